Context: an optimization exercise on an open-source flow, tuned for small area, a short achievable clock period and few clock cycles per item. The choices shown serve that exercise and are no tape-out recipe. The RTL was checked by simulation tests, not by an equivalence proof against the original design. The runs stand in the order in which they began. Some may have run side by side, so a run need not build on the results above it, and the first need not be the original design. Not every run is shown, and edits may drop behaviour that the tests do not exercise. Power figures rest on the tool's default switching activity, not on a simulated workload.

==> flow/design.v <==
module cache(
    clk,
    proc_reset,
    proc_read,
    proc_write,
    proc_addr,
    proc_rdata,
    proc_wdata,
    proc_stall,
    mem_read,
    mem_write,
    mem_addr,
    mem_rdata,
    mem_wdata,
    mem_ready
);
    input          clk;
    input          proc_reset;
    input          proc_read, proc_write;
    input   [29:0] proc_addr;
    input   [31:0] proc_wdata;
    output         proc_stall;
    output  [31:0] proc_rdata;
    input  [127:0] mem_rdata;
    input          mem_ready;
    output         mem_read, mem_write;
    output  [27:0] mem_addr;
    output [127:0] mem_wdata;
parameter WAYS = 2;    
parameter BLOCK_WIDTH = 128;
parameter TAG_WIDTH = 26;
parameter WORD_WIDTH = 32;
parameter LINE_NUM = 4;
localparam S_IDLE = 0, S_WB = 1, S_FETCH = 2;
genvar gen_i;
integer i;
reg                     wen_sets    [0:WAYS-1];  
reg                     update_sets [0:WAYS-1];  
wire                    valid_sets    [0:WAYS-1];
wire                    hit_sets    [0:WAYS-1];
wire                    dirty_sets    [0:WAYS-1];
wire [TAG_WIDTH-1:0]    tag_sets    [0:WAYS-1];
wire [BLOCK_WIDTH-1:0]  rdata_sets  [0:WAYS-1];  
reg                     valid_next;  
reg                     dirty_next;  
wire                    input_src;  
reg  [BLOCK_WIDTH-1:0]  wdata;       
wire [BLOCK_WIDTH-1:0]  rdata;      
wire [1:0]              index_i;
wire [1:0]              offset_i;
reg  [1:0]              state_r, state_w;
reg                     lru_lines_r [0:LINE_NUM-1], lru_lines_w   [0:LINE_NUM-1];      
reg                    replace_sel;
wire [WAYS-1:0]         hit_tmp;
wire                    hit;  
wire                    dirty;
reg                     stall;
reg                     wen;  
reg                     update;
generate
    for (gen_i = 0; gen_i < WAYS; gen_i = gen_i + 1)begin:gen_blk1
        set u0(
            .clk(clk),
            .rst(proc_reset),
            .write_i(wen_sets[gen_i]),
            .update_i(update_sets[gen_i]),
            .valid_i(valid_next),
            .dirty_i(dirty_next),
            .input_src_i(input_src),
            .wdata_i(wdata),
            .addr_i(proc_addr),
            .dirty_o(dirty_sets[gen_i]),
            .valid_o(valid_sets[gen_i]),
            .hit_o(hit_sets[gen_i]),
            .tag_o(tag_sets[gen_i]),
            .rdata_o(rdata_sets[gen_i])
        );
        assign hit_tmp[gen_i] = hit_sets[gen_i];
    end
endgenerate
assign hit = |hit_tmp;
assign index_i = proc_addr[3:2];
assign offset_i = proc_addr[1:0];
assign dirty = dirty_sets[replace_sel];
assign input_src = (state_r == S_FETCH);
assign mem_read = (state_r == S_FETCH);
assign mem_write = (state_r == S_WB);
assign mem_addr = (state_r == S_WB) ? {tag_sets[replace_sel], index_i} : proc_addr[29:2];
assign mem_wdata = (state_r == S_WB) ? rdata_sets[replace_sel] : 0;
assign proc_stall = !(state_r == S_IDLE && hit);
assign proc_rdata = rdata[WORD_WIDTH*offset_i +: WORD_WIDTH];
always @(*) begin:state_logic
    state_w = state_r;
    update = 0;
    valid_next = 0;
    dirty_next = 0;
    wen = 0;
    wdata = 0;
    for (i = 0; i < LINE_NUM; i = i + 1)
        lru_lines_w[i] = lru_lines_r[i];
    case (state_r)
        S_IDLE: begin
            if (proc_read || proc_write) begin
                if (!hit) begin
                    if (dirty) 
                        state_w = S_WB;
                    else
                        state_w = S_FETCH;
                end else begin
                    lru_lines_w[index_i] = ~replace_sel;
                    if (proc_write) begin
                        wen = 1;
                        update = 1;
                        valid_next = 1;
                        dirty_next = 1;
                        wdata = proc_wdata;
                    end
                    state_w = S_IDLE;
                end
            end else begin
                state_w = S_IDLE;
            end
        end
        S_WB: begin
            if (mem_ready) begin
                state_w = S_FETCH;
            end else begin
                state_w = S_WB;
            end
        end
        S_FETCH: begin
            if (mem_ready) begin
                lru_lines_w[index_i] = ~replace_sel;
                state_w = S_IDLE;
                wen = 1;
                update = 1;
                valid_next = 1;
                if (proc_write) begin  
                    dirty_next = 1;
                    case (offset_i)
                        2'b00: wdata = {mem_rdata[127:32], proc_wdata[31:0]};
                        2'b01: wdata = {mem_rdata[127:64], proc_wdata[31:0], mem_rdata[31:0]};
                        2'b10: wdata = {mem_rdata[127:96], proc_wdata[31:0], mem_rdata[63:0]};
                        2'b11: wdata = {proc_wdata, mem_rdata[95:0]};
                    endcase
                end else begin
                    wdata = mem_rdata;
                    dirty_next = 0;
                end
            end else begin
                state_w = S_FETCH;
            end
        end
    endcase
end
generate 
    for (gen_i = 0;gen_i < BLOCK_WIDTH; gen_i = gen_i + 1) begin:gen_blk3
        assign rdata[gen_i] = rdata_sets[0][gen_i] & hit_sets[0] | rdata_sets[1][gen_i] & hit_sets[1];
    end
endgenerate
always @(*) begin: replace
    replace_sel = 0;
    if (hit) begin
        replace_sel = hit_sets[1];
    end else if (!valid_sets[0]) begin
        replace_sel = 0;
    end else if(!valid_sets[1]) begin
        replace_sel = 1;
    end else begin
        replace_sel = lru_lines_r[index_i];
    end
end
always @(*) begin: set_control_signal
    for (i = 0; i < WAYS; i = i + 1) begin
        wen_sets[i] = (i == replace_sel) ? wen : 0;
        update_sets[i] = (i == replace_sel) ? update : 0;
    end
end
always @(posedge clk) begin
    if (proc_reset) begin
        state_r <= S_IDLE;
        for (i = 0;i < LINE_NUM; i = i + 1) begin
            lru_lines_r[i] <= 0;
        end
    end else begin
        state_r <= state_w;
        for (i = 0;i < LINE_NUM; i = i + 1) begin
            lru_lines_r[i] <= lru_lines_w[i];
        end
    end
end
endmodule
module set #(
    parameter LINE_NUM = 4,
    parameter TAG_WIDTH = 26,
    parameter BLOCK_WIDTH = 128
)(
    input clk,
    input rst,
    input write_i,
    input update_i,
    input valid_i,
    input dirty_i,
    input input_src_i,  
    input [BLOCK_WIDTH-1:0] wdata_i,
    input [29:0] addr_i,
    output        valid_o,
    output        dirty_o,
    output        hit_o, 
    output [TAG_WIDTH-1:0] tag_o,
    output [BLOCK_WIDTH-1:0] rdata_o
);
wire                      valid_lines [0:LINE_NUM-1];
wire                      dirty_lines [0:LINE_NUM-1];
wire    [TAG_WIDTH-1:0]   tag_lines   [0:LINE_NUM-1];
wire    [BLOCK_WIDTH-1:0] rdata_lines [0:LINE_NUM-1];
wire    [TAG_WIDTH-1:0]            tag_i;
wire    [1:0]             index_i;
wire    [1:0]             offset_i;
wire                      valid;
wire                      dirty;
wire                      hit;
wire    [BLOCK_WIDTH-1:0] rdata;
wire    [1:0]             offset;
reg                       wen_lines    [0:LINE_NUM-1];  
wire                      valid_next;  
wire                      dirty_next;  
reg     [BLOCK_WIDTH-1:0] wdata;       
genvar gen_i;
integer i;
assign {tag_i, index_i, offset_i} = addr_i;
assign valid = valid_lines[index_i];
assign dirty = dirty_lines[index_i];
assign rdata  = rdata_lines[index_i];
assign hit  = (valid && (tag_i == tag_lines[index_i]));
assign valid_o = valid;
assign hit_o = hit;
assign rdata_o = rdata;
assign dirty_o = dirty;
assign tag_o = tag_lines[index_i];
generate
    for (gen_i = 0; gen_i < LINE_NUM; gen_i = gen_i + 1) begin:gen_blk2
        line l(
            .clk(clk),
            .rst(rst),
            .write_i(wen_lines[gen_i]),
            .valid_i(valid_next),
            .dirty_i(dirty_next),
            .tag_i(tag_i),
            .wdata_i(wdata),
            .valid_o(valid_lines[gen_i]),
            .dirty_o(dirty_lines[gen_i]),
            .tag_o(tag_lines[gen_i]),
            .rdata_o(rdata_lines[gen_i])
        );
    end
endgenerate
always @(*) begin
    for (i = 0; i < LINE_NUM; i = i + 1) begin
        wen_lines[i] = (write_i || update_i)&& (index_i == i);
    end
    if (write_i) begin
        if (input_src_i) begin
            wdata = wdata_i;
        end else begin
            case(offset_i)
                2'b00: wdata = {rdata[127:32], wdata_i[31:0]};
                2'b01: wdata = {rdata[127:64], wdata_i[31:0], rdata[31:0]};
                2'b10: wdata = {rdata[127:96], wdata_i[31:0], rdata[63:0]};
                2'b11: wdata = {wdata_i, rdata[95:0]};
            endcase
        end
    end else begin
        wdata = rdata;
    end
end
assign valid_next = (update_i) ? valid_i : valid;
assign dirty_next = (update_i) ? dirty_i : dirty;
endmodule
module line #(
    parameter TAG_WIDTH = 26,
    parameter BLOCK_WIDTH = 128,
    parameter WORD_WIDTH = 32
)(
    input clk,
    input rst,
    input write_i,
    input valid_i,
    input dirty_i,
    input [TAG_WIDTH-1:0] tag_i,
    input [BLOCK_WIDTH-1:0] wdata_i,
    output valid_o,
    output dirty_o,
    output [TAG_WIDTH-1:0] tag_o,
    output [BLOCK_WIDTH-1:0] rdata_o
);
integer i;
reg         valid_r, valid_w;
reg         dirty_r, dirty_w;
reg [TAG_WIDTH-1:0] tag_r, tag_w;
reg [BLOCK_WIDTH-1:0]  data_r, data_w;
assign valid_o = valid_r;
assign dirty_o = dirty_r;
assign tag_o = tag_r;
assign rdata_o = data_r;
always @(*) begin:update_logic
    if (write_i) begin
        valid_w = valid_i;
        dirty_w = dirty_i;
        tag_w = tag_i;
        data_w = wdata_i;
    end else begin
        valid_w = valid_r;
        dirty_w = dirty_r;
        tag_w = tag_r;
        data_w = data_r;
    end
end
always @(posedge clk) begin
    if (rst) begin
        valid_r <= 0;
        dirty_r <= 0;
        tag_r <= 0;
        data_r <= 0;
    end else begin
        valid_r <= valid_w;
        dirty_r <= dirty_w;
        tag_r <= tag_w;
        data_r <= data_w;
    end
end
endmodule
==> flow/run.sh <==
#!/bin/bash
# synth_recipe.tcl (not shown) runs the flow's synth.tcl, then flattens the netlist and writes it again
# the make line also repeats each setting of config.mk as NAME=value (left out here)
make -C /OpenROAD-flow-scripts/flow DESIGN_CONFIG=/design/flow/config.mk WORK_HOME=/design/flow/orfs CLKGATE_MAP_FILE= SYNTH_SCRIPT=/design/flow/synth_recipe.tcl finish
==> flow/config.mk <==
export PLATFORM = sky130hd
export DESIGN_NAME = cache
export DESIGN_NICKNAME = cache
export VERILOG_FILES = /design/flow/design.v
export SDC_FILE = /design/flow/constraint.sdc
export NUM_CORES = 4
export LEC_CHECK = 0
export CAP_MARGIN = 20
export CORE_MARGIN = 2
export CORE_UTILIZATION = 40
export SETUP_SLACK_MARGIN = 0.4
export SLEW_MARGIN = 20
==> flow/constraint.sdc <==
create_clock -name core_clock -period 8.0 [get_ports {clk}]
set_input_delay 1.6000 -clock core_clock [delete_from_list [all_inputs] [get_ports {clk}]]
set_output_delay 1.6000 -clock core_clock [all_outputs]
set_load 0.01 [all_outputs]
==> results of run 1 <==
registers in the layout (all words and copies together) (netlist names):
name / cells
state_r: 2
gen_blk1.u0.gen_blk2.l.data_r: 1024
gen_blk1.u0.gen_blk2.l.valid_r: 8
gen_blk1.u0.gen_blk2.l.tag_r: 208
gen_blk1.u0.gen_blk2.l.dirty_r: 8
lru_lines_r: 4
cell type report:
type,instances,area [um2],share of cell area
tap,2058,2570,0.0350
inverter,98,368,0.00500
sequential,1254,25100,0.341
timing repair buffer,655,6650,0.0905
clock inverter,35,377,0.00512
antenna,16,40.0,0.000545
multi-input combinational,4972,34200,0.465
clock buffer,211,4200,0.0571
cell usage after synthesis, types with 4 or more instances:
cell	n	area, um2
mux4_2	304	6850
nor3b_1	5	37.5
o221ai_1	4	35.0
a31oi_1	60	375
nand3b_1	137	1030
and2_1	89	557
o21bai_1	4	30.0
clkbuf_1	511	1920
buf_6	9	101
nor2b_1	33	206
a211oi_1	438	3290
nand2b_1	20	125
nor3_1	10	50.1
buf_2	177	886
o31ai_1	12	90.1
buf_1	34	128
o21ai_1	14	70.1
o21ai_2	4	35.0
mux2_2	7	78.8
a21oi_1	413	2070
o21ai_0	102	510
nand4_1	12	75.1
nor2_1	866	3250
nand3_1	115	576
xnor2_1	33	289
mux2i_1	47	470
nand2_1	1046	3930
o22ai_1	6	37.5
dfxtp_1	1254	25100
ha_1	4	50.1
a22oi_1	241	1810
a21o_1	119	893
inv_1	97	364
a21boi_0	129	968
buf_4	15	113
a221oi_1	165	1450
o211ai_1	20	150
a221o_1	28	280
or3_1	37	231
a311oi_1	392	3430
timing repair:
item / 4_1_cts / 5_1_grt
cloned: 1 / 1
hold buffers: 0 / 0
buffers inserted: 4 / 0
pin swaps: 2 / 2
setup endpoints to repair: 27 / 42
gates resized for setup: 11 / 17
hold endpoints to repair: 0 / 0
worst reg2reg max path, delay by kind of cell, from the launching register on:
kind	cells	cell delay [ps]
simple gates	4	2140
flops	1	350
compound gates	2	450
buf+inv	3	800
fa+ha+maj	1	750
metal layers:
metal	vias to the layer above	routed length (um)	global-route usage
met1	29400	107000	0.449
li1	26300	-	-
met3	845	35900	0.0960
met4	14	23000	0.239
met2	4078	118000	0.492
met5	-	97	0
report_power, final:
group	leakage [nW]	switching [mW]	internal [mW]
Sequential	10.1	0.0346	6.32
Clock	2.25	2.76	3.76
Combinational	10.9	1.03	0.473
Total	23.3	3.82	10.5
cell families after synthesis:
family | count (synthesis) | share of synthesized area
xor+xnor | 35 | 0.00491
mux | 358 | 0.118
flops | 1254 | 0.402
fa+ha+maj | 4 | 0.000801
compound gates | 2175 | 0.252
buf+inv | 844 | 0.0562
simple gates | 2400 | 0.166
worst paths after layout:
kind                                                          endpoint                                                 start  slack (ps)  cells after the start
setup / recovery                                         mem_wdata[49]                                          proc_addr[3]         390                     12
hold / removal    gen_blk1[1].u0.gen_blk2[2].l.data_r[10]$_SDFFE_PP0P_  gen_blk1[1].u0.gen_blk2[2].l.data_r[10]$_SDFFE_PP0P_         450                      2
setup reg to reg  gen_blk1[0].u0.gen_blk2[3].l.data_r[41]$_SDFFE_PP0P_                               state_r[0]$_SDFFE_PP0P_        3410                     10
hold reg to reg   gen_blk1[1].u0.gen_blk2[2].l.data_r[10]$_SDFFE_PP0P_  gen_blk1[1].u0.gen_blk2[2].l.data_r[10]$_SDFFE_PP0P_         450                      2
==> qor.yml, run 1 <==
drc: 0
ant_nets: 0
initial_utilization: 0.401
rsz0062_at_grt: "true"
die_area_um2: 159000
finalPower_mw: 14.4
grt_max_degree: 243
arrival_ps: 6010
crit_family: "buffers and inverters"
cp_max_fo: 91
end_kind: "primary output"
fin_crit_sh: 0.951
grt_antenna_before_repair: 24
crit_slowest_cell: "clkdlybuf4s50_1"
wl_per_cell_um: 30.5
yosys_warnings: 13
ys_types: 75
grt_use_total: 0.345
finalClockSkew_ps: 37.9
final_cell_mix: "dfxtp_1, nand2_1, nor2_1, a211oi_1, a21oi_1"
slew_violations: 0
p_leak_nw: 23.3
die_height_um: 399
netlist_instances: 7070
final_nets: 7323
cts.sinks: 1254
synth_nets: 7269
first_pass_iters: 7
tritoncts: "yes"
hold_viol: 0
path_cells: "buf_16 -> buf_4 -> mux4_2 -> xnor2_1 -> nand4_1 -> nor3_1 -> nand4bb_1 -> nand2_4 -> buf_12 -> nand2_1 -> a21boi_0 -> clkdlybuf4s50_1"
ys_ff_latch: 1254
setup_slack_ps: 388
avgSynthCellArea_um2: 8.84
p_per_area_nw_per_um2: 195
holdWs_ps: 452
place.gp.congestion: 0.997
dp.final_hpwl_um: 187000
cp-start-kind: "primary input"
utilization: 0.472
wirelength_um: 284000
fin_area_um2: 73500
synth_flop_cell: "dfxtp_1"
ir_worst_vdd_mv: 0.182
setup_tns_ps: 0
cts_buffers: 143
period_minus_slack_ps: 7610
core_area_um2: 156000
worstMarginPinSlew_ps: 1280
clockBufferDepth: 3
place_area_um2: 68700
num_vias: 60700
port_buffers: 385
hold_path_class: "register to register"
clockRootBuffer: "clkbuf_16"
worst-path-buf-inv: 4
relSlewSlack: 0.145
fp-row-count: 145
synth-edff-count: 0
grt_pass1_wl_um: 404000
final_cells: 9299
routed_via_density: 6.53
yosysSeqAreaShare: 0.402
required_ps: 6400
htreeDepth: 4
fillCellCount: 14800
final_common_cell: "dfxtp_1"
maxCapViolCount: 0
fmax_mhz: 131
layout-drive-gt1-share: 0.121
die_w_um: 399
area_growth_pct: 17.7
drt_first_iter_violations: 8861
overflow: 0
clkLatencyLatePin_ps: 820
synth_area_um2: 62500
path_class: "primary input to primary output"
pre_cts_slack_ps: -81.6
finalSetupViolations: 0
pin_count: 386
synthArstFlopShare: 0
clkTransAtPathRegs_ps: 60
slowest_delay_ps: 650
status: "timing/DRC/antenna clean"
grt_pass1_vias: 55700
dpl.cell_count: 9031
Testbench counts, summed over its fixed seeds: cycles 99,976, requests 18,000.
==> inputs of run 2 (changes only) <==
==> flow/design.v (replaced) <==
module cache(
    clk,
    proc_reset,
    proc_read,
    proc_write,
    proc_addr,
    proc_rdata,
    proc_wdata,
    proc_stall,
    mem_read,
    mem_write,
    mem_addr,
    mem_rdata,
    mem_wdata,
    mem_ready
);
    input          clk;
    input          proc_reset;
    input          proc_read, proc_write;
    input   [29:0] proc_addr;
    input   [31:0] proc_wdata;
    output         proc_stall;
    output  [31:0] proc_rdata;
    input  [127:0] mem_rdata;
    input          mem_ready;
    output         mem_read, mem_write;
    output  [27:0] mem_addr;
    output [127:0] mem_wdata;
    localparam S_IDLE = 2'd0, S_WB = 2'd1, S_RD = 2'd2;
    integer i, k;
    reg [127:0] data_r  [0:7];
    reg  [25:0] tag_r   [0:7];
    reg   [7:0] valid_r;
    reg   [7:0] dirty_r;
    reg   [3:0] lru_r;           
    reg   [1:0] state_r;
    wire  [1:0] idx    = proc_addr[3:2];
    wire  [1:0] off    = proc_addr[1:0];
    wire [25:0] tag_in = proc_addr[29:4];
    wire        req    = proc_read | proc_write;
    wire s_idle = (state_r == S_IDLE);
    wire s_wb   = (state_r == S_WB);
    wire s_rd   = (state_r == S_RD);
    wire [127:0] blk0 = data_r[{idx, 1'b0}];
    wire [127:0] blk1 = data_r[{idx, 1'b1}];
    wire  [25:0] tag0 = tag_r[{idx, 1'b0}];
    wire  [25:0] tag1 = tag_r[{idx, 1'b1}];
    wire         v0   = valid_r[{idx, 1'b0}];
    wire         v1   = valid_r[{idx, 1'b1}];
    wire         d0   = dirty_r[{idx, 1'b0}];
    wire         d1   = dirty_r[{idx, 1'b1}];
    wire hit0 = v0 & (tag0 == tag_in);
    wire hit1 = v1 & (tag1 == tag_in);
    wire hit  = hit0 | hit1;
    wire vict = v0 ? (v1 ? lru_r[idx] : 1'b1) : 1'b0;
    wire vict_dirty = vict ? (v1 & d1) : (v0 & d0);
    wire miss_start = s_idle & req & ~hit;
    wire fill = s_rd & mem_ready;
    assign mem_write = s_wb | (miss_start & vict_dirty);
    assign mem_read  = s_rd | (miss_start & ~vict_dirty);
    wire   wb_addr   = s_wb | (s_idle & vict_dirty);
    assign mem_addr  = {wb_addr ? (vict ? tag1 : tag0) : tag_in, idx};
    assign mem_wdata = vict ? blk1 : blk0;
    wire [31:0] w0 = blk0[32*off +: 32];
    wire [31:0] w1 = blk1[32*off +: 32];
    wire [31:0] wm = mem_rdata[32*off +: 32];
    assign proc_rdata = s_rd ? wm : (hit1 ? w1 : w0);
    assign proc_stall = ~((s_idle & hit) | fill);
    wire wway = s_rd ? vict : hit1;
    wire whit = s_idle & hit & proc_write;
    reg [127:0] din;
    always @(*) begin
        for (k = 0; k < 4; k = k + 1)
            din[32*k +: 32] = (s_rd & ~(proc_write & (off == k))) ? mem_rdata[32*k +: 32] : proc_wdata;
    end
    always @(posedge clk) begin
        for (i = 0; i < 8; i = i + 1) begin
            for (k = 0; k < 4; k = k + 1)
                if ((i[2:1] == idx) && (i[0] == wway) && (fill | (whit & (off == k))))
                    data_r[i][32*k +: 32] <= din[32*k +: 32];
            if ((i[2:1] == idx) && (i[0] == wway) && fill)
                tag_r[i] <= tag_in;
            if ((i[2:1] == idx) && (i[0] == wway) && (fill | whit))
                dirty_r[i] <= proc_write;
        end
        if ((s_idle & hit & req) | fill)
            lru_r[idx] <= ~wway;
    end
    always @(posedge clk) begin
        if (proc_reset) begin
            state_r <= S_IDLE;
            valid_r <= 8'd0;
        end else begin
            if (fill)
                valid_r[{idx, wway}] <= 1'b1;
            case (state_r)
                S_IDLE: if (req & ~hit) state_r <= vict_dirty ? S_WB : S_RD;
                S_WB:   if (mem_ready) state_r <= S_RD;
                S_RD:   if (mem_ready) state_r <= S_IDLE;
                default: state_r <= S_IDLE;
            endcase
        end
    end
endmodule
==> qor.yml, run 2 <==
routed_via_density: 6.33  # -3.0%
swShare: 0.257  # -0.00936
tritoncts: "yes"
pwr-share-comb: 0.132  # +0.028
synth_nets: 4102  # -44%
required_ps: 6400  # about the same
hold_path_class: "register to register"
finalSetupViolations: 0  # unchanged
netlist_instances: 3899  # -45%
hold_viol: 0  # unchanged
relSlewSlack: 0.262  # +0.117
clkTransAtPathRegs_ps: 60  # about the same
grt_pass1_wl_um: 288000  # -29%
seq_power_share: 0.476  # +0.034
setup_tns_ps: 0  # unchanged
ir_worst_vdd_mv: 0.189  # +3.9%
synthArstFlopShare: 0  # unchanged
finalPower_mw: 15.5  # +8.0%
path_class: "primary input to primary output"
end_kind: "primary output"
p_per_area_nw_per_um2: 230  # +18%
fin_crit_sh: 0.959  # +0.00772
final_nets: 4680  # -36%
fmax_mhz: 130  # -0.80%
synth_flop_cell: "edfxtp_1"
grt_pass1_vias: 38100  # -31%
p_clk_frac: 0.392  # -0.062
grt_max_degree: 140  # -42%
num_vias: 40300  # -34%
overflow: 0  # unchanged
wirelength_um: 208000  # -27%
dpl.cell_count: 6097  # -32%
finalClockSkew_ps: 32.4  # -5.49 ps
grt_use_total: 0.294  # -0.0503
synth-edff-count: 1244  # +1244
arrival_ps: 6070  # +60 ps
fp-row-count: 134  # -7.6%
worstMarginPinSlew_ps: 1110  # -175 ps
drc: 0  # unchanged
initial_utilization: 0.404  # +0.00282
place.gp.congestion: 0.968  # -3.0%
core_area_um2: 134000  # -14%
final_cell_mix: "edfxtp_1, clkdlybuf4s50_1, o21ai_0, a22oi_1, buf_4"
pin_count: 386  # unchanged
final_cells: 6358  # -32%
first_pass_iters: 8  # +1
ant_nets: 0  # unchanged
internal-power_mw: 11.5  # +9.4%
slew_violations: 0  # unchanged
ys_types: 68  # -9.3%
drt_first_iter_violations: 6262  # -29%
period_minus_slack_ps: 7670  # +61.7 ps
area_growth_pct: 24.7
largest_reg_flops: 1024  # unchanged
cp-start-kind: "primary input"
fin_area_um2: 67500  # -8.2%
dp.final_hpwl_um: 136000  # -27%
final_common_cell: "edfxtp_1"
utilization: 0.504  # +0.0316
avgSynthCellArea_um2: 13.9  # +57%
synth_most_common_cell: "edfxtp_1"
grt_antenna_before_repair: 12  # -50%
rsz0062_at_grt: "true"
die_height_um: 372  # -6.8%
cts_buffers: 136  # -4.9%
largest-register: "data_r"
die_w_um: 372  # -6.8%
yosys_warnings: 3  # -10
p_leak_nw: 23.2  # -0.29%
status: "timing/DRC/antenna clean"
die_area_um2: 138000  # -13%
clockBufferDepth: 3  # unchanged
clockRootBuffer: "clkbuf_16"
htreeDepth: 4  # unchanged
cp_max_fo: 12  # -87%
clkLatencyLatePin_ps: 790  # -30 ps
cts.sinks: 1254  # unchanged
synth.top_cells.by_count: "edfxtp_1, o21ai_0, a22oi_1"
yosysTopAreaCell: "edfxtp_1"
synthTopCellsByArea: "edfxtp_1, a22oi_1, mux2i_1"
yosysSeqAreaShare: 0.694  # +0.292
port_buffers: 385  # unchanged
reg_top3: "data_r: 1024 flops, tag_r: 208 flops"
wl_per_cell_um: 32.7  # +7.2%
synth_top_cell_area_share: 0.690  # +0.288
layout-drive-gt1-share: 0.178  # +0.0574
ys_ff_latch: 1254  # unchanged
synth_area_um2: 54100  # -13%
switchingPower_mw: 3.98  # +4.2%
place_area_um2: 62800  # -8.6%
maxCapViolCount: 0  # unchanged
run 2: final cells by class:
type / count / area, um2
Fill cell: 11400 / 66500
Sequential cell: 1254 / 37600
Multi-Input combinational cell: 2313 / 15900
Timing Repair Buffer: 749 / 7470
Clock buffer: 157 / 3500
Tap cell: 1768 / 2210
Clock inverter: 89 / 776
Inverter: 23 / 96.3
Antenna cell: 5 / 12.5
run 2: timing repair:
action / CTS / global route
buffers inserted: 0 / 6
hold buffers: 0 / 0
setup endpoints to repair: 33 / 31
gates resized for setup: 73 / 36
pin swaps: 16 / 15
gates cloned: 4 / 0
run 2: through the flow:
step,setup slack (ps),hold slack [ps]
6_report,327,477
5_1_grt,312,501
4_1_cts,212,475
3_5_place_dp,-587,459
3_3_place_gp,-608,441
2_1_floorplan,856,432
run 2: cell families after synthesis:
kind of cell / count (synthesis) / synth area share
mux: 336 / 0.0665
flops: 1254 / 0.694
compound gates: 1008 / 0.128
fa+ha+maj: 8 / 0.00185
xor+xnor: 26 / 0.00421
buf+inv: 332 / 0.0241
simple gates: 935 / 0.0812
run 2: worst max-delay path, stage by stage:
cell             delay (ps)
buf_2                   140
buf_6                   140
ha_4                    160
or4_4                   590
buf_6                   160
nor2_4                  100
o32ai_1                 100
or4_4                   500
or4_4                   590
nor3_4                  290
buf_12                  170
buf_12                  150
buf_12                  110
buf_12                  130
nor3_1                   60
nor2_1                  250
a22oi_1                 120
buf_4                   180
clkdlybuf4s50_1         480
run 2: worst paths after layout:
check | start | end | slack, ps | cells after the start
setup / recovery | proc_addr[3] | proc_rdata[4] | 330 | 19
setup reg to reg | tag_r[0][9]$_DFFE_PP_ | data_r[7][65]$_DFFE_PP_ | 2950 | 15
hold reg to reg | valid_r[6]$_SDFFE_PP0P_ | valid_r[6]$_SDFFE_PP0P_ | 480 | 2
hold / removal | valid_r[6]$_SDFFE_PP0P_ | valid_r[6]$_SDFFE_PP0P_ | 480 | 2
run 2: per-layer routing:
| metal | track usage | part of all wire | vias to the layer above | wire length, um |
|---|---|---|---|---|
| li1 | - | - | 16800 | - |
| met1 | 0.407 | 0.39 | 20300 | 81800 |
| met2 | 0.449 | 0.45 | 2731 | 92800 |
| met3 | 0.0792 | 0.12 | 390 | 25700 |
| met4 | 0.0991 | 0.037 | 18 | 7620 |
| met5 | 0 | 0.00057 | - | 119 |
run 2: power by group through the flow:
stage / Combinational (mW) / Clock [mW] / Sequential (mW)
floorplan: 0.873 / 0 / 7.52
global placement: 1.98 / 0 / 7.52
detailed placement: 1.99 / 0 / 7.52
CTS: 2.01 / 6.14 / 7.38
global route: 2.13 / 6.40 / 7.38
finish: 2.05 / 6.09 / 7.38
Testbench counts for the RTL of run 2, summed over its fixed seeds: cycles 79,804, requests 18,000.
==> inputs of run 3 (changes only) <==
==> flow/design.v (replaced) <==
module cache(
    clk,
    proc_reset,
    proc_read,
    proc_write,
    proc_addr,
    proc_rdata,
    proc_wdata,
    proc_stall,
    mem_read,
    mem_write,
    mem_addr,
    mem_rdata,
    mem_wdata,
    mem_ready
);
    input          clk;
    input          proc_reset;
    input          proc_read, proc_write;
    input   [29:0] proc_addr;
    input   [31:0] proc_wdata;
    output         proc_stall;
    output  [31:0] proc_rdata;
    input  [127:0] mem_rdata;
    input          mem_ready;
    output         mem_read, mem_write;
    output  [27:0] mem_addr;
    output [127:0] mem_wdata;
    integer i, k;
    reg [127:0] data_r  [0:7];
    reg  [25:0] tag_r   [0:7];
    reg   [7:0] valid_r;
    reg   [7:0] dirty_r;
    reg   [3:0] lru_r;           
    reg         done_r, wb_r, rd_r;
    reg         stall_r;         
    reg   [7:0] hsel_r;          
    reg  [31:0] rdata_r;
    reg  [27:0] maddr_r;
    reg [127:0] mwdata_r;
    wire  [1:0] idx    = proc_addr[3:2];
    wire  [1:0] off    = proc_addr[1:0];
    wire [25:0] tag_in = proc_addr[29:4];
    wire        req    = proc_read | proc_write;
    wire        look   = ~(done_r | wb_r | rd_r);
    wire [3:0] sset  = 4'b0001 << idx;
    wire [3:0] sword = 4'b0001 << off;
    reg [3:0] vict_set, vdirty_set;
    always @(*) begin
        for (i = 0; i < 4; i = i + 1) begin
            vict_set[i] = valid_r[2*i] ? (valid_r[2*i+1] ? lru_r[i] : 1'b1) : 1'b0;
            vdirty_set[i] = vict_set[i] ? (valid_r[2*i+1] & dirty_r[2*i+1])
                                        : (valid_r[2*i] & dirty_r[2*i]);
        end
    end
    reg [7:0] hv;        
    reg [7:0] vsel;      
    always @(*) begin
        for (i = 0; i < 8; i = i + 1) begin
            hv[i] = sset[i/2] & valid_r[i] & (tag_r[i] == tag_in);
            vsel[i] = sset[i/2] & (vict_set[i/2] == i[0]);
        end
    end
    wire hit0 = hv[0] | hv[2] | hv[4] | hv[6];
    wire hit1 = hv[1] | hv[3] | hv[5] | hv[7];
    wire hit  = hit0 | hit1;
    wire vict       = |(sset & vict_set);
    wire vict_dirty = |(sset & vdirty_set);
    reg [127:0] vblk;
    reg  [25:0] vtag;
    always @(*) begin
        vblk = 128'd0;
        vtag = 26'd0;
        for (i = 0; i < 8; i = i + 1) begin
            vblk = vblk | ({128{vsel[i]}} & data_r[i]);
            vtag = vtag | ({26{vsel[i]}} & tag_r[i]);
        end
    end
    reg [31:0] w0, w1, wm;
    always @(*) begin
        w0 = 32'd0;
        w1 = 32'd0;
        wm = 32'd0;
        for (i = 0; i < 4; i = i + 1)
            for (k = 0; k < 4; k = k + 1) begin
                w0 = w0 | ({32{sset[i] & sword[k]}} & data_r[2*i][32*k +: 32]);
                w1 = w1 | ({32{sset[i] & sword[k]}} & data_r[2*i+1][32*k +: 32]);
            end
        for (k = 0; k < 4; k = k + 1)
            wm = wm | ({32{sword[k]}} & mem_rdata[32*k +: 32]);
    end
    wire miss = look & req & ~hit;
    wire fill = rd_r & mem_ready;
    wire to_done = (look & req & hit) | fill;
    wire to_wb = (miss & vict_dirty) | (wb_r & ~mem_ready);
    wire to_rd = (miss & ~vict_dirty) | (wb_r & mem_ready) | (rd_r & ~mem_ready);
    assign proc_stall = stall_r;
    assign proc_rdata = rdata_r;
    assign mem_write  = wb_r;
    assign mem_read   = rd_r;
    assign mem_addr   = maddr_r;
    assign mem_wdata  = mwdata_r;
    reg [127:0] din;
    always @(*) begin
        for (k = 0; k < 4; k = k + 1)
            din[32*k +: 32] = (rd_r & ~(proc_write & sword[k])) ? mem_rdata[32*k +: 32] : proc_wdata;
    end
    wire whit = done_r & proc_write;
    always @(posedge clk) begin
        hsel_r   <= hv;
        rdata_r  <= ({32{hit0}} & w0) | ({32{hit1}} & w1) | ({32{rd_r}} & wm);
        maddr_r  <= {((look & vict_dirty) | (wb_r & ~mem_ready)) ? vtag : tag_in, idx};
        mwdata_r <= vblk;
        for (i = 0; i < 8; i = i + 1) begin
            for (k = 0; k < 4; k = k + 1)
                if ((vsel[i] & fill) | (hsel_r[i] & whit & sword[k]))
                    data_r[i][32*k +: 32] <= din[32*k +: 32];
            if (vsel[i] & fill)
                tag_r[i] <= tag_in;
            if ((vsel[i] & fill) | (hsel_r[i] & whit))
                dirty_r[i] <= proc_write;
        end
        for (i = 0; i < 4; i = i + 1) begin
            if (sset[i] & fill)
                lru_r[i] <= ~vict;
            if (done_r & (hsel_r[2*i] | hsel_r[2*i+1]))
                lru_r[i] <= hsel_r[2*i];
        end
    end
    always @(posedge clk) begin
        if (proc_reset) begin
            done_r  <= 1'b0;
            wb_r    <= 1'b0;
            rd_r    <= 1'b0;
            stall_r <= 1'b1;
            valid_r <= 8'd0;
        end else begin
            done_r  <= to_done;
            wb_r    <= to_wb;
            rd_r    <= to_rd;
            stall_r <= ~to_done;
            for (i = 0; i < 8; i = i + 1)
                if (vsel[i] & fill)
                    valid_r[i] <= 1'b1;
        end
    end
endmodule
--- a/flow/config.mk
+++ b/flow/config.mk
@@ -9,4 +9,5 @@
 export CORE_MARGIN = 2
-export CORE_UTILIZATION = 40
-export SETUP_SLACK_MARGIN = 0.4
+export CORE_UTILIZATION = 60
+export SETUP_SLACK_MARGIN = 5.0
 export SLEW_MARGIN = 20
+export TNS_END_PERCENT = 5
==> qor.yml, run 3 <==
die_height_um: 322  # -14%
critPathMostFrequentCell: "buf_4"
initial_utilization: 0.605  # +0.201
pwr-share-comb: 0.098  # -0.034
cp_max_fo: 11  # -1
synthArstFlopShare: 0  # unchanged
wirelength_um: 250000  # +20%
fmax_mhz: 301  # +130%
p_clk_frac: 0.404  # +0.012
setup_tns_ps: 0  # unchanged
core_area_um2: 100000  # -25%
pre_cts_slack_ps: 2880  # +3470 ps
routed_via_density: 7.95  # +25%
die_area_um2: 103000  # -25%
port_buffers: 385  # unchanged
seq_power_share: 0.498  # +0.022
cp-start-kind: "primary input"
grt_pass1_vias: 44100  # +16%
worst-path-buf-inv: 3  # -6
path_class: "primary input to register"
synth_nets: 4164  # +1.5%
netlist_instances: 3969  # +1.8%
clkLatencyLatePin_ps: 790  # about the same
slew_violations: 0  # unchanged
status: "timing/DRC/antenna clean"
avgSynthCellArea_um2: 15.2  # +9.7%
yosysTopAreaCell: "edfxtp_1"
ys_ff_latch: 1452  # +16%
synth-edff-count: 1244  # unchanged
setup_slack_ps: 4680  # +4350 ps
layout-drive-gt1-share: 0.179  # +0.00102
switchingPower_mw: 4.17  # +4.7%
die_w_um: 322  # -14%
maxCapViolCount: 0  # unchanged
yosysSeqAreaShare: 0.686  # -0.00720
num_vias: 46200  # +15%
ir_worst_vdd_mv: 0.212  # +12%
ant_nets: 0  # unchanged
period_minus_slack_ps: 3320  # -4350 ps
path_cells: "clkdlybuf4s15_2 -> and2_1 -> nand2_1 -> o21ai_4 -> buf_4 -> buf_4"
reg_top3: "data_r: 1024 flops, tag_r: 208 flops, mwdata_r: 128 flops"
hold_path_class: "register to register"
first_pass_iters: 10  # +2
drt_first_iter_violations: 10300  # +65%
worstMarginPinSlew_ps: 1320  # +215 ps
clkTransAtPathRegs_ps: 60  # about the same
final_cell_mix: "edfxtp_1, a22oi_1, clkdlybuf4s50_1, nand3_1, mux2_2"
required_ps: 8450  # +2050 ps
grt_max_degree: 96  # -31%
tritoncts: "yes"
finalSetupViolations: 0  # unchanged
largest-register: "data_r"
fp-row-count: 116  # -13%
rsz0062_at_grt: "true"
htreeDepth: 4  # unchanged
drc: 0  # unchanged
arrival_ps: 3780  # -2290 ps
final_common_cell: "edfxtp_1"
overflow: 0  # unchanged
relSlewSlack: 0.119  # -0.143
p_per_area_nw_per_um2: 240  # +4.4%
end_kind: "register"
grt_use_total: 0.476  # +0.181
pin_count: 386  # unchanged
grt_pass1_wl_um: 339000  # +18%
hold_viol: 0  # unchanged
yosys_warnings: 3  # unchanged
largest_reg_flops: 1024  # unchanged
clockBufferDepth: 3  # unchanged
cts_buffers: 150  # +10%
crit_slowest_cell: "o21ai_4"
synthTopCellsByArea: "edfxtp_1, a22oi_1, dfxtp_1"
wl_per_cell_um: 42.9  # +31%
r2r-start: "valid_r[5]$_SDFFE_PP0P_"
synth.top_cells.by_count: "edfxtp_1, a22oi_1, dfxtp_1"
slowest_delay_ps: 510  # -80 ps
fillCellCount: 6604  # -42%
crit_family: "buffers and inverters"
clockRootBuffer: "clkbuf_16"
area_growth_pct: 19.3
synth_area_um2: 60500  # +12%
dp.final_hpwl_um: 131000  # -4.0%
place.gp.congestion: 0.908  # -6.2%
cts.sinks: 1452  # +16%
hold_start: "data_r[2][78]$_DFFE_PP_"
grt_antenna_before_repair: 12  # unchanged
ys_types: 58  # -15%
fin_crit_sh: 0.415  # -0.544
p_leak_nw: 24.0  # +3.6%
synth_top_cell_area_share: 0.618  # -0.0724
final_nets: 4572  # -2.3%
internal-power_mw: 13.1  # +14%
rrSetupSlack_ps: 5000  # +2050 ps
cp-startpoint: "proc_write"
synth_flop_cell: "edfxtp_1"
finalClockSkew_ps: 31.0  # -1.42 ps
swShare: 0.241  # -0.0158
synth_most_common_cell: "edfxtp_1"
==> run 3: changes by cell type in the layout (fill, tap and decap cells not counted), moves of 139 or more <==
cell	previous run	this run
o21ai_0	326	8
nor3_1	201	5
nor2_1	235	92
a22oi_1	312	744
nand2_1	162	23
buf_4	296	97
a22o_1	13	152
dfxtp_1	10	187
xor2_1	0	187
mux2i_1	190	18
a221oi_1	1	150
==> run 3: layout make-up <==
type	instances	area [um2]	share of cell area
Sequential cell	1452	41500	0.576
Multi-Input combinational cell	2206	18200	0.253
Clock inverter	73	701	0.00971
Clock buffer	205	4170	0.0578
Inverter	13	63.8	0.000885
Tap cell	1298	1620	0.0225
Timing Repair Buffer	550	5720	0.0793
Antenna cell	11	27.5	0.000382
Timing Repair inverter	4	30.0	0.000416
==> run 3: metal layers <==
| metal | routed length (um) | up-vias | global-route usage |
|---|---|---|---|
| met2 | 104000 | 5156 | 0.676 |
| met1 | 80200 | 22400 | 0.610 |
| met3 | 44700 | 1300 | 0.186 |
| met5 | 42 | - | 0 |
| li1 | - | 17400 | - |
| met4 | 20900 | 6 | 0.309 |
==> run 3: logic make-up after synthesis <==
group                  after synthesis  share of synthesized area
AO/OA/AOI/OAI                     1212                      0.156
XOR/XNOR                           208                     0.0302
buffers and inverters              326                     0.0280
flip-flops                        1452                      0.686
multiplexers                       244                     0.0510
AND/OR/NAND/NOR                    527                     0.0487
==> run 3: worst register-to-register path: cells and delay by family, from the launching register on <==
| kind | cells | cell delay, ps |
|---|---|---|
| buf+inv | 3 | 1180 |
| compound gates | 3 | 940 |
| flops | 1 | 350 |
| simple gates | 2 | 460 |
==> run 3: metrics by stage <==
step	power (mW)	instance area, um2	std cells	util	hold WS, ps
finish	17.3	72100	5812	0.721	516
global route	17.6	72100	5801	0.721	531
CTS	17.2	72000	5797	0.720	505
detailed placement	10.3	65700	5440	0.657	498
global placement	10.3	65700	5440	0.657	486
floorplan	9.51	60900	3969	-	469
==> run 3: what timing repair did <==
item                        CTS  global route
setup buffers                52             2
hold buffers                  0             0
resized for setup           431            16
setup endpoints to repair  2652          1653
pin swaps                    54             1
cloned                       27             2
==> run 3: worst paths after layout <==
path,endpoint,cells past startpoint
max reg2reg,mwdata_r[71]$_DFF_P_,8
max,data_r[7][60]$_DFFE_PP_,6
min reg2reg,mwdata_r[78]$_DFF_P_,2
min,mwdata_r[78]$_DFF_P_,2
==> run 3: power groups by stage <==
stage	clock (mW)	sequential, mW	combinational [mW]
final	7.00	8.62	1.69
after global routing	7.28	8.62	1.72
after CTS	6.98	8.61	1.62
after detailed placement	0	8.78	1.54
after global placement	0	8.78	1.53
after floorplan	0	8.76	0.753
Testbench counts for the RTL of run 3, summed over its fixed seeds: cycles 107,890, requests 18,000.
==> inputs of run 4 (changes only) <==
--- a/flow/config.mk
+++ b/flow/config.mk
@@ -10,4 +10,4 @@
 export CORE_UTILIZATION = 60
-export SETUP_SLACK_MARGIN = 5.0
+export SETUP_SLACK_MARGIN = 4.8
 export SLEW_MARGIN = 20
-export TNS_END_PERCENT = 5
+export TNS_END_PERCENT = 20
==> qor.yml, run 4 <==
ctsHoldBuffers: 0  # unchanged
fillCellCount: 6513  # -1.4%
cp.depth: 1  # -5
finalSetupViolations: 0  # unchanged
cts_buffers: 147  # -2.0%
finalPower_mw: 17.2  # -0.88%
area_growth_pct: 19.4
synthArstFlopShare: 0  # unchanged
synth_area_um2: 60500  # unchanged
crit_slowest_cell: "clkdlybuf4s50_1"
setup_tns_ps: 0  # unchanged
cp-startpoint: "mwdata_r[38]$_DFF_P_"
port_buffers: 385  # unchanged
p_per_area_nw_per_um2: 237  # -1.0%
path_cells: "clkdlybuf4s50_1"
path_class: "register to primary output"
synth_flop_cell: "edfxtp_1"
fin_area_um2: 72200  # +0.15%
relSlewSlack: 0.108  # -0.0112
regArea_um2: 41500  # about the same
rrSetupSlack_ps: 4640  # -360 ps
p_leak_nw: 23.8  # -0.88%
cts.sinks: 1452  # unchanged
worst-path-buf-inv: 1  # -2
worstMarginPinSlew_ps: 1340  # +16.8 ps
routed_via_density: 7.93  # -0.20%
yosys_warnings: 3  # unchanged
clockBufferDepth: 3  # unchanged
worstRegToRegCells: 8  # unchanged
yosysSeqAreaShare: 0.686  # unchanged
endpoint: "mem_wdata[38]"
grt_antenna_before_repair: 13  # +1
reg2reg_to: "mwdata_r[118]$_DFF_P_"
wirelength_um: 248000  # -0.62%
largest-register: "data_r"
first_pass_iters: 9  # -1
synthSimpleGateAreaFrac: 0.0487  # unchanged
finalClockSkew_ps: 33.6  # +2.63 ps
htreeDepth: 4  # unchanged
fin_crit_sh: 0.430  # +0.0148
hold_path_class: "register to register"
required_ps: 6400  # -2050 ps
pre_cts_slack_ps: 2860  # -21.9 ps
synth-adder-area-share: 0  # unchanged
core_area_um2: 100000  # unchanged
cp-start-kind: "register"
slew_violations: 0  # unchanged
synthXorXnorAreaFrac: 0.0302  # unchanged
die_area_um2: 103000  # unchanged
drc: 0  # unchanged
netlist_instances: 3969  # unchanged
maxCapViolCount: 0  # unchanged
die_height_um: 322  # unchanged
synth_top_family_by_area: "compound AO/OA/AOI/OAI gates"
clkLatencyLatePin_ps: 780  # about the same
ys_ff_latch: 1452  # unchanged
synthMuxAreaShare: 0.0510  # unchanged
holdWs_ps: 506  # -9.97 ps
setup_slack_ps: 4560  # -118 ps
pin_count: 386  # unchanged
fp-row-count: 116  # unchanged
grt_pass1_wl_um: 341000  # +0.66%
arrival_ps: 1840  # -1940 ps
ir_worst_vdd_mv: 0.203  # -4.3%
synth.top_cells.by_count: "edfxtp_1, a22oi_1, dfxtp_1"
wl_per_cell_um: 42.7  # -0.60%
final_cell_mix: "edfxtp_1, a22oi_1, clkdlybuf4s50_1, dfxtp_1, nand3_1"
die_w_um: 322  # unchanged
drt_first_iter_violations: 10100  # -1.9%
overflow: 0  # unchanged
synth_top_cell_area_share: 0.618  # unchanged
status: "timing/DRC/antenna clean"
hold_viol: 0  # unchanged
clkTransAtPathRegs_ps: 60  # about the same
initial_utilization: 0.605  # unchanged
crit_family: "buffers and inverters"
fmax_mhz: 291  # -3.4%
clockRootBuffer: "clkbuf_16"
end_kind: "primary output"
utilization: 0.722  # +0.00109
avgSynthCellArea_um2: 15.2  # unchanged
grt_use_total: 0.476  # +0.000688
final_cells: 5811  # -0.017%
largest_reg_flops: 1024  # unchanged
slowest_delay_ps: 600  # +90 ps
dpl.cell_count: 5437  # -0.055%
yosysTopAreaCell: "edfxtp_1"
grt_pass1_vias: 44800  # +1.7%
synthTopCellsByArea: "edfxtp_1, a22oi_1, dfxtp_1"
synth_most_common_cell: "edfxtp_1"
synth_nets: 4164  # unchanged
reg_top3: "data_r: 1024 flops, tag_r: 208 flops, mwdata_r: 128 flops"
place.gp.congestion: 0.915  # +0.72%
layout-drive-gt1-share: 0.180  # +0.000911
synth_compound_area_frac: 0.156  # unchanged
final_common_cell: "edfxtp_1"
r2r-start: "valid_r[1]$_SDFFE_PP0P_"
place_area_um2: 65800  # about the same
ys_types: 58  # unchanged
ant_nets: 0  # unchanged
final_nets: 4581  # +0.20%
multi_input_area_um2: 18300  # +0.19%
num_vias: 46100  # -0.22%
rsz0062_at_grt: "true"
dp.final_hpwl_um: 130000  # -0.20%
period_minus_slack_ps: 3440  # +118 ps
cp_max_fo: 1  # -10
grt_max_degree: 123  # +28%
tritoncts: "yes"
synth-edff-count: 1244  # unchanged
[run 4: cell counts after synthesis]
No cell type changed its count.
[run 4: layout make-up]
| cell class | instances | share of cell area |
|---|---|---|
| clock buffer | 202 | 0.0575 |
| clock inverter | 69 | 0.00781 |
| inverter | 13 | 0.000935 |
| sequential | 1452 | 0.575 |
| timing repair buffer | 559 | 0.0826 |
| multi-input combinational | 2209 | 0.253 |
| antenna | 5 | 0.000173 |
| tap | 1298 | 0.0225 |
| timing repair inverter | 4 | 0.000416 |
[run 4: cells by family after synthesis]
logic type	after synthesis
flip-flops	1452
AO/OA/AOI/OAI	1212
AND/OR/NAND/NOR	527
multiplexers	244
XOR/XNOR	208
buffers and inverters	326
[run 4: timing repair]
action                                  in CTS  in global routing
cloned                                      33                  0
pin swaps                                   50                 21
setup buffers                               60                  5
endpoints found under the setup margin    2580               1706
hold endpoints to repair                     0                  0
gates resized for setup                    262                107
[run 4: how the worst min path moves through the flow]
stage / startpoint / end / slack [ps] / cells after the start
final: data_r[5][127]$_DFFE_PP_ / mwdata_r[127]$_DFF_P_ / 510 / 2
after global routing: data_r[3][110]$_DFFE_PP_ / mwdata_r[110]$_DFF_P_ / 530 / 2
after CTS: data_r[5][127]$_DFFE_PP_ / mwdata_r[127]$_DFF_P_ / 500 / 2
after detailed placement: data_r[3][127]$_DFFE_PP_ / mwdata_r[127]$_DFF_P_ / 490 / 2
after global placement: data_r[2][42]$_DFFE_PP_ / mwdata_r[42]$_DFF_P_ / 490 / 2
after floorplan: valid_r[0]$_SDFFE_PP0P_ / hsel_r[0]$_DFF_P_ / 470 / 2
[run 4: where the power goes]
part,internal (mW),switching (mW)
Clock,3.90,2.91
Combinational,0.650,1.08
Sequential,8.50,0.114
Total,13.1,4.11
[run 4: metal layers]
layer	share of wire	track usage	up-vias
li1	-	-	17400
met1	0.32	0.606	22200
met2	0.41	0.667	5210
met3	0.18	0.192	1341
met4	0.086	0.332	18
met5	0.00047	0	-
==> inputs of run 5 (changes only) <==
--- a/flow/design.v
+++ b/flow/design.v
@@ -36,3 +36,3 @@
     reg         stall_r;         
-    reg   [7:0] hsel_r;          
+    reg   [7:0] hw_r;            
     reg  [31:0] rdata_r;
@@ -44,3 +44,3 @@
     wire        req    = proc_read | proc_write;
-    wire        look   = ~(done_r | wb_r | rd_r);
+    wire        look   = ~(done_r | rd_r);
     wire [3:0] sset  = 4'b0001 << idx;
@@ -68,12 +68,16 @@
     wire vict_dirty = |(sset & vdirty_set);
-    reg [127:0] vblk;
+    reg [127:0] blk0, blk1;
     reg  [25:0] vtag;
     always @(*) begin
-        vblk = 128'd0;
+        blk0 = 128'd0;
+        blk1 = 128'd0;
         vtag = 26'd0;
-        for (i = 0; i < 8; i = i + 1) begin
-            vblk = vblk | ({128{vsel[i]}} & data_r[i]);
+        for (i = 0; i < 4; i = i + 1) begin
+            blk0 = blk0 | ({128{sset[i]}} & data_r[2*i]);
+            blk1 = blk1 | ({128{sset[i]}} & data_r[2*i+1]);
+        end
+        for (i = 0; i < 8; i = i + 1)
             vtag = vtag | ({26{vsel[i]}} & tag_r[i]);
-        end
     end
+    wire [127:0] vblk = vict ? blk1 : blk0;
     reg [31:0] w0, w1, wm;
@@ -83,10 +87,9 @@
         wm = 32'd0;
-        for (i = 0; i < 4; i = i + 1)
-            for (k = 0; k < 4; k = k + 1) begin
-                w0 = w0 | ({32{sset[i] & sword[k]}} & data_r[2*i][32*k +: 32]);
-                w1 = w1 | ({32{sset[i] & sword[k]}} & data_r[2*i+1][32*k +: 32]);
-            end
-        for (k = 0; k < 4; k = k + 1)
+        for (k = 0; k < 4; k = k + 1) begin
+            w0 = w0 | ({32{sword[k]}} & blk0[32*k +: 32]);
+            w1 = w1 | ({32{sword[k]}} & blk1[32*k +: 32]);
             wm = wm | ({32{sword[k]}} & mem_rdata[32*k +: 32]);
+        end
     end
+    wire wb_busy = wb_r & ~mem_ready;    
     wire miss = look & req & ~hit;
@@ -94,4 +97,4 @@
     wire to_done = (look & req & hit) | fill;
-    wire to_wb = (miss & vict_dirty) | (wb_r & ~mem_ready);
-    wire to_rd = (miss & ~vict_dirty) | (wb_r & mem_ready) | (rd_r & ~mem_ready);
+    wire to_rd = (miss & ~wb_busy) | (rd_r & ~mem_ready);
+    wire to_wb = (fill & vict_dirty) | wb_busy;
     assign proc_stall = stall_r;
@@ -107,11 +110,13 @@
     end
-    wire whit = done_r & proc_write;
+    wire whit = done_r;
     always @(posedge clk) begin
-        hsel_r   <= hv;
+        hw_r     <= hv & {8{proc_write}};
         rdata_r  <= ({32{hit0}} & w0) | ({32{hit1}} & w1) | ({32{rd_r}} & wm);
-        maddr_r  <= {((look & vict_dirty) | (wb_r & ~mem_ready)) ? vtag : tag_in, idx};
-        mwdata_r <= vblk;
+        if (fill | (~rd_r & ~wb_busy))
+            maddr_r <= {rd_r ? vtag : tag_in, idx};
+        if (fill)
+            mwdata_r <= vblk;
         for (i = 0; i < 8; i = i + 1) begin
             for (k = 0; k < 4; k = k + 1)
-                if ((vsel[i] & fill) | (hsel_r[i] & whit & sword[k]))
+                if ((vsel[i] & fill) | (hw_r[i] & whit & sword[k]))
                     data_r[i][32*k +: 32] <= din[32*k +: 32];
@@ -119,3 +124,3 @@
                 tag_r[i] <= tag_in;
-            if ((vsel[i] & fill) | (hsel_r[i] & whit))
+            if ((vsel[i] & fill) | (hw_r[i] & whit))
                 dirty_r[i] <= proc_write;
@@ -125,4 +130,4 @@
                 lru_r[i] <= ~vict;
-            if (done_r & (hsel_r[2*i] | hsel_r[2*i+1]))
-                lru_r[i] <= hsel_r[2*i];
+            if (look & req & (hv[2*i] | hv[2*i+1]))
+                lru_r[i] <= hv[2*i];
         end
==> flow/flow/run.sh (new file) <==
#!/bin/bash
# The standard layout, with three changes: ports are buffered with buf_2
# cells instead of the default delay-buffer cells; the resizer may swap cells
# across footprints (so those buffers can be resized like any other cell);
# and clock tree synthesis adds no dummy loads.
set -euo pipefail
bash standard.sh MATCH_CELL_FOOTPRINT=0 \
  "BUFFER_PORTS_ARGS=-buffer_cell sky130_fd_sc_hd__buf_2" \
  "CTS_ARGS=-sink_clustering_enable -repair_clock_nets -sink_clustering_size 25 -sink_clustering_max_diameter 100 -dont_use_dummy_load" \
  finish > standard.log 2>&1
==> flow/standard.sh (new file) <==
#!/bin/bash
# synth_recipe.tcl (not shown) runs the flow's synth.tcl, then flattens the netlist and writes it again
# the make line also repeats each setting of config.mk as NAME=value (left out here)
make -C /OpenROAD-flow-scripts/flow DESIGN_CONFIG=/design/flow/config.mk WORK_HOME=/design/flow/orfs CLKGATE_MAP_FILE= SYNTH_SCRIPT=/design/flow/synth_recipe.tcl "${@:-finish}"
--- a/flow/config.mk
+++ b/flow/config.mk
@@ -10,4 +10,6 @@
 export CORE_UTILIZATION = 60
-export SETUP_SLACK_MARGIN = 4.8
+export CTS_CLUSTER_DIAMETER = 100
+export CTS_CLUSTER_SIZE = 25
+export SETUP_SLACK_MARGIN = 5.0
 export SLEW_MARGIN = 20
-export TNS_END_PERCENT = 20
+export TNS_END_PERCENT = 5
removed: flow/run.sh
==> qor.yml, run 5 <==
status: "timing/DRC/antenna clean"
end_kind: "register"
ir_worst_vdd_mv: 0.180  # -11%
die_area_um2: 103000  # -0.26%
seq_power_share: 0.624  # +0.122
htreeDepth: 3  # -1
initial_utilization: 0.604  # -0.000700
wl_per_cell_um: 36.1  # -15%
overflow: 0  # unchanged
swShare: 0.229  # -0.0106
fin_area_um2: 68300  # -5.4%
ctsHoldBuffers: 0  # unchanged
synth_most_common_cell: "edfxtp_1"
die_w_um: 321  # -0.13%
final_nets: 3913  # -15%
synth_flop_cell: "edfxtp_1"
synth_nets: 3453  # -17%
routed_via_density: 6.83  # -14%
place_area_um2: 64000  # -2.6%
p_leak_nw: 23.0  # -3.7%
synth.top_cells.by_count: "edfxtp_1, nand2_1, mux4_2"
avgSynthCellArea_um2: 18.5  # +22%
die_height_um: 321  # -0.13%
clkLatencyLatePin_ps: 680  # -100 ps
largest_reg_flops: 1024  # unchanged
p_per_area_nw_per_um2: 201  # -16%
clkTransAtPathRegs_ps: 100  # +40 ps
period_minus_slack_ps: 3290  # -155 ps
largest-register: "data_r"
required_ps: 8560  # +2160 ps
setup_slack_ps: 4710  # +155 ps
reg_top3: "data_r: 1024 flops, tag_r: 208 flops, mwdata_r: 128 flops"
relSlewSlack: 0.309  # +0.201
finalPower_mw: 13.7  # -20%
core_area_um2: 99900  # -0.15%
utilization: 0.684  # -0.0382
pwr-share-comb: 0.101  # about the same
grt_antenna_before_repair: 5  # -8
drc: 0  # unchanged
synthArstFlopShare: 0  # unchanged
cts.sinks: 1452  # unchanged
setup_tns_ps: 0  # unchanged
fp-row-count: 116  # unchanged
synth-edff-count: 1400  # +13%
clockRootBuffer: "clkbuf_16"
clockBufferDepth: 3  # unchanged
p_clk_frac: 0.275  # -0.122
ant_nets: 0  # unchanged
final_common_cell: "edfxtp_1"
rsz0062_at_grt: "true"
hold_path_class: "register to register"
synth_area_um2: 60300  # -0.26%
path_class: "primary input to register"
finalClockSkew_ps: 91.1  # +57.4 ps
synth_top_cell_area_share: 0.697  # +0.0793
internal-power_mw: 10.6  # -19%
place.gp.congestion: 0.908  # -0.70%
first_pass_iters: 7  # -2
port_buffers: 385  # unchanged
arrival_ps: 3850  # +2010 ps
fin_crit_sh: 0.411  # -0.0194
dp.final_hpwl_um: 109000  # -17%
grt_pass1_vias: 33500  # -25%
ys_types: 51  # -12%
area_growth_pct: 13.3
grt_max_degree: 150  # +22%
synthTopCellsByArea: "edfxtp_1, mux4_2, nand2_1"
cp_max_fo: 11  # +10
grt_use_total: 0.344  # -0.132
tritoncts: "yes"
switchingPower_mw: 3.13  # -24%
slew_violations: 0  # unchanged
ys_ff_latch: 1452  # unchanged
yosysTopAreaCell: "edfxtp_1"
fmax_mhz: 304  # +4.7%
final_cell_mix: "edfxtp_1, nand2_1, mux4_2, buf_2, mux2_2"
maxCapViolCount: 0  # unchanged
drt_first_iter_violations: 4955  # -51%
yosysSeqAreaShare: 0.714  # +0.0277
hold_viol: 0  # unchanged
cp-start-kind: "primary input"
grt_pass1_wl_um: 247000  # -28%
worstMarginPinSlew_ps: 1030  # -304 ps
yosys_warnings: 3  # unchanged
finalSetupViolations: 0  # unchanged
num_vias: 34300  # -26%
cts_buffers: 68  # -54%
pre_cts_slack_ps: 2470  # -390 ps
wirelength_um: 181000  # -27%
pin_count: 386  # unchanged
layout-drive-gt1-share: 0.349  # +0.169
netlist_instances: 3258  # -18%
-- run 5: cell types whose count changed after synthesis, sizes merged, moves of 133 or more --
cell | previous run | this run
a221oi | 153 | 20
a22o | 152 | 18
a22oi | 744 | 28
dfxtp | 208 | 52
edfxtp | 1244 | 1400
mux4 | 32 | 355
nand2 | 30 | 452
nand3 | 193 | 6
-- run 5: per-stage QoR --
stage,instances,hold WS (ps)
3_5_place_dp,4826,524
6_report,5018,536
2_1_floorplan,3258,455
3_3_place_gp,4823,505
4_1_cts,4954,520
5_1_grt,5014,569
-- run 5: kinds of logic after synthesis --
group,share of synthesized area
AOI/OAI and AO/OA,0.0271
xor gates and xnor gates,0.0302
buffers and inverters,0.0219
DFF,0.714
muxes,0.163
and+or+nand+nor,0.0438
-- run 5: layout make-up --
| type | instances | area [um2] |
|---|---|---|
| timing repair inverter | 4 | 25.0 |
| sequential | 1452 | 43100 |
| clock buffer | 68 | 1700 |
| inverter | 82 | 330 |
| tap | 1298 | 1620 |
| fill | 6644 | 31500 |
| timing repair buffer | 572 | 4510 |
| antenna | 4 | 10.0 |
| multi-input combinational | 1538 | 17000 |
-- run 5: power by group through the flow --
stage | combinational (mW) | sequential [mW] | clock (mW)
2_1_floorplan | 0.733 | 8.75 | 0
3_3_place_gp | 1.23 | 8.73 | 0
3_5_place_dp | 1.25 | 8.74 | 0
4_1_cts | 1.32 | 8.56 | 3.81
5_1_grt | 1.45 | 8.56 | 4.05
6_report | 1.38 | 8.56 | 3.77
-- run 5: worst max-delay path: stages --
cell and delay, ps:
buf_16 130, xnor2_4 170, nand4_1 240, nor4_4 540
nand4_1 310, and4_4 320, buf_16 200, buf_4 170
o221ai_4 130
-- run 5: what timing repair did --
| item | 4_1_cts | 5_1_grt |
|---|---|---|
| buffers inserted | 48 | 47 |
| pin swaps | 27 | 27 |
| cloned | 12 | 13 |
| endpoints found under the setup margin | 2432 | 2118 |
| gates resized for setup | 166 | 143 |
-- run 5: worst paths after layout --
check                          startpoint                      to  slack (ps)  cells past startpoint
setup / recovery            proc_addr[19]     rdata_r[14]$_DFF_P_        4710                      9
hold reg to reg   valid_r[3]$_SDFFE_PP0P_         hw_r[3]$_DFF_P_         540                      2
setup reg to reg       lru_r[0]$_DFFE_PP_  mwdata_r[92]$_DFFE_PP_        5060                      8
hold / removal    valid_r[3]$_SDFFE_PP0P_         hw_r[3]$_DFF_P_         540                      2
-- run 5: metal layers --
layer | track usage | share of wire | vias up
li1 | - | - | 13700
met1 | 0.495 | 0.37 | 18000
met2 | 0.543 | 0.48 | 2222
met3 | 0.0619 | 0.11 | 284
met4 | 0.113 | 0.036 | 0
met5 | 0 | 0 | -
Testbench counts for the RTL of run 5, summed over its fixed seeds: cycles 94,456, requests 18,000.
==> inputs of run 6 (changes only) <==
==> flow/run.sh (new file) <==
#!/bin/bash
# synth_recipe.tcl (not shown) runs the flow's synth.tcl, then flattens the netlist and writes it again
# the make line also repeats each setting of config.mk as NAME=value (left out here)
make -C /OpenROAD-flow-scripts/flow DESIGN_CONFIG=/design/flow/config.mk WORK_HOME=/design/flow/orfs CLKGATE_MAP_FILE= SYNTH_SCRIPT=/design/flow/synth_recipe.tcl finish
removed: flow/flow/run.sh
removed: flow/standard.sh
==> qor.yml, run 6 <==
dp.final_hpwl_um: 109000  # +0.26%
final_nets: 3904  # -0.23%
worst-path-buf-inv: 1  # -2
finalClockSkew_ps: 25.2  # -65.9 ps
largest_reg_flops: 1024  # unchanged
swShare: 0.229  # +0.000625
fin_crit_sh: 0.419  # +0.00867
synth-edff-count: 1400  # unchanged
holdWs_ps: 558  # +22.2 ps
final_cell_mix: "edfxtp_1, nand2_1, mux4_2, clkdlybuf4s50_1, mux2_2"
synthArstFlopShare: 0  # unchanged
pin_count: 386  # unchanged
die_w_um: 321  # unchanged
yosys_warnings: 3  # unchanged
synth_top_family_by_area: "multiplexers"
synth_top_cell_area_share: 0.697  # unchanged
crit_family: "buffers and inverters"
num_vias: 34900  # +1.9%
wl_per_cell_um: 37.1  # +2.6%
overflow: 0  # unchanged
required_ps: 6400  # -2160 ps
fmax_mhz: 298  # -2.1%
grt_max_degree: 133  # -11%
cts_buffers: 68  # unchanged
grt_pass1_wl_um: 259000  # +4.9%
grt_antenna_before_repair: 6  # +1
switchingPower_mw: 3.22  # +2.8%
netlist_instances: 3258  # unchanged
rsz0062_at_grt: "true"
fillCellCount: 6241  # -6.1%
htreeDepth: 3  # unchanged
synth_area_um2: 60300  # unchanged
clockRootBuffer: "clkbuf_16"
area_growth_pct: 16.3
ys_types: 51  # unchanged
tritoncts: "yes"
fin_area_um2: 70200  # +2.7%
maxCapViolCount: 0  # unchanged
wirelength_um: 187000  # +3.3%
slowest_delay_ps: 600  # +60 ps
p_per_area_nw_per_um2: 200  # -0.23%
cp_max_fo: 1  # -10
status: "timing/DRC/antenna clean"
p_clk_frac: 0.284  # +0.009
synth-adder-area-share: 0  # unchanged
die_area_um2: 103000  # unchanged
first_pass_iters: 6  # -1
yosysTopAreaCell: "edfxtp_1"
synth_most_common_cell: "edfxtp_1"
yosysSeqAreaShare: 0.714  # unchanged
crit_slowest_cell: "clkdlybuf4s50_1"
synthTopCellsByArea: "edfxtp_1, mux4_2, nand2_1"
pwr-share-comb: 0.106  # +0.005
min_path_cells: 2  # unchanged
layout-drive-gt1-share: 0.250  # -0.0988
synth_flop_cell: "edfxtp_1"
ir_worst_vdd_mv: 0.162  # -9.8%
ant_nets: 0  # unchanged
place_area_um2: 65900  # +2.9%
cp-startpoint: "mwdata_r[32]$_DFFE_PP_"
worstMarginPinSlew_ps: 1020  # -14.2 ps
cts.sinks: 1452  # unchanged
core_area_um2: 99900  # unchanged
drc: 0  # unchanged
final_common_cell: "edfxtp_1"
grt_pass1_vias: 34300  # +2.2%
clkLatencyLatePin_ps: 680  # about the same
worstRegToRegCells: 10  # +2
setup_tns_ps: 0  # unchanged
p_leak_nw: 23.0  # about the same
place.gp.congestion: 0.889  # -2.2%
reg_top3: "data_r: 1024 flops, tag_r: 208 flops, mwdata_r: 128 flops"
finalSetupViolations: 0  # unchanged
clkTransAtPathRegs_ps: 100  # about the same
die_height_um: 321  # unchanged
arrival_ps: 1750  # -2100 ps
port_buffers: 385  # unchanged
clockBufferDepth: 3  # unchanged
synthSimpleGateAreaFrac: 0.0438  # unchanged
largest-register: "data_r"
fp-row-count: 116  # unchanged
drt_first_iter_violations: 5058  # +2.1%
synth.top_cells.by_count: "edfxtp_1, nand2_1, mux4_2"
hold_path_class: "register to register"
cp.depth: 1  # -8
slew_violations: 0  # unchanged
internal-power_mw: 10.8  # +2.4%
period_minus_slack_ps: 3350  # +69.3 ps
hold_viol: 0  # unchanged
hold_start: "valid_r[3]$_SDFFE_PP0P_"
avgSynthCellArea_um2: 18.5  # unchanged
cp-start-kind: "register"
seq_power_share: 0.610  # -0.014
initial_utilization: 0.604  # unchanged
r2r-start: "valid_r[7]$_SDFFE_PP0P_"
routed_via_density: 6.91  # +1.1%
synthMuxAreaShare: 0.163  # unchanged
path_cells: "clkdlybuf4s50_1"
end_kind: "primary output"
grt_use_total: 0.362  # +0.0177
synth_compound_area_frac: 0.0271  # unchanged
synth_nets: 3453  # unchanged
finalPower_mw: 14.0  # +2.5%
relSlewSlack: 0.320  # +0.0113
ys_ff_latch: 1452  # unchanged
path_class: "register to primary output"
synthXorXnorAreaFrac: 0.0302  # unchanged
## run 6: changes by cell type in the layout (fill, tap and decap cells not counted), sizes merged
cell,before,now
clkdlybuf4s18,0,1
dlymetal6s2s,0,1
diode,4,2
clkinv,61,67
dlygate4sd2,0,1
clkbuf,90,116
clkinvlp,10,8
clkdlybuf4s50,0,352
buf,550,194
inv,15,13
bufbuf,0,10
## run 6: cells by family after synthesis
| kind of cell | after synthesis |
|---|---|
| flops | 1452 |
| simple gates | 615 |
| mux | 520 |
| buf+inv | 270 |
| xor+xnor | 208 |
| compound gates | 193 |
## run 6: final timing paths
path / endpoint / slack (ps)
worst min-delay path: valid_r[3]$_SDFFE_PP0P_ / 560
worst max register to register: mwdata_r[34]$_DFFE_PP_ / 4830
worst min register to register: valid_r[3]$_SDFFE_PP0P_ / 560
worst max-delay path: mem_wdata[32] / 4650
## run 6: area by class of cell
cell class	count	area, um2	share of cell area
repair inverters	4	25.0	0.000357
diodes	2	5.00	0.0000713
inverters	82	340	0.00485
clock inverters	2	38.8	0.000553
repair buffers	563	6160	0.0878
flip-flops and latches	1452	43100	0.614
multi-input cells	1538	17000	0.242
well taps	1298	1620	0.0231
clock buffers	112	1930	0.0275
## run 6: per-stage QoR
stage          cells  utilization  worst slack (ps)
5_1_grt         5052        0.703              4620
3_5_place_dp    4826        0.660              2210
6_report        5053        0.703              4650
2_1_floorplan   3258            -              4270
3_3_place_gp    4826        0.660              2230
4_1_cts         5029        0.699              4620
## run 6: power by group through the flow
stage	registers (mW)	logic [mW]	clock network, mW
2_1_floorplan	8.75	0.736	0
5_1_grt	8.57	1.55	4.26
4_1_cts	8.56	1.46	4.01
6_report	8.56	1.49	3.99
3_5_place_dp	8.73	1.37	0
3_3_place_gp	8.73	1.35	0
## run 6: routing by layer
metal / vias to the layer above / GRT usage / part of all wire
li1: 13700 / - / -
met1: 18200 / 0.508 / 0.37
met2: 2535 / 0.569 / 0.47
met3: 385 / 0.0770 / 0.12
met4: 8 / 0.132 / 0.041
met5: - / 0 / 0.00028
## run 6: repair_timing
item,CTS,global route
gates resized for setup,338,37
setup endpoints to repair,2785,2604
endpoints found under the hold margin,0,0
buffers inserted,68,18
hold buffers,0,0
cloned,21,4
pin swaps,38,3
==> inputs of run 7 (changes only) <==
--- a/flow/design.v
+++ b/flow/design.v
@@ -37,2 +37,5 @@
     reg   [7:0] hw_r;            
+    reg   [7:0] vs_r;            
+    reg   [3:0] sw_r;            
+    reg         way_r;           
     reg  [31:0] rdata_r;
@@ -108,3 +111,3 @@
         for (k = 0; k < 4; k = k + 1)
-            din[32*k +: 32] = (rd_r & ~(proc_write & sword[k])) ? mem_rdata[32*k +: 32] : proc_wdata;
+            din[32*k +: 32] = sw_r[k] ? proc_wdata : mem_rdata[32*k +: 32];
     end
@@ -113,3 +116,6 @@
         hw_r     <= hv & {8{proc_write}};
-        rdata_r  <= ({32{hit0}} & w0) | ({32{hit1}} & w1) | ({32{rd_r}} & wm);
+        rdata_r  <= hit1 ? w1 : (rd_r ? wm : w0);
+        vs_r     <= vsel;
+        sw_r     <= sword & {4{proc_write}};
+        way_r    <= rd_r ? vict : hit1;
         if (fill | (~rd_r & ~wb_busy))
@@ -120,15 +126,12 @@
             for (k = 0; k < 4; k = k + 1)
-                if ((vsel[i] & fill) | (hw_r[i] & whit & sword[k]))
+                if ((vs_r[i] & fill) | (hw_r[i] & whit & sw_r[k]))
                     data_r[i][32*k +: 32] <= din[32*k +: 32];
-            if (vsel[i] & fill)
+            if (vs_r[i] & fill)
                 tag_r[i] <= tag_in;
-            if ((vsel[i] & fill) | (hw_r[i] & whit))
+            if ((vs_r[i] & fill) | (hw_r[i] & whit))
                 dirty_r[i] <= proc_write;
         end
-        for (i = 0; i < 4; i = i + 1) begin
-            if (sset[i] & fill)
-                lru_r[i] <= ~vict;
-            if (look & req & (hv[2*i] | hv[2*i+1]))
-                lru_r[i] <= hv[2*i];
-        end
+        for (i = 0; i < 4; i = i + 1)
+            if (sset[i] & done_r)
+                lru_r[i] <= ~way_r;
     end
@@ -147,3 +150,3 @@
             for (i = 0; i < 8; i = i + 1)
-                if (vsel[i] & fill)
+                if (vs_r[i] & fill)
                     valid_r[i] <= 1'b1;
==> flow/flow/run.sh (new file) <==
#!/bin/bash
# The standard layout, with three changes: ports are buffered with buf_2
# cells instead of the default delay-buffer cells; the resizer may swap cells
# across footprints (so those buffers can be resized like any other cell);
# and clock tree synthesis adds no dummy loads.
set -euo pipefail
bash standard.sh MATCH_CELL_FOOTPRINT=0 \
  "BUFFER_PORTS_ARGS=-buffer_cell sky130_fd_sc_hd__buf_2" \
  "CTS_ARGS=-sink_clustering_enable -repair_clock_nets -sink_clustering_size 25 -sink_clustering_max_diameter 100 -dont_use_dummy_load" \
  finish > standard.log 2>&1
==> flow/standard.sh (new file) <==
#!/bin/bash
# synth_recipe.tcl (not shown) runs the flow's synth.tcl, then flattens the netlist and writes it again
# the make line also repeats each setting of config.mk as NAME=value (left out here)
make -C /OpenROAD-flow-scripts/flow DESIGN_CONFIG=/design/flow/config.mk WORK_HOME=/design/flow/orfs CLKGATE_MAP_FILE= SYNTH_SCRIPT=/design/flow/synth_recipe.tcl "${@:-finish}"
removed: flow/run.sh
==> qor.yml, run 7 <==
hold_start: "valid_r[0]$_SDFFE_PP0P_"
first_pass_iters: 6  # unchanged
place_area_um2: 63700  # -3.4%
cp-start-kind: "register"
synth_nets: 3212  # -7.0%
ir_worst_vdd_mv: 0.167  # +3.1%
port_buffers: 385  # unchanged
clkLatencyLatePin_ps: 680  # about the same
die_area_um2: 103000  # about the same
final_cell_mix: "edfxtp_1, buf_2, mux4_2, mux2_2, xor2_1"
synthTopCellsByArea: "edfxtp_1, mux4_2, mux2_2"
pin_count: 386  # unchanged
holdPathEnd: "valid_r[0]$_SDFFE_PP0P_"
wirelength_um: 200000  # +6.6%
slew_violations: 0  # unchanged
grt_pass1_wl_um: 269000  # +3.9%
drt_first_iter_violations: 5940  # +17%
grt_antenna_before_repair: 9  # +3
rsz0062_at_grt: "true"
yosysSeqAreaShare: 0.718  # +0.00366
reg2reg_to: "data_r[0][102]$_DFFE_PP_"
synth_most_common_cell: "edfxtp_1"
end_kind: "register"
ys_ff_latch: 1465  # +0.90%
path_class: "register to register"
cts_buffers: 68  # unchanged
avgSynthCellArea_um2: 20.0  # +8.1%
fin_crit_sh: 0.412  # -0.00706
wl_per_cell_um: 41.5  # +12%
yosys_warnings: 3  # unchanged
initial_utilization: 0.605  # about the same
synth_top_cell_area_share: 0.696  # about the same
netlist_instances: 3017  # -7.4%
synth_area_um2: 60400  # about the same
grt_max_degree: 63  # -53%
fmax_mhz: 303  # +1.7%
ctsHoldBuffers: 0  # unchanged
finalSetupViolations: 0  # unchanged
clockRootBuffer: "clkbuf_16"
relSlewSlack: 0.211  # -0.109
fin_area_um2: 69600  # -0.80%
ant_nets: 0  # unchanged
die_height_um: 321  # about the same
fp-row-count: 116  # unchanged
p_leak_nw: 22.8  # -0.67%
overflow: 0  # unchanged
grt_pass1_vias: 33200  # -3.1%
r2r-start: "rd_r$_SDFF_PP0_"
core_area_um2: 99900  # unchanged
drc: 0  # unchanged
ys_types: 45  # -12%
hold_viol: 0  # unchanged
final_common_cell: "edfxtp_1"
routed_via_density: 7.25  # +5.0%
dp.final_hpwl_um: 99500  # -8.8%
maxCapViolCount: 0  # unchanged
area_growth_pct: 15.3
synth_flop_cell: "edfxtp_1"
cts.sinks: 1465  # +0.90%
clkTransAtPathRegs_ps: 110  # about the same
period_minus_slack_ps: 3300  # -56.5 ps
synthArstFlopShare: 0  # unchanged
synth.top_cells.by_count: "edfxtp_1, mux4_2, mux2_2"
num_vias: 34900  # +0.011%
cp_max_fo: 39  # +38
layout-drive-gt1-share: 0.397  # +0.147
p_per_area_nw_per_um2: 198  # -1.0%
synth-edff-count: 1400  # unchanged
final_nets: 3708  # -5.0%
rrSetupSlack_ps: 4700  # -130 ps
arrival_ps: 3610  # +1860 ps
worstRegToRegCells: 5  # -5
worstMarginPinSlew_ps: 1180  # +161 ps
place.gp.congestion: 0.925  # +4.1%
clockBufferDepth: 3  # unchanged
htreeDepth: 3  # unchanged
hold_path_class: "register to register"
setup_tns_ps: 0  # unchanged
reg_top3: "data_r: 1024 flops, tag_r: 208 flops, mwdata_r: 128 flops"
tritoncts: "yes"
status: "timing/DRC/antenna clean"
largest_reg_flops: 1024  # unchanged
min_path_cells: 2  # unchanged
largest-register: "data_r"
required_ps: 8320  # +1920 ps
yosysTopAreaCell: "edfxtp_1"
grt_use_total: 0.384  # +0.0222
die_w_um: 321  # about the same
finalClockSkew_ps: 34.0  # +8.82 ps
==> run 7: power breakdown <==
part / switching (mW) / total [mW] / internal, mW
Clock: 2.29 / 3.82 / 1.53
Combinational: 0.795 / 1.34 / 0.549
Sequential: 0.0729 / 8.62 / 8.55
==> run 7: per-layer routing <==
metal  GRT usage  wire length (um)  up-vias
li1            -                 -    13400
met1       0.535             72000    18500
met2       0.602             94000     2602
met3      0.0837             24800      415
met4       0.149              8720        6
met5           0                98        -
==> run 7: how the worst max path moves through the flow <==
| stage | start | endpoint | slack, ps | cells after the start |
|---|---|---|---|---|
| 4_1_cts | mem_ready | data_r[7][86]$_DFFE_PP_ | 4730 | 5 |
| 6_report | rd_r$_SDFF_PP0_ | data_r[0][102]$_DFFE_PP_ | 4700 | 5 |
| 3_3_place_gp | proc_addr[3] | mwdata_r[24]$_DFFE_PP_ | 2610 | 7 |
| 5_1_grt | proc_addr[2] | mwdata_r[63]$_DFFE_PP_ | 4780 | 8 |
| 2_1_floorplan | proc_addr[3] | mwdata_r[100]$_DFFE_PP_ | 4540 | 8 |
| 3_5_place_dp | proc_addr[2] | rdata_r[22]$_DFF_P_ | 2590 | 8 |
==> run 7: logic make-up after synthesis <==
| family | share of synthesized area |
|---|---|
| flops | 0.718 |
| mux | 0.186 |
| compound gates | 0.0308 |
| buf+inv | 0.0183 |
| xor+xnor | 0.0302 |
| simple gates | 0.0171 |
==> run 7: layout make-up <==
type / instances / area [um2]
inverter: 35 / 131
timing repair buffer: 583 / 5520
fill: 6257 / 30200
sequential: 1465 / 43400
multi-input combinational: 1360 / 17300
antenna: 5 / 12.5
tap: 1298 / 1620
clock buffer: 68 / 1700
==> run 7: per-stage QoR <==
stage | power (mW) | instances | util | hold WS (ps) | worst slack (ps)
final | 13.8 | 4814 | 0.697 | 553 | 4700
after global placement | 9.94 | 4543 | 0.637 | 488 | 2610
after global routing | 14.1 | 4813 | 0.697 | 570 | 4780
after floorplan | 9.50 | 3017 | - | 459 | 4540
after CTS | 13.8 | 4776 | 0.691 | 538 | 4730
after detailed placement | 9.96 | 4546 | 0.638 | 516 | 2590
==> run 7: what timing repair did <==
action                     in CTS  in global routing
setup endpoints to repair    1222               1197
pin swaps                      16                  0
gates cloned                   70                  4
resized for setup             250                 15
setup buffers                  92                 29
==> run 7: critical path: stages, from the launching register on <==
cell and delay (ps):
dfxtp_4 690, buf_8 430, and3_1 250, buf_6 470
a21o_2 440, o21a_4 510
Testbench counts for the RTL of run 7, summed over its fixed seeds: cycles 94,456, requests 18,000.
==> inputs of run 8 (changes only) <==
--- a/flow/config.mk
+++ b/flow/config.mk
@@ -9,3 +9,3 @@
 export CORE_MARGIN = 2
-export CORE_UTILIZATION = 60
+export CORE_UTILIZATION = 70
 export CTS_CLUSTER_DIAMETER = 100
==> qor.yml, run 8 <==
first_pass_iters: 9  # +3
yosys_warnings: 3  # unchanged
multi_input_area_um2: 17100  # -0.93%
pwr-share-comb: 0.095  # -0.003
synth_most_common_cell: "edfxtp_1"
final_nets: 3692  # -0.43%
setup_tns_ps: 0  # unchanged
pin_count: 386  # unchanged
fin_crit_sh: 0.421  # +0.00856
dp.final_hpwl_um: 96600  # -3.0%
p_per_area_nw_per_um2: 199  # +0.70%
ys_ff_latch: 1465  # unchanged
swShare: 0.226  # -0.00274
cts.sinks: 1465  # unchanged
crit_slowest_cell: "clkbuf_16"
drt_first_iter_violations: 6455  # +8.7%
slew_violations: 0  # unchanged
place.gp.congestion: 0.931  # +0.65%
netlist_instances: 3017  # unchanged
required_ps: 8540  # +220 ps
largest-register: "data_r"
finalClockSkew_ps: 58.1  # +24.0 ps
final_common_cell: "edfxtp_1"
wirelength_um: 197000  # -1.3%
num_vias: 35600  # +1.9%
internal-power_mw: 10.6  # -0.23%
core_area_um2: 85300  # -15%
ant_nets: 0  # unchanged
fmax_mhz: 297  # -2.0%
clkTransAtPathRegs_ps: 100  # about the same
slowest_delay_ps: 390  # -300 ps
grt_pass1_vias: 34500  # +3.8%
ctsHoldBuffers: 0  # unchanged
worstMarginPinSlew_ps: 1140  # -42.3 ps
relSlewSlack: 0.241  # +0.0299
period_minus_slack_ps: 3370  # +68.5 ps
fp-row-count: 107  # -7.8%
die_w_um: 298  # -7.3%
critPathMostFrequentCell: "mux2_2"
cp-start-kind: "primary input"
path_cells: "buf_16 -> buf_12 -> clkbuf_16 -> mux4_2 -> mux2_2 -> o22ai_1 -> a21oi_1 -> mux2_2"
final_cell_mix: "edfxtp_1, buf_2, mux4_2, mux2_2, xor2_1"
die_height_um: 298  # -7.3%
port_buffers: 385  # unchanged
ir_worst_vdd_mv: 0.267  # +60%
clkLatencyLatePin_ps: 660  # -20 ps
cp_max_fo: 61  # +56%
yosysTopAreaCell: "edfxtp_1"
synth.top_cells.by_count: "edfxtp_1, mux4_2, mux2_2"
status: "timing/DRC/antenna clean"
ys_types: 45  # unchanged
hold_path_class: "register to register"
arrival_ps: 3910  # +300 ps
clockBufferDepth: 3  # unchanged
htreeDepth: 3  # unchanged
yosysSeqAreaShare: 0.718  # unchanged
synth_area_um2: 60400  # unchanged
tritoncts: "yes"
rsz0062_at_grt: "true"
die_area_um2: 88600  # -14%
synth_flop_cell: "edfxtp_1"
path_class: "primary input to register"
overflow: 0  # unchanged
synth_top_cell_area_share: 0.696  # unchanged
layout-drive-gt1-share: 0.383  # -0.0139
grt_antenna_before_repair: 8  # -1
hold_viol: 0  # unchanged
routed_via_density: 7.66  # +5.6%
seq_power_share: 0.630  # +0.005
area_growth_pct: 13.8
largest_reg_flops: 1024  # unchanged
synth_nets: 3212  # unchanged
synthArstFlopShare: 0  # unchanged
grt_pass1_wl_um: 262000  # -2.4%
fillCellCount: 4186  # -33%
grt_max_degree: 66  # +4.8%
initial_utilization: 0.708  # +0.103
end_kind: "register"
grt_use_total: 0.431  # +0.0473
avgSynthCellArea_um2: 20.0  # unchanged
p_clk_frac: 0.275  # -0.002
maxCapViolCount: 0  # unchanged
reg_top3: "data_r: 1024 flops, tag_r: 208 flops, mwdata_r: 128 flops"
regArea_um2: 43400  # unchanged
clockRootBuffer: "clkbuf_16"
p_leak_nw: 22.5  # -1.5%
finalSetupViolations: 0  # unchanged
synthTopCellsByArea: "edfxtp_1, mux4_2, mux2_2"
switchingPower_mw: 3.10  # -1.8%
wl_per_cell_um: 42.4  # +2.3%
cts_buffers: 68  # unchanged
drc: 0  # unchanged
synth-edff-count: 1400  # unchanged
holdWs_ps: 529  # -23.5 ps
run 8: area by class of cell:
| type | count | area share |
|---|---|---|
| diodes | 5 | 0.000182 |
| inverters | 35 | 0.00191 |
| repair buffers | 566 | 0.0725 |
| clock buffers | 68 | 0.0248 |
| well taps | 1144 | 0.0208 |
| multi-input cells | 1361 | 0.249 |
| flip-flops and latches | 1465 | 0.631 |
run 8: cells by family after synthesis:
group	Yosys count	share of synthesized area
multiplexers	677	0.186
buffers and inverters	226	0.0183
flip-flops	1465	0.718
AND/OR/NAND/NOR	191	0.0171
AO/OA/AOI/OAI	250	0.0308
XOR/XNOR	208	0.0302
run 8: path summary, 6_finish.rpt:
path	from	end	cells past startpoint	slack (ps)
setup / recovery	proc_addr[3]	rdata_r[15]$_DFF_P_	8	4630
setup reg to reg	rd_r$_SDFF_PP0_	data_r[2][62]$_DFFE_PP_	4	5100
hold / removal	valid_r[0]$_SDFFE_PP0P_	valid_r[0]$_SDFFE_PP0P_	2	530
hold reg to reg	valid_r[0]$_SDFFE_PP0P_	valid_r[0]$_SDFFE_PP0P_	2	530
run 8: worst max-delay path, delay by kind of cell:
family,cells,cell delay (ps)
compound gates,2,310
buf+inv,3,880
mux,3,1010
run 8: through the flow:
| stage | total power, mW | utilization | instances | worst slack (ps) | area (um2) |
|---|---|---|---|---|---|
| finish | 13.7 | 0.806 | 4644 | 4630 | 68700 |
| global route | 14.0 | 0.806 | 4643 | 4680 | 68700 |
| CTS | 13.6 | 0.792 | 4573 | 4750 | 67500 |
| detailed placement | 9.95 | 0.744 | 4399 | 2510 | 63400 |
| global placement | 9.91 | 0.744 | 4399 | 2600 | 63400 |
| floorplan | 9.50 | - | 3017 | 4540 | 61000 |
run 8: timing repair:
action / CTS / global route
cloned: 50 / 7
resized for setup: 235 / 24
pin swaps: 12 / 1
endpoints found under the setup margin: 1267 / 1143
buffers inserted: 56 / 59
run 8: per-layer routing:
| layer | vias to the layer above | track usage | part of all wire |
|---|---|---|---|
| met5 | - | 0.00162 | 0.0010 |
| met4 | 8 | 0.216 | 0.063 |
| met3 | 699 | 0.112 | 0.15 |
| met2 | 3536 | 0.666 | 0.47 |
| met1 | 18000 | 0.581 | 0.31 |
| li1 | 13300 | - | - |
run 8: power by group through the flow:
stage          Combinational (mW)  Sequential, mW  Clock [mW]
6_report                     1.31            8.64        3.77
5_1_grt                      1.35            8.64        3.97
4_1_cts                      1.25            8.63        3.72
3_5_place_dp                 1.14            8.81           0
3_3_place_gp                 1.10            8.81           0
2_1_floorplan               0.698            8.80           0
==> inputs of run 9 (changes only) <==
--- a/flow/design.v
+++ b/flow/design.v
@@ -38,2 +38,5 @@
     reg   [7:0] vs_r;            
+    reg         vw_r;            
+    reg   [7:0] fl_r;            
+    reg   [3:0] so_r;            
     reg   [3:0] sw_r;            
@@ -82,5 +85,5 @@
         for (i = 0; i < 8; i = i + 1)
-            vtag = vtag | ({26{vsel[i]}} & tag_r[i]);
+            vtag = vtag | ({26{vs_r[i]}} & tag_r[i]);
     end
-    wire [127:0] vblk = vict ? blk1 : blk0;
+    wire [127:0] vblk = vw_r ? blk1 : blk0;
     reg [31:0] w0, w1, wm;
@@ -93,3 +96,3 @@
             w1 = w1 | ({32{sword[k]}} & blk1[32*k +: 32]);
-            wm = wm | ({32{sword[k]}} & mem_rdata[32*k +: 32]);
+            wm = wm | ({32{so_r[k]}} & mem_rdata[32*k +: 32]);
         end
@@ -113,7 +116,8 @@
     end
-    wire whit = done_r;
     always @(posedge clk) begin
-        hw_r     <= hv & {8{proc_write}};
+        hw_r     <= hv & {8{proc_write & look}};
         rdata_r  <= hit1 ? w1 : (rd_r ? wm : w0);
         vs_r     <= vsel;
+        vw_r     <= vict;
+        so_r     <= sword;
         sw_r     <= sword & {4{proc_write}};
@@ -126,7 +130,7 @@
             for (k = 0; k < 4; k = k + 1)
-                if ((vs_r[i] & fill) | (hw_r[i] & whit & sw_r[k]))
+                if ((fl_r[i] & mem_ready) | (hw_r[i] & sw_r[k]))
                     data_r[i][32*k +: 32] <= din[32*k +: 32];
-            if (vs_r[i] & fill)
+            if (fl_r[i] & mem_ready)
                 tag_r[i] <= tag_in;
-            if ((vs_r[i] & fill) | (hw_r[i] & whit))
+            if ((fl_r[i] & mem_ready) | hw_r[i])
                 dirty_r[i] <= proc_write;
@@ -144,3 +148,5 @@
             valid_r <= 8'd0;
+            fl_r    <= 8'd0;
         end else begin
+            fl_r    <= vsel & {8{to_rd}};
             done_r  <= to_done;
@@ -150,3 +156,3 @@
             for (i = 0; i < 8; i = i + 1)
-                if (vs_r[i] & fill)
+                if (fl_r[i] & mem_ready)
                     valid_r[i] <= 1'b1;
--- a/flow/config.mk
+++ b/flow/config.mk
@@ -9,3 +9,3 @@
 export CORE_MARGIN = 2
-export CORE_UTILIZATION = 70
+export CORE_UTILIZATION = 60
 export CTS_CLUSTER_DIAMETER = 100
==> qor.yml, run 9 <==
place.gp.congestion: 0.924  # -0.82%
final_common_cell: "edfxtp_1"
cts_buffers: 70  # +2.9%
slowest_delay_ps: 550  # +160 ps
dp.final_hpwl_um: 106000  # +10%
synth_flop_cell: "edfxtp_1"
htreeDepth: 3  # unchanged
crit_family: "simple AND/OR/NAND/NOR gates"
cts.sinks: 1478  # +0.89%
synth_top_cell_area_share: 0.694  # -0.00236
synthSimpleGateAreaFrac: 0.0306  # +0.0135
die_area_um2: 104000  # +17%
fillCellCount: 6668  # +59%
status: "timing/DRC/antenna clean"
layout-drive-gt1-share: 0.345  # -0.0385
clockBufferDepth: 3  # unchanged
path_cells: "clkbuf_4 -> xor2_1 -> nor4_2 -> nand2_1 -> or4_4 -> and4_4 -> clkbuf_16 -> mux2_4"
pre_cts_slack_ps: 2540  # +28.6 ps
area_growth_pct: 9.61
synth_top_family_by_area: "multiplexers"
ctsHoldBuffers: 0  # unchanged
maxCapViolCount: 0  # unchanged
cp.depth: 8  # unchanged
grt_pass1_wl_um: 251000  # -4.4%
grt_antenna_before_repair: 10  # +2
grt_use_total: 0.351  # -0.0799
crit_slowest_cell: "or4_4"
avgSynthCellArea_um2: 19.5  # -2.7%
yosysTopAreaCell: "edfxtp_1"
overflow: 0  # unchanged
synth.top_cells.by_count: "edfxtp_1, mux4_2, mux2_2"
ant_nets: 0  # unchanged
tritoncts: "yes"
fmax_mhz: 297  # about the same
r2r-start: "rd_r$_SDFF_PP0_"
synth_area_um2: 60600  # +0.34%
final_cell_mix: "edfxtp_1, buf_2, mux4_2, mux2_2, xor2_1"
synthArstFlopShare: 0  # unchanged
die_w_um: 322  # +8.1%
synth_most_common_cell: "edfxtp_1"
relSlewSlack: 0.289  # +0.0484
grt_max_degree: 75  # +14%
yosysSeqAreaShare: 0.720  # +0.00186
first_pass_iters: 6  # -3
routed_via_density: 7.06  # -7.8%
finalSetupViolations: 0  # unchanged
wl_per_cell_um: 38.3  # -9.7%
initial_utilization: 0.605  # -0.103
num_vias: 33500  # -5.8%
grt_pass1_vias: 33300  # -3.3%
synthTopCellsByArea: "edfxtp_1, mux4_2, mux2_2"
cp_max_fo: 17  # -72%
slew_violations: 0  # unchanged
endpoint: "rdata_r[13]$_DFF_P_"
reg_top3: "data_r: 1024 flops, tag_r: 208 flops, mwdata_r: 128 flops"
synth_nets: 3306  # +2.9%
cp-start-kind: "primary input"
yosys_warnings: 3  # unchanged
drc: 0  # unchanged
cp-startpoint: "proc_addr[11]"
ys_ff_latch: 1478  # +0.89%
clockRootBuffer: "clkbuf_16"
setup_tns_ps: 0  # unchanged
synth_compound_area_frac: 0.0315  # +0.000722
reg2reg_to: "mwdata_r[26]$_DFFE_PP_"
worstRegToRegCells: 3  # -1
netlist_instances: 3111  # +3.1%
worstMarginPinSlew_ps: 1060  # -75.5 ps
clkTransAtPathRegs_ps: 100  # about the same
period_minus_slack_ps: 3370  # +1.51 ps
largest_reg_flops: 1024  # unchanged
rrSetupSlack_ps: 5250  # +150 ps
die_height_um: 322  # +8.1%
worst-path-buf-inv: 2  # -1
wirelength_um: 182000  # -7.8%
drt_first_iter_violations: 4651  # -28%
synth-edff-count: 1400  # unchanged
clkLatencyLatePin_ps: 680  # +20 ps
finalClockSkew_ps: 38.6  # -19.5 ps
path_class: "primary input to register"
pin_count: 386  # unchanged
p_per_area_nw_per_um2: 210  # +5.1%
largest-register: "data_r"
hold_path_class: "register to register"
ir_worst_vdd_mv: 0.219  # -18%
end_kind: "register"
synth-adder-area-share: 0  # unchanged
hold_viol: 0  # unchanged
fin_crit_sh: 0.421  # about the same
ys_types: 45  # unchanged
arrival_ps: 3930  # +20 ps
core_area_um2: 100000  # +17%
port_buffers: 385  # unchanged
final_nets: 3639  # -1.4%
required_ps: 8560  # +20 ps
rsz0062_at_grt: "true"
p_leak_nw: 21.8  # -3.2%
fp-row-count: 116  # +8.4%
synthXorXnorAreaFrac: 0.0301  # -0.000102
setup_slack_ps: 4630  # -1.51 ps
synthMuxAreaShare: 0.175  # -0.0110
[run 9: cell count changes after synthesis, sizes merged, moves of 31 or more]
cell	previous run	this run
a21oi	37	5
a221oi	52	84
a22o	52	84
buf	112	48
clkbuf	79	139
mux2	355	289
nand2	5	111
nor4	42	88
o21a	32	1
o21ai	2	34
o22ai	35	4
[run 9: cell type report]
| class | instances | area (um2) | share of cell area |
|---|---|---|---|
| antenna | 4 | 10.0 | 0.000151 |
| tap | 1298 | 1620 | 0.0245 |
| timing repair buffer | 448 | 2820 | 0.0425 |
| multi-input combinational | 1428 | 16500 | 0.249 |
| sequential | 1478 | 43600 | 0.657 |
| inverter | 18 | 67.6 | 0.00102 |
| clock buffer | 70 | 1750 | 0.0264 |
[run 9: worst min-delay path by stage]
stage                                  startpoint                       to  cells after the start
final                     valid_r[0]$_SDFFE_PP0P_  valid_r[0]$_SDFFE_PP0P_                      2
after global routing      valid_r[0]$_SDFFE_PP0P_  valid_r[0]$_SDFFE_PP0P_                      2
after CTS                 valid_r[0]$_SDFFE_PP0P_  valid_r[0]$_SDFFE_PP0P_                      2
after detailed placement  valid_r[0]$_SDFFE_PP0P_  valid_r[0]$_SDFFE_PP0P_                      2
after global placement    valid_r[0]$_SDFFE_PP0P_  valid_r[0]$_SDFFE_PP0P_                      2
after floorplan           valid_r[7]$_SDFFE_PP0P_  valid_r[7]$_SDFFE_PP0P_                      2
[run 9: repair_timing]
action                                  4_1_cts  5_1_grt
gates resized for setup                      53       30
gates cloned                                  9        1
buffers inserted                             10        1
endpoints found under the setup margin      232      130
pin swaps                                     4        4
[run 9: routing by layer]
layer  track usage  up-vias  share of wire
met5             0        -        0.00015
met4         0.141        4          0.047
met3        0.0519      414          0.092
met2         0.573     2123           0.49
met1         0.484    17600           0.37
li1              -    13400              -
[run 9: cells by family (layout without fill, tap and decap cells)]
| logic type | count (synthesis) | after routing |
|---|---|---|
| AO/OA/AOI/OAI | 244 | 244 |
| XOR/XNOR | 208 | 208 |
| buffers and inverters | 205 | 536 |
| flip-flops | 1478 | 1478 |
| multiplexers | 612 | 612 |
| other | 0 | 4 |
| AND/OR/NAND/NOR | 364 | 364 |
[run 9: through the flow]
step / hold slack [ps] / util / instances / area, um2 / power, mW
after floorplan: 441 / - / 3111 / 60700 / 9.66
after global placement: 467 / 0.639 / 4649 / 64000 / 10.2
after detailed placement: 474 / 0.639 / 4649 / 64000 / 10.2
after CTS: 494 / 0.662 / 4738 / 66300 / 13.9
after global routing: 527 / 0.663 / 4742 / 66400 / 14.3
final: 505 / 0.663 / 4744 / 66400 / 13.9
[run 9: report_power, final]
part / internal (mW) / switching [mW] / total [mW]
clock network: 1.58 / 2.27 / 3.84
logic: 0.519 / 0.803 / 1.32
registers: 8.68 / 0.0884 / 8.76
total: 10.8 / 3.16 / 13.9
[run 9: tightest hold or removal path, stage by stage (launching register included)]
cell and delay (ps):
dfxtp_1 330, nor2_1 100, nor2_1 40
Testbench counts for the RTL of run 9, summed over its fixed seeds: cycles 94,456, requests 18,000.
==> inputs of run 10 (changes only) <==
--- a/flow/config.mk
+++ b/flow/config.mk
@@ -14,2 +14,2 @@
 export SLEW_MARGIN = 20
-export TNS_END_PERCENT = 5
+export TNS_END_PERCENT = 15
==> qor.yml, run 10 <==
path_class: "primary input to register"
clkTransAtPathRegs_ps: 100  # about the same
synth_top_cell_area_share: 0.694  # unchanged
cts_buffers: 69  # -1.4%
worstRegToRegCells: 3  # unchanged
hold_start: "valid_r[7]$_SDFFE_PP0P_"
met1_usage: 0.502  # +0.0181
synthTopCellsByArea: "edfxtp_1, mux4_2, mux2_2"
synth-adder-area-share: 0  # unchanged
drt_first_iter_violations: 4841  # +4.1%
place_area_um2: 64100  # about the same
ys_ff_latch: 1478  # unchanged
end_kind: "register"
ctsHoldBuffers: 0  # unchanged
arrival_ps: 3860  # -70 ps
regArea_um2: 43600  # about the same
grt_max_degree: 76  # +1.3%
num_vias: 33900  # +1.3%
multi_input_area_um2: 16700  # +1.3%
final_nets: 3652  # +0.36%
die_w_um: 322  # unchanged
synth_flop_cell: "edfxtp_1"
layout-drive-gt1-share: 0.356  # +0.0114
place.gp.congestion: 0.968  # +4.8%
ir_worst_vdd_mv: 0.204  # -7.1%
dpl.cell_count: 4649  # unchanged
largest-register: "data_r"
status: "timing/DRC/antenna clean"
clockRootBuffer: "clkbuf_16"
synthXorXnorAreaFrac: 0.0301  # unchanged
fin_area_um2: 66800  # +0.63%
cp-startpoint: "proc_addr[2]"
grt_antenna_before_repair: 5  # -5
relSlewSlack: 0.311  # +0.0217
synthArstFlopShare: 0  # unchanged
core_area_um2: 100000  # unchanged
overflow: 0  # unchanged
finalClockSkew_ps: 52.4  # +13.9 ps
yosys_warnings: 3  # unchanged
fp-row-count: 116  # unchanged
synth_area_um2: 60600  # unchanged
fin_crit_sh: 0.412  # -0.00899
finalSetupViolations: 0  # unchanged
setup_tns_ps: 0  # unchanged
synthSimpleGateAreaFrac: 0.0306  # unchanged
synth_compound_area_frac: 0.0315  # unchanged
dp.final_hpwl_um: 108000  # +1.8%
r2r-start: "sw_r[3]$_DFF_P_"
fmax_mhz: 303  # +2.2%
ys_types: 45  # unchanged
synth_most_common_cell: "edfxtp_1"
netlist_instances: 3111  # unchanged
ant_nets: 0  # unchanged
drc: 0  # unchanged
avgSynthCellArea_um2: 19.5  # unchanged
p_leak_nw: 21.9  # +0.57%
period_minus_slack_ps: 3300  # -71.9 ps
worstMarginPinSlew_ps: 1030  # -29.7 ps
wirelength_um: 187000  # +2.9%
yosysTopAreaCell: "edfxtp_1"
synth.top_cells.by_count: "edfxtp_1, mux4_2, mux2_2"
cts.sinks: 1478  # unchanged
first_pass_iters: 5  # -1
die_area_um2: 104000  # unchanged
slew_violations: 0  # unchanged
busiest_layer: "met2"
cp_max_fo: 10  # -7
final_cells: 4757  # +0.27%
tritoncts: "yes"
synth_top_family_by_area: "multiplexers"
initial_utilization: 0.605  # unchanged
hold_viol: 0  # unchanged
final_common_cell: "edfxtp_1"
clkLatencyLatePin_ps: 680  # about the same
min_path_cells: 2  # unchanged
reg_top3: "data_r: 1024 flops, tag_r: 208 flops, mwdata_r: 128 flops"
maxCapViolCount: 0  # unchanged
largest_reg_flops: 1024  # unchanged
synth_nets: 3306  # unchanged
required_ps: 8570  # about the same
fillCellCount: 6604  # -0.96%
yosysSeqAreaShare: 0.720  # unchanged
clockBufferDepth: 3  # unchanged
grt_pass1_vias: 33100  # -0.67%
final_cell_mix: "edfxtp_1, buf_2, mux4_2, mux2_2, xor2_1"
port_buffers: 385  # unchanged
p_per_area_nw_per_um2: 209  # -0.44%
routed_via_density: 7.13  # +0.97%
synth-edff-count: 1400  # unchanged
rsz0062_at_grt: "true"
grt_pass1_wl_um: 256000  # +2.1%
use_met2: 0.583  # +0.00967
wl_per_cell_um: 39.3  # +2.6%
area_growth_pct: 10.3
cp-start-kind: "primary input"
grt_use_met3: 0.0624  # +0.0105
pin_count: 386  # unchanged
htreeDepth: 3  # unchanged
hold_path_class: "register to register"
die_height_um: 322  # unchanged
grt_use_total: 0.360  # +0.00912
synthMuxAreaShare: 0.175  # unchanged
run 10: cell counts after synthesis:
Identical to the previous run, type by type.
run 10: layer usage:
layer	up-vias	routed length [um]
met5	-	14
met4	2	7610
met3	345	18400
met2	2263	91000
met1	18000	69700
li1	13400	-
run 10: path summary, 6_finish.rpt:
path / end / slack (ps)
worst max-delay path: rdata_r[31]$_DFF_P_ / 4700
worst min-delay path: valid_r[7]$_SDFFE_PP0P_ / 490
worst max register to register: data_r[5][112]$_DFFE_PP_ / 5110
worst min register to register: valid_r[7]$_SDFFE_PP0P_ / 490
run 10: per-stage QoR:
step	hold slack, ps	worst slack [ps]	utilization	total power [mW]
floorplan	441	4140	-	9.67
global placement	463	3070	0.639	10.2
detailed placement	473	3070	0.640	10.2
CTS	488	4700	0.664	13.9
global route	507	4680	0.667	14.3
finish	485	4700	0.667	14.0
run 10: logic make-up (layout without fill, tap and decap cells):
family                    after synthesis  in the layout
muxes                                 612            612
DFF                                  1478           1478
xor gates and xnor gates              208            208
and+or+nand+nor                       364            365
other                                   0              4
AOI/OAI and AO/OA                     244            244
buffers and inverters                 205            548
run 10: power by group:
part	total, mW	switching (mW)	internal (mW)
Sequential	8.76	0.0815	8.68
Combinational	1.37	0.835	0.534
Clock	3.83	2.27	1.55
Total	14.0	3.19	10.8
run 10: final cells by class:
| cell class | instances | area share |
|---|---|---|
| Antenna cell | 4 | 0.000150 |
| Clock buffer | 69 | 0.0258 |
| Sequential cell | 1478 | 0.653 |
| Multi-Input combinational cell | 1429 | 0.250 |
| Inverter | 18 | 0.00101 |
| Tap cell | 1298 | 0.0243 |
| Timing Repair Buffer | 461 | 0.0456 |
run 10: critical path, stage by stage:
cell and delay [ps]:
buf_16 120, or3b_4 420, or4b_4 490, or4_4 480, and4_4 250, buf_12 170
mux2_1 320
run 10: what timing repair did:
| item | 4_1_cts | 5_1_grt |
|---|---|---|
| endpoints found under the setup margin | 270 | 156 |
| resized for setup | 57 | 50 |
| pin swaps | 8 | 7 |
| buffers inserted | 19 | 2 |
| cloned | 10 | 4 |
==> inputs of run 11 (changes only) <==
--- a/flow/design.v
+++ b/flow/design.v
@@ -61,12 +61,21 @@
     end
-    reg [7:0] hv;        
     reg [7:0] vsel;      
+    reg [7:0] sv;        
     always @(*) begin
         for (i = 0; i < 8; i = i + 1) begin
-            hv[i] = sset[i/2] & valid_r[i] & (tag_r[i] == tag_in);
             vsel[i] = sset[i/2] & (vict_set[i/2] == i[0]);
-        end
-    end
-    wire hit0 = hv[0] | hv[2] | hv[4] | hv[6];
-    wire hit1 = hv[1] | hv[3] | hv[5] | hv[7];
+            sv[i] = sset[i/2] & valid_r[i];
+        end
+    end
+    wire [7:0] hv_n;     
+    genvar gl;
+    generate
+        for (gl = 0; gl < 8; gl = gl + 1) begin : g_match
+            tag_miss u_miss(.a(tag_r[gl]), .b(tag_in), .v(sv[gl]), .y(hv_n[gl]));
+        end
+    endgenerate
+    wire [7:0] hv = ~hv_n;
+    wire hit0, hit1;
+    g_nand4 u_hit0(.a(hv_n[0]), .b(hv_n[2]), .c(hv_n[4]), .d(hv_n[6]), .y(hit0));
+    g_nand4 u_hit1(.a(hv_n[1]), .b(hv_n[3]), .c(hv_n[5]), .d(hv_n[7]), .y(hit1));
     wire hit  = hit0 | hit1;
@@ -118,3 +127,3 @@
         hw_r     <= hv & {8{proc_write & look}};
-        rdata_r  <= hit1 ? w1 : (rd_r ? wm : w0);
+        rdata_r  <= hit1 ? w1 : ((|fl_r) ? wm : w0);
         vs_r     <= vsel;
@@ -161 +170,49 @@
 endmodule
+module tag_miss(
+    input  [25:0] a,
+    input  [25:0] b,
+    input         v,
+    output        y
+);
+    wire [25:0] d;
+    wire [13:0] ok1;     
+    wire  [6:0] bad2;    
+    wire  [2:0] ok3;
+    genvar g;
+    generate
+        for (g = 0; g < 26; g = g + 1) begin : g_d
+            g_xor2 u(.a(a[g]), .b(b[g]), .y(d[g]));
+        end
+        for (g = 0; g < 13; g = g + 1) begin : g_ok1
+            g_nor2 u(.a(d[2*g]), .b(d[2*g+1]), .y(ok1[g]));
+        end
+    endgenerate
+    assign ok1[13] = v;
+    generate
+        for (g = 0; g < 7; g = g + 1) begin : g_bad2
+            g_nand2 u(.a(ok1[2*g]), .b(ok1[2*g+1]), .y(bad2[g]));
+        end
+    endgenerate
+    g_nor3  u_ok3a(.a(bad2[0]), .b(bad2[1]), .c(bad2[2]), .y(ok3[0]));
+    g_nor2  u_ok3b(.a(bad2[3]), .b(bad2[4]), .y(ok3[1]));
+    g_nor2  u_ok3c(.a(bad2[5]), .b(bad2[6]), .y(ok3[2]));
+    g_nand3 u_y(.a(ok3[0]), .b(ok3[1]), .c(ok3[2]), .y(y));
+endmodule
+module g_xor2(input a, input b, output y);
+    assign y = a ^ b;
+endmodule
+module g_nor2(input a, input b, output y);
+    assign y = ~(a | b);
+endmodule
+module g_nand2(input a, input b, output y);
+    assign y = ~(a & b);
+endmodule
+module g_nor3(input a, input b, input c, output y);
+    assign y = ~(a | b | c);
+endmodule
+module g_nand3(input a, input b, input c, output y);
+    assign y = ~(a & b & c);
+endmodule
+module g_nand4(input a, input b, input c, input d, output y);
+    assign y = ~(a & b & c & d);
+endmodule
--- a/flow/config.mk
+++ b/flow/config.mk
@@ -14,2 +14,4 @@
 export SLEW_MARGIN = 20
+export SYNTH_HIERARCHICAL = 1
+export SYNTH_MINIMUM_KEEP_SIZE = 0
 export TNS_END_PERCENT = 15
==> qor.yml, run 11 <==
avgSynthCellArea_um2: 16.0  # -18%
grt_pass1_vias: 36800  # +11%
area_growth_pct: 10.5
pre_cts_slack_ps: 2740  # -322 ps
synth_most_common_cell: "edfxtp_1"
path_class: "primary input to register"
fmax_mhz: 307  # +1.3%
rrSetupSlack_ps: 4770  # -340 ps
cts.sinks: 1478  # unchanged
synth_nets: 4061  # +23%
fin_crit_sh: 0.407  # -0.00510
ir_worst_vdd_mv: 0.188  # -7.8%
reg_top3: "data_r: 1024 flops, tag_r: 208 flops, mwdata_r: 128 flops"
maxCapViolCount: 0  # unchanged
drc: 0  # unchanged
wl_per_cell_um: 36.8  # -6.4%
place.gp.congestion: 0.955  # -1.3%
num_vias: 38900  # +15%
cts_buffers: 69  # unchanged
worstMarginPinSlew_ps: 1390  # +351 ps
synthArstFlopShare: 0  # unchanged
fp-row-count: 117  # +0.86%
synth_flop_cell: "edfxtp_1"
yosys_warnings: 11  # +8
final_common_cell: "edfxtp_1"
synth.top_cells.by_count: "edfxtp_1, nand2_1, xor2_1"
clkTransAtPathRegs_ps: 100  # about the same
wirelength_um: 205000  # +9.9%
grt_antenna_before_repair: 17  # +12
yosysSeqAreaShare: 0.706  # -0.0134
die_area_um2: 105000  # +1.9%
slew_violations: 0  # unchanged
hold_path_class: "register to register"
reg2reg_to: "mwdata_r[0]$_DFFE_PP_"
grt_max_degree: 110  # +45%
clockBufferDepth: 3  # unchanged
utilization: 0.670  # +0.00240
cp-startpoint: "proc_addr[3]"
final_cells: 5582  # +17%
netlist_instances: 3866  # +24%
grt_pass1_wl_um: 279000  # +9.1%
initial_utilization: 0.606  # +0.000944
ys_types: 48  # +6.7%
holdWs_ps: 503  # +18.3 ps
ys_ff_latch: 1478  # unchanged
dp.final_hpwl_um: 122000  # +12%
dpl.cell_count: 5460  # +17%
worstRegToRegCells: 3  # unchanged
core_area_um2: 102000  # +1.7%
routed_via_density: 6.96  # -2.4%
final_cell_mix: "edfxtp_1, nand2_1, buf_2, xor2_1, mux2_2"
first_pass_iters: 6  # +1
finalSetupViolations: 0  # unchanged
yosysTopAreaCell: "edfxtp_1"
final_nets: 4403  # +21%
synthTopCellsByArea: "edfxtp_1, mux4_2, mux2_2"
ant_nets: 0  # unchanged
layout-drive-gt1-share: 0.256  # -0.100
clockRootBuffer: "clkbuf_16"
synth_top_cell_area_share: 0.681  # -0.0129
htreeDepth: 3  # unchanged
setup_tns_ps: 0  # unchanged
relSlewSlack: 0.0669  # -0.244
cp_max_fo: 42  # +32
grt_use_total: 0.379  # +0.0182
p_per_area_nw_per_um2: 206  # -1.4%
port_buffers: 385  # unchanged
arrival_ps: 3460  # -400 ps
largest_reg_flops: 1024  # unchanged
period_minus_slack_ps: 3260  # -40.8 ps
synth_area_um2: 61700  # +1.9%
p_leak_nw: 23.2  # +6.1%
end_kind: "register"
ctsHoldBuffers: 0  # unchanged
status: "timing/DRC/antenna clean"
required_ps: 8200  # -370 ps
synth-edff-count: 1400  # unchanged
largest-register: "data_r"
clkLatencyLatePin_ps: 680  # about the same
r2r-start: "vw_r$_DFF_P_"
endpoint: "mwdata_r[16]$_DFFE_PP_"
cp-start-kind: "primary input"
pin_count: 386  # unchanged
die_height_um: 325  # +0.93%
setup_slack_ps: 4740  # +40.8 ps
drt_first_iter_violations: 6280  # +30%
hold_viol: 0  # unchanged
finalClockSkew_ps: 68.5  # +16.0 ps
rsz0062_at_grt: "true"
overflow: 0  # unchanged
die_w_um: 325  # +0.93%
tritoncts: "yes"
[run 11: changes by cell type after synthesis, sizes merged, moves of 78 or more]
cell	delta
mux2	-104
nand2	+368
nor2	+121
o21ai	+87
mux2i	+130
a22oi	+84
a31o	+78
nor4	-85
mux4	-160
[run 11: worst min-delay path by stage]
| stage | startpoint | end | depth (start not counted) |
|---|---|---|---|
| after floorplan | valid_r[6]$_SDFFE_PP0P_ | vs_r[6]$_DFF_P_ | 1 |
| after global placement | valid_r[6]$_SDFFE_PP0P_ | vs_r[6]$_DFF_P_ | 1 |
| after detailed placement | valid_r[4]$_SDFFE_PP0P_ | valid_r[4]$_SDFFE_PP0P_ | 2 |
| after CTS | valid_r[6]$_SDFFE_PP0P_ | vs_r[6]$_DFF_P_ | 1 |
| after global routing | valid_r[4]$_SDFFE_PP0P_ | valid_r[4]$_SDFFE_PP0P_ | 2 |
| final | valid_r[6]$_SDFFE_PP0P_ | vs_r[6]$_DFF_P_ | 1 |
[run 11: critical path: stages]
cell,delay (ps)
buf_16,210
buf_4,570
mux4_2,420
nand2_1,80
o21ai_0,500
[run 11: cell families after synthesis]
group                     share of synthesized area
xor gates and xnor gates                     0.0295
AOI/OAI and AO/OA                            0.0757
muxes                                         0.114
buffers and inverters                        0.0176
DFF                                           0.706
and+or+nand+nor                              0.0573
[run 11: area by class of cell]
type / count / area [um2]
inverters: 21 / 85.1
repair buffers: 498 / 3640
diodes: 8 / 20.0
multi-input cells: 2140 / 17400
clock buffers: 69 / 1730
well taps: 1368 / 1710
flip-flops and latches: 1478 / 43600
fillers: 7177 / 33600
[run 11: stage by stage]
step | power (mW) | instance area (um2)
final | 14.0 | 68200
after CTS | 14.0 | 67600
after global placement | 10.2 | 65200
after global routing | 14.4 | 68200
after floorplan | 9.62 | 61800
after detailed placement | 10.3 | 65200
[run 11: modules after synthesis, one instance, submodules excluded, excerpt]
| module | flip-flops and latches | cells |
|---|---|---|
| cache | 1478 | 3464 |
| g_nor3 | 0 | 1 |
| g_xor2 | 0 | 1 |
| g_nand4 | 0 | 1 |
| g_nand3 | 0 | 1 |
| g_nand2 | 0 | 1 |
| g_nor2 | 0 | 1 |
[run 11: per-layer routing]
| layer | GRT usage | share of wire |
|---|---|---|
| met1 | 0.555 | 0.38 |
| met2 | 0.553 | 0.44 |
| met3 | 0.102 | 0.14 |
| met4 | 0.134 | 0.043 |
| met5 | 0 | 0.00070 |
[run 11: timing repair]
action                                  CTS  global route
cloned                                   12            12
endpoints found under the setup margin  175           112
resized for setup                        95            83
setup buffers                             7            14
pin swaps                                13            18
[run 11: power breakdown]
| group | switching (mW) | total [mW] | internal, mW |
|---|---|---|---|
| Sequential | 0.103 | 8.76 | 8.66 |
| Combinational | 0.946 | 1.44 | 0.498 |
| Clock | 2.29 | 3.85 | 1.55 |
Testbench counts for the RTL of run 11, summed over its fixed seeds: cycles 94,456, requests 18,000.
==> inputs of run 12 (changes only) <==
--- a/flow/config.mk
+++ b/flow/config.mk
@@ -16,2 +16,2 @@
 export SYNTH_MINIMUM_KEEP_SIZE = 0
-export TNS_END_PERCENT = 15
+export TNS_END_PERCENT = 5
==> qor.yml, run 12 <==
endpoint: "mem_wdata[120]"
maxCapViolCount: 0  # unchanged
synth-edff-count: 1400  # unchanged
required_ps: 6400  # -1800 ps
die_area_um2: 105000  # unchanged
cp-startpoint: "mwdata_r[120]$_DFFE_PP_"
routed_via_density: 6.96  # about the same
clkTransAtPathRegs_ps: 100  # about the same
status: "timing/DRC/antenna clean"
fin_area_um2: 67900  # -0.56%
p_leak_nw: 23.0  # -0.71%
ys_ff_latch: 1478  # unchanged
netlist_instances: 3866  # unchanged
slowest_delay_ps: 710  # +140 ps
clockRootBuffer: "clkbuf_16"
grt_pass1_vias: 36700  # -0.022%
r2r-start: "vw_r$_DFF_P_"
path_class: "register to primary output"
end_kind: "primary output"
yosysTopAreaCell: "edfxtp_1"
hold_viol: 0  # unchanged
utilization: 0.666  # -0.00376
arrival_ps: 1640  # -1820 ps
crit_slowest_cell: "edfxtp_1"
synth.top_cells.by_count: "edfxtp_1, nand2_1, xor2_1"
ir_worst_vdd_mv: 0.188  # +0.25%
synth_flop_cell: "edfxtp_1"
overflow: 0  # unchanged
reg_top3: "data_r: 1024 flops, tag_r: 208 flops, mwdata_r: 128 flops"
initial_utilization: 0.606  # unchanged
yosys_warnings: 11  # unchanged
final_common_cell: "edfxtp_1"
slew_violations: 0  # unchanged
reg2reg_to: "mwdata_r[0]$_DFFE_PP_"
grt_max_degree: 110  # unchanged
avgSynthCellArea_um2: 16.0  # unchanged
relSlewSlack: 0.245  # +0.178
die_w_um: 325  # unchanged
drt_first_iter_violations: 6175  # -1.7%
num_vias: 38700  # -0.34%
worst-path-buf-inv: 1  # -1
hold_start: "valid_r[4]$_SDFFE_PP0P_"
fp-row-count: 117  # unchanged
yosysSeqAreaShare: 0.706  # unchanged
cp.depth: 1  # -4
grt_use_total: 0.378  # -0.000866
first_pass_iters: 7  # +1
hold_path_class: "register to register"
cp_max_fo: 1  # -98%
fmax_mhz: 309  # +0.51%
fin_crit_sh: 0.405  # -0.00208
path_cells: "buf_2"
cts_buffers: 69  # unchanged
worstRegToRegCells: 3  # unchanged
setup_tns_ps: 0  # unchanged
core_area_um2: 102000  # unchanged
ant_nets: 0  # unchanged
regArea_um2: 43600  # unchanged
layout-drive-gt1-share: 0.251  # -0.00517
largest-register: "data_r"
clkLatencyLatePin_ps: 680  # about the same
rsz0062_at_grt: "true"
synth_area_um2: 61700  # unchanged
fillCellCount: 7233  # +0.78%
finalSetupViolations: 0  # unchanged
cp-start-kind: "register"
clockBufferDepth: 3  # unchanged
grt_pass1_wl_um: 279000  # -0.20%
port_buffers: 385  # unchanged
rrSetupSlack_ps: 4800  # +30 ps
synth_nets: 4061  # unchanged
crit_family: "flip-flops"
p_per_area_nw_per_um2: 207  # +0.42%
finalClockSkew_ps: 67.4  # -1.03 ps
die_height_um: 325  # unchanged
grt_antenna_before_repair: 16  # -1
synth_top_cell_area_share: 0.681  # unchanged
dp.final_hpwl_um: 122000  # unchanged
final_nets: 4386  # -0.39%
drc: 0  # unchanged
pin_count: 386  # unchanged
ctsHoldBuffers: 0  # unchanged
synthArstFlopShare: 0  # unchanged
largest_reg_flops: 1024  # unchanged
holdWs_ps: 506  # +2.27 ps
worstMarginPinSlew_ps: 1130  # -252 ps
multi_input_area_um2: 17400  # -0.42%
htreeDepth: 3  # unchanged
final_cell_mix: "edfxtp_1, nand2_1, buf_2, xor2_1, mux2_2"
synth_most_common_cell: "edfxtp_1"
area_growth_pct: 9.91
finalPower_mw: 14.0  # -0.14%
cts.sinks: 1478  # unchanged
place.gp.congestion: 0.955  # unchanged
wl_per_cell_um: 36.6  # -0.37%
period_minus_slack_ps: 3240  # -16.6 ps
place_area_um2: 65200  # unchanged
ys_types: 48  # unchanged
synthTopCellsByArea: "edfxtp_1, mux4_2, mux2_2"
tritoncts: "yes"
wirelength_um: 204000  # -0.69%
run 12: cell counts after synthesis:
Identical to the previous run, type by type.
run 12: cell families after synthesis:
kind of cell | share of synthesized area
and+or+nand+nor | 0.0573
DFF | 0.706
xor gates and xnor gates | 0.0295
buffers and inverters | 0.0176
muxes | 0.114
AOI/OAI and AO/OA | 0.0757
run 12: worst min-delay path by stage:
stage	end	slack (ps)	cells past startpoint
5_1_grt	valid_r[4]$_SDFFE_PP0P_	530	2
3_3_place_gp	vs_r[6]$_DFF_P_	460	1
6_report	valid_r[4]$_SDFFE_PP0P_	510	2
3_5_place_dp	valid_r[4]$_SDFFE_PP0P_	480	2
2_1_floorplan	vs_r[6]$_DFF_P_	440	1
4_1_cts	vs_r[6]$_DFF_P_	500	1
run 12: worst reg2reg max path: cells and delay by family (launching register included):
family | cells | cell delay (ps)
buf+inv | 2 | 1530
compound gates | 1 | 580
flops | 1 | 710
run 12: routing by layer:
metal / routed length [um] / global-route usage
met1: 77900 / 0.555
met2: 89200 / 0.552
met3: 28100 / 0.0987
met4: 8460 / 0.133
met5: 88 / 0
run 12: what timing repair did:
action | CTS | global route
gates resized for setup | 92 | 30
setup buffers | 7 | 2
setup endpoints to repair | 175 | 129
gates cloned | 10 | 9
pin swaps | 13 | 2
run 12: per-stage QoR:
step	cells	worst slack, ps
6_report	5564	4760
5_1_grt	5561	4740
4_1_cts	5546	4810
3_5_place_dp	5460	2740
3_3_place_gp	5459	2700
2_1_floorplan	3866	3940
run 12: modules after synthesis (local to each module, per instance), a selection:
module / flip-flops and latches / cells inside / copies in the design
g_nor3: 0 / 1 / 8
g_nand4: 0 / 1 / 2
g_xor2: 0 / 1 / 208
g_nand3: 0 / 1 / 8
g_nor2: 0 / 1 / 120
g_nand2: 0 / 1 / 56
cache: 1478 / 3464 / 1
run 12: final cells by class:
| class | instances | share of cell area |
|---|---|---|
| Sequential cell | 1478 | 0.643 |
| Multi-Input combinational cell | 2140 | 0.256 |
| Timing Repair Buffer | 481 | 0.0491 |
| Clock buffer | 69 | 0.0254 |
| Tap cell | 1368 | 0.0252 |
| Inverter | 21 | 0.00125 |
| Antenna cell | 7 | 0.000258 |
run 12: where the power goes:
| group | internal [mW] | switching [mW] |
|---|---|---|
| clock network | 1.55 | 2.29 |
| registers | 8.66 | 0.103 |
| logic | 0.483 | 0.936 |
| total | 10.7 | 3.33 |
==> inputs of run 13 (changes only) <==
--- a/flow/design.v
+++ b/flow/design.v
@@ -83,26 +83,22 @@
     wire vict_dirty = |(sset & vdirty_set);
-    reg [127:0] blk0, blk1;
+    wire [127:0] blk0, blk1;
+    wire  [31:0] w0, w1, wm;
+    genvar gb;
+    generate
+        for (gb = 0; gb < 128; gb = gb + 1) begin : g_blk
+            sel_ao4 u0(.s(sset), .d({data_r[6][gb], data_r[4][gb], data_r[2][gb], data_r[0][gb]}), .y(blk0[gb]));
+            sel_ao4 u1(.s(sset), .d({data_r[7][gb], data_r[5][gb], data_r[3][gb], data_r[1][gb]}), .y(blk1[gb]));
+        end
+        for (gb = 0; gb < 32; gb = gb + 1) begin : g_word
+            sel_ao4 u0(.s(sword), .d({blk0[96+gb], blk0[64+gb], blk0[32+gb], blk0[gb]}), .y(w0[gb]));
+            sel_ao4 u1(.s(sword), .d({blk1[96+gb], blk1[64+gb], blk1[32+gb], blk1[gb]}), .y(w1[gb]));
+            sel_ao4 um(.s(so_r), .d({mem_rdata[96+gb], mem_rdata[64+gb], mem_rdata[32+gb], mem_rdata[gb]}), .y(wm[gb]));
+        end
+    endgenerate
+    wire [127:0] vblk = vw_r ? blk1 : blk0;
     reg  [25:0] vtag;
     always @(*) begin
-        blk0 = 128'd0;
-        blk1 = 128'd0;
         vtag = 26'd0;
-        for (i = 0; i < 4; i = i + 1) begin
-            blk0 = blk0 | ({128{sset[i]}} & data_r[2*i]);
-            blk1 = blk1 | ({128{sset[i]}} & data_r[2*i+1]);
-        end
         for (i = 0; i < 8; i = i + 1)
             vtag = vtag | ({26{vs_r[i]}} & tag_r[i]);
-    end
-    wire [127:0] vblk = vw_r ? blk1 : blk0;
-    reg [31:0] w0, w1, wm;
-    always @(*) begin
-        w0 = 32'd0;
-        w1 = 32'd0;
-        wm = 32'd0;
-        for (k = 0; k < 4; k = k + 1) begin
-            w0 = w0 | ({32{sword[k]}} & blk0[32*k +: 32]);
-            w1 = w1 | ({32{sword[k]}} & blk1[32*k +: 32]);
-            wm = wm | ({32{so_r[k]}} & mem_rdata[32*k +: 32]);
-        end
     end
@@ -200,2 +196,9 @@
 endmodule
+module sel_ao4(
+    input  [3:0] s,
+    input  [3:0] d,
+    output       y
+);
+    assign y = (s[0] & d[0]) | (s[1] & d[1]) | (s[2] & d[2]) | (s[3] & d[3]);
+endmodule
 module g_xor2(input a, input b, output y);
--- a/flow/config.mk
+++ b/flow/config.mk
@@ -16,2 +16,2 @@
 export SYNTH_MINIMUM_KEEP_SIZE = 0
-export TNS_END_PERCENT = 5
+export TNS_END_PERCENT = 15
==> qor.yml, run 13 <==
status: "timing/DRC/antenna clean"
area_growth_pct: 11.5
synth_top_cell_area_share: 0.715  # +0.0344
dp.final_hpwl_um: 103000  # -15%
grt_use_total: 0.356  # -0.0215
yosysSeqAreaShare: 0.742  # +0.0357
setup_tns_ps: 0  # unchanged
clkLatencyLatePin_ps: 680  # about the same
grt_antenna_before_repair: 13  # -3
overflow: 0  # unchanged
final_cells: 5495  # -1.2%
arrival_ps: 3590  # +1950 ps
clkTransAtPathRegs_ps: 100  # about the same
drt_first_iter_violations: 5448  # -12%
initial_utilization: 0.607  # +0.000871
core_area_um2: 96900  # -4.9%
synth_most_common_cell: "edfxtp_1"
crit_family: "simple AND/OR/NAND/NOR gates"
fin_crit_sh: 0.383  # -0.0214
fp-row-count: 114  # -2.6%
die_height_um: 317  # -2.4%
final_common_cell: "edfxtp_1"
grt_pass1_wl_um: 252000  # -9.6%
synthTopCellsByArea: "edfxtp_1, a22oi_1, mux2_2"
synth_flop_cell: "edfxtp_1"
ir_worst_vdd_mv: 0.196  # +4.2%
final_cell_mix: "edfxtp_1, a22oi_1, nand2_1, buf_2, mux2_2"
rsz0062_at_grt: "true"
netlist_instances: 3713  # -4.0%
p_leak_nw: 22.7  # -1.5%
synth_area_um2: 58800  # -4.8%
largest_reg_flops: 1024  # unchanged
fmax_mhz: 326  # +5.6%
reg_top3: "data_r: 1024 flops, tag_r: 208 flops, mwdata_r: 128 flops"
slowest_delay_ps: 320  # -390 ps
wl_per_cell_um: 33.8  # -7.7%
cts.sinks: 1478  # unchanged
synth_nets: 3908  # -3.8%
maxCapViolCount: 0  # unchanged
yosysTopAreaCell: "edfxtp_1"
ant_nets: 0  # unchanged
worstMarginPinSlew_ps: 1190  # +54.5 ps
tritoncts: "yes"
synthArstFlopShare: 0  # unchanged
num_vias: 37500  # -3.1%
grt_max_degree: 121  # +10%
cts_buffers: 69  # unchanged
synth.top_cells.by_count: "edfxtp_1, a22oi_1, nand2_1"
relSlewSlack: 0.205  # -0.0399
period_minus_slack_ps: 3070  # -171 ps
place_area_um2: 62700  # -3.8%
worst-path-buf-inv: 2  # +1
routed_via_density: 6.83  # -1.8%
avgSynthCellArea_um2: 15.8  # -0.88%
largest-register: "data_r"
hold_viol: 0  # unchanged
place.gp.congestion: 0.868  # -9.2%
clockBufferDepth: 3  # unchanged
cp_max_fo: 11  # +10
dpl.cell_count: 5374  # -1.6%
grt_pass1_vias: 35300  # -3.9%
die_area_um2: 100000  # -4.7%
pre_cts_slack_ps: 3320  # +573 ps
die_w_um: 317  # -2.4%
synth-edff-count: 1400  # unchanged
hold_path_class: "register to register"
clockRootBuffer: "clkbuf_16"
path_class: "primary input to register"
required_ps: 8520  # +2120 ps
port_buffers: 385  # unchanged
cp-start-kind: "primary input"
slew_violations: 0  # unchanged
ys_ff_latch: 1478  # unchanged
wirelength_um: 186000  # -8.8%
first_pass_iters: 6  # -1
yosys_warnings: 11  # unchanged
p_per_area_nw_per_um2: 212  # +2.5%
path_cells: "clkbuf_4 -> nor2b_4 -> buf_4 -> and2_1 -> nand2_1 -> nor2_1 -> nand3_1 -> nand4_1 -> nor2_1 -> o2111ai_1 -> a21o_1 -> nor2_1"
end_kind: "register"
finalSetupViolations: 0  # unchanged
setup_slack_ps: 4930  # +171 ps
htreeDepth: 3  # unchanged
finalClockSkew_ps: 64.5  # -2.96 ps
ys_types: 37  # -23%
critPathMostFrequentCell: "nor2_1"
fin_area_um2: 65500  # -3.5%
layout-drive-gt1-share: 0.217  # -0.0338
drc: 0  # unchanged
final_nets: 4411  # +0.57%
pin_count: 386  # unchanged
crit_slowest_cell: "nor2b_4"
utilization: 0.676  # +0.0103
[run 13: changes by cell type after synthesis, moves of 26 or more]
cell and change:
clkbuf_1 -108, a221oi_1 -30, a22o_1 -57, a22oi_1 +619, mux2_2 +76, and2_1 -56, a31oi_1 -32, a31o_2 -64
o21ai_1 -38, mux2i_1 -101, nor2b_1 -26, mux4_2 -160, o21ai_0 -47, nand2_1 +40
[run 13: final timing paths]
path                           start                       end  slack (ps)  cells after the start
max reg2reg          sw_r[3]$_DFF_P_  data_r[1][119]$_DFFE_PP_        5330                      4
min reg2reg  valid_r[7]$_SDFFE_PP0P_   valid_r[7]$_SDFFE_PP0P_         510                      2
min          valid_r[7]$_SDFFE_PP0P_   valid_r[7]$_SDFFE_PP0P_         510                      2
max                     proc_addr[3]        fl_r[1]$_SDFF_PP0_        4930                     12
[run 13: cell families (layout without fill, tap and decap cells)]
kind of cell	Yosys count	after routing	synth area share
XOR/XNOR	208	208	0.0310
AO/OA/AOI/OAI	885	886	0.113
other	0	5	0
AND/OR/NAND/NOR	750	755	0.0507
buffers and inverters	99	594	0.00769
flip-flops	1478	1478	0.742
multiplexers	293	293	0.0555
[run 13: report_power, final]
part	internal (mW)	total, mW	switching, mW
combinational	0.442	1.33	0.886
sequential	8.65	8.75	0.0943
clock	1.55	3.80	2.25
[run 13: timing repair]
| item | CTS | global route |
|---|---|---|
| setup buffers | 13 | 8 |
| pin swaps | 5 | 8 |
| hold buffers | 0 | 0 |
| setup endpoints to repair | 180 | 81 |
| gates cloned | 13 | 12 |
| resized for setup | 61 | 50 |
[run 13: tightest hold or removal path, delay by kind of cell (launching register included)]
kind | cells | cell delay (ps)
AOI/OAI and AO/OA | 1 | 60
buffers and inverters | 1 | 80
DFF | 1 | 330
[run 13: metrics by stage]
step | hold WS, ps | total power, mW
6_report | 509 | 13.9
3_3_place_gp | 490 | 10.1
2_1_floorplan | 458 | 9.55
3_5_place_dp | 487 | 10.1
5_1_grt | 545 | 14.2
4_1_cts | 505 | 13.9
[run 13: final cells by class]
cell class	count	area, um2
timing repair buffer	501	3460
inverter	24	93.8
clock buffer	69	1730
tap	1276	1600
sequential	1478	43600
multi-input combinational	2142	15000
fill	6686	31400
antenna	5	12.5
[run 13: modules after synthesis (local to each module, per instance), excerpt]
module   area, um2  times used  flops+latches  cells inside
cache        49500           1           1478          2255
g_nand2       3.75          56              0             1
g_nor2        3.75         120              0             1
g_nor3        10.0           8              0             1
g_xor2        8.76         208              0             1
sel_ao4       18.8         352              0             3
[run 13: metal layers]
metal	routed length, um	vias to the layer above	global-route usage
met5	116	-	0.00758
met4	6050	4	0.113
met3	22400	285	0.0771
met2	86500	2552	0.556
met1	70900	19000	0.506
li1	-	15700	-
Testbench counts for the RTL of run 13, summed over its fixed seeds: cycles 94,456, requests 18,000.
==> inputs of run 14 (changes only) <==
--- a/flow/design.v
+++ b/flow/design.v
@@ -38,3 +38,3 @@
     reg   [7:0] vs_r;            
-    reg         vw_r;            
+    reg         vw0_r, vw1_r;    
     reg   [7:0] fl_r;            
@@ -97,3 +97,3 @@
     endgenerate
-    wire [127:0] vblk = vw_r ? blk1 : blk0;
+    wire [127:0] vblk = ({128{vw1_r}} & blk1) | ({128{vw0_r}} & blk0);
     reg  [25:0] vtag;
@@ -121,2 +121,15 @@
     end
+    wire  [27:0] maddr_n;
+    wire [127:0] mwdata_n;
+    wire         maddr_ld = fill | (~rd_r & ~wb_busy);
+    wire  [27:0] maddr_d = {rd_r ? vtag : tag_in, idx};
+    genvar gm;
+    generate
+        for (gm = 0; gm < 28; gm = gm + 1) begin : g_maddr
+            hold_mux u(.ld(maddr_ld), .q(maddr_r[gm]), .d(maddr_d[gm]), .y(maddr_n[gm]));
+        end
+        for (gm = 0; gm < 128; gm = gm + 1) begin : g_mwdata
+            hold_mux u(.ld(fill), .q(mwdata_r[gm]), .d(vblk[gm]), .y(mwdata_n[gm]));
+        end
+    endgenerate
     always @(posedge clk) begin
@@ -125,3 +138,4 @@
         vs_r     <= vsel;
-        vw_r     <= vict;
+        vw1_r    <= vict;
+        vw0_r    <= ~vict;
         so_r     <= sword;
@@ -129,6 +143,4 @@
         way_r    <= rd_r ? vict : hit1;
-        if (fill | (~rd_r & ~wb_busy))
-            maddr_r <= {rd_r ? vtag : tag_in, idx};
-        if (fill)
-            mwdata_r <= vblk;
+        maddr_r  <= maddr_n;
+        mwdata_r <= mwdata_n;
         for (i = 0; i < 8; i = i + 1) begin
@@ -196,2 +208,10 @@
 endmodule
+module hold_mux(
+    input  ld,
+    input  q,
+    input  d,
+    output y
+);
+    assign y = ld ? d : q;
+endmodule
 module sel_ao4(
--- a/flow/config.mk
+++ b/flow/config.mk
@@ -16,2 +16,2 @@
 export SYNTH_MINIMUM_KEEP_SIZE = 0
-export TNS_END_PERCENT = 15
+export TNS_END_PERCENT = 5
==> qor.yml, run 14 <==
status: "timing/DRC/antenna clean"
worstRegToRegCells: 4  # unchanged
largest-register: "data_r"
p_leak_nw: 23.6  # +4.1%
arrival_ps: 3540  # -50 ps
ant_nets: 0  # unchanged
r2r-start: "sw_r[3]$_DFF_P_"
cts_buffers: 69  # unchanged
utilization: 0.667  # -0.00951
grt_pass1_wl_um: 263000  # +4.3%
die_height_um: 318  # +0.43%
slew_violations: 0  # unchanged
hold_start: "mwdata_r[93]$_DFF_P_"
place.gp.congestion: 0.823  # -5.2%
finalClockSkew_ps: 73.7  # +9.24 ps
port_buffers: 385  # unchanged
reg_top3: "data_r: 1024 flops, tag_r: 208 flops, mwdata_r: 128 flops"
synth_top_cell_area_share: 0.630  # -0.0852
pin_count: 386  # unchanged
wl_per_cell_um: 33.7  # -0.31%
required_ps: 8300  # -220 ps
crit_family: "simple AND/OR/NAND/NOR gates"
drt_first_iter_violations: 5597  # +2.7%
first_pass_iters: 6  # unchanged
grt_max_degree: 161  # +33%
place_area_um2: 63100  # +0.68%
synth_flop_cell: "edfxtp_1"
layout-drive-gt1-share: 0.209  # -0.00775
final_cell_mix: "edfxtp_1, a22oi_1, nand2_1, buf_2, dfxtp_1"
wirelength_um: 190000  # +2.0%
cts.sinks: 1479  # +0.068%
yosys_warnings: 11  # unchanged
core_area_um2: 98100  # +1.3%
relSlewSlack: 0.170  # -0.0347
end_kind: "register"
dp.final_hpwl_um: 105000  # +1.5%
ir_worst_vdd_mv: 0.175  # -10%
yosysSeqAreaShare: 0.710  # -0.0324
die_w_um: 318  # +0.43%
path_class: "primary input to register"
final_common_cell: "edfxtp_1"
final_nets: 4529  # +2.7%
htreeDepth: 3  # unchanged
holdPathEnd: "mwdata_r[93]$_DFF_P_"
drc: 0  # unchanged
worst-path-buf-inv: 2  # unchanged
period_minus_slack_ps: 3240  # +175 ps
rrSetupSlack_ps: 4930  # -400 ps
netlist_instances: 3886  # +4.7%
fin_area_um2: 65400  # -0.10%
reg2reg_to: "data_r[7][107]$_DFFE_PP_"
clockBufferDepth: 3  # unchanged
clockRootBuffer: "clkbuf_16"
synthArstFlopShare: 0  # unchanged
fillCellCount: 7109  # +6.3%
tritoncts: "yes"
avgSynthCellArea_um2: 15.3  # -3.6%
fp-row-count: 115  # +0.88%
path_cells: "buf_2 -> nand2_1 -> nand2_2 -> buf_4"
die_area_um2: 101000  # +0.86%
ctsHoldBuffers: 0  # unchanged
synth_area_um2: 59300  # +0.87%
hold_viol: 0  # unchanged
grt_use_total: 0.362  # +0.00607
ys_ff_latch: 1479  # +0.068%
routed_via_density: 6.88  # +0.77%
ys_types: 38  # +2.7%
clkLatencyLatePin_ps: 680  # about the same
grt_antenna_before_repair: 4  # -9
crit_slowest_cell: "nand2_2"
slowest_delay_ps: 720  # +400 ps
synthTopCellsByArea: "edfxtp_1, a22oi_1, dfxtp_1"
maxCapViolCount: 0  # unchanged
num_vias: 38700  # +3.1%
cp_max_fo: 19  # +8
fin_crit_sh: 0.405  # +0.0219
synth_nets: 4081  # +4.4%
min_path_cells: 1  # -1
p_per_area_nw_per_um2: 224  # +5.8%
setup_tns_ps: 0  # unchanged
finalPower_mw: 14.7  # +5.7%
rsz0062_at_grt: "true"
synth-edff-count: 1244  # -11%
overflow: 0  # unchanged
finalSetupViolations: 0  # unchanged
area_growth_pct: 10.4
initial_utilization: 0.604  # -0.00271
largest_reg_flops: 1024  # unchanged
synth_most_common_cell: "edfxtp_1"
hold_path_class: "register to register"
worstMarginPinSlew_ps: 1250  # +57.4 ps
grt_pass1_vias: 36700  # +4.1%
yosysTopAreaCell: "edfxtp_1"
clkTransAtPathRegs_ps: 90  # about the same
cp-start-kind: "primary input"
cp.depth: 4  # -8
synth.top_cells.by_count: "edfxtp_1, a22oi_1, nand2_1"
fmax_mhz: 308  # -5.4%
==> run 14: cell types whose count changed after synthesis, moves of 14 or more <==
cell      delta
a22o_1     +128
buf_2       -14
mux2_4     +156
clkbuf_1    +26
dfxtp_1    +157
edfxtp_1   -156
mux2_2     -129
==> run 14: final cells by class <==
class	instances	area, um2	share of cell area
multi-input cells	2297	17000	0.261
diodes	4	10.0	0.000153
inverters	25	97.6	0.00149
clock buffers	69	1730	0.0264
well taps	1287	1610	0.0246
repair inverters	1	5.00	0.0000765
repair buffers	461	2850	0.0436
flip-flops and latches	1479	42100	0.643
==> run 14: cell families after synthesis <==
family                    synth area share
and+or+nand+nor                     0.0504
AOI/OAI and AO/OA                    0.131
xor gates and xnor gates            0.0307
DFF                                  0.710
buffers and inverters              0.00827
muxes                               0.0700
==> run 14: power breakdown <==
part / internal, mW / leakage [nW] / switching, mW
Combinational: 0.802 / 9.60 / 1.08
Sequential: 8.68 / 13.2 / 0.272
Clock: 1.55 / 0.850 / 2.27
==> run 14: per-layer routing <==
layer / GRT usage / vias to the layer above / part of all wire
met5: 0 / - / 0
met4: 0.141 / 0 / 0.044
met3: 0.0729 / 397 / 0.12
met2: 0.554 / 2581 / 0.45
met1: 0.517 / 19500 / 0.39
li1: - / 16200 / -
==> run 14: modules after synthesis (local to each module, per instance), excerpt <==
| module | area [um2] | copies in the design | flops+latches | cells |
|---|---|---|---|---|
| hold_mux | 15.0 | 156 | 0 | 1 |
| g_nor2 | 3.75 | 120 | 0 | 1 |
| g_xor2 | 8.76 | 208 | 0 | 1 |
| g_nand4 | 6.26 | 2 | 0 | 1 |
| cache | 47700 | 1 | 1479 | 2272 |
| sel_ao4 | 18.8 | 352 | 0 | 3 |
| g_nand3 | 5.00 | 8 | 0 | 1 |
| g_nor3 | 10.0 | 8 | 0 | 1 |
| g_nand2 | 3.75 | 56 | 0 | 1 |
==> run 14: repair_timing <==
action / CTS / global route
resized for setup: 37 / 35
pin swaps: 4 / 4
cloned: 6 / 7
endpoints found under the setup margin: 277 / 277
setup buffers: 9 / 5
==> run 14: metrics by stage <==
step | setup WS, ps | cells | hold slack (ps)
floorplan | 2490 | 3886 | 458
global placement | 3690 | 5523 | 464
detailed placement | 3620 | 5523 | 468
CTS | 4820 | 5607 | 493
global route | 4820 | 5623 | 504
finish | 4760 | 5623 | 489
==> run 14: worst max-delay path by stage <==
stage,to,slack [ps],start
floorplan,fl_r[7]$_SDFF_PP0_,2490,proc_addr[3]
global placement,rdata_r[12]$_DFF_P_,3690,proc_addr[3]
detailed placement,fl_r[0]$_SDFF_PP0_,3620,proc_addr[3]
CTS,mem_read,4820,rd_r$_SDFF_PP0_
global route,data_r[2][75]$_DFFE_PP_,4820,mem_ready
finish,data_r[2][75]$_DFFE_PP_,4760,mem_ready
Testbench counts for the RTL of run 14, summed over its fixed seeds: cycles 94,456, requests 18,000.
==> inputs of run 15 (changes only) <==
--- a/flow/design.v
+++ b/flow/design.v
@@ -62,9 +62,14 @@
     reg [7:0] vsel;      
-    reg [7:0] sv;        
-    always @(*) begin
-        for (i = 0; i < 8; i = i + 1) begin
+    always @(*) begin
+        for (i = 0; i < 8; i = i + 1)
             vsel[i] = sset[i/2] & (vict_set[i/2] == i[0]);
-            sv[i] = sset[i/2] & valid_r[i];
-        end
-    end
+    end
+    wire [7:0] sv;
+    wire [1:0] idx_n = ~idx;
+    genvar gs;
+    generate
+        for (gs = 0; gs < 8; gs = gs + 1) begin : g_sv
+            g_and3 u(.a(gs[2] ? idx[1] : idx_n[1]), .b(gs[1] ? idx[0] : idx_n[0]), .c(valid_r[gs]), .y(sv[gs]));
+        end
+    endgenerate
     wire [7:0] hv_n;     
@@ -76,3 +81,2 @@
     endgenerate
-    wire [7:0] hv = ~hv_n;
     wire hit0, hit1;
@@ -80,3 +84,4 @@
     g_nand4 u_hit1(.a(hv_n[1]), .b(hv_n[3]), .c(hv_n[5]), .d(hv_n[7]), .y(hit1));
-    wire hit  = hit0 | hit1;
+    wire nhit;
+    g_nor2 u_nhit(.a(hit0), .b(hit1), .y(nhit));
     wire vict       = |(sset & vict_set);
@@ -105,6 +110,3 @@
     wire wb_busy = wb_r & ~mem_ready;    
-    wire miss = look & req & ~hit;
     wire fill = rd_r & mem_ready;
-    wire to_done = (look & req & hit) | fill;
-    wire to_rd = (miss & ~wb_busy) | (rd_r & ~mem_ready);
     wire to_wb = (fill & vict_dirty) | wb_busy;
@@ -134,5 +136,34 @@
     endgenerate
+    wire        rst_n = ~proc_reset;
+    wire        go_rd = rst_n & look & req & ~wb_busy;   
+    wire        rd_on = rst_n & rd_r & ~mem_ready;       
+    wire        go_dn = rst_n & look & req;              
+    wire        fl_dn = rst_n & fill;
+    wire        nwl   = ~(proc_write & look);
+    wire        rd_n, done_n, stall_n, way_n;
+    wire  [7:0] fl_n, hw_n;
+    wire [31:0] rdata_n;
+    wire [31:0] wx = (|fl_r) ? wm : w0;
+    g_ao21  u_rd(.a(go_rd), .b(nhit), .c(rd_on), .y(rd_n));
+    g_ooa   u_done(.a(hit0), .b(hit1), .c(go_dn), .d(fl_dn), .y(done_n));
+    g_ooai  u_stall(.a(hit0), .b(hit1), .c(go_dn), .d(fl_dn), .y(stall_n));
+    g_mux2  u_way(.s(rd_r), .a(hit1), .b(vict), .y(way_n));
+    genvar gn;
+    generate
+        for (gn = 0; gn < 8; gn = gn + 1) begin : g_next
+            g_ao21 uf(.a(go_rd & vsel[gn]), .b(nhit), .c(rd_on & vsel[gn]), .y(fl_n[gn]));
+            g_nor2 uh(.a(hv_n[gn]), .b(nwl), .y(hw_n[gn]));
+        end
+        for (gn = 0; gn < 32; gn = gn + 1) begin : g_rdata
+            g_mux2 u(.s(hit1), .a(wx[gn]), .b(w1[gn]), .y(rdata_n[gn]));
+        end
+    endgenerate
     always @(posedge clk) begin
-        hw_r     <= hv & {8{proc_write & look}};
-        rdata_r  <= hit1 ? w1 : ((|fl_r) ? wm : w0);
+        rd_r     <= rd_n;
+        fl_r     <= fl_n;
+        done_r   <= done_n;
+        stall_r  <= stall_n;
+        way_r    <= way_n;
+        hw_r     <= hw_n;
+        rdata_r  <= rdata_n;
         vs_r     <= vsel;
@@ -142,3 +173,2 @@
         sw_r     <= sword & {4{proc_write}};
-        way_r    <= rd_r ? vict : hit1;
         maddr_r  <= maddr_n;
@@ -160,14 +190,6 @@
         if (proc_reset) begin
-            done_r  <= 1'b0;
             wb_r    <= 1'b0;
-            rd_r    <= 1'b0;
-            stall_r <= 1'b1;
             valid_r <= 8'd0;
-            fl_r    <= 8'd0;
         end else begin
-            fl_r    <= vsel & {8{to_rd}};
-            done_r  <= to_done;
             wb_r    <= to_wb;
-            rd_r    <= to_rd;
-            stall_r <= ~to_done;
             for (i = 0; i < 8; i = i + 1)
@@ -223,2 +245,17 @@
 endmodule
+module g_and3(input a, input b, input c, output y);
+    assign y = a & b & c;
+endmodule
+module g_ao21(input a, input b, input c, output y);
+    assign y = (a & b) | c;
+endmodule
+module g_ooa(input a, input b, input c, input d, output y);
+    assign y = ((a | b) & c) | d;
+endmodule
+module g_ooai(input a, input b, input c, input d, output y);
+    assign y = ~(((a | b) & c) | d);
+endmodule
+module g_mux2(input s, input a, input b, output y);
+    assign y = s ? b : a;
+endmodule
 module g_xor2(input a, input b, output y);
==> qor.yml, run 15 <==
final_common_cell: "edfxtp_1"
grt_antenna_before_repair: 9  # +5
fin_area_um2: 66900  # +2.3%
setup_slack_ps: 4830  # +72.7 ps
fin_crit_sh: 0.396  # -0.00909
setup_tns_ps: 0  # unchanged
drc: 0  # unchanged
finalClockSkew_ps: 72.6  # -1.14 ps
utilization: 0.679  # +0.0124
place_area_um2: 63700  # +0.89%
yosys_warnings: 11  # unchanged
largest_reg_flops: 1024  # unchanged
synth_most_common_cell: "edfxtp_1"
required_ps: 8310  # about the same
initial_utilization: 0.606  # +0.00195
p_per_area_nw_per_um2: 224  # +0.11%
clkTransAtPathRegs_ps: 90  # about the same
die_area_um2: 102000  # +0.75%
slew_violations: 0  # unchanged
hold_viol: 0  # unchanged
synthArstFlopShare: 0  # unchanged
ys_types: 42  # +11%
finalPower_mw: 15.0  # +2.4%
wirelength_um: 197000  # +4.0%
final_cell_mix: "edfxtp_1, a22oi_1, nand2_1, buf_2, dfxtp_1"
final_cells: 5671  # +0.85%
cp-start-kind: "primary input"
final_nets: 4576  # +1.0%
relSlewSlack: 0.177  # +0.00751
die_height_um: 320  # +0.38%
yosysSeqAreaShare: 0.704  # -0.00538
synth_area_um2: 59700  # +0.76%
dpl.cell_count: 5534  # +0.20%
place.gp.congestion: 0.842  # +2.3%
pre_cts_slack_ps: 3030  # -590 ps
clkLatencyLatePin_ps: 690  # about the same
end_kind: "register"
path_class: "primary input to register"
dp.final_hpwl_um: 105000  # about the same
synth.top_cells.by_count: "edfxtp_1, a22oi_1, nand2_1"
synth-edff-count: 1244  # unchanged
grt_pass1_wl_um: 272000  # +3.5%
holdWs_ps: 489  # +0.384 ps
synth_nets: 4068  # -0.32%
overflow: 0  # unchanged
pin_count: 386  # unchanged
cp_max_fo: 23  # +4
grt_use_total: 0.374  # +0.0119
grt_max_degree: 76  # -53%
ys_ff_latch: 1479  # unchanged
worstMarginPinSlew_ps: 1230  # -11.3 ps
die_w_um: 320  # +0.38%
cts_buffers: 69  # unchanged
layout-drive-gt1-share: 0.241  # +0.0322
largest-register: "data_r"
clockRootBuffer: "clkbuf_16"
drt_first_iter_violations: 6094  # +8.9%
yosysTopAreaCell: "edfxtp_1"
port_buffers: 385  # unchanged
routed_via_density: 6.96  # +1.2%
synthTopCellsByArea: "edfxtp_1, a22oi_1, dfxtp_1"
period_minus_slack_ps: 3170  # -72.7 ps
hold_path_class: "register to register"
finalSetupViolations: 0  # unchanged
synth_flop_cell: "edfxtp_1"
first_pass_iters: 6  # unchanged
p_leak_nw: 24.4  # +3.4%
rsz0062_at_grt: "true"
maxCapViolCount: 0  # unchanged
cts.sinks: 1479  # unchanged
wl_per_cell_um: 34.8  # +3.1%
core_area_um2: 98600  # +0.44%
ant_nets: 0  # unchanged
ir_worst_vdd_mv: 0.208  # +19%
synth_top_cell_area_share: 0.625  # -0.00478
clockBufferDepth: 3  # unchanged
num_vias: 39500  # +2.0%
fmax_mhz: 315  # +2.3%
status: "timing/DRC/antenna clean"
tritoncts: "yes"
htreeDepth: 3  # unchanged
avgSynthCellArea_um2: 15.4  # +1.1%
netlist_instances: 3873  # -0.33%
grt_pass1_vias: 37500  # +2.0%
arrival_ps: 3480  # -60 ps
reg_top3: "data_r: 1024 flops, tag_r: 208 flops, mwdata_r: 128 flops"
area_growth_pct: 12.1
fp-row-count: 115  # unchanged
-- run 15: cell count changes after synthesis, sizes merged, moves of 4 or more --
cell    previous run  this run
mux2             288       350
o21ai             36         4
mux2i             32         2
nand2            519       495
nor2             175       191
buf               39        27
and2              11         3
a21o               2         9
and3               4        11
o211ai             4         0
-- run 15: worst max-delay path, cell delays in order --
cell and delay (ps):
buf_2 250, nand2_1 330, nand2_2 570, buf_4 690
-- run 15: path summary, 6_finish.rpt --
kind	start	to	slack, ps	cells after the start
worst max-delay path	mem_ready	data_r[3][64]$_DFFE_PP_	4830	4
worst min-delay path	mwdata_r[127]$_DFF_P_	mwdata_r[127]$_DFF_P_	490	1
worst max register to register	sw_r[2]$_DFF_P_	data_r[0][78]$_DFFE_PP_	5030	4
worst min register to register	mwdata_r[127]$_DFF_P_	mwdata_r[127]$_DFF_P_	490	1
-- run 15: timing repair --
action                                  CTS  global route
endpoints found under the setup margin  216           191
buffers inserted                         15            12
hold endpoints to repair                  0             0
hold buffers                              0             0
pin swaps                                 7            27
gates resized for setup                  82            97
cloned                                   23            13
-- run 15: report_power, final --
group,internal [mW],switching [mW],total (mW)
Clock,1.55,2.28,3.84
Sequential,8.73,0.262,9.00
Combinational,0.975,1.21,2.18
Total,11.3,3.75,15.0
-- run 15: logic make-up (layout without fill, tap and decap cells) --
logic type / Yosys count / count (layout) / share of synthesized area
AO/OA/AOI/OAI: 984 / 984 / 0.128
XOR/XNOR: 208 / 208 / 0.0305
buffers and inverters: 105 / 608 / 0.00742
flip-flops: 1479 / 1479 / 0.704
multiplexers: 352 / 352 / 0.0801
other: 0 / 5 / 0
AND/OR/NAND/NOR: 745 / 748 / 0.0500
-- run 15: per-layer routing --
metal,global-route usage,share of wire,vias to the layer above
li1,-,-,16300
met1,0.524,0.37,20000
met2,0.588,0.46,2788
met3,0.0696,0.12,463
met4,0.141,0.045,6
met5,0,0.00014,-
-- run 15: layout make-up --
type,instances,area (um2)
Timing Repair Buffer,510,3690
Inverter,26,109
Clock buffer,69,1730
Timing Repair inverter,3,22.5
Fill cell,6870,31600
Sequential cell,1479,42100
Antenna cell,5,12.5
Multi-Input combinational cell,2292,17700
Tap cell,1287,1610
-- run 15: per-module statistics from Yosys, one instance, submodules excluded, excerpt --
module | cells | copies in the design
sel_ao4 | 3 | 352
g_nor3 | 1 | 8
g_ao21 | 1 | 9
g_mux2 | 1 | 33
g_nand3 | 1 | 8
g_xor2 | 1 | 208
g_nor2 | 1 | 129
hold_mux | 1 | 156
g_ooa | 2 | 1
Testbench counts for the RTL of run 15, summed over its fixed seeds: cycles 94,456, requests 18,000.
==> inputs of run 16 (changes only) <==
--- a/flow/design.v
+++ b/flow/design.v
@@ -35,2 +35,3 @@
     reg         done_r, wb_r, rd_r;
+    reg         mrd_r;           
     reg         stall_r;         
@@ -115,3 +116,3 @@
     assign mem_write  = wb_r;
-    assign mem_read   = rd_r;
+    assign mem_read   = mrd_r;
     assign mem_addr   = maddr_r;
@@ -142,3 +143,3 @@
     wire        nwl   = ~(proc_write & look);
-    wire        rd_n, done_n, stall_n, way_n;
+    wire        rd_n, mrd_n, done_n, stall_n, way_n;
     wire  [7:0] fl_n, hw_n;
@@ -147,2 +148,3 @@
     g_ao21  u_rd(.a(go_rd), .b(nhit), .c(rd_on), .y(rd_n));
+    g_ao21  u_mrd(.a(go_rd), .b(nhit), .c(rst_n & mrd_r & ~mem_ready), .y(mrd_n));
     g_ooa   u_done(.a(hit0), .b(hit1), .c(go_dn), .d(fl_dn), .y(done_n));
@@ -162,2 +164,3 @@
         rd_r     <= rd_n;
+        mrd_r    <= mrd_n;
         fl_r     <= fl_n;
==> qor.yml, run 16 <==
synth.top_cells.by_count: "edfxtp_1, a22oi_1, nand2_1"
clockBufferDepth: 3  # unchanged
grt_pass1_wl_um: 270000  # -0.58%
worstRegToRegCells: 4  # unchanged
cp_max_fo: 65  # +180%
cts.sinks: 1480  # +0.068%
tritoncts: "yes"
setup_tns_ps: 0  # unchanged
final_common_cell: "edfxtp_1"
grt_antenna_before_repair: 7  # -2
grt_max_degree: 87  # +14%
yosysTopAreaCell: "edfxtp_1"
synth-edff-count: 1244  # unchanged
maxCapViolCount: 0  # unchanged
fp-row-count: 115  # unchanged
p_leak_nw: 24.1  # -1.3%
worstMarginPinSlew_ps: 1180  # -58.5 ps
layout-drive-gt1-share: 0.225  # -0.0160
dpl.cell_count: 5531  # -0.054%
largest-register: "data_r"
arrival_ps: 3820  # +340 ps
htreeDepth: 3  # unchanged
synth_most_common_cell: "edfxtp_1"
overflow: 0  # unchanged
synth_flop_cell: "edfxtp_1"
synth_area_um2: 59800  # about the same
path_class: "primary input to register"
hold_start: "mwdata_r[11]$_DFF_P_"
p_per_area_nw_per_um2: 226  # +0.86%
rsz0062_at_grt: "true"
clkTransAtPathRegs_ps: 100  # about the same
hold_viol: 0  # unchanged
slew_violations: 0  # unchanged
reg2reg_to: "data_r[0][116]$_DFFE_PP_"
netlist_instances: 3874  # +0.026%
place.gp.congestion: 0.846  # +0.56%
yosys_warnings: 11  # unchanged
drt_first_iter_violations: 5410  # -11%
wirelength_um: 192000  # -2.6%
cts_buffers: 69  # unchanged
synthArstFlopShare: 0  # unchanged
final_cell_mix: "edfxtp_1, a22oi_1, nand2_1, buf_2, dfxtp_1"
ir_worst_vdd_mv: 0.210  # +0.84%
wl_per_cell_um: 34.0  # -2.1%
area_growth_pct: 10.5
fmax_mhz: 313  # -0.75%
ctsHoldBuffers: 0  # unchanged
finalSetupViolations: 0  # unchanged
period_minus_slack_ps: 3190  # +24.1 ps
ys_ff_latch: 1480  # +0.068%
grt_use_total: 0.372  # -0.00265
reg_top3: "data_r: 1024 flops, tag_r: 208 flops, mwdata_r: 128 flops"
largest_reg_flops: 1024  # unchanged
yosysSeqAreaShare: 0.704  # about the same
relSlewSlack: 0.216  # +0.0390
synthTopCellsByArea: "edfxtp_1, a22oi_1, dfxtp_1"
r2r-start: "sw_r[3]$_DFF_P_"
clockRootBuffer: "clkbuf_16"
num_vias: 38800  # -1.7%
synth_nets: 4069  # +0.025%
final_cells: 5640  # -0.55%
synth_top_cell_area_share: 0.625  # about the same
status: "timing/DRC/antenna clean"
hold_path_class: "register to register"
die_w_um: 320  # about the same
rrSetupSlack_ps: 5180  # +150 ps
dp.final_hpwl_um: 105000  # +0.34%
routed_via_density: 6.88  # -1.1%
final_nets: 4546  # -0.66%
holdPathEnd: "mwdata_r[11]$_DFF_P_"
end_kind: "register"
min_path_cells: 1  # unchanged
avgSynthCellArea_um2: 15.4  # about the same
ant_nets: 0  # unchanged
clkLatencyLatePin_ps: 680  # about the same
grt_pass1_vias: 37500  # +0.17%
finalClockSkew_ps: 80.8  # +8.18 ps
die_height_um: 320  # about the same
fillCellCount: 7043  # +2.5%
port_buffers: 385  # unchanged
required_ps: 8630  # +320 ps
first_pass_iters: 6  # unchanged
fin_crit_sh: 0.399  # +0.00301
core_area_um2: 98600  # unchanged
initial_utilization: 0.606  # about the same
cp-start-kind: "primary input"
die_area_um2: 102000  # about the same
drc: 0  # unchanged
pin_count: 386  # unchanged
ys_types: 39  # -7.1%
## run 16: cell types whose count changed after synthesis, moves of 2 or more
cell and change:
and2_1 +2, nand2_1 -3, nand4_1 +2, nor2_1 -2
## run 16: cell families after synthesis
kind of cell	share of synthesized area
DFF	0.704
AOI/OAI and AO/OA	0.128
and+or+nand+nor	0.0500
muxes	0.0801
xor gates and xnor gates	0.0305
buffers and inverters	0.00743
## run 16: metal layers
metal | part of all wire | GRT usage | wire (um) | up-vias
met5 | 0.000068 | 0 | 13 | -
met4 | 0.044 | 0.144 | 8490 | 2
met3 | 0.12 | 0.0792 | 22600 | 433
met2 | 0.47 | 0.589 | 89500 | 2648
met1 | 0.37 | 0.508 | 71400 | 19500
li1 | - | - | - | 16200
## run 16: how the worst max path moves through the flow
| stage | from | endpoint | slack, ps | depth (start not counted) |
|---|---|---|---|---|
| after floorplan | proc_addr[2] | rdata_r[11]$_DFF_P_ | 2580 | 7 |
| after CTS | mem_ready | data_r[4][98]$_DFFE_PP_ | 4870 | 4 |
| after global routing | mem_ready | data_r[1][115]$_DFFE_PP_ | 4780 | 4 |
| after global placement | proc_addr[3] | rdata_r[11]$_DFF_P_ | 3300 | 10 |
| after detailed placement | proc_addr[3] | rdata_r[11]$_DFF_P_ | 3280 | 10 |
| final | proc_addr[1] | rdata_r[12]$_DFF_P_ | 4810 | 7 |
## run 16: where the power goes
part           internal [mW]  switching, mW  total, mW  leakage [nW]
clock                   1.55           2.29       3.84         0.850
sequential              8.74          0.240       8.98          13.2
combinational          0.938           1.18       2.12          10.1
## run 16: modules after synthesis, one instance, submodules excluded, a selection
module / area [um2] / times used / cells inside / flops+latches
cache: 47500 / 1 / 2196 / 1480
g_mux2: 15.0 / 33 / 1 / 0
g_ooai: 11.3 / 1 / 2 / 0
g_ooa: 11.3 / 1 / 2 / 0
g_nor3: 10.0 / 8 / 1 / 0
g_xor2: 8.76 / 208 / 1 / 0
g_ao21: 7.51 / 10 / 1 / 0
g_nand4: 6.26 / 2 / 1 / 0
g_nand3: 5.00 / 8 / 1 / 0
g_nand2: 3.75 / 56 / 1 / 0
g_nor2: 3.75 / 129 / 1 / 0
## run 16: critical path, stage by stage
cell	delay, ps
buf_2	360
nor2b_4	220
buf_4	870
a22oi_1	280
nand2_1	130
mux2_4	140
mux2_4	130
## run 16: cell type report
cell class              count  area, um2  share of cell area
multi-input cells        2292      17500               0.265
flip-flops and latches   1480      42100               0.637
clock buffers              69       1730              0.0261
inverters                  26        105             0.00159
repair inverters            1       7.51            0.000114
well taps                1287       1610              0.0244
diodes                      4       10.0            0.000152
repair buffers            481       2970              0.0450
## run 16: through the flow
| step | worst slack (ps) | power [mW] | area (um2) | util | hold slack, ps |
|---|---|---|---|---|---|
| 2_1_floorplan | 2580 | 10.3 | 59800 | - | 450 |
| 3_3_place_gp | 3300 | 11.2 | 63700 | 0.646 | 463 |
| 3_5_place_dp | 3280 | 11.2 | 63700 | 0.646 | 464 |
| 4_1_cts | 4870 | 14.9 | 66000 | 0.670 | 492 |
| 5_1_grt | 4780 | 15.4 | 66000 | 0.670 | 505 |
| 6_report | 4810 | 14.9 | 66000 | 0.670 | 492 |
## run 16: timing repair
| action | 4_1_cts | 5_1_grt |
|---|---|---|
| gates cloned | 16 | 0 |
| endpoints found under the setup margin | 252 | 239 |
| buffers inserted | 20 | 0 |
| gates resized for setup | 52 | 8 |
| pin swaps | 6 | 0 |
Testbench counts for the RTL of run 16, summed over its fixed seeds: cycles 94,456, requests 18,000.
==> inputs of run 17 (changes only) <==
==> flow/flow/run.sh (replaced) <==
#!/bin/bash
set -euo pipefail
bash standard.sh MATCH_CELL_FOOTPRINT=0 SETUP_SLACK_MARGIN=5.5 \
  "BUFFER_PORTS_ARGS=-buffer_cell sky130_fd_sc_hd__buf_2" \
  "CTS_ARGS=-sink_clustering_enable -repair_clock_nets -sink_clustering_size 25 -sink_clustering_max_diameter 100 -dont_use_dummy_load" \
  finish > standard.log 2>&1
--- a/flow/config.mk
+++ b/flow/config.mk
@@ -12,3 +12,2 @@
 export CTS_CLUSTER_SIZE = 25
-export SETUP_SLACK_MARGIN = 5.0
 export SLEW_MARGIN = 20
==> qor.yml, run 17 <==
status: "timing/DRC/antenna clean"
synth-adder-area-share: 0  # unchanged
ant_nets: 0  # unchanged
setup_tns_ps: 0  # unchanged
clkTransAtPathRegs_ps: 100  # about the same
reg_top3: "data_r: 1024 flops, tag_r: 208 flops, mwdata_r: 128 flops"
final_cells: 5711  # +1.3%
grt_pass1_wl_um: 281000  # +4.0%
cts.sinks: 1480  # unchanged
synthMuxAreaShare: 0.0801  # unchanged
worstMarginPinSlew_ps: 1110  # -64.4 ps
netlist_instances: 3874  # unchanged
num_vias: 39800  # +2.6%
overflow: 0  # unchanged
period_minus_slack_ps: 2990  # -203 ps
wirelength_um: 203000  # +5.5%
pre_cts_slack_ps: 3280  # unchanged
die_height_um: 320  # unchanged
rrSetupSlack_ps: 5140  # -40 ps
r2r-start: "sw_r[3]$_DFF_P_"
htreeDepth: 3  # unchanged
place_area_um2: 63700  # unchanged
hold_path_class: "register to register"
maxCapViolCount: 0  # unchanged
p_leak_nw: 24.8  # +2.8%
yosys_warnings: 11  # unchanged
yosysSeqAreaShare: 0.704  # unchanged
cp-startpoint: "proc_addr[2]"
synth_area_um2: 59800  # unchanged
synth_compound_area_frac: 0.128  # unchanged
area_growth_pct: 13.6
pin_count: 386  # unchanged
clkLatencyLatePin_ps: 690  # about the same
largest-register: "data_r"
synthXorXnorAreaFrac: 0.0305  # unchanged
ir_worst_vdd_mv: 0.209  # -0.36%
cts_buffers: 69  # unchanged
finalSetupViolations: 0  # unchanged
endpoint: "rdata_r[1]$_DFF_P_"
grt_max_degree: 71  # -18%
reg2reg_to: "data_r[6][105]$_DFFE_PP_"
final_nets: 4618  # +1.6%
cp_max_fo: 9  # -86%
tritoncts: "yes"
finalClockSkew_ps: 79.9  # -0.880 ps
avgSynthCellArea_um2: 15.4  # unchanged
synth_top_cell_area_share: 0.625  # unchanged
synth-edff-count: 1244  # unchanged
die_area_um2: 102000  # unchanged
drt_first_iter_violations: 5656  # +4.5%
first_pass_iters: 6  # unchanged
synthTopCellsByArea: "edfxtp_1, a22oi_1, dfxtp_1"
hold_viol: 0  # unchanged
rsz0062_at_grt: "true"
grt_pass1_vias: 38300  # +2.1%
fin_crit_sh: 0.374  # -0.0254
grt_use_total: 0.390  # +0.0185
clockBufferDepth: 3  # unchanged
clockRootBuffer: "clkbuf_16"
final_common_cell: "edfxtp_1"
dpl.cell_count: 5531  # unchanged
fmax_mhz: 334  # +6.8%
synth_nets: 4069  # unchanged
wl_per_cell_um: 35.5  # +4.2%
dp.final_hpwl_um: 105000  # unchanged
end_kind: "register"
arrival_ps: 3560  # -260 ps
setup_slack_ps: 5010  # +203 ps
ys_types: 39  # unchanged
grt_antenna_before_repair: 7  # unchanged
slew_violations: 0  # unchanged
port_buffers: 385  # unchanged
fp-row-count: 115  # unchanged
synth_top_family_by_area: "compound AO/OA/AOI/OAI gates"
worstRegToRegCells: 4  # unchanged
relSlewSlack: 0.259  # +0.0429
core_area_um2: 98600  # unchanged
synth.top_cells.by_count: "edfxtp_1, a22oi_1, nand2_1"
p_per_area_nw_per_um2: 222  # -1.8%
die_w_um: 320  # unchanged
place.gp.congestion: 0.846  # unchanged
layout-drive-gt1-share: 0.259  # +0.0341
synth_flop_cell: "edfxtp_1"
routed_via_density: 6.97  # +1.3%
synthSimpleGateAreaFrac: 0.0500  # unchanged
drc: 0  # unchanged
largest_reg_flops: 1024  # unchanged
synthArstFlopShare: 0  # unchanged
finalPower_mw: 15.1  # +0.97%
required_ps: 8560  # -70 ps
fin_area_um2: 67900  # +2.8%
cp-start-kind: "primary input"
initial_utilization: 0.606  # unchanged
ys_ff_latch: 1480  # unchanged
path_class: "primary input to register"
final_cell_mix: "edfxtp_1, a22oi_1, nand2_1, buf_2, mux2_4"
synth_most_common_cell: "edfxtp_1"
yosysTopAreaCell: "edfxtp_1"
## run 17: cell counts after synthesis
Identical to the previous run, type by type.
## run 17: final cells by class
class                   instances  area [um2]
fillers                      6860       30700
multi-input cells            2295       18000
repair buffers                550        4280
clock buffers                  69        1730
inverters                      26         109
well taps                    1287        1610
flip-flops and latches       1480       42100
diodes                          3        7.51
repair inverters                1        7.51
## run 17: modules after synthesis, one instance, submodules excluded, a selection
module / flip-flops and latches / cells inside
cache: 1480 / 2196
g_and3: 0 / 1
g_ao21: 0 / 1
g_mux2: 0 / 1
g_nand2: 0 / 1
g_nand3: 0 / 1
g_nand4: 0 / 1
g_nor2: 0 / 1
g_nor3: 0 / 1
g_ooa: 0 / 2
g_ooai: 0 / 2
g_xor2: 0 / 1
hold_mux: 0 / 1
sel_ao4: 0 / 3
## run 17: report_power, final
part	switching, mW	leakage (nW)	internal (mW)
clock	2.30	0.850	1.55
sequential	0.242	13.2	8.74
combinational	1.25	10.8	1.01
## run 17: worst min path at each step
stage / from / to / slack, ps / depth (start not counted)
floorplan: valid_r[1]$_SDFFE_PP0P_ / valid_r[1]$_SDFFE_PP0P_ / 450 / 2
global placement: valid_r[1]$_SDFFE_PP0P_ / valid_r[1]$_SDFFE_PP0P_ / 460 / 2
detailed placement: maddr_r[26]$_DFF_P_ / maddr_r[26]$_DFF_P_ / 460 / 1
CTS: maddr_r[16]$_DFF_P_ / maddr_r[16]$_DFF_P_ / 490 / 1
global route: mwdata_r[45]$_DFF_P_ / mwdata_r[45]$_DFF_P_ / 510 / 1
finish: mwdata_r[91]$_DFF_P_ / mwdata_r[91]$_DFF_P_ / 490 / 1
## run 17: through the flow
step	util	hold slack (ps)
floorplan	-	450
global placement	0.646	463
detailed placement	0.646	464
CTS	0.685	492
global route	0.689	505
finish	0.689	491
## run 17: kinds of logic after synthesis
| family | Yosys count |
|---|---|
| DFF | 1480 |
| buffers and inverters | 105 |
| muxes | 352 |
| and+or+nand+nor | 744 |
| xor gates and xnor gates | 208 |
| AOI/OAI and AO/OA | 985 |
## run 17: repair_timing
action                                   CTS  global route
buffers inserted                          54            11
resized for setup                        246            66
hold buffers                               0             0
endpoints found under the setup margin  1387          1417
pin swaps                                 38            30
gates cloned                              42             1
## run 17: worst max-delay path, stage by stage
cell and delay [ps]:
clkbuf_16 150, nand2_8 90, clkinvlp_4 110, buf_12 190, buf_12 170, a22oi_2 120
nand2_1 110, a22oi_2 360, nand2_1 110, mux2_4 280, mux2_4 270
## run 17: per-layer routing
metal / vias up / GRT usage / wire (um)
met2: 2801 / 0.611 / 93100
met1: 20100 / 0.524 / 73900
met5: - / 0 / 25
met4: 4 / 0.168 / 10300
met3: 550 / 0.0952 / 25100
li1: 16400 / - / -
==> inputs of run 18 (changes only) <==
--- a/flow/design.v
+++ b/flow/design.v
@@ -90,3 +90,5 @@
     wire [127:0] blk0, blk1;
-    wire  [31:0] w0, w1, wm;
+    wire  [31:0] w0x, w1, wm;
+    wire         fetch = |fl_r;           
+    wire   [3:0] sword0 = sword & {4{~fetch}};
     genvar gb;
@@ -98,3 +100,3 @@
         for (gb = 0; gb < 32; gb = gb + 1) begin : g_word
-            sel_ao4 u0(.s(sword), .d({blk0[96+gb], blk0[64+gb], blk0[32+gb], blk0[gb]}), .y(w0[gb]));
+            sel_ao5 u0(.s(sword0), .d({blk0[96+gb], blk0[64+gb], blk0[32+gb], blk0[gb]}), .f(fetch), .m(wm[gb]), .y(w0x[gb]));
             sel_ao4 u1(.s(sword), .d({blk1[96+gb], blk1[64+gb], blk1[32+gb], blk1[gb]}), .y(w1[gb]));
@@ -126,3 +128,3 @@
     wire [127:0] mwdata_n;
-    wire         maddr_ld = fill | (~rd_r & ~wb_busy);
+    wire         maddr_ld = mem_ready | ~(rd_r | wb_r);
     wire  [27:0] maddr_d = {rd_r ? vtag : tag_in, idx};
@@ -134,3 +136,3 @@
         for (gm = 0; gm < 128; gm = gm + 1) begin : g_mwdata
-            hold_mux u(.ld(fill), .q(mwdata_r[gm]), .d(vblk[gm]), .y(mwdata_n[gm]));
+            hold_mux u(.ld(fetch), .q(mwdata_r[gm]), .d(vblk[gm]), .y(mwdata_n[gm]));
         end
@@ -146,3 +148,2 @@
     wire [31:0] rdata_n;
-    wire [31:0] wx = (|fl_r) ? wm : w0;
     g_ao21  u_rd(.a(go_rd), .b(nhit), .c(rd_on), .y(rd_n));
@@ -159,3 +160,3 @@
         for (gn = 0; gn < 32; gn = gn + 1) begin : g_rdata
-            g_mux2 u(.s(hit1), .a(wx[gn]), .b(w1[gn]), .y(rdata_n[gn]));
+            g_mux2 u(.s(hit1), .a(w0x[gn]), .b(w1[gn]), .y(rdata_n[gn]));
         end
@@ -241,2 +242,11 @@
 endmodule
+module sel_ao5(
+    input  [3:0] s,
+    input  [3:0] d,
+    input        f,
+    input        m,
+    output       y
+);
+    assign y = (s[0] & d[0]) | (s[1] & d[1]) | (s[2] & d[2]) | (s[3] & d[3]) | (f & m);
+endmodule
 module sel_ao4(
--- a/flow/flow/run.sh
+++ b/flow/flow/run.sh
@@ -1,4 +1,8 @@
 #!/bin/bash
+# The standard layout, with three changes: ports are buffered with buf_2
+# cells instead of the default delay-buffer cells; the resizer may swap cells
+# across footprints (so those buffers can be resized like any other cell);
+# and clock tree synthesis adds no dummy loads.
 set -euo pipefail
-bash standard.sh MATCH_CELL_FOOTPRINT=0 SETUP_SLACK_MARGIN=5.5 \
+bash standard.sh MATCH_CELL_FOOTPRINT=0 \
   "BUFFER_PORTS_ARGS=-buffer_cell sky130_fd_sc_hd__buf_2" \
--- a/flow/config.mk
+++ b/flow/config.mk
@@ -12,2 +12,3 @@
 export CTS_CLUSTER_SIZE = 25
+export SETUP_SLACK_MARGIN = 5.0
 export SLEW_MARGIN = 20
==> qor.yml, run 18 <==
status: "timing/DRC/antenna clean"
worstMarginPinSlew_ps: 1150  # +43.3 ps
netlist_instances: 3843  # -0.80%
final_nets: 4520  # -2.1%
final_cells: 5611  # -1.8%
finalClockSkew_ps: 59.7  # -20.2 ps
ant_nets: 0  # unchanged
hold_viol: 0  # unchanged
synthTopCellsByArea: "edfxtp_1, a22oi_1, dfxtp_1"
cts_buffers: 69  # unchanged
p_leak_nw: 24.1  # -2.6%
cts.sinks: 1480  # unchanged
first_pass_iters: 8  # +2
clockBufferDepth: 3  # unchanged
required_ps: 8310  # -250 ps
grt_pass1_wl_um: 261000  # -7.3%
synth_most_common_cell: "edfxtp_1"
dp.final_hpwl_um: 102000  # -2.5%
clockRootBuffer: "clkbuf_16"
holdWs_ps: 478  # -12.9 ps
end_kind: "register"
switchingPower_mw: 3.83  # +1.3%
fmax_mhz: 320  # -4.2%
arrival_ps: 3440  # -120 ps
layout-drive-gt1-share: 0.224  # -0.0355
swShare: 0.252  # +0.00171
place.gp.congestion: 0.855  # +1.1%
yosys_warnings: 11  # unchanged
tritoncts: "yes"
ctsHoldBuffers: 0  # unchanged
grt_use_total: 0.359  # -0.0309
routed_via_density: 6.87  # -1.5%
avgSynthCellArea_um2: 15.5  # +0.33%
synth_area_um2: 59500  # -0.48%
rsz0062_at_grt: "true"
num_vias: 38500  # -3.2%
core_area_um2: 98300  # -0.29%
finalPower_mw: 15.2  # +0.63%
fin_crit_sh: 0.390  # +0.0166
cp-start-kind: "primary input"
initial_utilization: 0.605  # -0.00113
finalSetupViolations: 0  # unchanged
synthArstFlopShare: 0  # unchanged
largest_reg_flops: 1024  # unchanged
synth_nets: 4038  # -0.76%
area_growth_pct: 11.0
setup_tns_ps: 0  # unchanged
ir_worst_vdd_mv: 0.190  # -8.9%
pwr-share-comb: 0.149  # about the same
ys_types: 45  # +15%
synth-edff-count: 1244  # unchanged
die_height_um: 319  # -0.24%
grt_antenna_before_repair: 3  # -4
overflow: 0  # unchanged
path_class: "primary input to register"
yosysSeqAreaShare: 0.708  # +0.00338
port_buffers: 385  # unchanged
yosysTopAreaCell: "edfxtp_1"
p_per_area_nw_per_um2: 230  # +3.5%
p_clk_frac: 0.251  # -0.004
internal-power_mw: 11.4  # +0.41%
seq_power_share: 0.600  # +0.004
wl_per_cell_um: 33.4  # -5.8%
relSlewSlack: 0.230  # -0.0289
clkLatencyLatePin_ps: 670  # -20 ps
grt_max_degree: 138  # +94%
pin_count: 386  # unchanged
largest-register: "data_r"
clkTransAtPathRegs_ps: 90  # about the same
hold_path_class: "register to register"
drc: 0  # unchanged
die_area_um2: 102000  # -0.47%
die_w_um: 319  # -0.24%
ys_ff_latch: 1480  # unchanged
htreeDepth: 3  # unchanged
period_minus_slack_ps: 3120  # +133 ps
synth_flop_cell: "edfxtp_1"
synth_top_cell_area_share: 0.628  # +0.00300
reg_top3: "data_r: 1024 flops, tag_r: 208 flops, mwdata_r: 128 flops"
fp-row-count: 115  # unchanged
fillCellCount: 6919  # +0.86%
slew_violations: 0  # unchanged
cp_max_fo: 18  # +9
drt_first_iter_violations: 5398  # -4.6%
wirelength_um: 187000  # -7.4%
utilization: 0.672  # -0.0172
final_cell_mix: "edfxtp_1, a22oi_1, nand2_1, buf_2, dfxtp_1"
final_common_cell: "edfxtp_1"
grt_pass1_vias: 36900  # -3.8%
synth.top_cells.by_count: "edfxtp_1, a22oi_1, nand2_1"
maxCapViolCount: 0  # unchanged
dpl.cell_count: 5508  # -0.42%
run 18: what timing repair did:
action                     4_1_cts  5_1_grt
pin swaps                        7       20
resized for setup               75       53
cloned                          13        5
setup endpoints to repair      198      157
buffers inserted                 6        9
hold endpoints to repair         0        0
run 18: logic make-up after synthesis:
logic type / share of synthesized area
flops: 0.708
compound gates: 0.130
simple gates: 0.0508
mux: 0.0725
xor+xnor: 0.0306
buf+inv: 0.00882
run 18: metrics by stage:
stage | setup WS (ps) | instance area, um2
6_report | 4880 | 66000
5_1_grt | 4890 | 66000
4_1_cts | 4950 | 65600
3_5_place_dp | 3360 | 63400
3_3_place_gp | 3400 | 63400
2_1_floorplan | 2590 | 59500
run 18: area by class of cell:
type	count	area, um2	area share
multi-input cells	2263	17200	0.261
inverters	26	101	0.00154
clock buffers	69	1730	0.0262
well taps	1287	1610	0.0244
flip-flops and latches	1480	42100	0.638
repair buffers	485	3240	0.0491
diodes	1	2.50	0.0000379
run 18: worst max-delay path: stages:
cell and delay [ps]:
buf_2 290, nand2_1 300, nand2_2 660, buf_4 560
run 18: layer usage:
metal,share of wire,global-route usage
met1,0.39,0.501
met2,0.46,0.566
met3,0.11,0.0721
met4,0.037,0.128
met5,0.00014,0
run 18: path summary, 6_finish.rpt:
| check | startpoint | cells past startpoint | slack (ps) | to |
|---|---|---|---|---|
| worst max-delay path | mem_ready | 4 | 4880 | data_r[6][15]$_DFFE_PP_ |
| worst min-delay path | maddr_r[11]$_DFF_P_ | 1 | 480 | maddr_r[11]$_DFF_P_ |
| worst max register to register | sw_r[1]$_DFF_P_ | 4 | 5120 | data_r[1][40]$_DFFE_PP_ |
| worst min register to register | maddr_r[11]$_DFF_P_ | 1 | 480 | maddr_r[11]$_DFF_P_ |
run 18: power by group through the flow:
stage | Clock [mW] | Sequential (mW) | Combinational (mW)
CTS | 3.84 | 9.10 | 2.21
global placement | 0 | 9.27 | 2.13
finish | 3.82 | 9.11 | 2.26
detailed placement | 0 | 9.27 | 2.16
global route | 4.08 | 9.13 | 2.37
floorplan | 0 | 9.28 | 1.19
run 18: Yosys stat by module, one instance, submodules excluded, excerpt:
module   cell area (um2)  flops+latches
cache              47200           1480
sel_ao5             21.3              0
sel_ao4             18.8              0
g_mux2              15.0              0
g_nor3              10.0              0
g_xor2              8.76              0
g_and3              6.26              0
g_nand4             6.26              0
g_nand3             5.00              0
g_nor2              3.75              0
Testbench counts for the RTL of run 18, summed over its fixed seeds: cycles 94,456, requests 18,000.
==> inputs of run 19 (changes only) <==
--- a/flow/design.v
+++ b/flow/design.v
@@ -87,2 +87,9 @@
     g_nor2 u_nhit(.a(hit0), .b(hit1), .y(nhit));
+    wire [3:0] hit1c;
+    genvar gh;
+    generate
+        for (gh = 0; gh < 4; gh = gh + 1) begin : g_hit1c
+            g_nand4 u(.a(hv_n[1]), .b(hv_n[3]), .c(hv_n[5]), .d(hv_n[7]), .y(hit1c[gh]));
+        end
+    endgenerate
     wire vict       = |(sset & vict_set);
@@ -92,12 +99,22 @@
     wire         fetch = |fl_r;           
-    wire   [3:0] sword0 = sword & {4{~fetch}};
+    wire         nfetch = ~fetch;
+    wire   [3:0] ssetc   [0:15];
+    wire   [3:0] swordc  [0:3];
+    wire   [3:0] sword0c [0:3];
     genvar gb;
     generate
+        for (gb = 0; gb < 16; gb = gb + 1) begin : g_ssetc
+            dec4 u(.a(idx), .y(ssetc[gb]));
+        end
+        for (gb = 0; gb < 4; gb = gb + 1) begin : g_swordc
+            dec4  u1(.a(off), .y(swordc[gb]));
+            dec4e u0(.a(off), .e(nfetch), .y(sword0c[gb]));
+        end
         for (gb = 0; gb < 128; gb = gb + 1) begin : g_blk
-            sel_ao4 u0(.s(sset), .d({data_r[6][gb], data_r[4][gb], data_r[2][gb], data_r[0][gb]}), .y(blk0[gb]));
-            sel_ao4 u1(.s(sset), .d({data_r[7][gb], data_r[5][gb], data_r[3][gb], data_r[1][gb]}), .y(blk1[gb]));
+            sel_ao4 u0(.s(ssetc[gb/8]), .d({data_r[6][gb], data_r[4][gb], data_r[2][gb], data_r[0][gb]}), .y(blk0[gb]));
+            sel_ao4 u1(.s(ssetc[gb/8]), .d({data_r[7][gb], data_r[5][gb], data_r[3][gb], data_r[1][gb]}), .y(blk1[gb]));
         end
         for (gb = 0; gb < 32; gb = gb + 1) begin : g_word
-            sel_ao5 u0(.s(sword0), .d({blk0[96+gb], blk0[64+gb], blk0[32+gb], blk0[gb]}), .f(fetch), .m(wm[gb]), .y(w0x[gb]));
-            sel_ao4 u1(.s(sword), .d({blk1[96+gb], blk1[64+gb], blk1[32+gb], blk1[gb]}), .y(w1[gb]));
+            sel_ao5 u0(.s(sword0c[gb/8]), .d({blk0[96+gb], blk0[64+gb], blk0[32+gb], blk0[gb]}), .f(fetch), .m(wm[gb]), .y(w0x[gb]));
+            sel_ao4 u1(.s(swordc[gb/8]), .d({blk1[96+gb], blk1[64+gb], blk1[32+gb], blk1[gb]}), .y(w1[gb]));
             sel_ao4 um(.s(so_r), .d({mem_rdata[96+gb], mem_rdata[64+gb], mem_rdata[32+gb], mem_rdata[gb]}), .y(wm[gb]));
@@ -160,3 +177,10 @@
         for (gn = 0; gn < 32; gn = gn + 1) begin : g_rdata
-            g_mux2 u(.s(hit1), .a(w0x[gn]), .b(w1[gn]), .y(rdata_n[gn]));
+            g_mux2 u(.s(hit1c[gn/8]), .a(w0x[gn]), .b(w1[gn]), .y(rdata_n[gn]));
+        end
+    endgenerate
+    wire [63:0] den;
+    genvar ge;
+    generate
+        for (ge = 0; ge < 64; ge = ge + 1) begin : g_den
+            g_ao22 u(.a(fl_r[ge/8]), .b(mem_ready), .c(hw_r[ge/8]), .d(sw_r[(ge%8)/2]), .y(den[ge]));
         end
@@ -180,5 +204,5 @@
         for (i = 0; i < 8; i = i + 1) begin
-            for (k = 0; k < 4; k = k + 1)
-                if ((fl_r[i] & mem_ready) | (hw_r[i] & sw_r[k]))
-                    data_r[i][32*k +: 32] <= din[32*k +: 32];
+            for (k = 0; k < 8; k = k + 1)
+                if (den[8*i+k])
+                    data_r[i][16*k +: 16] <= din[16*k +: 16];
             if (fl_r[i] & mem_ready)
@@ -258,2 +282,11 @@
 endmodule
+module dec4(input [1:0] a, output [3:0] y);
+    assign y = 4'b0001 << a;
+endmodule
+module dec4e(input [1:0] a, input e, output [3:0] y);
+    assign y = {4{e}} & (4'b0001 << a);
+endmodule
+module g_ao22(input a, input b, input c, input d, output y);
+    assign y = (a & b) | (c & d);
+endmodule
 module g_and3(input a, input b, input c, output y);
==> qor.yml, run 19 <==
period_minus_slack_ps: 3100  # -19.8 ps
switchingPower_mw: 3.88  # +1.1%
hold_path_class: "register to register"
clockRootBuffer: "clkbuf_16"
finalPower_mw: 15.2  # +0.28%
internal-power_mw: 11.4  # about the same
port_buffers: 385  # unchanged
grt_max_degree: 79  # -43%
synth_most_common_cell: "edfxtp_1"
pwr-share-comb: 0.152  # +0.003
path_class: "primary input to register"
synth.top_cells.by_count: "edfxtp_1, a22oi_1, nand2_1"
final_cell_mix: "edfxtp_1, a22oi_1, nand2_1, buf_2, a22o_1"
fin_area_um2: 66300  # +0.42%
rsz0062_at_grt: "true"
ant_nets: 0  # unchanged
htreeDepth: 3  # unchanged
die_area_um2: 103000  # +1.5%
ys_ff_latch: 1480  # unchanged
pre_cts_slack_ps: 3190  # -176 ps
grt_antenna_before_repair: 12  # +9
ctsHoldBuffers: 0  # unchanged
p_per_area_nw_per_um2: 230  # -0.14%
synthArstFlopShare: 0  # unchanged
final_nets: 4590  # +1.5%
initial_utilization: 0.604  # -0.000730
grt_use_met3: 0.0775  # +0.00537
largest-register: "data_r"
finalClockSkew_ps: 70.9  # +11.1 ps
ys_types: 48  # +6.7%
required_ps: 8280  # -30 ps
clockBufferDepth: 3  # unchanged
die_height_um: 321  # +0.73%
hold_viol: 0  # unchanged
avgSynthCellArea_um2: 15.3  # -0.86%
netlist_instances: 3934  # +2.4%
use_met2: 0.527  # -0.0398
synth_area_um2: 60400  # +1.5%
overflow: 0  # unchanged
met1_usage: 0.501  # about the same
yosysSeqAreaShare: 0.697  # -0.0104
synth_top_cell_area_share: 0.619  # -0.00919
clkTransAtPathRegs_ps: 90  # about the same
tritoncts: "yes"
end_kind: "register"
pin_count: 386  # unchanged
final_common_cell: "edfxtp_1"
finalSetupViolations: 0  # unchanged
place_area_um2: 64200  # +1.3%
wirelength_um: 182000  # -3.0%
area_growth_pct: 9.81
maxCapViolCount: 0  # unchanged
relSlewSlack: 0.236  # +0.00538
largest_reg_flops: 1024  # unchanged
cp_max_fo: 78  # +60
synth-edff-count: 1244  # unchanged
p_clk_frac: 0.250  # about the same
cts_buffers: 69  # unchanged
ir_worst_vdd_mv: 0.206  # +8.4%
synth_flop_cell: "edfxtp_1"
synthTopCellsByArea: "edfxtp_1, a22oi_1, dfxtp_1"
core_area_um2: 99900  # +1.6%
num_vias: 38400  # -0.41%
status: "timing/DRC/antenna clean"
busiest_layer: "met2"
clkLatencyLatePin_ps: 690  # +20 ps
cp-start-kind: "primary input"
slew_violations: 0  # unchanged
layout-drive-gt1-share: 0.219  # -0.00516
cts.sinks: 1480  # unchanged
grt_pass1_wl_um: 256000  # -1.6%
fin_crit_sh: 0.388  # -0.00248
yosysTopAreaCell: "edfxtp_1"
setup_slack_ps: 4900  # +19.8 ps
first_pass_iters: 9  # +1
fmax_mhz: 322  # +0.64%
holdWs_ps: 490  # +12.5 ps
p_leak_nw: 24.1  # -0.16%
wl_per_cell_um: 31.9  # -4.4%
fp-row-count: 116  # +0.87%
drc: 0  # unchanged
swShare: 0.255  # +0.00204
setup_tns_ps: 0  # unchanged
synth_nets: 4129  # +2.3%
grt_use_total: 0.346  # -0.0129
fillCellCount: 7215  # +4.3%
arrival_ps: 3380  # -60 ps
yosys_warnings: 11  # unchanged
place.gp.congestion: 0.958  # +12%
grt_pass1_vias: 36600  # -0.71%
die_w_um: 321  # +0.73%
worstMarginPinSlew_ps: 1150  # -8.06 ps
seq_power_share: 0.598  # -0.002
drt_first_iter_violations: 5291  # -2.0%
dp.final_hpwl_um: 121000  # +19%
routed_via_density: 6.74  # -1.9%
reg_top3: "data_r: 1024 flops, tag_r: 208 flops, mwdata_r: 128 flops"
run 19: cell count changes in the layout (fill, tap and decap cells not counted), moves of 10 or more:
| cell | delta |
|---|---|
| buf_6 | -12 |
| a22o_2 | +14 |
| and2_2 | +21 |
| nand2_1 | -35 |
| nor2_1 | +24 |
| nor2b_1 | +21 |
| nand2_4 | -10 |
| and2b_2 | +17 |
| mux2_1 | +10 |
| nand2_2 | -26 |
| a22o_1 | +50 |
run 19: metrics by stage:
stage / std cells / util
4_1_cts: 5690 / 0.663
3_5_place_dp: 5611 / 0.643
6_report: 5698 / 0.664
3_3_place_gp: 5610 / 0.643
5_1_grt: 5696 / 0.664
2_1_floorplan: 3934 / -
run 19: worst paths after layout:
check / startpoint / depth (start not counted) / slack [ps] / endpoint
setup / recovery: mem_ready / 3 / 4900 / data_r[0][98]$_DFFE_PP_
hold / removal: mwdata_r[125]$_DFF_P_ / 1 / 490 / mwdata_r[125]$_DFF_P_
setup reg to reg: fl_r[7]$_DFF_P_ / 8 / 5030 / rdata_r[21]$_DFF_P_
hold reg to reg: mwdata_r[125]$_DFF_P_ / 1 / 490 / mwdata_r[125]$_DFF_P_
run 19: per-module statistics from Yosys, one instance, submodules excluded, excerpt:
module	cells inside	cell area, um2
g_nand2	1	3.75
g_nand3	1	5.00
g_and3	1	6.26
g_ooai	2	11.3
hold_mux	1	15.0
sel_ao4	3	18.8
cache	2092	46800
g_nor3	1	10.0
g_ao22	1	8.76
g_ooa	2	11.3
g_nand4	1	6.26
g_mux2	1	15.0
dec4	4	26.3
run 19: repair_timing:
action                                  in CTS  in global routing
gates resized for setup                     31                 21
pin swaps                                    7                  1
buffers inserted                             8                  0
cloned                                       2                  1
endpoints found under the setup margin     359                602
run 19: cells by family (layout without fill, tap and decap cells):
| group | after synthesis | in the layout | synth area share |
|---|---|---|---|
| xor+xnor | 208 | 208 | 0.0302 |
| buf+inv | 92 | 550 | 0.00618 |
| simple gates | 790 | 791 | 0.0583 |
| mux | 319 | 319 | 0.0713 |
| other cells | 0 | 7 | 0 |
| flops | 1480 | 1480 | 0.697 |
| compound gates | 1045 | 1045 | 0.137 |
run 19: layer usage:
metal | vias to the layer above | share of wire
li1 | 16600 | -
met2 | 2112 | 0.45
met5 | - | 0.00039
met3 | 271 | 0.10
met4 | 10 | 0.033
met1 | 19400 | 0.41
run 19: layout make-up:
type                       instances  area, um2  area share
sequential                      1480      42100       0.635
multi-input combinational       2363      18100       0.273
timing repair buffer             466       2670      0.0403
clock buffer                      69       1730      0.0261
tap                             1298       1620      0.0245
inverter                          15       60.1    0.000906
antenna                            7       17.5    0.000264
run 19: critical path, cell delays in order:
cell and delay (ps):
buf_2 70, buf_4 590, a22o_1 1030
run 19: power by group through the flow:
| stage | combinational, mW | clock [mW] | sequential [mW] |
|---|---|---|---|
| after global placement | 2.22 | 0 | 9.26 |
| after CTS | 2.28 | 3.84 | 9.10 |
| after detailed placement | 2.26 | 0 | 9.27 |
| final | 2.32 | 3.81 | 9.10 |
| after floorplan | 1.18 | 0 | 9.28 |
| after global routing | 2.44 | 4.09 | 9.13 |
Testbench counts for the RTL of run 19, summed over its fixed seeds: cycles 94,456, requests 18,000.
==> inputs of run 20 (changes only) <==
==> flow/flow/run.sh (replaced) <==
#!/bin/bash
set -euo pipefail
bash standard.sh MATCH_CELL_FOOTPRINT=0 SETUP_SLACK_MARGIN=5.5 \
  "BUFFER_PORTS_ARGS=-buffer_cell sky130_fd_sc_hd__buf_2" \
  "CTS_ARGS=-sink_clustering_enable -repair_clock_nets -sink_clustering_size 25 -sink_clustering_max_diameter 100 -dont_use_dummy_load" \
  finish > standard.log 2>&1
--- a/flow/config.mk
+++ b/flow/config.mk
@@ -12,3 +12,2 @@
 export CTS_CLUSTER_SIZE = 25
-export SETUP_SLACK_MARGIN = 5.0
 export SLEW_MARGIN = 20
==> qor.yml, run 20 <==
layout-drive-gt1-share: 0.295  # +0.0760
hold_start: "maddr_r[15]$_DFF_P_"
cp_max_fo: 2  # -97%
crit_slowest_cell: "dfxtp_1"
cts_buffers: 69  # unchanged
end_kind: "primary output"
fin_area_um2: 68800  # +3.8%
hold_viol: 0  # unchanged
grt_use_total: 0.370  # +0.0235
die_w_um: 321  # unchanged
synth.top_cells.by_count: "edfxtp_1, a22oi_1, nand2_1"
rrSetupSlack_ps: 5290  # +260 ps
slowest_delay_ps: 420  # -610 ps
fin_crit_sh: 0.356  # -0.0319
synthXorXnorAreaFrac: 0.0302  # unchanged
synth_most_common_cell: "edfxtp_1"
place_area_um2: 64200  # about the same
holdPathEnd: "maddr_r[15]$_DFF_P_"
internal-power_mw: 11.5  # +1.1%
finalSetupViolations: 0  # unchanged
routed_via_density: 6.87  # +2.0%
synth_area_um2: 60400  # unchanged
die_area_um2: 103000  # unchanged
synthMuxAreaShare: 0.0713  # unchanged
synth_top_cell_area_share: 0.619  # unchanged
pre_cts_slack_ps: 3090  # -94.9 ps
core_area_um2: 99900  # unchanged
synth-adder-area-share: 0  # unchanged
worstMarginPinSlew_ps: 1270  # +127 ps
arrival_ps: 1250  # -2130 ps
dp.final_hpwl_um: 122000  # +0.35%
avgSynthCellArea_um2: 15.3  # unchanged
num_vias: 39800  # +3.7%
wirelength_um: 193000  # +6.3%
required_ps: 6400  # -1880 ps
drc: 0  # unchanged
clkTransAtPathRegs_ps: 90  # about the same
grt_pass1_vias: 37100  # +1.4%
synth_flop_cell: "edfxtp_1"
dpl.cell_count: 5608  # -0.053%
ys_types: 48  # unchanged
drt_first_iter_violations: 5715  # +8.0%
swShare: 0.258  # +0.00326
initial_utilization: 0.604  # unchanged
switchingPower_mw: 3.98  # +2.8%
yosys_warnings: 11  # unchanged
p_leak_nw: 25.0  # +3.7%
status: "timing/DRC/antenna clean"
synthSimpleGateAreaFrac: 0.0583  # unchanged
grt_antenna_before_repair: 4  # -8
worst-path-buf-inv: 1  # -1
ctsHoldBuffers: 0  # unchanged
clockRootBuffer: "clkbuf_16"
fmax_mhz: 351  # +9.0%
path_cells: "buf_2"
die_height_um: 321  # unchanged
seq_power_share: 0.593  # -0.005
relSlewSlack: 0.151  # -0.0846
synth_nets: 4129  # unchanged
setup_tns_ps: 0  # unchanged
pwr-share-comb: 0.161  # +0.009
maxCapViolCount: 0  # unchanged
clkLatencyLatePin_ps: 670  # -20 ps
final_nets: 4686  # +2.1%
utilization: 0.689  # +0.0254
synth_compound_area_frac: 0.137  # unchanged
setup_slack_ps: 5150  # +255 ps
htreeDepth: 3  # unchanged
overflow: 0  # unchanged
hold_path_class: "register to register"
cts.sinks: 1480  # unchanged
grt_max_degree: 80  # +1.3%
pin_count: 386  # unchanged
path_class: "register to primary output"
ant_nets: 0  # unchanged
slew_violations: 0  # unchanged
largest-register: "data_r"
ys_ff_latch: 1480  # unchanged
synth-edff-count: 1244  # unchanged
place.gp.congestion: 0.931  # -2.8%
holdWs_ps: 485  # -5.29 ps
r2r-start: "fl_r[1]$_DFF_P_"
synthArstFlopShare: 0  # unchanged
worstRegToRegCells: 9  # +1
largest_reg_flops: 1024  # unchanged
p_per_area_nw_per_um2: 225  # -2.2%
synthTopCellsByArea: "edfxtp_1, a22oi_1, dfxtp_1"
wl_per_cell_um: 33.4  # +4.6%
area_growth_pct: 14.0
synth_top_family_by_area: "compound AO/OA/AOI/OAI gates"
first_pass_iters: 6  # -3
p_clk_frac: 0.246  # -0.004
grt_pass1_wl_um: 271000  # +5.6%
yosysSeqAreaShare: 0.697  # unchanged
netlist_instances: 3934  # unchanged
ir_worst_vdd_mv: 0.210  # +1.5%
fp-row-count: 116  # unchanged
finalPower_mw: 15.5  # +1.5%
port_buffers: 385  # unchanged
reg2reg_to: "rdata_r[24]$_DFF_P_"
cp-start-kind: "register"
reg_top3: "data_r: 1024 flops, tag_r: 208 flops, mwdata_r: 128 flops"
clockBufferDepth: 3  # unchanged
rsz0062_at_grt: "true"
yosysTopAreaCell: "edfxtp_1"
final_cell_mix: "edfxtp_1, a22oi_1, nand2_1, buf_2, a22o_1"
crit_family: "flip-flops"
final_common_cell: "edfxtp_1"
final_cells: 5790  # +1.6%
finalClockSkew_ps: 56.8  # -14.1 ps
min_path_cells: 1  # unchanged
tritoncts: "yes"
period_minus_slack_ps: 2850  # -255 ps
## run 20: cell counts after synthesis
Identical to the previous run, type by type.
## run 20: worst max-delay path by stage
stage | from | to | slack (ps) | depth (start not counted)
final | mwdata_r[117]$_DFF_P_ | mem_wdata[117] | 5150 | 1
after global routing | mem_ready | data_r[2][108]$_DFFE_PP_ | 5130 | 3
after CTS | mwdata_r[113]$_DFF_P_ | mem_wdata[113] | 5140 | 1
after detailed placement | proc_addr[3] | rdata_r[7]$_DFF_P_ | 3090 | 9
after global placement | proc_addr[3] | rdata_r[5]$_DFF_P_ | 3140 | 9
after floorplan | proc_addr[12] | rdata_r[0]$_DFF_P_ | 4950 | 7
## run 20: cells by family (layout without fill, tap and decap cells)
logic type | Yosys count | in the layout
mux | 319 | 319
flops | 1480 | 1480
compound gates | 1045 | 1045
other cells | 0 | 3
simple gates | 790 | 803
buf+inv | 92 | 634
xor+xnor | 208 | 208
## run 20: what timing repair did
item	in CTS	in global routing
gates resized for setup	521	17
pin swaps	176	1
setup buffers	69	2
gates cloned	39	0
endpoints found under the setup margin	1660	1464
## run 20: cell type report
class,instances,area (um2)
timing repair buffer,550,3990
inverter,15,62.6
antenna,3,7.51
fill,6973,31000
clock buffer,69,1730
multi-input combinational,2375,19200
tap,1298,1620
sequential,1480,42200
## run 20: power groups by stage
stage | logic, mW | registers (mW) | clock network, mW
6_report | 2.49 | 9.16 | 3.80
4_1_cts | 2.44 | 9.15 | 3.83
3_5_place_dp | 2.25 | 9.30 | 0
3_3_place_gp | 2.22 | 9.30 | 0
5_1_grt | 2.60 | 9.18 | 4.09
2_1_floorplan | 1.18 | 9.28 | 0
## run 20: Yosys stat by module (local to each module, per instance), a selection
module / times used / flops+latches
cache: 1 / 1480
dec4e: 4 / 0
sel_ao5: 32 / 0
sel_ao4: 320 / 0
hold_mux: 156 / 0
g_ooa: 1 / 0
g_ao22: 64 / 0
g_xor2: 208 / 0
g_and3: 8 / 0
g_nand3: 8 / 0
g_nor2: 129 / 0
g_nand2: 56 / 0
## run 20: metal layers
layer,vias to the layer above,wire (um),track usage
li1,16800,-,-
met3,333,24500,0.0908
met2,2667,85400,0.548
met4,4,6890,0.122
met5,-,28,0
met1,20000,76500,0.541
==> inputs of run 21 (changes only) <==
==> flow/design.v: back to that of run 13 <==
==> qor.yml, run 21 <==
p_per_area_nw_per_um2: 205  # -8.8%
fp-row-count: 114  # -1.7%
pin_count: 386  # unchanged
maxCapViolCount: 0  # unchanged
die_height_um: 317  # -1.3%
synth.top_cells.by_count: "edfxtp_1, a22oi_1, nand2_1"
synthTopCellsByArea: "edfxtp_1, a22oi_1, mux2_2"
slowest_delay_ps: 580  # +160 ps
tritoncts: "yes"
num_vias: 39500  # -0.75%
synthArstFlopShare: 0  # unchanged
synth_most_common_cell: "edfxtp_1"
overflow: 0  # unchanged
fin_crit_sh: 0.384  # +0.0275
path_class: "primary input to register"
finalSetupViolations: 0  # unchanged
worstMarginPinSlew_ps: 998  # -275 ps
reg_top3: "data_r: 1024 flops, tag_r: 208 flops, mwdata_r: 128 flops"
utilization: 0.714  # +0.0245
clockRootBuffer: "clkbuf_16"
grt_max_degree: 79  # -1.3%
htreeDepth: 3  # unchanged
synth_flop_cell: "edfxtp_1"
required_ps: 8300  # +1900 ps
status: "timing/DRC/antenna clean"
initial_utilization: 0.607  # +0.00237
place.gp.congestion: 0.863  # -7.4%
final_common_cell: "edfxtp_1"
ys_ff_latch: 1478  # -0.14%
wl_per_cell_um: 36.4  # +8.9%
ys_types: 37  # -23%
ant_nets: 0  # unchanged
die_w_um: 317  # -1.3%
grt_pass1_wl_um: 273000  # +0.83%
grt_pass1_vias: 36700  # -1.2%
cts.sinks: 1478  # -0.14%
final_nets: 4553  # -2.8%
area_growth_pct: 17.6
ir_worst_vdd_mv: 0.166  # -21%
core_area_um2: 96900  # -3.0%
grt_use_total: 0.392  # +0.0220
first_pass_iters: 5  # -1
p_leak_nw: 24.2  # -3.1%
synth-edff-count: 1400  # +13%
ctsHoldBuffers: 0  # unchanged
layout-drive-gt1-share: 0.296  # +0.00119
grt_antenna_before_repair: 11  # +7
hold_path_class: "register to register"
largest_reg_flops: 1024  # unchanged
wirelength_um: 205000  # +6.0%
clkLatencyLatePin_ps: 680  # about the same
drc: 0  # unchanged
routed_via_density: 7.00  # +1.9%
drt_first_iter_violations: 5699  # -0.28%
final_cell_mix: "edfxtp_1, a22oi_1, nand2_1, buf_2, mux2_2"
cp_max_fo: 23  # +21
die_area_um2: 100000  # -2.6%
hold_viol: 0  # unchanged
yosysSeqAreaShare: 0.742  # +0.0447
avgSynthCellArea_um2: 15.8  # +3.2%
finalClockSkew_ps: 72.1  # +15.3 ps
rsz0062_at_grt: "true"
setup_tns_ps: 0  # unchanged
port_buffers: 385  # unchanged
period_minus_slack_ps: 3070  # +220 ps
clkTransAtPathRegs_ps: 100  # about the same
dpl.cell_count: 5378  # -4.1%
cts_buffers: 69  # unchanged
synth_nets: 3908  # -5.4%
path_cells: "buf_2 -> nand2_1 -> nand2_2 -> buf_4"
holdWs_ps: 516  # +31.4 ps
cp-start-kind: "primary input"
synth_area_um2: 58800  # -2.6%
slew_violations: 0  # unchanged
arrival_ps: 3370  # +2120 ps
fmax_mhz: 326  # -7.2%
synth_top_cell_area_share: 0.715  # +0.0964
relSlewSlack: 0.335  # +0.183
clockBufferDepth: 3  # unchanged
end_kind: "register"
yosysTopAreaCell: "edfxtp_1"
netlist_instances: 3713  # -5.6%
dp.final_hpwl_um: 103000  # -16%
crit_slowest_cell: "buf_4"
yosys_warnings: 11  # unchanged
final_cells: 5638  # -2.6%
largest-register: "data_r"
==> run 21: cell types whose count changed in the layout (fill, tap and decap cells not counted), moves of 35 or more <==
cell,delta
mux2_2,+92
nand2_2,+43
mux2_4,-140
clkbuf_16,+35
dfxtp_1,-106
nand2_1,+49
edfxtp_1,+156
a22o_1,-163
dfxtp_2,-45
==> run 21: metrics by stage <==
stage	total power [mW]	setup slack [ps]	area (um2)
5_1_grt	14.5	4980	69100
2_1_floorplan	9.55	2500	58800
3_3_place_gp	10.1	3020	62700
3_5_place_dp	10.1	3440	62700
4_1_cts	14.0	5000	67500
6_report	14.2	4930	69100
==> run 21: final cells by class <==
cell class	instances	area, um2
well taps	1276	1600
inverters	24	104
multi-input cells	2145	16300
fillers	6365	27700
repair buffers	640	5790
flip-flops and latches	1478	43600
clock buffers	69	1730
diodes	6	15.0
==> run 21: path summary, 6_finish.rpt <==
kind | start | endpoint | slack (ps) | depth (start not counted)
worst max register to register | sw_r[0]$_DFF_P_ | data_r[4][23]$_DFFE_PP_ | 5310 | 4
worst min register to register | way_r$_DFF_P_ | lru_r[3]$_DFFE_PP_ | 520 | 1
worst min-delay path | way_r$_DFF_P_ | lru_r[3]$_DFFE_PP_ | 520 | 1
worst max-delay path | mem_ready | data_r[1][121]$_DFFE_PP_ | 4930 | 4
==> run 21: critical path: cells and delay by family <==
kind                   cells  cell delay, ps
and+or+nand+nor            2             870
buffers and inverters      2             800
==> run 21: cells by family (layout without fill, tap and decap cells) <==
logic type | count (synthesis) | count (layout) | share of synthesized area
buffers and inverters | 99 | 733 | 0.00769
muxes | 293 | 293 | 0.0555
DFF | 1478 | 1478 | 0.742
xor gates and xnor gates | 208 | 208 | 0.0310
other | 0 | 6 | 0
and+or+nand+nor | 750 | 758 | 0.0507
AOI/OAI and AO/OA | 885 | 886 | 0.113
==> run 21: report_power, final <==
group	internal, mW	total, mW	switching, mW	leakage (nW)
combinational	0.577	1.58	1.00	10.0
sequential	8.65	8.74	0.0879	13.3
clock	1.55	3.84	2.29	0.850
total	10.8	14.2	3.38	24.2
==> run 21: modules after synthesis (local to each module, per instance), excerpt <==
module	times used	cells inside	flip-flops and latches	cell area, um2
cache	1	2255	1478	49500
g_nand4	2	1	0	6.26
g_nor2	120	1	0	3.75
g_nand3	8	1	0	5.00
g_xor2	208	1	0	8.76
sel_ao4	352	3	0	18.8
g_nor3	8	1	0	10.0
g_nand2	56	1	0	3.75
==> run 21: repair_timing <==
item                                     CTS  global route
endpoints found under the setup margin  1141          1166
resized for setup                        362           225
pin swaps                                145            84
gates cloned                              70            25
endpoints found under the hold margin      0             0
buffers inserted                          58            32
==> run 21: metal layers <==
layer  GRT usage  vias to the layer above  part of all wire
li1            -                    16000                 -
met1       0.539                    19900              0.36
met2       0.608                     3094              0.45
met3      0.0978                      573              0.14
met4       0.154                        8             0.055
met5           0                        -           0.00026
Testbench counts for the RTL of run 21, summed over its fixed seeds: cycles 94,456, requests 18,000.
==> inputs of run 22 (changes only) <==
--- a/flow/design.v
+++ b/flow/design.v
@@ -35,2 +35,3 @@
     reg         done_r, wb_r, rd_r;
+    reg         mrd_r;           
     reg         stall_r;         
@@ -38,3 +39,2 @@
     reg   [7:0] vs_r;            
-    reg         vw_r;            
     reg   [7:0] fl_r;            
@@ -62,9 +62,14 @@
     reg [7:0] vsel;      
-    reg [7:0] sv;        
     always @(*) begin
-        for (i = 0; i < 8; i = i + 1) begin
+        for (i = 0; i < 8; i = i + 1)
             vsel[i] = sset[i/2] & (vict_set[i/2] == i[0]);
-            sv[i] = sset[i/2] & valid_r[i];
-        end
-    end
+    end
+    wire [7:0] sv;
+    wire [1:0] idx_n = ~idx;
+    genvar gs;
+    generate
+        for (gs = 0; gs < 8; gs = gs + 1) begin : g_sv
+            g_and3 u(.a(gs[2] ? idx[1] : idx_n[1]), .b(gs[1] ? idx[0] : idx_n[0]), .c(valid_r[gs]), .y(sv[gs]));
+        end
+    endgenerate
     wire [7:0] hv_n;     
@@ -76,3 +81,2 @@
     endgenerate
-    wire [7:0] hv = ~hv_n;
     wire hit0, hit1;
@@ -80,3 +84,11 @@
     g_nand4 u_hit1(.a(hv_n[1]), .b(hv_n[3]), .c(hv_n[5]), .d(hv_n[7]), .y(hit1));
-    wire hit  = hit0 | hit1;
+    wire nhit;
+    g_nor2 u_nhit(.a(hit0), .b(hit1), .y(nhit));
+    wire [3:0] hit1c;
+    genvar gh;
+    generate
+        for (gh = 0; gh < 4; gh = gh + 1) begin : g_hit1c
+            g_nand4 u(.a(hv_n[1]), .b(hv_n[3]), .c(hv_n[5]), .d(hv_n[7]), .y(hit1c[gh]));
+        end
+    endgenerate
     wire vict       = |(sset & vict_set);
@@ -84,12 +96,24 @@
     wire [127:0] blk0, blk1;
-    wire  [31:0] w0, w1, wm;
+    wire  [31:0] w0x, w1, wm;
+    wire         fetch = |fl_r;           
+    wire         nfetch = ~fetch;
+    wire   [3:0] ssetc   [0:15];
+    wire   [3:0] swordc  [0:3];
+    wire   [3:0] sword0c [0:3];
     genvar gb;
     generate
+        for (gb = 0; gb < 16; gb = gb + 1) begin : g_ssetc
+            dec4 u(.a(idx), .y(ssetc[gb]));
+        end
+        for (gb = 0; gb < 4; gb = gb + 1) begin : g_swordc
+            dec4  u1(.a(off), .y(swordc[gb]));
+            dec4e u0(.a(off), .e(nfetch), .y(sword0c[gb]));
+        end
         for (gb = 0; gb < 128; gb = gb + 1) begin : g_blk
-            sel_ao4 u0(.s(sset), .d({data_r[6][gb], data_r[4][gb], data_r[2][gb], data_r[0][gb]}), .y(blk0[gb]));
-            sel_ao4 u1(.s(sset), .d({data_r[7][gb], data_r[5][gb], data_r[3][gb], data_r[1][gb]}), .y(blk1[gb]));
+            sel_ao4 u0(.s(ssetc[gb/8]), .d({data_r[6][gb], data_r[4][gb], data_r[2][gb], data_r[0][gb]}), .y(blk0[gb]));
+            sel_ao4 u1(.s(ssetc[gb/8]), .d({data_r[7][gb], data_r[5][gb], data_r[3][gb], data_r[1][gb]}), .y(blk1[gb]));
         end
         for (gb = 0; gb < 32; gb = gb + 1) begin : g_word
-            sel_ao4 u0(.s(sword), .d({blk0[96+gb], blk0[64+gb], blk0[32+gb], blk0[gb]}), .y(w0[gb]));
-            sel_ao4 u1(.s(sword), .d({blk1[96+gb], blk1[64+gb], blk1[32+gb], blk1[gb]}), .y(w1[gb]));
+            sel_ao5 u0(.s(sword0c[gb/8]), .d({blk0[96+gb], blk0[64+gb], blk0[32+gb], blk0[gb]}), .f(fetch), .m(wm[gb]), .y(w0x[gb]));
+            sel_ao4 u1(.s(swordc[gb/8]), .d({blk1[96+gb], blk1[64+gb], blk1[32+gb], blk1[gb]}), .y(w1[gb]));
             sel_ao4 um(.s(so_r), .d({mem_rdata[96+gb], mem_rdata[64+gb], mem_rdata[32+gb], mem_rdata[gb]}), .y(wm[gb]));
@@ -97,3 +121,3 @@
     endgenerate
-    wire [127:0] vblk = vw_r ? blk1 : blk0;
+    wire [127:0] vblk = vict ? blk1 : blk0;
     reg  [25:0] vtag;
@@ -105,6 +129,3 @@
     wire wb_busy = wb_r & ~mem_ready;    
-    wire miss = look & req & ~hit;
     wire fill = rd_r & mem_ready;
-    wire to_done = (look & req & hit) | fill;
-    wire to_rd = (miss & ~wb_busy) | (rd_r & ~mem_ready);
     wire to_wb = (fill & vict_dirty) | wb_busy;
@@ -113,3 +134,3 @@
     assign mem_write  = wb_r;
-    assign mem_read   = rd_r;
+    assign mem_read   = mrd_r;
     assign mem_addr   = maddr_r;
@@ -121,18 +142,65 @@
     end
+    wire  [27:0] maddr_n;
+    wire [127:0] mwdata_n;
+    wire         maddr_ld = mem_ready | ~(rd_r | wb_r);
+    wire         mw_ld = look & ~wb_busy;
+    wire  [27:0] maddr_d = {rd_r ? vtag : tag_in, idx};
+    genvar gm;
+    generate
+        for (gm = 0; gm < 28; gm = gm + 1) begin : g_maddr
+            hold_mux u(.ld(maddr_ld), .q(maddr_r[gm]), .d(maddr_d[gm]), .y(maddr_n[gm]));
+        end
+        for (gm = 0; gm < 128; gm = gm + 1) begin : g_mwdata
+            hold_mux u(.ld(mw_ld), .q(mwdata_r[gm]), .d(vblk[gm]), .y(mwdata_n[gm]));
+        end
+    endgenerate
+    wire        rst_n = ~proc_reset;
+    wire        go_rd = rst_n & look & req & ~wb_busy;   
+    wire        rd_on = rst_n & rd_r & ~mem_ready;       
+    wire        go_dn = rst_n & look & req;              
+    wire        fl_dn = rst_n & fill;
+    wire        nwl   = ~(proc_write & look);
+    wire        rd_n, mrd_n, done_n, stall_n, way_n;
+    wire  [7:0] fl_n, hw_n;
+    wire [31:0] rdata_n;
+    g_ao21  u_rd(.a(go_rd), .b(nhit), .c(rd_on), .y(rd_n));
+    g_ao21  u_mrd(.a(go_rd), .b(nhit), .c(rst_n & mrd_r & ~mem_ready), .y(mrd_n));
+    g_ooa   u_done(.a(hit0), .b(hit1), .c(go_dn), .d(fl_dn), .y(done_n));
+    g_ooai  u_stall(.a(hit0), .b(hit1), .c(go_dn), .d(fl_dn), .y(stall_n));
+    g_mux2  u_way(.s(rd_r), .a(hit1), .b(vict), .y(way_n));
+    genvar gn;
+    generate
+        for (gn = 0; gn < 8; gn = gn + 1) begin : g_next
+            g_ao21 uf(.a(go_rd & vsel[gn]), .b(nhit), .c(rd_on & vsel[gn]), .y(fl_n[gn]));
+            g_nor2 uh(.a(hv_n[gn]), .b(nwl), .y(hw_n[gn]));
+        end
+        for (gn = 0; gn < 32; gn = gn + 1) begin : g_rdata
+            g_mux2 u(.s(hit1c[gn/8]), .a(w0x[gn]), .b(w1[gn]), .y(rdata_n[gn]));
+        end
+    endgenerate
+    wire [63:0] den;
+    genvar ge;
+    generate
+        for (ge = 0; ge < 64; ge = ge + 1) begin : g_den
+            g_ao21 u(.a(hw_r[ge/8]), .b(sw_r[(ge%8)/2]), .c(fl_r[ge/8]), .y(den[ge]));
+        end
+    endgenerate
     always @(posedge clk) begin
-        hw_r     <= hv & {8{proc_write & look}};
-        rdata_r  <= hit1 ? w1 : ((|fl_r) ? wm : w0);
+        rd_r     <= rd_n;
+        mrd_r    <= mrd_n;
+        fl_r     <= fl_n;
+        done_r   <= done_n;
+        stall_r  <= stall_n;
+        way_r    <= way_n;
+        hw_r     <= hw_n;
+        rdata_r  <= rdata_n;
         vs_r     <= vsel;
-        vw_r     <= vict;
         so_r     <= sword;
         sw_r     <= sword & {4{proc_write}};
-        way_r    <= rd_r ? vict : hit1;
-        if (fill | (~rd_r & ~wb_busy))
-            maddr_r <= {rd_r ? vtag : tag_in, idx};
-        if (fill)
-            mwdata_r <= vblk;
+        maddr_r  <= maddr_n;
+        mwdata_r <= mwdata_n;
         for (i = 0; i < 8; i = i + 1) begin
-            for (k = 0; k < 4; k = k + 1)
-                if ((fl_r[i] & mem_ready) | (hw_r[i] & sw_r[k]))
-                    data_r[i][32*k +: 32] <= din[32*k +: 32];
+            for (k = 0; k < 8; k = k + 1)
+                if (den[8*i+k])
+                    data_r[i][16*k +: 16] <= din[16*k +: 16];
             if (fl_r[i] & mem_ready)
@@ -148,14 +216,6 @@
         if (proc_reset) begin
-            done_r  <= 1'b0;
             wb_r    <= 1'b0;
-            rd_r    <= 1'b0;
-            stall_r <= 1'b1;
             valid_r <= 8'd0;
-            fl_r    <= 8'd0;
         end else begin
-            fl_r    <= vsel & {8{to_rd}};
-            done_r  <= to_done;
             wb_r    <= to_wb;
-            rd_r    <= to_rd;
-            stall_r <= ~to_done;
             for (i = 0; i < 8; i = i + 1)
@@ -196,2 +256,19 @@
 endmodule
+module hold_mux(
+    input  ld,
+    input  q,
+    input  d,
+    output y
+);
+    assign y = ld ? d : q;
+endmodule
+module sel_ao5(
+    input  [3:0] s,
+    input  [3:0] d,
+    input        f,
+    input        m,
+    output       y
+);
+    assign y = (s[0] & d[0]) | (s[1] & d[1]) | (s[2] & d[2]) | (s[3] & d[3]) | (f & m);
+endmodule
 module sel_ao4(
@@ -203,2 +280,23 @@
 endmodule
+module dec4(input [1:0] a, output [3:0] y);
+    assign y = 4'b0001 << a;
+endmodule
+module dec4e(input [1:0] a, input e, output [3:0] y);
+    assign y = {4{e}} & (4'b0001 << a);
+endmodule
+module g_and3(input a, input b, input c, output y);
+    assign y = a & b & c;
+endmodule
+module g_ao21(input a, input b, input c, output y);
+    assign y = (a & b) | c;
+endmodule
+module g_ooa(input a, input b, input c, input d, output y);
+    assign y = ((a | b) & c) | d;
+endmodule
+module g_ooai(input a, input b, input c, input d, output y);
+    assign y = ~(((a | b) & c) | d);
+endmodule
+module g_mux2(input s, input a, input b, output y);
+    assign y = s ? b : a;
+endmodule
 module g_xor2(input a, input b, output y);
==> qor.yml, run 22 <==
status: "timing/DRC/antenna clean"
end_kind: "register"
initial_utilization: 0.603  # -0.00379
path_cells: "clkbuf_16 -> nor2b_4 -> buf_6 -> a22oi_1 -> nand2_1 -> a222oi_1 -> nand2_1 -> mux2_4"
netlist_instances: 3917  # +5.5%
cp_max_fo: 14  # -39%
cts.sinks: 1478  # unchanged
ys_types: 50  # +35%
finalSetupViolations: 0  # unchanged
reg2reg_to: "data_r[7][35]$_DFFE_PP_"
port_buffers: 385  # unchanged
maxCapViolCount: 0  # unchanged
rsz0062_at_grt: "true"
synth-edff-count: 1244  # -11%
internal-power_mw: 11.2  # +4.3%
min_path_cells: 1  # unchanged
cp-start-kind: "primary input"
grt_antenna_before_repair: 13  # +2
cts_buffers: 69  # unchanged
synth_flop_cell: "edfxtp_1"
pin_count: 386  # unchanged
largest-register: "data_r"
first_pass_iters: 6  # +1
clkLatencyLatePin_ps: 690  # about the same
ys_ff_latch: 1478  # unchanged
pwr-share-comb: 0.146  # +0.034
grt_max_degree: 59  # -25%
synth_nets: 4112  # +5.2%
worstMarginPinSlew_ps: 1140  # +139 ps
clkTransAtPathRegs_ps: 100  # about the same
grt_pass1_vias: 36200  # -1.3%
yosysTopAreaCell: "edfxtp_1"
r2r-start: "sw_r[1]$_DFF_P_"
reg_top3: "data_r: 1024 flops, tag_r: 208 flops, mwdata_r: 128 flops"
met1_usage: 0.485  # -0.0539
clockRootBuffer: "clkbuf_16"
p_leak_nw: 25.8  # +6.5%
slew_violations: 0  # unchanged
swShare: 0.251  # +0.0124
routed_via_density: 6.61  # -5.6%
synth_area_um2: 61100  # +3.9%
path_class: "primary input to register"
hold_path_class: "register to register"
area_growth_pct: 13.4
largest_reg_flops: 1024  # unchanged
synth_top_cell_area_share: 0.612  # -0.104
die_area_um2: 104000  # +3.9%
drt_first_iter_violations: 4963  # -13%
setup_tns_ps: 0  # unchanged
grt_pass1_wl_um: 259000  # -5.0%
ant_nets: 0  # unchanged
drc: 0  # unchanged
synthArstFlopShare: 0  # unchanged
utilization: 0.684  # -0.0299
period_minus_slack_ps: 2900  # -173 ps
seq_power_share: 0.599  # -0.018
final_common_cell: "edfxtp_1"
tritoncts: "yes"
grt_use_met3: 0.0723  # -0.0254
dp.final_hpwl_um: 119000  # +16%
rrSetupSlack_ps: 5120  # -190 ps
switchingPower_mw: 3.77  # +12%
clockBufferDepth: 3  # unchanged
layout-drive-gt1-share: 0.301  # +0.00471
busiest_layer: "met2"
finalClockSkew_ps: 58.2  # -13.9 ps
crit_slowest_cell: "a222oi_1"
fin_crit_sh: 0.362  # -0.0217
core_area_um2: 101000  # +4.6%
grt_use_total: 0.352  # -0.0396
die_w_um: 323  # +1.9%
wirelength_um: 190000  # -7.3%
p_per_area_nw_per_um2: 217  # +5.8%
p_clk_frac: 0.255  # -0.016
final_nets: 4691  # +3.0%
die_height_um: 323  # +1.9%
synthTopCellsByArea: "edfxtp_1, a22oi_1, dfxtp_1"
htreeDepth: 3  # unchanged
hold_viol: 0  # unchanged
fmax_mhz: 345  # +6.0%
hold_start: "maddr_r[20]$_DFF_P_"
relSlewSlack: 0.242  # -0.0928
required_ps: 8570  # +270 ps
worstRegToRegCells: 2  # -2
num_vias: 38800  # -1.8%
ir_worst_vdd_mv: 0.191  # +15%
place.gp.congestion: 0.913  # +5.8%
slowest_delay_ps: 660  # +80 ps
yosysSeqAreaShare: 0.688  # -0.0537
overflow: 0  # unchanged
wl_per_cell_um: 32.4  # -11%
use_met2: 0.560  # -0.0479
yosys_warnings: 11  # unchanged
synth.top_cells.by_count: "edfxtp_1, a22oi_1, nand2_1"
synth_most_common_cell: "edfxtp_1"
avgSynthCellArea_um2: 15.6  # -1.5%
critPathMostFrequentCell: "nand2_1"
final_cell_mix: "edfxtp_1, a22oi_1, nand2_1, buf_2, mux2_4"
fp-row-count: 117  # +2.6%
holdPathEnd: "maddr_r[20]$_DFF_P_"
arrival_ps: 3470  # +100 ps
-- run 22: cell count changes in the layout (fill, tap and decap cells not counted), moves of 64 or more --
cell | previous run | this run
a22oi_2 | 138 | 39
mux2_4 | 49 | 308
a22oi_1 | 566 | 633
nand2_2 | 101 | 18
edfxtp_1 | 1400 | 1244
a21o_1 | 2 | 66
dfxtp_1 | 67 | 149
mux2_2 | 212 | 139
-- run 22: routing by layer --
layer	share of wire	vias up	wire length [um]
li1	-	16600	-
met1	0.39	19700	73900
met2	0.47	2149	89100
met3	0.10	356	19300
met4	0.041	8	7770
met5	0.00033	-	62
-- run 22: per-module statistics from Yosys (local to each module, per instance), a selection --
module,cells inside,cell area (um2),copies in the design
g_ooai,2,11.3,1
g_nor3,1,10.0,8
g_mux2,1,15.0,33
cache,2075,47600,1
sel_ao4,3,18.8,320
g_nor2,1,3.75,129
g_xor2,1,8.76,208
sel_ao5,3,21.3,32
g_and3,1,6.26,8
hold_mux,1,15.0,156
dec4e,4,37.5,4
g_ao21,1,7.51,74
g_nand4,1,6.26,6
-- run 22: cell families after synthesis --
kind of cell           count (synthesis)  synth area share
AO/OA/AOI/OAI                        917             0.116
multiplexers                         448             0.101
AND/OR/NAND/NOR                      787            0.0578
flip-flops                          1478             0.688
XOR/XNOR                             208            0.0298
buffers and inverters                 79           0.00741
-- run 22: power by group through the flow --
stage               Combinational [mW]  Clock (mW)  Sequential [mW]
finish                            2.20        3.83             9.00
global route                      2.30        4.10             9.01
floorplan                         1.10           0             9.11
global placement                  1.96           0             9.13
CTS                               2.08        3.87             8.98
detailed placement                1.99           0             9.13
-- run 22: timing repair --
item                       4_1_cts  5_1_grt
gates resized for setup        210      227
cloned                          18       18
hold buffers                     0        0
buffers inserted                18       63
pin swaps                       17       83
setup endpoints to repair      687      655
-- run 22: worst max-delay path by stage --
| stage | startpoint | to | cells after the start |
|---|---|---|---|
| 6_report | proc_addr[3] | rdata_r[19]$_DFF_P_ | 8 |
| 5_1_grt | mwdata_r[127]$_DFF_P_ | mem_wdata[127] | 1 |
| 4_1_cts | mwdata_r[127]$_DFF_P_ | mem_wdata[127] | 1 |
| 3_5_place_dp | proc_addr[2] | mwdata_r[16]$_DFF_P_ | 7 |
| 3_3_place_gp | proc_addr[2] | mwdata_r[17]$_DFF_P_ | 7 |
| 2_1_floorplan | mem_ready | mwdata_r[0]$_DFF_P_ | 3 |
-- run 22: worst max-delay path, delay by kind of cell --
| family | cells | cell delay (ps) |
|---|---|---|
| AOI/OAI and AO/OA | 2 | 860 |
| buffers and inverters | 2 | 320 |
| and+or+nand+nor | 3 | 370 |
| muxes | 1 | 290 |
-- run 22: through the flow --
step	setup WS, ps	hold WS [ps]	std cells	area, um2	power (mW)
2_1_floorplan	4380	459	3917	61100	10.2
3_3_place_gp	3270	462	5674	64900	11.1
3_5_place_dp	3220	466	5675	64900	11.1
4_1_cts	5150	482	5780	67800	14.9
5_1_grt	5140	505	5865	69300	15.4
6_report	5100	482	5868	69300	15.0
-- run 22: area by class of cell --
class                      count  area (um2)
sequential                  1478       42200
fill                        7017       32000
multi-input combinational   2371       19300
timing repair buffer         561        4230
clock buffer                  69        1730
tap                         1368        1710
inverter                      15        60.1
antenna                        6        15.0
Testbench counts for the RTL of run 22, summed over its fixed seeds: cycles 94,456, requests 18,000.
==> inputs of run 23 (changes only) <==
--- a/flow/flow/run.sh
+++ b/flow/flow/run.sh
@@ -2,3 +2,3 @@
 set -euo pipefail
-bash standard.sh MATCH_CELL_FOOTPRINT=0 SETUP_SLACK_MARGIN=5.5 \
+bash standard.sh MATCH_CELL_FOOTPRINT=0 SETUP_SLACK_MARGIN=5.8 \
   "BUFFER_PORTS_ARGS=-buffer_cell sky130_fd_sc_hd__buf_2" \
==> qor.yml, run 23 <==
finalPower_mw: 15.1  # +0.34%
yosys_warnings: 11  # unchanged
ys_ff_latch: 1478  # unchanged
slew_violations: 0  # unchanged
largest_reg_flops: 1024  # unchanged
maxCapViolCount: 0  # unchanged
ctsHoldBuffers: 0  # unchanged
hold_viol: 0  # unchanged
ys_types: 50  # unchanged
drc: 0  # unchanged
num_vias: 39100  # +0.75%
synth_most_common_cell: "edfxtp_1"
rrSetupSlack_ps: 5180  # +60 ps
end_kind: "register"
worstMarginPinSlew_ps: 1150  # +17.6 ps
cp-startpoint: "proc_addr[2]"
initial_utilization: 0.603  # unchanged
grt_max_degree: 59  # unchanged
synth_nets: 4112  # unchanged
cp-start-kind: "primary input"
wirelength_um: 192000  # +1.1%
arrival_ps: 3420  # -50 ps
die_height_um: 323  # unchanged
fillCellCount: 6933  # -1.2%
fmax_mhz: 352  # +1.8%
synthArstFlopShare: 0  # unchanged
die_area_um2: 104000  # unchanged
reg2reg_to: "data_r[0][92]$_DFFE_PP_"
finalSetupViolations: 0  # unchanged
status: "timing/DRC/antenna clean"
cts.sinks: 1478  # unchanged
dpl.cell_count: 5675  # unchanged
synth_top_cell_area_share: 0.612  # unchanged
final_cell_mix: "edfxtp_1, a22oi_1, nand2_1, buf_2, mux2_4"
wl_per_cell_um: 32.6  # +0.56%
endpoint: "rdata_r[18]$_DFF_P_"
yosysSeqAreaShare: 0.688  # unchanged
pin_count: 386  # unchanged
holdWs_ps: 481  # -0.580 ps
period_minus_slack_ps: 2840  # -50.7 ps
port_buffers: 385  # unchanged
ant_nets: 0  # unchanged
netlist_instances: 3917  # unchanged
overflow: 0  # unchanged
p_per_area_nw_per_um2: 215  # -0.86%
relSlewSlack: 0.230  # -0.0117
core_area_um2: 101000  # unchanged
synth_flop_cell: "edfxtp_1"
hold_path_class: "register to register"
area_growth_pct: 14.8
place.gp.congestion: 0.913  # unchanged
grt_pass1_vias: 36300  # +0.17%
first_pass_iters: 7  # +1
required_ps: 8570  # about the same
clkLatencyLatePin_ps: 690  # about the same
synth.top_cells.by_count: "edfxtp_1, a22oi_1, nand2_1"
p_clk_frac: 0.254  # about the same
reg_top3: "data_r: 1024 flops, tag_r: 208 flops, mwdata_r: 128 flops"
finalClockSkew_ps: 58.5  # +0.294 ps
largest-register: "data_r"
clkTransAtPathRegs_ps: 100  # about the same
clockBufferDepth: 3  # unchanged
synth-edff-count: 1244  # unchanged
fp-row-count: 117  # unchanged
swShare: 0.252  # +0.000663
final_cells: 5901  # +0.56%
drt_first_iter_violations: 5043  # +1.6%
tritoncts: "yes"
switchingPower_mw: 3.79  # +0.60%
worstRegToRegCells: 2  # unchanged
die_w_um: 323  # unchanged
r2r-start: "sw_r[2]$_DFF_P_"
pwr-share-comb: 0.149  # +0.003
p_leak_nw: 26.1  # +1.1%
layout-drive-gt1-share: 0.320  # +0.0195
yosysTopAreaCell: "edfxtp_1"
synth_area_um2: 61100  # unchanged
fin_crit_sh: 0.356  # -0.00633
final_common_cell: "edfxtp_1"
path_class: "primary input to register"
internal-power_mw: 11.3  # +0.25%
seq_power_share: 0.597  # -0.002
dp.final_hpwl_um: 119000  # unchanged
avgSynthCellArea_um2: 15.6  # unchanged
grt_antenna_before_repair: 11  # -2
cp_max_fo: 9  # -5
cts_buffers: 69  # unchanged
clockRootBuffer: "clkbuf_16"
grt_pass1_wl_um: 262000  # +0.85%
final_nets: 4723  # +0.68%
synthTopCellsByArea: "edfxtp_1, a22oi_1, dfxtp_1"
grt_use_total: 0.356  # +0.00359
ir_worst_vdd_mv: 0.192  # about the same
setup_tns_ps: 0  # unchanged
htreeDepth: 3  # unchanged
routed_via_density: 6.62  # +0.19%
rsz0062_at_grt: "true"
[run 23: through the flow]
step	instance area, um2	setup slack, ps	util
2_1_floorplan	61100	4380	-
3_3_place_gp	64900	3270	0.641
3_5_place_dp	64900	3220	0.641
4_1_cts	68000	5150	0.671
5_1_grt	70100	5140	0.692
6_report	70100	5160	0.692
[run 23: worst min path at each step]
stage | startpoint | end | slack, ps | cells after the start
floorplan | way_r$_DFF_P_ | lru_r[0]$_DFFE_PP_ | 460 | 1
global placement | maddr_r[16]$_DFF_P_ | maddr_r[16]$_DFF_P_ | 460 | 1
detailed placement | maddr_r[20]$_DFF_P_ | maddr_r[20]$_DFF_P_ | 470 | 1
CTS | maddr_r[20]$_DFF_P_ | maddr_r[20]$_DFF_P_ | 480 | 1
global route | mwdata_r[85]$_DFF_P_ | mwdata_r[85]$_DFF_P_ | 500 | 1
finish | maddr_r[20]$_DFF_P_ | maddr_r[20]$_DFF_P_ | 480 | 1
[run 23: area by class of cell]
class / count / area [um2] / share of cell area
inverter: 15 / 60.1 / 0.000857
antenna: 7 / 17.5 / 0.000250
sequential: 1478 / 42200 / 0.602
clock buffer: 69 / 1730 / 0.0246
tap: 1368 / 1710 / 0.0244
multi-input combinational: 2367 / 19600 / 0.280
timing repair buffer: 597 / 4790 / 0.0683
[run 23: power groups by stage]
stage | sequential [mW] | combinational (mW) | clock [mW]
after floorplan | 9.11 | 1.10 | 0
after global placement | 9.13 | 1.96 | 0
after detailed placement | 9.13 | 1.99 | 0
after CTS | 8.98 | 2.10 | 3.87
after global routing | 9.02 | 2.35 | 4.10
final | 9.00 | 2.24 | 3.83
[run 23: modules after synthesis, one instance, submodules excluded, excerpt]
module | area, um2 | times used
cache | 47600 | 1
dec4e | 37.5 | 4
hold_mux | 15.0 | 156
g_ooai | 11.3 | 1
g_ooa | 11.3 | 1
g_nor3 | 10.0 | 8
g_xor2 | 8.76 | 208
g_ao21 | 7.51 | 74
g_nand4 | 6.26 | 6
g_and3 | 6.26 | 8
g_nor2 | 3.75 | 129
[run 23: what timing repair did]
| item | 4_1_cts | 5_1_grt |
|---|---|---|
| cloned | 24 | 17 |
| endpoints found under the setup margin | 1304 | 1511 |
| endpoints found under the hold margin | 0 | 0 |
| buffers inserted | 22 | 86 |
| gates resized for setup | 222 | 307 |
| pin swaps | 18 | 155 |
[run 23: cells by family after synthesis]
logic type	share of synthesized area
flops	0.688
compound gates	0.116
simple gates	0.0578
mux	0.101
xor+xnor	0.0298
buf+inv	0.00741
[run 23: worst max-delay path, stage by stage]
cell      delay (ps)
buf_16           150
buf_12           150
nor2_4            70
buf_6            150
a22oi_2          190
nand2_2          110
a222oi_1         580
nand2_1          110
mux2_4           280
[run 23: routing by layer]
| metal | global-route usage | vias to the layer above | part of all wire |
|---|---|---|---|
| li1 | - | 16700 | - |
| met1 | 0.488 | 19800 | 0.39 |
| met2 | 0.565 | 2251 | 0.47 |
| met3 | 0.0735 | 362 | 0.10 |
| met4 | 0.133 | 6 | 0.042 |
| met5 | 0 | - | 0.00020 |
==> inputs of run 24 (changes only) <==
--- a/flow/flow/run.sh
+++ b/flow/flow/run.sh
@@ -2,3 +2,3 @@
 set -euo pipefail
-bash standard.sh MATCH_CELL_FOOTPRINT=0 SETUP_SLACK_MARGIN=5.8 \
+bash standard.sh MATCH_CELL_FOOTPRINT=0 SETUP_SLACK_MARGIN=5.5 \
   "BUFFER_PORTS_ARGS=-buffer_cell sky130_fd_sc_hd__buf_2" \
--- a/flow/config.mk
+++ b/flow/config.mk
@@ -9,3 +9,3 @@
 export CORE_MARGIN = 2
-export CORE_UTILIZATION = 60
+export CORE_UTILIZATION = 68
 export CTS_CLUSTER_DIAMETER = 100
==> qor.yml, run 24 <==
path_class: "register to register"
p_per_area_nw_per_um2: 216  # +0.38%
finalClockSkew_ps: 59.1  # +0.561 ps
htreeDepth: 3  # unchanged
wirelength_um: 189000  # -1.9%
hold_path_class: "register to register"
clockBufferDepth: 3  # unchanged
grt_max_degree: 59  # unchanged
overflow: 0  # unchanged
use_met2: 0.623  # +0.0577
place.gp.congestion: 0.924  # +1.2%
slew_violations: 0  # unchanged
seq_power_share: 0.599  # +0.002
fmax_mhz: 339  # -3.6%
grt_antenna_before_repair: 9  # -2
synth.top_cells.by_count: "edfxtp_1, a22oi_1, nand2_1"
die_area_um2: 92200  # -12%
synth_nets: 4112  # unchanged
required_ps: 8240  # -330 ps
p_clk_frac: 0.253  # about the same
clkTransAtPathRegs_ps: 100  # about the same
core_area_um2: 88600  # -12%
place_area_um2: 64700  # -0.38%
finalSetupViolations: 0  # unchanged
grt_pass1_wl_um: 262000  # +0.28%
wl_per_cell_um: 33.1  # +1.7%
grt_use_met3: 0.0879  # +0.0144
rsz0062_at_grt: "true"
p_leak_nw: 26.0  # -0.33%
synthArstFlopShare: 0  # unchanged
pre_cts_slack_ps: 2530  # -690 ps
ant_nets: 0  # unchanged
grt_pass1_vias: 38300  # +5.7%
final_cells: 5689  # -3.6%
synth_area_um2: 61100  # unchanged
cts.sinks: 1478  # unchanged
pwr-share-comb: 0.149  # about the same
synthTopCellsByArea: "edfxtp_1, a22oi_1, dfxtp_1"
fin_area_um2: 69400  # -1.0%
busiest_layer: "met2"
num_vias: 40100  # +2.7%
dp.final_hpwl_um: 117000  # -2.1%
arrival_ps: 3190  # -230 ps
pin_count: 386  # unchanged
tritoncts: "yes"
setup_slack_ps: 5050  # -105 ps
synth_most_common_cell: "edfxtp_1"
area_growth_pct: 13.6
port_buffers: 385  # unchanged
fp-row-count: 109  # -6.8%
grt_use_total: 0.394  # +0.0380
drc: 0  # unchanged
status: "timing/DRC/antenna clean"
netlist_instances: 3917  # unchanged
synth-edff-count: 1244  # unchanged
dpl.cell_count: 5472  # -3.6%
switchingPower_mw: 3.74  # -1.3%
yosys_warnings: 11  # unchanged
cp-start-kind: "register"
swShare: 0.250  # -0.00157
first_pass_iters: 7  # unchanged
drt_first_iter_violations: 6397  # +27%
die_height_um: 304  # -6.0%
ys_types: 50  # unchanged
hold_viol: 0  # unchanged
maxCapViolCount: 0  # unchanged
reg_top3: "data_r: 1024 flops, tag_r: 208 flops, mwdata_r: 128 flops"
setup_tns_ps: 0  # unchanged
yosysSeqAreaShare: 0.688  # unchanged
utilization: 0.783  # +0.0906
final_nets: 4718  # -0.11%
fillCellCount: 5099  # -26%
cp_max_fo: 33  # +24
largest_reg_flops: 1024  # unchanged
synth_flop_cell: "edfxtp_1"
ctsHoldBuffers: 0  # unchanged
internal-power_mw: 11.2  # -0.45%
end_kind: "register"
ir_worst_vdd_mv: 0.228  # +19%
worstMarginPinSlew_ps: 1260  # +103 ps
met1_usage: 0.531  # +0.0433
largest-register: "data_r"
routed_via_density: 7.05  # +6.5%
clkLatencyLatePin_ps: 660  # -30 ps
die_w_um: 304  # -6.0%
ys_ff_latch: 1478  # unchanged
clockRootBuffer: "clkbuf_16"
final_cell_mix: "edfxtp_1, a22oi_1, nand2_1, buf_2, mux2_4"
period_minus_slack_ps: 2950  # +105 ps
relSlewSlack: 0.161  # -0.0687
yosysTopAreaCell: "edfxtp_1"
final_common_cell: "edfxtp_1"
avgSynthCellArea_um2: 15.6  # unchanged
synth_top_cell_area_share: 0.612  # unchanged
layout-drive-gt1-share: 0.303  # -0.0167
fin_crit_sh: 0.369  # +0.0131
cts_buffers: 69  # unchanged
initial_utilization: 0.689  # +0.0861
run 24: cell counts after synthesis:
Identical to the previous run, type by type.
run 24: cell families (layout without fill, tap and decap cells):
logic type,count (synthesis),in the layout,share of synthesized area
XOR/XNOR,208,208,0.0298
flip-flops,1478,1478,0.688
other,0,3,0
buffers and inverters,79,677,0.00741
multiplexers,448,448,0.101
AO/OA/AOI/OAI,917,917,0.116
AND/OR/NAND/NOR,787,793,0.0578
run 24: what timing repair did:
item / in CTS / in global routing
cloned: 28 / 11
setup buffers: 33 / 72
gates resized for setup: 118 / 259
setup endpoints to repair: 640 / 614
pin swaps: 22 / 116
run 24: area by class of cell:
class	count	area, um2	share of cell area
Antenna cell	3	7.51	0.000108
Timing Repair Buffer	593	4580	0.0660
Multi-Input combinational cell	2366	19500	0.280
Clock buffer	69	1730	0.0249
Inverter	15	65.1	0.000938
Sequential cell	1478	42100	0.607
Tap cell	1165	1460	0.0210
run 24: worst max-delay path, stage by stage, from the launching register on:
cell     delay, ps
dfxtp_2        790
buf_4          660
a21o_1        1010
run 24: through the flow:
stage	power, mW	hold slack (ps)
after floorplan	10.2	459
after global placement	11.1	464
after detailed placement	11.1	464
after CTS	14.8	486
after global routing	15.3	503
final	15.0	481
run 24: power groups by stage:
stage / clock network, mW / registers [mW] / logic, mW
floorplan: 0 / 9.11 / 1.10
global placement: 0 / 9.11 / 1.95
detailed placement: 0 / 9.11 / 2.00
CTS: 3.79 / 8.94 / 2.09
global route: 4.02 / 8.97 / 2.31
finish: 3.78 / 8.96 / 2.23
run 24: worst paths after layout:
path                                     startpoint                  endpoint  slack [ps]  cells after the start
worst max-delay path                sw_r[3]$_DFF_P_  data_r[7][123]$_DFFE_PP_        5050                      2
worst min-delay path            maddr_r[19]$_DFF_P_       maddr_r[19]$_DFF_P_         480                      1
worst max register to register      sw_r[3]$_DFF_P_  data_r[7][123]$_DFFE_PP_        5050                      2
worst min register to register  maddr_r[19]$_DFF_P_       maddr_r[19]$_DFF_P_         480                      1
run 24: per-module statistics from Yosys, one instance, submodules excluded, a selection:
| module | flops+latches | cells | area [um2] |
|---|---|---|---|
| cache | 1478 | 2075 | 47600 |
| dec4e | 0 | 4 | 37.5 |
| sel_ao5 | 0 | 3 | 21.3 |
| sel_ao4 | 0 | 3 | 18.8 |
| hold_mux | 0 | 1 | 15.0 |
| g_ooai | 0 | 2 | 11.3 |
| g_nor3 | 0 | 1 | 10.0 |
| g_ao21 | 0 | 1 | 7.51 |
| g_and3 | 0 | 1 | 6.26 |
| g_nand4 | 0 | 1 | 6.26 |
| g_nand3 | 0 | 1 | 5.00 |
| g_nor2 | 0 | 1 | 3.75 |
| g_nand2 | 0 | 1 | 3.75 |
run 24: routing by layer:
metal  share of wire  wire, um
met3            0.12     23500
met2            0.47     87900
met5         0.00037        70
met4           0.054     10200
met1            0.35     66900
==> inputs of run 25 (changes only) <==
--- a/flow/design.v
+++ b/flow/design.v
@@ -39,2 +39,3 @@
     reg   [7:0] vs_r;            
+    reg         vw0_r, vw1_r;    
     reg   [7:0] fl_r;            
@@ -121,3 +122,3 @@
     endgenerate
-    wire [127:0] vblk = vict ? blk1 : blk0;
+    wire [127:0] vblk = ({128{vw1_r}} & blk1) | ({128{vw0_r}} & blk0);
     reg  [25:0] vtag;
@@ -145,3 +146,2 @@
     wire         maddr_ld = mem_ready | ~(rd_r | wb_r);
-    wire         mw_ld = look & ~wb_busy;
     wire  [27:0] maddr_d = {rd_r ? vtag : tag_in, idx};
@@ -153,3 +153,3 @@
         for (gm = 0; gm < 128; gm = gm + 1) begin : g_mwdata
-            hold_mux u(.ld(mw_ld), .q(mwdata_r[gm]), .d(vblk[gm]), .y(mwdata_n[gm]));
+            hold_mux u(.ld(fetch), .q(mwdata_r[gm]), .d(vblk[gm]), .y(mwdata_n[gm]));
         end
@@ -184,3 +184,3 @@
         for (ge = 0; ge < 64; ge = ge + 1) begin : g_den
-            g_ao21 u(.a(hw_r[ge/8]), .b(sw_r[(ge%8)/2]), .c(fl_r[ge/8]), .y(den[ge]));
+            g_ao22 u(.a(fl_r[ge/8]), .b(mem_ready), .c(hw_r[ge/8]), .d(sw_r[(ge%8)/2]), .y(den[ge]));
         end
@@ -197,2 +197,4 @@
         vs_r     <= vsel;
+        vw1_r    <= vict;
+        vw0_r    <= ~vict;
         so_r     <= sword;
@@ -286,2 +288,5 @@
 endmodule
+module g_ao22(input a, input b, input c, input d, output y);
+    assign y = (a & b) | (c & d);
+endmodule
 module g_and3(input a, input b, input c, output y);
--- a/flow/flow/run.sh
+++ b/flow/flow/run.sh
@@ -2,3 +2,3 @@
 set -euo pipefail
-bash standard.sh MATCH_CELL_FOOTPRINT=0 SETUP_SLACK_MARGIN=5.5 \
+bash standard.sh MATCH_CELL_FOOTPRINT=0 SETUP_SLACK_MARGIN=5.8 \
   "BUFFER_PORTS_ARGS=-buffer_cell sky130_fd_sc_hd__buf_2" \
--- a/flow/config.mk
+++ b/flow/config.mk
@@ -9,3 +9,3 @@
 export CORE_MARGIN = 2
-export CORE_UTILIZATION = 68
+export CORE_UTILIZATION = 60
 export CTS_CLUSTER_DIAMETER = 100
==> qor.yml, run 25 <==
fin_crit_sh: 0.354  # -0.0151
area_growth_pct: 16.2
drt_first_iter_violations: 5805  # -9.3%
wl_per_cell_um: 33.3  # +0.52%
rsz0062_at_grt: "true"
holdWs_ps: 486  # +4.35 ps
worst-path-buf-inv: 1  # unchanged
ant_nets: 0  # unchanged
grt_use_total: 0.370  # -0.0233
wirelength_um: 195000  # +3.2%
top_layer: "met5"
grt_max_degree: 79  # +34%
worstMarginPinSlew_ps: 1040  # -222 ps
largest_reg_flops: 1024  # unchanged
status: "timing/DRC/antenna clean"
layout-drive-gt1-share: 0.327  # +0.0232
tritoncts: "yes"
avgSynthCellArea_um2: 15.3  # -1.6%
cp.depth: 1  # -1
overflow: 0  # unchanged
slowest_delay_ps: 420  # -590 ps
reg_top3: "data_r: 1024 flops, tag_r: 208 flops, mwdata_r: 128 flops"
grt_antenna_before_repair: 6  # -3
synth_flop_cell: "edfxtp_1"
synth.top_cells.by_count: "edfxtp_1, a22oi_1, nand2_1"
required_ps: 6400  # -1840 ps
netlist_instances: 3934  # +0.43%
crit_family: "flip-flops"
path_class: "register to primary output"
port_buffers: 385  # unchanged
relSlewSlack: 0.309  # +0.148
path_cells: "buf_2"
cts.sinks: 1480  # +0.14%
hold_viol: 0  # unchanged
dp.final_hpwl_um: 122000  # +4.5%
final_common_cell: "edfxtp_1"
routed_via_density: 6.90  # -2.2%
finalPower_mw: 15.5  # +3.8%
synth_area_um2: 60400  # -1.2%
initial_utilization: 0.604  # -0.0847
yosysTopAreaCell: "edfxtp_1"
synth-edff-count: 1244  # unchanged
synth_top_cell_area_share: 0.619  # +0.00740
arrival_ps: 1230  # -1960 ps
wl_met3_um: 22200  # -5.6%
first_pass_iters: 8  # +1
ys_ff_latch: 1480  # +0.14%
p_per_area_nw_per_um2: 221  # +2.6%
htreeDepth: 3  # unchanged
clockRootBuffer: "clkbuf_16"
yosys_warnings: 11  # unchanged
synthArstFlopShare: 0  # unchanged
hold_path_class: "register to register"
pin_count: 386  # unchanged
fmax_mhz: 353  # +4.3%
crit_slowest_cell: "dfxtp_4"
synth_nets: 4129  # +0.41%
clockBufferDepth: 3  # unchanged
slew_violations: 0  # unchanged
min_path_cells: 1  # unchanged
drc: 0  # unchanged
die_w_um: 321  # +5.7%
grt_pass1_wl_um: 273000  # +4.0%
finalSetupViolations: 0  # unchanged
maxCapViolCount: 0  # unchanged
grt_pass1_vias: 38400  # +0.32%
largest-register: "data_r"
synth_most_common_cell: "edfxtp_1"
met1Wirelength_um: 76100  # +14%
clkLatencyLatePin_ps: 670  # about the same
fp-row-count: 116  # +6.4%
p_leak_nw: 25.5  # -2.0%
synthTopCellsByArea: "edfxtp_1, a22oi_1, dfxtp_1"
yosysSeqAreaShare: 0.697  # +0.00900
cp-start-kind: "register"
end_kind: "primary output"
final_nets: 4737  # +0.40%
clkTransAtPathRegs_ps: 90  # about the same
die_area_um2: 103000  # +12%
die_height_um: 321  # +5.7%
cts_buffers: 69  # unchanged
worstRegToRegCells: 8  # +6
cp_max_fo: 2  # -94%
place.gp.congestion: 0.925  # +0.13%
met2_length_um: 88000  # about the same
ctsHoldBuffers: 0  # unchanged
final_cell_mix: "edfxtp_1, a22oi_1, buf_2, nand2_1, xor2_1"
ys_types: 48  # -4.0%
setup_tns_ps: 0  # unchanged
num_vias: 40300  # +0.39%
core_area_um2: 99900  # +13%
period_minus_slack_ps: 2830  # -120 ps
finalClockSkew_ps: 54.5  # -4.55 ps
ir_worst_vdd_mv: 0.242  # +6.4%
-- run 25: layout make-up --
type	count	area, um2
Clock buffer	69	1730
Sequential cell	1480	42200
Fill cell	6699	29700
Inverter	15	60.1
Tap cell	1298	1620
Antenna cell	2	5.00
Timing Repair Buffer	586	4610
Multi-Input combinational cell	2390	19900
-- run 25: per-stage QoR --
step | util | std cells | setup slack, ps | instance area, um2
6_report | 0.702 | 5840 | 5170 | 70100
5_1_grt | 0.702 | 5839 | 5150 | 70100
4_1_cts | 0.696 | 5815 | 5140 | 69500
3_5_place_dp | 0.643 | 5594 | 3500 | 64200
3_3_place_gp | 0.643 | 5594 | 3550 | 64200
2_1_floorplan | - | 3934 | 4950 | 60500
-- run 25: timing repair --
item	4_1_cts	5_1_grt
setup buffers	102	19
cloned	50	4
setup endpoints to repair	1703	1747
resized for setup	589	117
pin swaps	256	58
-- run 25: path summary, 6_finish.rpt --
check	startpoint	to	slack [ps]
worst max register to register	fl_r[5]$_DFF_P_	rdata_r[20]$_DFF_P_	5320
worst min register to register	maddr_r[13]$_DFF_P_	maddr_r[13]$_DFF_P_	490
worst min-delay path	maddr_r[13]$_DFF_P_	maddr_r[13]$_DFF_P_	490
worst max-delay path	mwdata_r[25]$_DFF_P_	mem_wdata[25]	5170
-- run 25: worst reg2reg max path: stages, from the launching register on --
cell	delay [ps]
dfxtp_2	440
nor4_4	440
nand2_8	320
inv_1	170
buf_4	300
nor3b_4	520
a222oi_1	200
nand2_1	90
mux2_4	140
-- run 25: routing by layer --
layer / GRT usage / vias up
li1: - / 16900
met1: 0.523 / 20300
met2: 0.561 / 2682
met3: 0.0888 / 417
met4: 0.143 / 4
met5: 0 / -
-- run 25: cell families after synthesis --
group | synth area share
AOI/OAI and AO/OA | 0.137
and+or+nand+nor | 0.0583
muxes | 0.0713
xor gates and xnor gates | 0.0302
DFF | 0.697
buffers and inverters | 0.00618
-- run 25: Yosys stat by module, one instance, submodules excluded, excerpt --
module    cells inside  cell area, um2
hold_mux             1            15.0
dec4e                4            37.5
g_and3               1            6.26
g_nor3               1            10.0
g_ooai               2            11.3
g_ao21               1            7.51
g_ooa                2            11.3
sel_ao5              3            21.3
g_nand2              1            3.75
g_ao22               1            8.76
-- run 25: report_power, final --
part           switching, mW  leakage, nW  internal (mW)
logic                   1.42         11.4           1.19
registers              0.303         13.2           8.80
clock network           2.27        0.850           1.55
Testbench counts for the RTL of run 25, summed over its fixed seeds: cycles 94,456, requests 18,000.
==> inputs of run 26 (changes only) <==
--- a/flow/design.v
+++ b/flow/design.v
@@ -39,3 +39,2 @@
     reg   [7:0] vs_r;            
-    reg         vw0_r, vw1_r;    
     reg   [7:0] fl_r;            
@@ -122,3 +121,3 @@
     endgenerate
-    wire [127:0] vblk = ({128{vw1_r}} & blk1) | ({128{vw0_r}} & blk0);
+    wire [127:0] vblk = vict ? blk1 : blk0;
     reg  [25:0] vtag;
@@ -146,2 +145,3 @@
     wire         maddr_ld = mem_ready | ~(rd_r | wb_r);
+    wire         mw_ld = look & ~wb_busy;
     wire  [27:0] maddr_d = {rd_r ? vtag : tag_in, idx};
@@ -153,3 +153,3 @@
         for (gm = 0; gm < 128; gm = gm + 1) begin : g_mwdata
-            hold_mux u(.ld(fetch), .q(mwdata_r[gm]), .d(vblk[gm]), .y(mwdata_n[gm]));
+            hold_mux u(.ld(mw_ld), .q(mwdata_r[gm]), .d(vblk[gm]), .y(mwdata_n[gm]));
         end
@@ -184,3 +184,3 @@
         for (ge = 0; ge < 64; ge = ge + 1) begin : g_den
-            g_ao22 u(.a(fl_r[ge/8]), .b(mem_ready), .c(hw_r[ge/8]), .d(sw_r[(ge%8)/2]), .y(den[ge]));
+            g_ao21 u(.a(hw_r[ge/8]), .b(sw_r[(ge%8)/2]), .c(fl_r[ge/8]), .y(den[ge]));
         end
@@ -197,4 +197,2 @@
         vs_r     <= vsel;
-        vw1_r    <= vict;
-        vw0_r    <= ~vict;
         so_r     <= sword;
@@ -288,5 +286,2 @@
 endmodule
-module g_ao22(input a, input b, input c, input d, output y);
-    assign y = (a & b) | (c & d);
-endmodule
 module g_and3(input a, input b, input c, output y);
--- a/flow/config.mk
+++ b/flow/config.mk
@@ -15,2 +15,2 @@
 export SYNTH_MINIMUM_KEEP_SIZE = 0
-export TNS_END_PERCENT = 5
+export TNS_END_PERCENT = 10
==> qor.yml, run 26 <==
yosysSeqAreaShare: 0.688  # -0.00900
synth-adder-area-share: 0  # unchanged
pin_count: 386  # unchanged
rsz0062_at_grt: "true"
drt_first_iter_violations: 5036  # -13%
synthArstFlopShare: 0  # unchanged
period_minus_slack_ps: 2830  # +0.610 ps
layout-drive-gt1-share: 0.329  # +0.00230
final_nets: 4760  # +0.49%
synth_flop_cell: "edfxtp_1"
die_w_um: 323  # +0.60%
status: "timing/DRC/antenna clean"
synth_most_common_cell: "edfxtp_1"
path_class: "primary input to register"
p_leak_nw: 26.4  # +3.7%
synth-edff-count: 1244  # unchanged
final_cell_mix: "edfxtp_1, a22oi_1, nand2_1, mux2_4, buf_2"
yosys_warnings: 11  # unchanged
fmax_mhz: 353  # about the same
clkLatencyLatePin_ps: 690  # +20 ps
cp_max_fo: 8  # +6
die_area_um2: 104000  # +1.2%
setup_slack_ps: 5170  # -0.610 ps
synthMuxAreaShare: 0.101  # +0.0296
largest_reg_flops: 1024  # unchanged
num_vias: 39200  # -2.7%
drc: 0  # unchanged
clockRootBuffer: "clkbuf_16"
ir_worst_vdd_mv: 0.191  # -21%
regArea_um2: 42300  # +0.11%
port_buffers: 385  # unchanged
grt_use_total: 0.363  # -0.00715
fp-row-count: 117  # +0.86%
hold_start: "maddr_r[20]$_DFF_P_"
ys_types: 50  # +4.2%
fin_area_um2: 70800  # +0.96%
pre_cts_slack_ps: 3220  # -273 ps
ys_ff_latch: 1478  # -0.14%
grt_pass1_vias: 36900  # -3.9%
setup_tns_ps: 0  # unchanged
reg_top3: "data_r: 1024 flops, tag_r: 208 flops, mwdata_r: 128 flops"
cp-start-kind: "primary input"
tritoncts: "yes"
synth_top_cell_area_share: 0.612  # -0.00740
ctsHoldBuffers: 0  # unchanged
cts.sinks: 1478  # -0.14%
fin_crit_sh: 0.354  # about the same
area_growth_pct: 15.9
min_path_cells: 1  # unchanged
arrival_ps: 3410  # +2180 ps
synthTopCellsByArea: "edfxtp_1, a22oi_1, dfxtp_1"
maxCapViolCount: 0  # unchanged
grt_pass1_wl_um: 267000  # -2.1%
end_kind: "register"
r2r-start: "sw_r[2]$_DFF_P_"
hold_viol: 0  # unchanged
finalClockSkew_ps: 59.7  # +5.23 ps
netlist_instances: 3917  # -0.43%
yosysTopAreaCell: "edfxtp_1"
die_height_um: 323  # +0.60%
worstMarginPinSlew_ps: 1180  # +143 ps
cts_buffers: 69  # unchanged
wl_per_cell_um: 32.4  # -2.6%
synth_compound_area_frac: 0.116  # -0.0209
worstRegToRegCells: 2  # -6
clockBufferDepth: 3  # unchanged
hold_path_class: "register to register"
core_area_um2: 101000  # +1.4%
dp.final_hpwl_um: 119000  # -2.3%
avgSynthCellArea_um2: 15.6  # +1.6%
synth_area_um2: 61100  # +1.2%
finalSetupViolations: 0  # unchanged
clkTransAtPathRegs_ps: 100  # about the same
initial_utilization: 0.603  # -0.00142
htreeDepth: 3  # unchanged
required_ps: 8580  # +2180 ps
synth_nets: 4112  # -0.41%
cp-startpoint: "proc_addr[3]"
synthXorXnorAreaFrac: 0.0298  # -0.000361
fillCellCount: 6862  # +2.4%
largest-register: "data_r"
multi_input_area_um2: 19600  # -1.5%
overflow: 0  # unchanged
place.gp.congestion: 0.913  # -1.3%
final_common_cell: "edfxtp_1"
synthSimpleGateAreaFrac: 0.0578  # -0.000554
p_per_area_nw_per_um2: 214  # -3.2%
routed_via_density: 6.61  # -4.2%
first_pass_iters: 8  # unchanged
slew_violations: 0  # unchanged
holdWs_ps: 483  # -2.29 ps
synth_top_family_by_area: "compound AO/OA/AOI/OAI gates"
relSlewSlack: 0.214  # -0.0952
grt_antenna_before_repair: 10  # +4
ant_nets: 0  # unchanged
wirelength_um: 193000  # -1.0%
place_area_um2: 64900  # +1.2%
grt_max_degree: 59  # -25%
synth.top_cells.by_count: "edfxtp_1, a22oi_1, nand2_1"
-- run 26: worst max-delay path: stages --
cell and delay (ps):
clkbuf_16 160, nor2b_4 130, buf_6 140, a22oi_2 160, nand2_1 110, a222oi_1 680
nand2_1 110, mux2_4 280
-- run 26: through the flow --
| step | power (mW) | util | instances |
|---|---|---|---|
| after global routing | 15.6 | 0.699 | 5933 |
| after detailed placement | 11.1 | 0.641 | 5675 |
| final | 15.2 | 0.699 | 5936 |
| after global placement | 11.1 | 0.641 | 5674 |
| after CTS | 15.0 | 0.688 | 5880 |
| after floorplan | 10.2 | - | 3917 |
-- run 26: worst paths after layout --
check                                                to  slack, ps
worst max register to register  data_r[0][83]$_DFFE_PP_       5270
worst min-delay path                maddr_r[20]$_DFF_P_        480
worst max-delay path                rdata_r[19]$_DFF_P_       5170
worst min register to register      maddr_r[20]$_DFF_P_        480
-- run 26: area by class of cell --
type,instances,share of cell area
repair buffers,631,0.0768
well taps,1368,0.0242
diodes,5,0.000177
multi-input cells,2370,0.277
clock buffers,69,0.0244
inverters,15,0.000848
flip-flops and latches,1478,0.597
-- run 26: cell families (layout without fill, tap and decap cells) --
logic type                Yosys count  count (layout)
DFF                              1478            1478
buffers and inverters              79             715
and+or+nand+nor                   787             797
other                               0               5
xor gates and xnor gates          208             208
muxes                             448             448
AOI/OAI and AO/OA                 917             917
-- run 26: power by group --
| part | switching, mW | leakage [nW] | internal, mW | total (mW) |
|---|---|---|---|---|
| sequential | 0.270 | 13.2 | 8.74 | 9.01 |
| combinational | 1.26 | 12.3 | 1.07 | 2.34 |
| clock | 2.29 | 0.850 | 1.55 | 3.84 |
-- run 26: routing by layer --
metal / global-route usage / share of wire / vias to the layer above / routed length [um]
li1: - / - / 16800 / -
met1: 0.496 / 0.39 / 19800 / 74600
met2: 0.578 / 0.47 / 2269 / 90700
met3: 0.0756 / 0.10 / 355 / 19300
met4: 0.137 / 0.042 / 6 / 8010
met5: 0 / 0.00017 / - / 33
-- run 26: per-module statistics from Yosys (local to each module, per instance), a selection --
module,cells,area [um2]
dec4,4,26.3
dec4e,4,37.5
g_and3,1,6.26
g_mux2,1,15.0
g_nand4,1,6.26
g_nor3,1,10.0
g_ooa,2,11.3
g_xor2,1,8.76
hold_mux,1,15.0
sel_ao5,3,21.3
-- run 26: repair_timing --
action	in CTS	in global routing
cloned	43	3
setup endpoints to repair	1304	1488
buffers inserted	93	47
resized for setup	451	189
pin swaps	132	73
Testbench counts for the RTL of run 26, summed over its fixed seeds: cycles 94,456, requests 18,000.

-- what the ideal ports hide --
How much do the figures lean on ideal ports? The routed layouts below were timed once more, with nothing changed but the port constraints. Step 1 assumes that a clkbuf_16 drives the clock port and a buf_2 every other input. Step 2 also shifts input and output timing later by t, the mid clock arrival at the registers, as if the neighbouring blocks saw the same clock. a / b / c = no drivers / after step 1 / after step 2; a / b = the first two.
run | shift t [ns] | slack for setup (ns) | slew at the worst register clock pin (ns) | pins driven straight from the clock port
run 1 | 0.874 | 0.388 / 0.298 / 0.298 | 0.06 / 0.06 | 1
run 2 | 0.855 | 0.327 / 0.300 / 0.300 | 0.07 / 0.07 | 1
run 3 | 0.853 | 4.678 / 4.641 / 3.788 | 0.07 / 0.07 | 1
run 4 | 0.842 | 4.560 / 4.484 / 3.838 | 0.07 / 0.07 | 1
run 5 | 0.718 | 4.715 / 4.675 / 3.957 | 0.11 / 0.11 | 1
run 6 | 0.740 | 4.645 / 4.566 / 3.849 | 0.11 / 0.11 | 1
run 7 | 0.743 | 4.702 / 4.443 / 3.700 | 0.11 / 0.11 | 1
run 8 | 0.705 | 4.633 / 4.343 / 3.638 | 0.11 / 0.11 | 1
run 9 | 0.736 | 4.632 / 4.494 / 3.758 | 0.10 / 0.10 | 1
run 10 | 0.729 | 4.704 / 4.535 / 3.806 | 0.11 / 0.11 | 1
run 11 | 0.724 | 4.744 / 4.553 / 3.829 | 0.10 / 0.10 | 1
run 12 | 0.723 | 4.761 / 4.611 / 3.888 | 0.11 / 0.11 | 1
run 13 | 0.719 | 4.932 / 4.867 / 4.206 | 0.10 / 0.10 | 1
run 14 | 0.727 | 4.757 / 4.745 / 4.018 | 0.10 / 0.10 | 1
run 15 | 0.730 | 4.830 / 4.802 / 4.072 | 0.11 / 0.11 | 1
run 16 | 0.723 | 4.806 / 4.862 / 4.139 | 0.11 / 0.11 | 1
run 17 | 0.723 | 5.009 / 4.933 / 4.210 | 0.10 / 0.10 | 1
run 18 | 0.714 | 4.876 / 4.928 / 4.214 | 0.10 / 0.10 | 1
run 19 | 0.726 | 4.896 / 4.933 / 4.216 | 0.11 / 0.11 | 1
run 20 | 0.719 | 5.151 / 4.849 / 4.130 | 0.10 / 0.10 | 1
run 21 | 0.721 | 4.932 / 4.916 / 4.199 | 0.10 / 0.10 | 1
run 22 | 0.736 | 5.105 / 4.744 / 4.008 | 0.11 / 0.11 | 1
run 23 | 0.739 | 5.156 / 4.798 / 4.059 | 0.11 / 0.11 | 1
run 24 | 0.711 | 5.051 / 4.831 / 4.121 | 0.11 / 0.11 | 1
run 25 | 0.731 | 5.171 / 4.926 / 4.195 | 0.11 / 0.11 | 1
run 26 | 0.739 | 5.170 / 4.789 / 4.050 | 0.11 / 0.11 | 1
After both steps setup and hold are still met in every run listed. The setup slack of run 26, which loses most, moves by -0.381 ns with the drivers and by -1.120 ns with both steps.
